This design comes from an exercise in tuning for a short achievable clock period and few clock cycles on the open sky130 flow, not from production work. Where RTL was checked, it was by simulation tests only, not by an equivalence proof against the original. Order is by start time. A run may have started before the one above it ended, and the first run may already hold edits. The series may have gaps, and a smaller design here may also do less where the tests do not look. Only the layout flow was run in runs 1 to 4, 8 to 10, 12, 14, 15, 21 and 25; the RTL was not checked for function there. No activity file was given, so power comes from the tool's default toggle rates.

[run.sh]
#!/bin/bash
# synth_recipe.tcl (not shown) runs the flow's synth.tcl, then flattens the netlist and writes it again
# the make line also repeats each setting of config.mk as NAME=value (left out here)
make -C /OpenROAD-flow-scripts/flow DESIGN_CONFIG=/design/flow/config.mk WORK_HOME=/design/flow/orfs CLKGATE_MAP_FILE= SYNTH_SCRIPT=/design/flow/synth_recipe.tcl finish
[config.mk]
export PLATFORM = sky130hd
export DESIGN_NAME = toplevel
export DESIGN_NICKNAME = toplevel
export VERILOG_FILES = /design/flow/design.v
export SDC_FILE = /design/flow/constraint.sdc
export NUM_CORES = 4
export LEC_CHECK = 0
export CAP_MARGIN = 20
export CORE_MARGIN = 2
export CORE_UTILIZATION = 40
export SLEW_MARGIN = 20
[constraint.sdc]
create_clock -name core_clock -period 5.0 [get_ports {clk}]
set_input_delay 1.0000 -clock core_clock [delete_from_list [all_inputs] [get_ports {clk}]]
set_output_delay 1.0000 -clock core_clock [all_outputs]
set_load 0.01 [all_outputs]
[design.v]
module pc(rst, clk, pc_en, pc_load, pc_in, pc_out);
  input rst, clk, pc_en, pc_load;
  input [7:0] pc_in;
  output reg [7:0] pc_out;
  always @(posedge clk or posedge rst) begin
    if (rst)
      pc_out <= 0;
    else if (pc_en) begin
      if (pc_load)
        pc_out <= pc_in;
      else
        pc_out <= pc_out + 1;
    end
  end
endmodule
module instr_reg(clk, rst, instr_in, instr_out, instr_load);
input wire clk,rst,instr_load;
input wire [7:0]instr_in;
output reg [7:0]instr_out;
always @(posedge clk or posedge rst) begin
    if (rst)
	instr_out <= 8'h00;
    else if (instr_load)
        instr_out <= instr_in;
  end
endmodule
module control_unit(
input clk, rst,
input [2:0] opcode,
output reg pc_en, pc_load, ir_load, reg_write, mem_read, mem_write,
output reg [2:0] alu_op
);
reg [1:0] state, next_state ;
parameter s0=2'b00, s1=2'b01, s2=2'b10, s3=2'b11;
always @(posedge clk or posedge rst) begin
    if (rst)
        state <= s0;       
    else
        state <= next_state;
end
always @(*) begin
pc_en = 0; 
pc_load = 0; 
ir_load = 0;
reg_write = 0; 
mem_read = 0;
mem_write = 0;
alu_op = 3'b000;
next_state = s0;
	case (state) 
	s0: begin  
		pc_en = 1; 
		pc_load = 0; 
		ir_load = 1;
		reg_write = 0; 
		mem_read = 0;
		mem_write = 0;
		next_state = s1;
		end
	s1: begin  
		pc_en = 0; 
		ir_load = 0; next_state = s2;
		end
	s2: begin  
		if(opcode <= 3'b100)  alu_op = opcode;
		else if (opcode == 3'b101)   mem_read = 1;
		else if (opcode == 3'b110)   mem_write = 1;
		else if (opcode == 3'b111)   begin pc_en = 1; pc_load = 1; end
		next_state = s3;
		end
	s3: begin  
		if(opcode<=3'b100) begin reg_write = 1; alu_op = opcode; end
		else if (opcode == 3'b101)   begin reg_write = 1; mem_read = 1; end
		next_state = s0;
		end
	endcase
end
endmodule
module reg_file(clk, rst, rs_addr, rt_addr, rd_addr, wr_data, reg_write, rs_data, rt_data);
  input wire clk, rst, reg_write;
  input wire [2:0] rs_addr, rd_addr, rt_addr;
  input wire [7:0] wr_data;
  output wire [7:0] rs_data, rt_data;
  reg [7:0] regs [0:7];
  assign rs_data = regs[rs_addr];
  assign rt_data = regs[rt_addr]; 
  integer i;
  always @(posedge clk or posedge rst) begin
    if (rst) begin
      for (i = 0; i < 8; i = i + 1)
        regs[i] <= 8'h00;
    end	
    else if (reg_write) begin
      regs[rd_addr] <= wr_data;
    end
  end
endmodule
module alu(a, b, alu_op, result, zero, carry);
input  wire [7:0] a, b;
input  wire [2:0] alu_op;
output reg  [7:0] result;
output wire       zero;
output reg        carry;
reg [8:0] temp;  
always @(*) begin
    result = 8'h00;
    carry  = 1'b0;
    temp   = 9'h000;
    case (alu_op)
        3'b000: begin   
            temp   = {1'b0, a} + {1'b0, b};
            result = temp[7:0];
            carry  = temp[8];
        end
        3'b001: begin   
            temp   = {1'b0, a} - {1'b0, b};
            result = temp[7:0];
            carry  = temp[8];
        end
        3'b010: result = a & b; 
        3'b011: result = a | b;
        3'b100: result = a ^ b;
        3'b101: result = b;
        3'b110: result = a;
        default: result = 8'h00;
    endcase
end
assign zero = (result == 8'h00);
endmodule
module toplevel(
    input  wire clk,
    input  wire rst,
    output wire [7:0] imem_addr,
    input  wire [7:0] imem_data,
    output wire [7:0] dmem_addr,
    output wire [7:0] dmem_wdata,
    output wire       dmem_we,
    input  wire [7:0] dmem_rdata
);
    wire [7:0] pc;
    wire [7:0] instr_mem_out;
    wire [7:0] ir_out;
    wire [2:0] opcode;
    wire [2:0] rd;
    wire [1:0] rs;
    wire [2:0] rs_addr;
    wire pc_en, pc_load, ir_load;
    wire reg_write, mem_read, mem_write;
    wire [2:0] alu_op;
    wire [7:0] rs_data, rt_data;
    wire [7:0] alu_result;
    wire alu_zero, alu_carry;
    wire [7:0] mem_data;
    wire [7:0] writeback_data;
    assign opcode = ir_out[7:5];
    assign rd     = ir_out[4:2];
    assign rs     = ir_out[1:0];
    assign rs_addr = {1'b0, rs};
    assign writeback_data =
        mem_read ? mem_data : alu_result;
    pc pc_inst (
        .clk(clk),
        .rst(rst),
        .pc_en(pc_en),
        .pc_load(pc_load),
        .pc_in(rt_data),       
        .pc_out(pc)
    );
    assign imem_addr     = pc;
    assign instr_mem_out = imem_data;
    instr_reg ir (
        .clk(clk),
        .rst(rst),
        .instr_in(instr_mem_out),
        .instr_out(ir_out),
        .instr_load(ir_load)
    );
    control_unit cu (
        .clk(clk),
        .rst(rst),
        .opcode(opcode),
        .pc_en(pc_en),
        .pc_load(pc_load),
        .ir_load(ir_load),
        .reg_write(reg_write),
        .mem_read(mem_read),
        .mem_write(mem_write),
        .alu_op(alu_op)
    );
    reg_file rf (
        .clk(clk),
        .rst(rst),
        .rs_addr(rd),
        .rt_addr(rs_addr),
        .rd_addr(rd),
        .wr_data(writeback_data),
        .reg_write(reg_write),
        .rs_data(rs_data),
        .rt_data(rt_data)
    );
    alu alu_inst (
        .a(rs_data),
        .b(rt_data),
        .alu_op(alu_op),
        .result(alu_result),
        .zero(alu_zero),
        .carry(alu_carry)
    );
    assign dmem_addr  = rt_data;
    assign dmem_wdata = rs_data;
    assign dmem_we    = mem_write;
    assign mem_data   = mem_read ? dmem_rdata : 8'h00;
endmodule
==> results.json, run 1 <==
{
  "status": "finished clean",
  "ys_warn_count": 6,
  "critPathArrivalTime_ps": 4480,
  "grt_pass1_vias": 4090,
  "cp_num_buf_inv": 0,
  "synth-main-ff-cell": "dfrtp_1",
  "dpl.hpwl_um": 9830,
  "htreeDepth": 3,
  "synth-seq-area-share_pct": 40.2,
  "vias_per_cell": 5.65,
  "wirelength_um": 13000,
  "final_util_pct": 47.8,
  "drc_errors": 0,
  "cts_sinks": 82,
  "power.density_nw_per_um2": 577,
  "max_freq_ghz": 0.233,
  "dieArea_um2": 13700,
  "die_y_um": 117,
  "clk_pin_slew_ps": 60,
  "clk-insertion-delay-late_ps": 350,
  "ys_ff_latch": 82,
  "cts_hold_buf": 0,
  "drtAntennaViolNets": 0,
  "hold_depth": 2,
  "crit_fanout": 12,
  "cpLargestDelayFamily": "compound AO/OA/AOI/OAI gates",
  "pin_count": 43,
  "die_w_um": 117,
  "ys_async_sr_fraction_pct": 100,
  "grt_setup_unrepaired": "false",
  "grt_max_degree": 52,
  "timing_worst_setup_path_type": "flop to flop",
  "drt_iter0_markers": 187,
  "synth_nets": 554,
  "ff2ff_path_depth": 13,
  "tns_ps": 0,
  "tightest_slew_ps": 899,
  "cts_buffers": 9,
  "syn_inst": 504,
  "clockRootBuffer": "clkbuf_16",
  "layout_commonest_cell": "dfrtp_1",
  "globalRouteOverflowTotal": 0,
  "crit_required_ps": 5190,
  "grt_pass1_wl_um": 21300,
  "drive_above_1_share_pct": 17.7,
  "path_cells": "nor2b_1 > a22oi_1 > o22ai_1 > a211oi_1 > nor2_1 > ha_1 > nor2b_1 > o21a_1 > o21ai_0 > a21oi_1 > or3_1 > a31oi_1 > o31ai_1",
  "slew_violations": 0,
  "place.gp.congestion": 0.911,
  "cts_setup_buffers": 0,
  "vias": 4069,
  "syn_to_final_growth_pct": 17.3,
  "antenna_found_initial": 0,
  "grt.total_usage_pct": 20.5,
  "ir_worst_vdd_v": 0.000222,
  "finalCriticalPeriod_ps": 4290,
  "fill_cells": 1204,
  "clock_skew_ps": 10.9,
  "rows": 41,
  "cts_resized": 0,
  "diodes": 0,
  "final_nets": 593,
  "port_buffers": 42,
  "syn_area_per_cell_um2": 10.1,
  "cts_tree": "yes",
  "finalSetupViolations": 0,
  "fin_crit_sh_pct": 85.8,
  "slowest_delay_ps": 640,
  "crit_top_cell": "nor2b_1",
  "synth_edf_count": 0,
  "leakage_nw": 2.58,
  "startpoint_type": "flop",
  "ys_types": 48,
  "wl_per_cell_um": 18.1,
  "max-slew-margin-rel_pct": 40.0,
  "worstSetupPathDepth": 13,
  "max-cap-violations": 0,
  "syn_area_um2": 5100,
  "cp-end-kind": "flop",
  "first_pass_iters": 4,
  "power.total_mw": 3.45,
  "mostFrequentLayoutCells": "dfrtp_1 (82), mux2_2 (57), nand2_1 (55), clkdlybuf4s50_1 (42), nor2_1 (35)",
  "hold_viol_final": 0,
  "slowest_stage": "a31oi_1",
  "initial_core_util_pct": 40.8,
  "clockBufferDepth": 2,
  "hp-class": "flop to flop",
  "core_area_um2": 12500
}
-- worst min-delay path: cells and delay by family (launching register included) --
kind | cells | cell delay (ps)
AO/OA/AOI/OAI | 1 | 60
flip-flops | 1 | 340
AND/OR/NAND/NOR | 1 | 50
-- per-layer routing --
layer  routed length (um)  share of wire (%)  global-route usage, %  vias up
met4                  378                2.9                   8.63        0
met3                  429                3.3                   3.86       29
met5                    0                  0                      0        -
met1                 5760                 44                   25.9     2037
li1                     -                  -                      -     1917
met2                 6480                 50                   34.7       86
-- stage by stage --
step	instance area (um^2)	setup WS [ps]	hold WS, ps	std cells
6_report	5990	708	483	720
5_1_grt	5990	246	514	720
4_1_cts	5990	715	483	720
3_5_place_dp	5710	712	470	704
3_3_place_gp	5710	868	456	704
2_1_floorplan	5100	1190	443	504
-- cells in the mapped netlist, types with 9 or more instances --
| library cell | instances | area share [%] |
|---|---|---|
| dfrtp_1 | 82 | 40 |
| mux2_2 | 57 | 13 |
| nand2_1 | 55 | 4.0 |
| nor2_1 | 35 | 2.6 |
| ha_1 | 31 | 7.6 |
| inv_1 | 27 | 2.0 |
| a21oi_1 | 25 | 2.5 |
| o21ai_0 | 17 | 1.7 |
| o22ai_1 | 17 | 2.1 |
| o31ai_1 | 15 | 2.2 |
| clkbuf_1 | 14 | 1.0 |
| mux2i_1 | 13 | 2.5 |
| nand3_1 | 10 | 0.98 |
| a22oi_1 | 9 | 1.3 |
| xnor2_1 | 9 | 1.5 |
-- kinds of logic (layout without fill, tap and decap cells) --
| group | count (synthesis) | count (layout) | share of synthesized area [%] |
|---|---|---|---|
| buffers and inverters | 51 | 95 | 4.17 |
| flip-flops | 82 | 82 | 40.2 |
| adder cells (fa/ha/maj) | 32 | 32 | 7.99 |
| XOR/XNOR | 10 | 10 | 1.72 |
| AND/OR/NAND/NOR | 131 | 131 | 11.7 |
| multiplexers | 78 | 78 | 18.7 |
| AO/OA/AOI/OAI | 120 | 120 | 15.6 |
-- power by group --
part	internal, mW	switching (mW)
sequential	0.919	0.200
combinational	0.772	0.927
clock	0.350	0.285
-- layout make-up --
class                      instances  area [um^2]  area share, %
clock buffer                      10          239           3.99
clock inverter                     6         41.3          0.690
inverter                          27          103           1.71
multi-input combinational        371         2840           47.4
sequential                        82         2050           34.3
tap                              172          215           3.60
timing repair buffer              52          495           8.28
-- worst paths after layout --
path / slack, ps / to / startpoint
setup reg to reg: 710 / rf.regs[7][5] / ir.instr_out[2]
setup / recovery: 710 / rf.regs[7][5] / ir.instr_out[2]
min in group asynchronous: 1150 / rf.regs[5][3] / rst
hold / removal: 480 / rf.regs[5][5] / rf.regs[5][5]
hold reg to reg: 480 / rf.regs[5][5] / rf.regs[5][5]
max in group asynchronous: 2910 / rf.regs[0][0] / rst
-- state kept, by name, indices dropped and copies added, names as in the netlist --
| name | flops |
|---|---|
| pc_inst.pc_out | 8 |
| rf.regs | 64 |
| cu.state | 2 |
| ir.instr_out | 8 |
==> inputs of run 2 (changes only) <==
==> design.v (replaced) <==
module toplevel(
    input  wire clk,
    input  wire rst,
    output wire [7:0] imem_addr,
    input  wire [7:0] imem_data,
    output wire [7:0] dmem_addr,
    output wire [7:0] dmem_wdata,
    output wire       dmem_we,
    input  wire [7:0] dmem_rdata
);
    reg [7:0] fpc;
    reg [7:0] r0, r1, r2, r3, r4, r5, r6, r7;
    reg [7:0] op_a, op_b;      
    reg       fwd_a, fwd_b;    
    reg [7:0] last_res;        
    reg       e_wr;            
    reg [2:0] e_rd;
    reg       e_load, e_store;
    reg [2:0] e_op;
    wire [7:0] a = fwd_a ? last_res : op_a;
    wire [7:0] b = fwd_b ? last_res : op_b;
    reg [7:0] alu;
    always @(*) begin
        case (e_op)
            3'b000:  alu = a + b;
            3'b001:  alu = a - b;
            3'b010:  alu = a & b;
            3'b011:  alu = a | b;
            default: alu = a ^ b;
        endcase
    end
    wire [7:0] res = e_load ? dmem_rdata : alu;
    assign dmem_addr  = b;
    assign dmem_wdata = a;
    assign dmem_we    = e_store;
    wire [7:0] ins = imem_data;
    wire [2:0] f_op = ins[7:5];
    wire [2:0] f_rd = ins[4:2];
    wire [1:0] f_rs = ins[1:0];
    reg [7:0] rd_val, rs_val;
    always @(*) begin
        case (f_rd)
            3'd0: rd_val = r0;
            3'd1: rd_val = r1;
            3'd2: rd_val = r2;
            3'd3: rd_val = r3;
            3'd4: rd_val = r4;
            3'd5: rd_val = r5;
            3'd6: rd_val = r6;
            default: rd_val = r7;
        endcase
        case (f_rs)
            2'd0: rs_val = r0;
            2'd1: rs_val = r1;
            2'd2: rs_val = r2;
            default: rs_val = r3;
        endcase
    end
    wire f_jmp   = (f_op == 3'b111);
    wire f_store = (f_op == 3'b110);
    wire f_load  = (f_op == 3'b101);
    wire f_wr    = ~f_jmp & ~f_store;
    wire hit_a   = e_wr & (e_rd == f_rd);
    wire hit_b   = e_wr & (e_rd == {1'b0, f_rs});
    wire stall   = f_jmp & hit_b;
    always @(posedge clk or posedge rst) begin
        if (rst) begin
            fpc <= 8'd0;
        end else if (f_jmp) begin
            if (!stall) fpc <= rs_val;
        end else begin
            fpc <= fpc + 8'd1;
        end
    end
    assign imem_addr = fpc;
    always @(posedge clk or posedge rst) begin
        if (rst) begin
            op_a <= 8'd0; op_b <= 8'd0;
            fwd_a <= 1'b0; fwd_b <= 1'b0;
            e_wr <= 1'b0; e_rd <= 3'd0;
            e_load <= 1'b0; e_store <= 1'b0; e_op <= 3'd0;
            last_res <= 8'd0;
        end else begin
            op_a <= rd_val; op_b <= rs_val;
            fwd_a <= hit_a; fwd_b <= hit_b;
            e_wr <= f_wr; e_rd <= f_rd;
            e_load <= f_load; e_store <= f_store; e_op <= f_op;
            last_res <= res;
        end
    end
    always @(posedge clk or posedge rst) begin
        if (rst) begin
            r0 <= 8'd0; r1 <= 8'd0; r2 <= 8'd0; r3 <= 8'd0;
            r4 <= 8'd0; r5 <= 8'd0; r6 <= 8'd0; r7 <= 8'd0;
        end else if (e_wr) begin
            case (e_rd)
                3'd0: r0 <= res;
                3'd1: r1 <= res;
                3'd2: r2 <= res;
                3'd3: r3 <= res;
                3'd4: r4 <= res;
                3'd5: r5 <= res;
                3'd6: r6 <= res;
                default: r7 <= res;
            endcase
        end
    end
endmodule
--- a/config.mk
+++ b/config.mk
@@ -9,3 +9,4 @@
 export CORE_MARGIN = 2
 export CORE_UTILIZATION = 40
+export SETUP_SLACK_MARGIN = 3.5
 export SLEW_MARGIN = 20
==> run 2 against run 1 <==
  * Total power rose by 57%
  * Cell count rose by 27%
  * Clock power rose by 25%
  * Largest cell class unchanged
  * Global-route usage rose by 4.1 points
  * Utilization rose by 13 points
  * Setup slack improved by 1300 ps
  * Highest routed layer unchanged
  * Critical endpoint is now r4[7]
  * Critical path depth did not move
  * Register-to-register slack improved by 1300 ps
  * Critical path type unchanged
  * Sequential share of layout area fell by 3.5 points
==> results.json, run 2 <==
{
  "combPwrFrac_pct": 56.7,
  "drive_above_1_share_pct": 43.9,
  "ys_warn_count": 1,
  "cp_num_buf_inv": 4,
  "dieArea_um2": 15600,
  "syn_inst": 594,
  "slew_violations": 0,
  "pin_count": 43,
  "vias_per_cell": 5.75,
  "mostFrequentLayoutCells": "dfrtp_1 (100), nand2_1 (79), buf_4 (65), nor2_1 (44), o21ai_1 (39)",
  "placed_area_um2": 6600,
  "seqPwrFrac_pct": 28.6,
  "grt_max_degree": 26,
  "stdcell_area_um2": 8730,
  "ff2ff_path_depth": 13,
  "clockPowerShare_pct": 14.6,
  "startpoint_type": "flop",
  "p_switching_mw": 2.22,
  "synth.area.mux_share_pct": 11.2,
  "holdCritStartpoint": "r7[4]",
  "hold_end": "r7[4]",
  "crit_top_cell": "buf_6",
  "grt_setup_unrepaired": "true",
  "max-cap-violations": 0,
  "crit_fanout": 7,
  "grt.total_usage_pct": 24.7,
  "ys_ff_latch": 107,
  "tightest_slew_ps": 1140,
  "grt_pass1_wl_um": 29800,
  "synth_compound_area_share_pct": 16.2,
  "reg2reg_to": "r4[7]",
  "dpl.hpwl_um": 11200,
  "finalCriticalPeriod_ps": 3040,
  "diodes": 0,
  "ys_top_cells_by_area": "dfrtp_1 (46%), mux4_2 (6.1%), o21ai_0 (5.5%)",
  "crit_required_ps": 5280,
  "synth.most_common_cell": "dfrtp_1",
  "place.gp.congestion": 0.926,
  "synth-main-ff-cell": "dfrtp_1",
  "die_w_um": 125,
  "path_cells": "mux2i_4 > buf_4 > buf_6 > buf_6 > o21ai_4 > inv_1 > ha_1 > nor2b_1 > o21ai_2 > a31o_2 > a21o_1 > mux2_4 > a31oi_2",
  "power.total_mw": 5.43,
  "port_buffers": 42,
  "regToRegStartpoint": "fwd_b",
  "fin_crit_sh_pct": 60.8,
  "globalRouteOverflowTotal": 0,
  "slowest_delay_ps": 560,
  "synth_top_family_by_area": "compound AO/OA/AOI/OAI gates",
  "cts_sinks": 107,
  "intPower_mw": 3.20,
  "drt_iter0_markers": 439,
  "tns_ps": 0,
  "synthSimpleGateAreaFrac_pct": 14.2,
  "status": "finished clean",
  "power.density_nw_per_um2": 622,
  "cp-end-kind": "flop",
  "final_util_pct": 60.5,
  "die_y_um": 125,
  "first_pass_iters": 5,
  "holdWs_ps": 488,
  "timing_worst_setup_path_type": "flop to flop",
  "clock_skew_ps": 13.5,
  "syn_area_um2": 5860,
  "syn_area_per_cell_um2": 9.87,
  "core_area_um2": 14400,
  "synthTopCellsByCount": "dfrtp_1 (107), nand2_1 (83), o21ai_0 (65)",
  "hold_depth": 2,
  "worstSetupPathDepth": 13,
  "slowest_stage": "dfrtp_4",
  "synth_edf_count": 0,
  "layout_commonest_cell": "dfrtp_1",
  "rows": 44,
  "cpLargestDelayFamily": "compound AO/OA/AOI/OAI gates",
  "grt_pass1_vias": 5324,
  "synth_nets": 638,
  "initial_core_util_pct": 40.7,
  "vias": 5269,
  "clk-insertion-delay-late_ps": 360,
  "leakage_nw": 3.80,
  "htreeDepth": 3,
  "max-slew-margin-rel_pct": 23.7,
  "final_nets": 771,
  "synthAdderAreaFrac_pct": 5.68,
  "synth-seq-area-share_pct": 45.7,
  "critPathArrivalTime_ps": 3310,
  "cts_tree": "yes",
  "cts_buffers": 9,
  "max_freq_ghz": 0.329,
  "drtAntennaViolNets": 0,
  "yosys.area.top_type": "dfrtp_1",
  "yosysTopAreaCellShare_pct": 45.7,
  "hp-class": "flop to flop",
  "clockBufferDepth": 2,
  "wl_per_cell_um": 21.5,
  "syn_to_final_growth_pct": 48.9,
  "regToRegSetupSlack_ps": 1960,
  "clockRootBuffer": "clkbuf_16",
  "synth-xor-area-share_pct": 2.24,
  "hold_viol_final": 0,
  "antenna_found_initial": 0,
  "ir_worst_vdd_v": 0.000302,
  "finalSetupViolations": 0,
  "wirelength_um": 19700,
  "power_switching_share_pct": 41.0,
  "drc_errors": 0,
  "ys_types": 60,
  "clk_pin_slew_ps": 70,
  "ys_async_sr_fraction_pct": 100
}
==> run 2: cell count changes after synthesis, sizes merged, moves of 8 or more <==
| cell | change |
|---|---|
| o22ai | -11 |
| o31ai | -11 |
| a21oi | +9 |
| nand2 | +28 |
| dfrtp | +25 |
| mux2 | -49 |
| o21ai | +51 |
| nor2 | +12 |
| a22oi | -8 |
| mux4 | +8 |
==> run 2: cells by family (layout without fill, tap and decap cells) <==
group           after synthesis  count (layout)
compound gates              158             160
xor+xnor                     15              15
fa+ha+maj                    26              26
buf+inv                      60             194
flops                       107             107
mux                          44              46
simple gates                184             184
==> run 2: cell type report <==
| cell class | instances | area (um^2) |
|---|---|---|
| Fill cell | 1113 | 5690 |
| Timing Repair inverter | 2 | 12.5 |
| Inverter | 31 | 125 |
| Sequential cell | 107 | 2690 |
| Clock inverter | 5 | 93.8 |
| Clock buffer | 11 | 243 |
| Tap cell | 184 | 230 |
| Timing Repair Buffer | 145 | 1530 |
| Multi-Input combinational cell | 431 | 3810 |
==> run 2: layer usage <==
metal | vias to the layer above | global-route usage (%) | part of all wire, %
met5 | - | 0 | 0
met4 | 0 | 7.45 | 3.0
met3 | 48 | 5.73 | 5.5
met2 | 201 | 41.8 | 50
met1 | 2639 | 31.7 | 42
li1 | 2381 | - | -
==> run 2: worst max path at each step <==
stage / slack (ps) / start / endpoint
2_1_floorplan: 2250 / fwd_b / r1[7]
6_report: 1960 / fwd_b / r4[7]
3_5_place_dp: 1630 / fwd_b / r7[7]
3_3_place_gp: 1680 / imem_data[2] / op_a[0]
4_1_cts: 2040 / fwd_b / dmem_addr[5]
5_1_grt: 1890 / fwd_b / r4[7]
==> run 2: power groups by stage <==
stage	Sequential (mW)	Clock [mW]	Combinational (mW)
3_3_place_gp	1.49	0	1.88
3_5_place_dp	1.51	0	1.92
4_1_cts	1.53	0.804	2.65
6_report	1.55	0.795	3.08
2_1_floorplan	1.43	0	1.39
5_1_grt	1.59	0.844	3.28
==> run 2: what timing repair did <==
item	4_1_cts	5_1_grt
setup endpoints to repair	234	115
resized for setup	271	85
cloned	12	1
pin swaps	36	31
setup buffers	65	25
hold buffers	0	0
hold endpoints to repair	0	0
==> run 2: stage by stage <==
stage	std cells	worst slack, ps
2_1_floorplan	594	2250
3_3_place_gp	797	1680
3_5_place_dp	797	1630
4_1_cts	890	2040
5_1_grt	916	1890
6_report	916	1960
==> run 2: worst min-delay path, stage by stage (launching register included) <==
cell	delay, ps
dfrtp_1	340
nand2_1	50
o21ai_1	60
==> inputs of run 3 (changes only) <==
==> design.v (replaced) <==
module toplevel(
    input  wire clk,
    input  wire rst,
    output wire [7:0] imem_addr,
    input  wire [7:0] imem_data,
    output wire [7:0] dmem_addr,
    output wire [7:0] dmem_wdata,
    output wire       dmem_we,
    input  wire [7:0] dmem_rdata
);
    reg [7:0] fpc;
    reg [7:0] r0, r1, r2, r3, r4, r5, r6, r7;
    reg [7:0] op_a, op_b;               
    reg [7:0] st_data, st_addr;         
    reg       e_add, e_sub, e_and, e_or, e_xor, e_load, e_store;
    reg [7:0] e_we;                     
    wire [7:0] sum  = op_a + op_b;
    wire [7:0] diff = op_a - op_b;
    wire [7:0] res  = ({8{e_add}}  & sum)
                    | ({8{e_sub}}  & diff)
                    | ({8{e_and}}  & (op_a & op_b))
                    | ({8{e_or}}   & (op_a | op_b))
                    | ({8{e_xor}}  & (op_a ^ op_b))
                    | ({8{e_load}} & dmem_rdata);
    assign dmem_addr  = st_addr;
    assign dmem_wdata = st_data;
    assign dmem_we    = e_store;
    wire [7:0] ins = imem_data;
    wire [2:0] f_op = ins[7:5];
    wire [2:0] f_rd = ins[4:2];
    wire [1:0] f_rs = ins[1:0];
    reg [7:0] rd_val, rs_val;
    reg       hit_a, hit_b;
    always @(*) begin
        case (f_rd)
            3'd0: rd_val = r0;
            3'd1: rd_val = r1;
            3'd2: rd_val = r2;
            3'd3: rd_val = r3;
            3'd4: rd_val = r4;
            3'd5: rd_val = r5;
            3'd6: rd_val = r6;
            default: rd_val = r7;
        endcase
        case (f_rs)
            2'd0: rs_val = r0;
            2'd1: rs_val = r1;
            2'd2: rs_val = r2;
            default: rs_val = r3;
        endcase
        hit_a = e_we[f_rd];
        hit_b = e_we[{1'b0, f_rs}];
    end
    wire [7:0] a_next = hit_a ? res : rd_val;
    wire [7:0] b_next = hit_b ? res : rs_val;
    wire f_jmp   = (f_op == 3'b111);
    wire f_store = (f_op == 3'b110);
    wire f_wr    = ~f_jmp & ~f_store;
    always @(posedge clk or posedge rst) begin
        if (rst) begin
            fpc <= 8'd0;
        end else if (f_jmp) begin
            if (!hit_b) fpc <= rs_val;
        end else begin
            fpc <= fpc + 8'd1;
        end
    end
    assign imem_addr = fpc;
    always @(posedge clk) begin
        op_a    <= a_next;
        op_b    <= b_next;
        st_data <= a_next;
        st_addr <= b_next;
    end
    always @(posedge clk or posedge rst) begin
        if (rst) begin
            e_add <= 1'b0; e_sub <= 1'b0; e_and <= 1'b0; e_or <= 1'b0;
            e_xor <= 1'b0; e_load <= 1'b0; e_store <= 1'b0;
            e_we <= 8'd0;
        end else begin
            e_add   <= (f_op == 3'b000);
            e_sub   <= (f_op == 3'b001);
            e_and   <= (f_op == 3'b010);
            e_or    <= (f_op == 3'b011);
            e_xor   <= (f_op == 3'b100);
            e_load  <= (f_op == 3'b101);
            e_store <= f_store;
            e_we    <= f_wr ? (8'd1 << f_rd) : 8'd0;
        end
    end
    always @(posedge clk or posedge rst) begin
        if (rst) begin
            r0 <= 8'd0; r1 <= 8'd0; r2 <= 8'd0; r3 <= 8'd0;
            r4 <= 8'd0; r5 <= 8'd0; r6 <= 8'd0; r7 <= 8'd0;
        end else begin
            if (e_we[0]) r0 <= res;
            if (e_we[1]) r1 <= res;
            if (e_we[2]) r2 <= res;
            if (e_we[3]) r3 <= res;
            if (e_we[4]) r4 <= res;
            if (e_we[5]) r5 <= res;
            if (e_we[6]) r6 <= res;
            if (e_we[7]) r7 <= res;
        end
    end
endmodule
==> run 3 against run 2 <==
  * Clock power decreased by 11%
  * Still clean
  * Critical path depth is 4 lower
  * Total power is 2.6% lower
  * Via count increased by 4.1%
  * Largest cell class unchanged
==> results.json, run 3 <==
{
  "dieArea_um2": 15200,
  "grt_setup_unrepaired": "true",
  "leakage_nw": 3.64,
  "ys_async_sr_fraction_pct": 84.5,
  "hold_depth": 2,
  "place.gp.congestion": 0.878,
  "status": "finished clean",
  "wl_per_cell_um": 22.8,
  "wirelength_um": 20700,
  "synth-xor-area-share_pct": 0,
  "pin_count": 43,
  "synthAdderAreaFrac_pct": 5.97,
  "diodes": 0,
  "ff2ff_path_depth": 9,
  "crit_fanout": 10,
  "mostFrequentLayoutCells": "dfrtp_1 (78), nor2_1 (72), buf_6 (57), buf_4 (53), a21oi_1 (36)",
  "port_buffers": 42,
  "ys_types": 67,
  "synth-main-ff-cell": "dfrtp_1",
  "cts_hold_buf": 0,
  "drive_above_1_share_pct": 50.1,
  "antenna_found_initial": 0,
  "synth_compound_area_share_pct": 22.3,
  "holdWs_ps": 518,
  "cpLargestDelayFamily": "compound AO/OA/AOI/OAI gates",
  "core_area_um2": 13900,
  "cp-end-kind": "flop",
  "power.density_nw_per_um2": 598,
  "die_y_um": 123,
  "grt_pass1_wl_um": 31000,
  "synth-seq-area-share_pct": 43.8,
  "synth.most_common_cell": "dfrtp_1",
  "layout_commonest_cell": "dfrtp_1",
  "htreeDepth": 3,
  "grt_pass1_vias": 5489,
  "final_util_pct": 63.7,
  "worstSetupPathDepth": 9,
  "syn_area_per_cell_um2": 9.63,
  "synthSimpleGateAreaFrac_pct": 13.4,
  "path_cells": "inv_4 > ha_4 > fa_2 > o21bai_4 > a21oi_2 > a221o_1 > a221oi_4 > buf_12 > a21oi_1",
  "clock_skew_ps": 11.6,
  "drc_errors": 0,
  "vias_per_cell": 6.04,
  "globalRouteOverflowTotal": 0,
  "critPathArrivalTime_ps": 2470,
  "vias": 5484,
  "drt_iter0_markers": 441,
  "cp_num_buf_inv": 2,
  "first_pass_iters": 5,
  "finalCriticalPeriod_ps": 2260,
  "tightest_slew_ps": 687,
  "grt_max_degree": 37,
  "die_w_um": 123,
  "power.total_mw": 5.29,
  "startpoint_type": "flop",
  "drtAntennaViolNets": 0,
  "syn_area_um2": 5700,
  "max_freq_ghz": 0.442,
  "slowest_delay_ps": 420,
  "max-slew-margin-rel_pct": 54.2,
  "fin_crit_sh_pct": 45.2,
  "clk-insertion-delay-late_ps": 350,
  "syn_to_final_growth_pct": 55.0,
  "clk_pin_slew_ps": 60,
  "hp-class": "flop to flop",
  "cts_sinks": 103,
  "final.setup.worst_slack_ps": 2740,
  "stdcell_area_um2": 8840,
  "synth_edf_count": 0,
  "dpl.hpwl_um": 11500,
  "ys_warn_count": 1,
  "synthTopCellsByCount": "dfrtp_1 (87), nor2_1 (77), a21oi_1 (76)",
  "ir_worst_vdd_v": 0.000244,
  "ys_ff_latch": 103,
  "ys_top_cells_by_area": "dfrtp_1 (38%), a21oi_1 (6.7%), dfxtp_1 (5.6%)",
  "place_ws_ps": 1720,
  "max-cap-violations": 0,
  "placed_area_um2": 6420,
  "tns_ps": 0,
  "grt.total_usage_pct": 27.3,
  "clockBufferDepth": 2,
  "hold_viol_final": 0,
  "syn_inst": 592,
  "timing_worst_setup_path_type": "flop to flop",
  "cts_tree": "yes",
  "crit_required_ps": 5210,
  "synth.area.mux_share_pct": 9.04,
  "yosysTopAreaCellShare_pct": 38.2,
  "initial_core_util_pct": 41.1,
  "synth_nets": 636,
  "final_nets": 767,
  "clockRootBuffer": "clkbuf_16",
  "finalSetupViolations": 0,
  "synth_top_family_by_area": "compound AO/OA/AOI/OAI gates",
  "final_cells": 908,
  "cts_buffers": 9,
  "rows": 43,
  "slowest_stage": "fa_2",
  "yosys.area.top_type": "dfrtp_1",
  "slew_violations": 0,
  "place_inst": 779
}
[run 3: cell count changes in the layout (fill, tap and decap cells not counted), moves of 12 or more]
cell     before  now
mux2i_4      17    4
nor2_1       44   72
nand2_1      79   16
o21ai_1      39    8
buf_4        65   53
a21oi_2       8   31
dfrtp_1     100   78
buf_6        28   57
[run 3: area by class of cell]
class / instances / area [um^2]
clock buffers: 13 / 250
clock inverters: 3 / 42.5
fillers: 1053 / 5040
inverters: 35 / 150
multi-input cells: 414 / 3770
flip-flops and latches: 103 / 2550
well taps: 180 / 225
repair buffers: 159 / 1840
repair inverters: 1 / 7.51
[run 3: final timing paths]
| path | endpoint | slack [ps] | startpoint |
|---|---|---|---|
| setup reg to reg | r3[4] | 2740 | st_data[0] |
| setup / recovery | r3[4] | 2740 | st_data[0] |
| max in group asynchronous | r5[2] | 3520 | rst |
| hold reg to reg | r6[1] | 520 | r6[1] |
| min in group asynchronous | r4[5] | 1090 | rst |
| hold / removal | r6[1] | 520 | r6[1] |
[run 3: logic make-up (layout without fill, tap and decap cells)]
logic type | Yosys count | count (layout)
buffers and inverters | 76 | 211
AO/OA/AOI/OAI | 191 | 191
flip-flops | 103 | 103
AND/OR/NAND/NOR | 163 | 164
multiplexers | 33 | 33
adder cells (fa/ha/maj) | 26 | 26
[run 3: report_power, final]
group	leakage, nW	switching (mW)	internal, mW	total [mW]
Sequential	1.14	0.285	1.16	1.44
Combinational	2.36	1.56	1.58	3.14
Clock	0.140	0.307	0.402	0.709
Total	3.64	2.15	3.14	5.29
[run 3: timing repair]
item / 4_1_cts / 5_1_grt
endpoints found under the hold margin: 0 / 0
setup endpoints to repair: 191 / 141
pin swaps: 50 / 41
buffers inserted: 82 / 18
gates resized for setup: 354 / 70
cloned: 12 / 1
[run 3: worst reg2reg max path, stage by stage (launching register included)]
cell and delay [ps]:
dfxtp_4 400, inv_4 50, ha_4 160, fa_2 420
o21bai_4 150, a21oi_2 80, a221o_1 350, a221oi_4 270
buf_12 180, a21oi_1 70
[run 3: routing by layer]
metal | vias up | share of wire (%) | track usage (%)
met3 | 59 | 6.8 | 4.34
met4 | 0 | 3.6 | 10.5
met2 | 289 | 50 | 47.0
met1 | 2728 | 39 | 34.3
met5 | - | 0 | 0
li1 | 2408 | - | -
==> inputs of run 4 (changes only) <==
--- a/config.mk
+++ b/config.mk
@@ -6,4 +6,5 @@
 export NUM_CORES = 4
 export LEC_CHECK = 0
+export ABC_CLOCK_PERIOD_IN_PS = 1500
 export CAP_MARGIN = 20
 export CORE_MARGIN = 2
==> run 4 against run 3 <==
  * Combinational power about the same
  * Synthesized cell count unchanged
  * Hold slack unchanged
  * Fmax unchanged
  * Routed wire length unchanged
  * Sequential share of layout area unchanged
  * Clock power about the same
  * Non-clock buffer count unchanged
==> results.json, run 4 <==
{
  "status": "finished clean",
  "synth.most_common_cell": "dfrtp_1",
  "tns_ps": 0,
  "clk_pin_slew_ps": 60,
  "initial_core_util_pct": 41.1,
  "crit_fanout": 10,
  "max-cap-violations": 0,
  "vias": 5484,
  "synth_nets": 636,
  "mostFrequentLayoutCells": "dfrtp_1 (78), nor2_1 (72), buf_6 (57), buf_4 (53), a21oi_1 (36)",
  "power.density_nw_per_um2": 598,
  "hold_viol_final": 0,
  "dpl.hpwl_um": 11500,
  "ff_latch_area_um2": 2550,
  "clock_skew_ps": 11.6,
  "ir_worst_vdd_v": 0.000244,
  "hp-class": "flop to flop",
  "cp-end-kind": "flop",
  "critPathArrivalTime_ps": 2470,
  "rows": 43,
  "syn_area_um2": 5700,
  "ys_warn_count": 1,
  "fill_cells": 1053,
  "grt_pass1_vias": 5489,
  "ys_async_sr_fraction_pct": 84.5,
  "ys_ff_latch": 103,
  "first_pass_iters": 5,
  "htreeDepth": 3,
  "antenna_found_initial": 0,
  "globalRouteOverflowTotal": 0,
  "grt_pass1_wl_um": 31000,
  "cts_sinks": 103,
  "syn_area_per_cell_um2": 9.63,
  "place.gp.congestion": 0.878,
  "finalSetupViolations": 0,
  "fin_crit_sh_pct": 45.2,
  "wirelength_um": 20700,
  "grt.total_usage_pct": 27.3,
  "diodes": 0,
  "startpoint_type": "flop",
  "synth-seq-area-share_pct": 43.8,
  "drt_iter0_markers": 441,
  "clockRootBuffer": "clkbuf_16",
  "synthTopCellsByCount": "dfrtp_1 (87), nor2_1 (77), a21oi_1 (76)",
  "cts_tree": "yes",
  "multiInputGateArea_um2": 3770,
  "port_buffers": 42,
  "clockPowerShare_pct": 13.4,
  "drive_above_1_share_pct": 50.1,
  "max_freq_ghz": 0.442,
  "finalCriticalPeriod_ps": 2260,
  "combPwrFrac_pct": 59.3,
  "yosys.area.top_type": "dfrtp_1",
  "syn_inst": 592,
  "clk-insertion-delay-late_ps": 350,
  "cts_hold_buf": 0,
  "yosysTopAreaCellShare_pct": 38.2,
  "die_y_um": 123,
  "drc_errors": 0,
  "grt_max_degree": 37,
  "syn_to_final_growth_pct": 55.0,
  "tightest_slew_ps": 687,
  "layout_commonest_cell": "dfrtp_1",
  "max-slew-margin-rel_pct": 54.2,
  "crit_required_ps": 5210,
  "final_nets": 767,
  "vias_per_cell": 6.04,
  "seqPwrFrac_pct": 27.3,
  "intPower_mw": 3.14,
  "synth-main-ff-cell": "dfrtp_1",
  "leakage_nw": 3.64,
  "slew_violations": 0,
  "drtAntennaViolNets": 0,
  "ys_types": 67,
  "power.total_mw": 5.29,
  "die_w_um": 123,
  "power_switching_share_pct": 40.7,
  "p_switching_mw": 2.15,
  "timing_worst_setup_path_type": "flop to flop",
  "grt_setup_unrepaired": "true",
  "cts_buffers": 9,
  "clockBufferDepth": 2,
  "ys_top_cells_by_area": "dfrtp_1 (38%), a21oi_1 (6.7%), dfxtp_1 (5.6%)",
  "pin_count": 43,
  "wl_per_cell_um": 22.8,
  "core_area_um2": 13900,
  "synth_edf_count": 0,
  "dieArea_um2": 15200
}
run 4: cell counts in the layout (fill, tap and decap cells not counted):
Identical to the previous run, type by type.
run 4: kinds of logic after synthesis:
logic type      share of synthesized area [%]
compound gates                           22.3
fa+ha+maj                                5.97
buf+inv                                  5.51
simple gates                             13.4
flops                                    43.8
mux                                      9.04
run 4: layout make-up:
type	instances	share of cell area, %
clock inverters	3	0.481
repair buffers	159	20.8
clock buffers	13	2.83
flip-flops and latches	103	28.9
inverters	35	1.70
well taps	180	2.55
repair inverters	1	0.0849
multi-input cells	414	42.7
run 4: timing repair:
action | 4_1_cts | 5_1_grt
endpoints found under the hold margin | 0 | 0
setup endpoints to repair | 191 | 141
buffers inserted | 82 | 18
pin swaps | 50 | 41
gates cloned | 12 | 1
gates resized for setup | 354 | 70
run 4: path summary, 6_finish.rpt:
kind / startpoint / end / slack [ps] / depth (start not counted)
setup / recovery: st_data[0] / r3[4] / 2740 / 9
setup reg to reg: st_data[0] / r3[4] / 2740 / 9
hold / removal: r6[1] / r6[1] / 520 / 2
min in group asynchronous: rst / r4[5] / 1090 / 2
max in group asynchronous: rst / r5[2] / 3520 / 4
hold reg to reg: r6[1] / r6[1] / 520 / 2
run 4: worst max-delay path, stage by stage (launching register included):
cell and delay [ps]:
dfxtp_4 400, inv_4 50, ha_4 160, fa_2 420, o21bai_4 150, a21oi_2 80, a221o_1 350, a221oi_4 270
buf_12 180, a21oi_1 70
run 4: per-layer routing:
metal	vias to the layer above	global-route usage (%)	part of all wire [%]
met5	-	0	0
met4	0	10.5	3.6
met3	59	4.34	6.8
met2	289	47.0	50
met1	2728	34.3	39
li1	2408	-	-
run 4: power groups by stage:
stage	sequential, mW	clock, mW	combinational, mW
final	1.44	0.709	3.14
after global routing	1.47	0.755	3.32
after CTS	1.42	0.714	2.72
after detailed placement	1.44	0	1.74
after global placement	1.44	0	1.70
after floorplan	1.37	0	1.25
run 4: stage by stage:
step	hold slack (ps)	instances	util (%)	area, um^2	setup WS (ps)
finish	518	908	63.7	8840	2740
CTS	519	889	60.4	8380	2740
detailed placement	516	779	46.2	6420	1720
global placement	506	779	46.2	6420	1760
floorplan	482	592	-	6040	2880
global route	539	908	63.7	8840	2670
==> inputs of run 5 (changes only) <==
==> design.v (replaced) <==
module toplevel(
    input  wire clk,
    input  wire rst,
    output wire [7:0] imem_addr,
    input  wire [7:0] imem_data,
    output wire [7:0] dmem_addr,
    output wire [7:0] dmem_wdata,
    output wire       dmem_we,
    input  wire [7:0] dmem_rdata
);
    reg [7:0] fpc;
    reg [7:0] r0, r1, r2, r3, r4, r5, r6, r7;
    reg [7:0] op_a, op_b;               
    reg [7:0] op_bs;                    
    reg [7:0] st_data, st_addr;         
    reg       e_arith, e_sub, e_and, e_or, e_xor, e_load, e_store;
    reg [7:0] e_we;                     
    reg [7:0] w_res;
    reg [7:0] w_we;                     
    wire [7:0] sum   = op_a + op_bs + {7'd0, e_sub};
    wire [7:0] other = ({8{e_and}}  & (op_a & op_b))
                     | ({8{e_or}}   & (op_a | op_b))
                     | ({8{e_xor}}  & (op_a ^ op_b))
                     | ({8{e_load}} & dmem_rdata);
    wire [7:0] res   = e_arith ? sum : other;
    assign dmem_addr  = st_addr;
    assign dmem_wdata = st_data;
    assign dmem_we    = e_store;
    wire [7:0] q0 = w_we[0] ? w_res : r0;
    wire [7:0] q1 = w_we[1] ? w_res : r1;
    wire [7:0] q2 = w_we[2] ? w_res : r2;
    wire [7:0] q3 = w_we[3] ? w_res : r3;
    wire [7:0] q4 = w_we[4] ? w_res : r4;
    wire [7:0] q5 = w_we[5] ? w_res : r5;
    wire [7:0] q6 = w_we[6] ? w_res : r6;
    wire [7:0] q7 = w_we[7] ? w_res : r7;
    always @(posedge clk or posedge rst) begin
        if (rst) begin
            r0 <= 8'd0; r1 <= 8'd0; r2 <= 8'd0; r3 <= 8'd0;
            r4 <= 8'd0; r5 <= 8'd0; r6 <= 8'd0; r7 <= 8'd0;
        end else begin
            r0 <= q0; r1 <= q1; r2 <= q2; r3 <= q3;
            r4 <= q4; r5 <= q5; r6 <= q6; r7 <= q7;
        end
    end
    wire [7:0] ins = imem_data;
    wire [2:0] f_op = ins[7:5];
    wire [2:0] f_rd = ins[4:2];
    wire [1:0] f_rs = ins[1:0];
    reg [7:0] rd_val, rs_val;
    reg       hit_a, hit_b;
    always @(*) begin
        case (f_rd)
            3'd0: rd_val = q0;
            3'd1: rd_val = q1;
            3'd2: rd_val = q2;
            3'd3: rd_val = q3;
            3'd4: rd_val = q4;
            3'd5: rd_val = q5;
            3'd6: rd_val = q6;
            default: rd_val = q7;
        endcase
        case (f_rs)
            2'd0: rs_val = q0;
            2'd1: rs_val = q1;
            2'd2: rs_val = q2;
            default: rs_val = q3;
        endcase
        hit_a = e_we[f_rd];
        hit_b = e_we[{1'b0, f_rs}];
    end
    wire f_jmp   = (f_op == 3'b111);
    wire f_store = (f_op == 3'b110);
    wire f_sub   = (f_op == 3'b001);
    wire f_wr    = ~f_jmp & ~f_store;
    wire [7:0] a_next = hit_a ? res : rd_val;
    wire [7:0] b_next = hit_b ? res : rs_val;
    always @(posedge clk or posedge rst) begin
        if (rst) begin
            fpc <= 8'd0;
        end else if (f_jmp) begin
            if (!hit_b) fpc <= rs_val;
        end else begin
            fpc <= fpc + 8'd1;
        end
    end
    assign imem_addr = fpc;
    always @(posedge clk) begin
        op_a    <= a_next;
        op_b    <= b_next;
        op_bs   <= f_sub ? ~b_next : b_next;
        st_data <= a_next;
        st_addr <= b_next;
        w_res   <= res;
    end
    always @(posedge clk or posedge rst) begin
        if (rst) begin
            e_arith <= 1'b0; e_sub <= 1'b0; e_and <= 1'b0; e_or <= 1'b0;
            e_xor <= 1'b0; e_load <= 1'b0; e_store <= 1'b0;
            e_we <= 8'd0; w_we <= 8'd0;
        end else begin
            e_arith <= (f_op == 3'b000) | f_sub;
            e_sub   <= f_sub;
            e_and   <= (f_op == 3'b010);
            e_or    <= (f_op == 3'b011);
            e_xor   <= (f_op == 3'b100);
            e_load  <= (f_op == 3'b101);
            e_store <= f_store;
            e_we    <= f_wr ? (8'd1 << f_rd) : 8'd0;
            w_we    <= e_we;
        end
    end
endmodule
--- a/config.mk
+++ b/config.mk
@@ -6,8 +6,7 @@
 export NUM_CORES = 4
 export LEC_CHECK = 0
-export ABC_CLOCK_PERIOD_IN_PS = 1500
 export CAP_MARGIN = 20
 export CORE_MARGIN = 2
 export CORE_UTILIZATION = 40
-export SETUP_SLACK_MARGIN = 3.5
+export SETUP_SLACK_MARGIN = 3.0
 export SLEW_MARGIN = 20
==> run 5 against run 4 <==
  * Still clean
  * Non-clock buffer count shrank 46
  * Largest cell class unchanged
  * Synthesized cell count is 1.9% lower
  * Cell count stayed put
==> results.json, run 5 <==
{
  "die_w_um": 130,
  "finalSetupViolations": 0,
  "grt_pass1_vias": 5058,
  "timing_worst_setup_path_type": "flop to flop",
  "cts_hold_buf": 0,
  "vias": 5065,
  "cpLargestDelayFamily": "adder cells",
  "cp_num_buf_inv": 1,
  "drc_errors": 0,
  "cts_sinks": 127,
  "final_util_pct": 53.6,
  "crit_required_ps": 5290,
  "ys_types": 74,
  "max-cap-violations": 0,
  "port_buffers": 42,
  "grt.total_usage_pct": 22.4,
  "status": "finished clean",
  "synth_edf_count": 0,
  "vias_per_cell": 5.58,
  "ys_top_cells_by_area": "dfrtp_1 (37%), mux2_2 (11%), dfxtp_1 (10%)",
  "cts_buffers": 17,
  "synthTopCellsByCount": "dfrtp_1 (95), mux2_2 (62), nor2_1 (42)",
  "placed_area_um2": 7000,
  "syn_to_final_growth_pct": 32.0,
  "diodes": 0,
  "ff2ff_path_depth": 9,
  "core_area_um2": 15700,
  "stdcell_area_um2": 8420,
  "rows": 46,
  "layout_commonest_cell": "dfrtp_1",
  "ys_ff_latch": 127,
  "place_ws_ps": 1560,
  "ys_warn_count": 1,
  "first_pass_iters": 5,
  "clk-insertion-delay-late_ps": 430,
  "globalRouteOverflowTotal": 0,
  "drive_above_1_share_pct": 42.9,
  "htreeDepth": 4,
  "max_freq_ghz": 0.453,
  "ir_worst_vdd_v": 0.000268,
  "yosys.area.top_type": "dfrtp_1",
  "startpoint_type": "flop",
  "power.density_nw_per_um2": 541,
  "wl_per_cell_um": 20.2,
  "synth-seq-area-share_pct": 47.3,
  "clk_pin_slew_ps": 50,
  "yosysTopAreaCellShare_pct": 37.3,
  "pin_count": 43,
  "drt_iter0_markers": 324,
  "max-slew-margin-rel_pct": 63.4,
  "tns_ps": 0,
  "place.gp.congestion": 0.933,
  "critPathArrivalTime_ps": 2500,
  "hold_viol_final": 0,
  "synth-main-ff-cell": "dfrtp_1",
  "antenna_found_initial": 0,
  "hp-class": "flop to flop",
  "fin_crit_sh_pct": 44.2,
  "mostFrequentLayoutCells": "dfrtp_1 (82), mux2_2 (62), buf_4 (60), nor2_1 (37), nand2_1 (27)",
  "tightest_slew_ps": 547,
  "grt_pass1_wl_um": 28400,
  "final_cells": 908,
  "slowest_delay_ps": 370,
  "drtAntennaViolNets": 0,
  "path_cells": "fa_2 > inv_2 > fa_2 > nor2b_2 > o31a_1 > a21oi_2 > mux2i_2 > mux2i_2 > xor2_1",
  "hold_depth": 0,
  "dpl.hpwl_um": 12000,
  "final.setup.worst_slack_ps": 2790,
  "grt_setup_unrepaired": "true",
  "regToRegSetupSlack_ps": 2790,
  "clockRootBuffer": "clkbuf_16",
  "crit_fanout": 3,
  "dieArea_um2": 17000,
  "syn_area_um2": 6380,
  "place_inst": 809,
  "grt_max_degree": 29,
  "ys_async_sr_fraction_pct": 74.8,
  "holdCritStartpoint": "e_we[6]",
  "reg2reg_to": "op_bs[4]",
  "cts_tree": "yes",
  "cp-end-kind": "flop",
  "slowest_stage": "dfxtp_4",
  "wirelength_um": 18300,
  "regToRegStartpoint": "st_data[0]",
  "clockBufferDepth": 2,
  "synth_nets": 624,
  "synth.most_common_cell": "dfrtp_1",
  "syn_area_per_cell_um2": 11.0,
  "leakage_nw": 3.74,
  "initial_core_util_pct": 40.6,
  "hold_end": "w_we[6]",
  "slew_violations": 0,
  "final_nets": 722,
  "finalCriticalPeriod_ps": 2210,
  "clock_skew_ps": 12.4,
  "die_y_um": 130,
  "syn_inst": 581
}
-- run 5: cell types whose count changed after synthesis, moves of 11 or more --
cell,previous run,this run
clkbuf_1,26,14
a21oi_1,76,27
mux2i_1,11,22
mux2_2,8,62
nor2_1,77,42
dfxtp_1,16,32
o22ai_1,16,4
-- run 5: logic make-up (layout without fill, tap and decap cells) --
| family | Yosys count | count (layout) | share of synthesized area (%) |
|---|---|---|---|
| AOI/OAI and AO/OA | 133 | 133 | 14.4 |
| DFF | 127 | 127 | 47.3 |
| and+or+nand+nor | 125 | 125 | 9.24 |
| muxes | 94 | 94 | 17.8 |
| buffers and inverters | 68 | 179 | 4.85 |
| adders and majority gates | 25 | 25 | 5.14 |
| xor gates and xnor gates | 9 | 9 | 1.24 |
-- run 5: final cells by class --
cell class	count	area, um^2
fill	1361	7300
clock buffer	22	474
multi-input combinational	386	3310
timing repair inverter	3	20.0
clock inverter	10	135
inverter	31	131
timing repair buffer	113	992
sequential	127	3080
tap	216	270
-- run 5: how the worst max path moves through the flow --
| stage | start | end | slack (ps) | depth (start not counted) |
|---|---|---|---|---|
| 6_report | st_data[0] | op_bs[4] | 2790 | 9 |
| 4_1_cts | st_data[0] | op_bs[6] | 2840 | 9 |
| 2_1_floorplan | imem_data[2] | st_data[7] | 2730 | 6 |
| 3_5_place_dp | imem_data[0] | fpc[7] | 1560 | 7 |
| 3_3_place_gp | imem_data[0] | fpc[7] | 1610 | 7 |
| 5_1_grt | op_bs[0] | op_bs[4] | 2710 | 9 |
-- run 5: routing by layer --
| layer | vias up | global-route usage, % | part of all wire (%) |
|---|---|---|---|
| met5 | - | 0 | 0 |
| met4 | 0 | 8.98 | 2.5 |
| met3 | 33 | 5.99 | 6.3 |
| met2 | 182 | 36.2 | 48 |
| met1 | 2554 | 28.9 | 43 |
| li1 | 2296 | - | - |
-- run 5: timing repair --
| action | CTS | global route |
|---|---|---|
| buffers inserted | 40 | 21 |
| hold endpoints to repair | 0 | 0 |
| pin swaps | 15 | 14 |
| gates cloned | 4 | 2 |
| gates resized for setup | 220 | 35 |
| setup endpoints to repair | 122 | 73 |
-- run 5: power by group --
group | internal [mW] | switching [mW]
registers | 1.40 | 0.247
logic | 0.799 | 0.833
clock network | 0.820 | 0.452
total | 3.02 | 1.53
-- run 5: per-stage QoR --
| stage | power (mW) | hold WS, ps |
|---|---|---|
| finish | 4.56 | 370 |
| global route | 4.80 | 397 |
| CTS | 4.47 | 377 |
| detailed placement | 3.04 | 364 |
| global placement | 2.98 | 353 |
| floorplan | 2.52 | 349 |
Testbench counts for the RTL of run 5, summed over its fixed seeds: cycles 49,571.
==> inputs of run 6 (changes only) <==
--- a/config.mk
+++ b/config.mk
@@ -9,4 +9,4 @@
 export CORE_MARGIN = 2
 export CORE_UTILIZATION = 40
-export SETUP_SLACK_MARGIN = 3.0
+export SETUP_SLACK_MARGIN = 3.2
 export SLEW_MARGIN = 20
==> run 6 against run 5 <==
  * Count of clock-buffer cells in the layout stayed put
  * Combinational power is 7% higher
  * Clock power is 9% higher
  * Non-clock buffer count is 6 lower
  * Area after synthesis stayed put
  * Global-route usage hardly changed
  * Synthesized cell count stayed put
  * Routed wire length is 1.4% lower
  * Clock skew is 2.3 ps lower
  * Die area stayed put
==> results.json, run 6 <==
{
  "grt_pass1_wl_um": 28400,
  "die_w_um": 130,
  "syn_to_final_growth_pct": 35.4,
  "endpoint": "op_bs[4]",
  "first_pass_iters": 5,
  "ff_latch_area_um2": 3070,
  "ys_ff_latch": 127,
  "routedLengthMet1_um": 8160,
  "place.gp.congestion": 0.867,
  "fin_crit_sh_pct": 43.6,
  "startpoint_type": "flop",
  "synth_edf_count": 0,
  "status": "finished clean",
  "clock_skew_ps": 10.1,
  "dieArea_um2": 17000,
  "port_buffers": 42,
  "vias_per_cell": 5.50,
  "slew_violations": 0,
  "clk-insertion-delay-late_ps": 430,
  "regToRegStartpoint": "e_sub",
  "initial_core_util_pct": 40.6,
  "final_cells": 900,
  "core_area_um2": 15700,
  "synthTopCellsByCount": "dfrtp_1 (95), mux2_2 (62), nor2_1 (42)",
  "drc_errors": 0,
  "wl_per_cell_um": 20.1,
  "top_layer": "met4",
  "synth_nets": 624,
  "syn_area_um2": 6380,
  "power.total_mw": 4.79,
  "ir_worst_vdd_v": 0.000391,
  "yosys.area.top_type": "dfrtp_1",
  "drive_above_1_share_pct": 44.3,
  "globalRouteOverflowTotal": 0,
  "wirelength_um": 18000,
  "ys_async_sr_fraction_pct": 74.8,
  "holdWs_ps": 361,
  "tightest_slew_ps": 764,
  "final.setup.worst_slack_ps": 2820,
  "syn_inst": 581,
  "fill_cells": 1278,
  "grt_pass1_vias": 5071,
  "hp-class": "flop to flop",
  "finalSetupViolations": 0,
  "synth.most_common_cell": "dfrtp_1",
  "layout_commonest_cell": "dfrtp_1",
  "mostFrequentLayoutCells": "dfrtp_1 (84), mux2_2 (59), buf_4 (49), nor2_1 (35), buf_6 (32)",
  "ys_top_cells_by_area": "dfrtp_1 (37%), mux2_2 (11%), dfxtp_1 (10%)",
  "max_freq_ghz": 0.459,
  "cts_sinks": 127,
  "critPathArrivalTime_ps": 2530,
  "final_util_pct": 55.0,
  "stdcell_area_um2": 8640,
  "place_ws_ps": 1370,
  "crit_fanout": 3,
  "antenna_found_initial": 0,
  "route.met2.wl_um": 8740,
  "ys_warn_count": 1,
  "placed_area_um2": 7010,
  "cts_tree": "yes",
  "final_nets": 714,
  "grt.total_usage_pct": 22.5,
  "leakage_nw": 3.81,
  "clockBufferDepth": 2,
  "place_inst": 808,
  "regToRegSetupSlack_ps": 2820,
  "drt_iter0_markers": 387,
  "cp-end-kind": "flop",
  "synth-seq-area-share_pct": 47.3,
  "finalCriticalPeriod_ps": 2180,
  "crit_required_ps": 5350,
  "dpl.hpwl_um": 11800,
  "cts_buffers": 17,
  "die_y_um": 130,
  "drtAntennaViolNets": 0,
  "wl_met3_um": 669,
  "max-cap-violations": 0,
  "worstSetupStartpoint": "e_sub",
  "syn_area_per_cell_um2": 11.0,
  "diodes": 0,
  "reg2reg_to": "op_bs[4]",
  "vias": 4951,
  "grt_max_degree": 39,
  "multiInputGateArea_um2": 3400,
  "power.density_nw_per_um2": 554,
  "tns_ps": 0,
  "pin_count": 43,
  "clk_pin_slew_ps": 50,
  "rows": 46,
  "hold_viol_final": 0,
  "synth-main-ff-cell": "dfrtp_1",
  "ys_types": 74,
  "yosysTopAreaCellShare_pct": 37.3,
  "grt_setup_unrepaired": "true",
  "ff2ff_path_depth": 9,
  "clockRootBuffer": "clkbuf_16",
  "timing_worst_setup_path_type": "flop to flop",
  "max-slew-margin-rel_pct": 48.8,
  "htreeDepth": 4
}
[run 6: cell counts after synthesis]
Identical to the previous run, type by type.
[run 6: layer usage]
layer | vias to the layer above | track usage, %
li1 | 2289 | -
met1 | 2504 | 29.9
met2 | 123 | 35.8
met3 | 35 | 4.31
met4 | 0 | 10.2
met5 | - | 0
[run 6: report_power, final]
part,internal [mW],switching (mW)
Combinational,0.890,0.846
Sequential,1.41,0.261
Clock,0.935,0.450
[run 6: timing repair]
| action | 4_1_cts | 5_1_grt |
|---|---|---|
| gates cloned | 2 | 1 |
| buffers inserted | 45 | 12 |
| endpoints found under the setup margin | 138 | 98 |
| hold buffers | 0 | 0 |
| pin swaps | 25 | 12 |
| gates resized for setup | 279 | 25 |
[run 6: logic make-up after synthesis]
logic type / Yosys count / synth area share (%)
AOI/OAI and AO/OA: 133 / 14.4
DFF: 127 / 47.3
and+or+nand+nor: 125 / 9.24
muxes: 94 / 17.8
buffers and inverters: 68 / 4.85
adders and majority gates: 25 / 5.14
xor gates and xnor gates: 9 / 1.24
[run 6: worst max-delay path: stages (launching register included)]
cell     delay, ps
dfrtp_1        380
fa_2           400
inv_2           80
fa_2           210
nor2b_2         50
o31a_1         280
a21oi_2        170
mux2i_4        120
mux2i_2        230
xor2_1         180
[run 6: worst min path at each step]
stage,startpoint,endpoint,slack [ps],cells after the start
after floorplan,e_we[6],w_we[6],350,0
after global placement,e_we[4],w_we[4],360,0
after detailed placement,e_we[5],w_we[5],360,0
after CTS,e_we[5],w_we[5],370,0
after global routing,e_we[5],w_we[5],370,0
final,e_we[5],w_we[5],360,0
[run 6: layout make-up]
cell class,count,share of cell area [%]
flip-flops and latches,127,35.6
inverters,31,1.58
well taps,216,3.13
repair buffers,107,12.6
clock buffers,22,5.61
repair inverters,1,0.0579
clock inverters,10,2.10
multi-input cells,386,39.3
==> inputs of run 7 (changes only) <==
==> flow/run.sh (new file) <==
#!/bin/bash
# Standard ORFS layout, with the port buffers inserted as buf_4 cells instead of
# the resizer's default choice (a slow delay buffer).
set -euo pipefail
bash standard.sh "BUFFER_PORTS_ARGS=-buffer_cell sky130_fd_sc_hd__buf_4" finish > standard.log 2>&1
==> standard.sh (new file) <==
#!/bin/bash
# synth_recipe.tcl (not shown) runs the flow's synth.tcl, then flattens the netlist and writes it again
# the make line also repeats each setting of config.mk as NAME=value (left out here)
make -C /OpenROAD-flow-scripts/flow DESIGN_CONFIG=/design/flow/config.mk WORK_HOME=/design/flow/orfs CLKGATE_MAP_FILE= SYNTH_SCRIPT=/design/flow/synth_recipe.tcl "${@:-finish}"
--- a/config.mk
+++ b/config.mk
@@ -9,4 +9,4 @@
 export CORE_MARGIN = 2
 export CORE_UTILIZATION = 40
-export SETUP_SLACK_MARGIN = 3.2
+export SETUP_SLACK_MARGIN = 3.5
 export SLEW_MARGIN = 20
removed: run.sh
==> run 7 against run 6 <==
  * Still clean
  * Synthesized cell count unchanged
  * Hold slack gained 20 ps
  * Area after synthesis is the same
  * Count of clock-buffer cells in the layout is 4 higher
  * Critical path depth unchanged
  * Die area is the same
  * Highest routed layer unchanged
==> results.json, run 7 <==
{
  "hold_depth": 0,
  "holdCritStartpoint": "e_we[4]",
  "timing_worst_setup_path_type": "flop to flop",
  "hp-class": "flop to flop",
  "synth-seq-area-share_pct": 47.3,
  "initial_core_util_pct": 40.6,
  "max-slew-margin-rel_pct": 63.2,
  "grt_pass1_wl_um": 27800,
  "leakage_nw": 3.84,
  "tns_ps": 0,
  "final_nets": 715,
  "slowest_stage": "fa_2",
  "vias": 4994,
  "finalSetupViolations": 0,
  "drive_above_1_share_pct": 46.3,
  "syn_area_um2": 6380,
  "regToRegStartpoint": "e_sub",
  "grt_pass1_vias": 4975,
  "cts_sinks": 127,
  "antenna_found_initial": 0,
  "power.total_mw": 4.75,
  "synth.most_common_cell": "dfrtp_1",
  "clk_pin_slew_ps": 60,
  "cts_tree": "yes",
  "port_buffers": 42,
  "ys_top_cells_by_area": "dfrtp_1 (37%), mux2_2 (11%), dfxtp_1 (10%)",
  "finalCriticalPeriod_ps": 2130,
  "clockBufferDepth": 2,
  "status": "finished clean",
  "dpl.hpwl_um": 11700,
  "crit_fanout": 3,
  "yosysTopAreaCellShare_pct": 37.3,
  "diodes": 0,
  "ir_worst_vdd_v": 0.000277,
  "tightest_slew_ps": 552,
  "final.setup.worst_slack_ps": 2870,
  "drtAntennaViolNets": 0,
  "max-cap-violations": 0,
  "ys_warn_count": 1,
  "first_pass_iters": 5,
  "clockRootBuffer": "clkbuf_16",
  "mostFrequentLayoutCells": "dfrtp_1 (86), buf_4 (64), mux2_2 (52), buf_6 (37), nor2_1 (36)",
  "regToRegSetupSlack_ps": 2870,
  "yosys.area.top_type": "dfrtp_1",
  "clk-insertion-delay-late_ps": 410,
  "grt_setup_unrepaired": "true",
  "syn_to_final_growth_pct": 35.5,
  "synth-main-ff-cell": "dfrtp_1",
  "synthTopCellsByCount": "dfrtp_1 (95), mux2_2 (62), nor2_1 (42)",
  "crit_top_cell": "fa_2",
  "drt_iter0_markers": 301,
  "core_area_um2": 15700,
  "ff2ff_path_depth": 9,
  "crit_required_ps": 5340,
  "ys_ff_latch": 127,
  "hold_end": "w_we[4]",
  "syn_area_per_cell_um2": 11.0,
  "htreeDepth": 4,
  "wirelength_um": 18100,
  "dieArea_um2": 17000,
  "drc_errors": 0,
  "power.density_nw_per_um2": 550,
  "synth_nets": 624,
  "wl_per_cell_um": 20.1,
  "hold_viol_final": 0,
  "place_ws_ps": 1800,
  "cp-end-kind": "flop",
  "cts_buffers": 17,
  "grt_max_degree": 77,
  "max_freq_ghz": 0.470,
  "vias_per_cell": 5.54,
  "fin_crit_sh_pct": 42.5,
  "globalRouteOverflowTotal": 0,
  "place.gp.congestion": 0.898,
  "synth_edf_count": 0,
  "syn_inst": 581,
  "grt.total_usage_pct": 22.0,
  "pin_count": 43,
  "slowest_delay_ps": 390,
  "ys_async_sr_fraction_pct": 74.8,
  "slew_violations": 0,
  "path_cells": "fa_2 > inv_2 > fa_2 > nor2b_2 > o31a_1 > a21oi_2 > mux2i_2 > mux2i_1 > xor2_1",
  "ys_types": 74,
  "startpoint_type": "flop",
  "layout_commonest_cell": "dfrtp_1",
  "critPathArrivalTime_ps": 2460,
  "clock_skew_ps": 6.10,
  "die_y_um": 130,
  "die_w_um": 130,
  "rows": 46,
  "reg2reg_to": "op_bs[4]"
}
==> run 7: cell type report <==
type | instances | area (um^2)
flip-flops and latches | 127 | 3080
clock buffers | 26 | 489
inverters | 31 | 140
fillers | 1335 | 7070
well taps | 216 | 270
multi-input cells | 386 | 3460
repair buffers | 109 | 1090
clock inverters | 6 | 108
==> run 7: worst max path at each step <==
stage,from,endpoint,slack (ps),depth (start not counted)
after global placement,imem_data[2],st_data[7],1930,6
after floorplan,imem_data[2],st_data[7],2730,6
final,e_sub,op_bs[4],2870,9
after CTS,e_sub,op_bs[6],2820,8
after detailed placement,imem_data[2],st_data[7],1800,6
after global routing,e_sub,st_addr[6],2790,9
==> run 7: kinds of logic after synthesis <==
group / after synthesis / synth area share, %
AO/OA/AOI/OAI: 133 / 14.4
flip-flops: 127 / 47.3
AND/OR/NAND/NOR: 125 / 9.24
multiplexers: 94 / 17.8
buffers and inverters: 68 / 4.85
adder cells (fa/ha/maj): 25 / 5.14
XOR/XNOR: 9 / 1.24
==> run 7: power by group <==
group          switching (mW)  internal [mW]  total [mW]
Sequential              0.268           1.41        1.68
Clock                   0.433          0.823        1.26
Combinational           0.859          0.958        1.82
==> run 7: timing repair <==
action,4_1_cts,5_1_grt
pin swaps,27,12
gates cloned,2,0
hold buffers,0,0
hold endpoints to repair,0,0
gates resized for setup,132,30
setup endpoints to repair,144,66
setup buffers,50,14
==> run 7: layer usage <==
metal | share of wire (%) | GRT usage, % | up-vias | wire, um
met4 | 2.7 | 8.98 | 0 | 495
met3 | 4.9 | 5.21 | 36 | 889
met2 | 51 | 36.7 | 129 | 9200
li1 | - | - | 2302 | -
met1 | 41 | 27.6 | 2527 | 7500
met5 | 0 | 0 | - | 0
==> run 7: through the flow <==
| stage | hold slack (ps) | util, % | instances | cell area, um^2 |
|---|---|---|---|---|
| global placement | 363 | 44.1 | 803 | 6940 |
| detailed placement | 360 | 44.1 | 803 | 6940 |
| global route | 398 | 55.0 | 901 | 8640 |
| CTS | 375 | 53.6 | 887 | 8410 |
| finish | 381 | 55.0 | 901 | 8640 |
| floorplan | 349 | - | 581 | 6670 |
==> run 7: critical path, delay by kind of cell (launching register included) <==
kind	cells	cell delay, ps
XOR/XNOR	1	170
AND/OR/NAND/NOR	1	50
flip-flops	1	370
adder cells (fa/ha/maj)	2	590
multiplexers	2	340
AO/OA/AOI/OAI	2	460
buffers and inverters	1	70
==> inputs of run 8 (changes only) <==
--- a/design.v
+++ b/design.v
@@ -12,5 +12,5 @@
     reg [7:0] r0, r1, r2, r3, r4, r5, r6, r7;
     reg [7:0] op_a, op_b;               
-    reg [7:0] op_bs;                    
+    reg [7:0] op_as;                    
     reg [7:0] st_data, st_addr;         
     reg       e_arith, e_sub, e_and, e_or, e_xor, e_load, e_store;
@@ -18,10 +18,10 @@
     reg [7:0] w_res;
     reg [7:0] w_we;                     
-    wire [7:0] sum   = op_a + op_bs + {7'd0, e_sub};
+    wire [7:0] sum   = op_as + op_b;
     wire [7:0] other = ({8{e_and}}  & (op_a & op_b))
                      | ({8{e_or}}   & (op_a | op_b))
                      | ({8{e_xor}}  & (op_a ^ op_b))
                      | ({8{e_load}} & dmem_rdata);
-    wire [7:0] res   = e_arith ? sum : other;
+    wire [7:0] res   = e_arith ? (sum ^ {8{e_sub}}) : other;
     assign dmem_addr  = st_addr;
     assign dmem_wdata = st_data;
@@ -74,4 +74,5 @@
     wire f_sub   = (f_op == 3'b001);
     wire f_wr    = ~f_jmp & ~f_store;
+    wire f_mem   = (f_op == 3'b101) | f_store;
     wire [7:0] a_next = hit_a ? res : rd_val;
     wire [7:0] b_next = hit_b ? res : rs_val;
@@ -89,7 +90,7 @@
         op_a    <= a_next;
         op_b    <= b_next;
-        op_bs   <= f_sub ? ~b_next : b_next;
-        st_data <= a_next;
-        st_addr <= b_next;
+        op_as   <= f_sub ? ~a_next : a_next;
+        st_data <= f_store ? a_next : 8'd0;
+        st_addr <= f_mem ? b_next : 8'd0;
         w_res   <= res;
     end
==> run.sh (new file) <==
#!/bin/bash
# synth_recipe.tcl (not shown) runs the flow's synth.tcl, then flattens the netlist and writes it again
# the make line also repeats each setting of config.mk as NAME=value (left out here)
make -C /OpenROAD-flow-scripts/flow DESIGN_CONFIG=/design/flow/config.mk WORK_HOME=/design/flow/orfs CLKGATE_MAP_FILE= SYNTH_SCRIPT=/design/flow/synth_recipe.tcl finish
removed: flow/run.sh
removed: standard.sh
==> run 8 against run 7 <==
  * Hold slack improved by 8.6 ps
  * Highest routed layer unchanged
  * Largest power group is now sequential cells
  * Die area rose by 4.4%
  * Area after synthesis grew 4.5%
  * Routed wire length up 4.4%
==> results.json, run 8 <==
{
  "status": "finished clean",
  "cts_buffers": 17,
  "dieArea_um2": 17700,
  "clk-insertion-delay-late_ps": 420,
  "first_pass_iters": 5,
  "ys_async_sr_fraction_pct": 66.4,
  "synth-seq-area-share_pct": 50.1,
  "final.setup.worst_slack_ps": 2830,
  "startpoint_type": "primary input",
  "antenna_found_initial": 0,
  "place_ws_ps": 1190,
  "clock_skew_ps": 8.88,
  "hp-class": "flop to flop",
  "die_y_um": 133,
  "ys_types": 62,
  "syn_inst": 587,
  "timing_worst_setup_path_type": "primary input to flop",
  "max-slew-margin-rel_pct": 69.1,
  "synth_nets": 630,
  "clockRootBuffer": "clkbuf_16",
  "path_cells": "buf_16 > mux4_2 > mux2i_4 > buf_12 > buf_16 > o21ai_2 > o22ai_2 > xor2_1",
  "synth.most_common_cell": "dfrtp_1",
  "rows": 47,
  "yosysTopAreaCellShare_pct": 35.7,
  "crit_required_ps": 5340,
  "drive_above_1_share_pct": 48.7,
  "slowest_delay_ps": 530,
  "vias": 5041,
  "ys_top_cells_by_area": "dfrtp_1 (36%), dfxtp_1 (14%), mux2_2 (11%)",
  "yosys.area.top_type": "dfrtp_1",
  "port_buffers": 42,
  "grt_pass1_vias": 5128,
  "wirelength_um": 18900,
  "grt_pass1_wl_um": 28900,
  "stdcell_area_um2": 9320,
  "ys_ff_latch": 143,
  "crit_fanout": 6,
  "drt_iter0_markers": 375,
  "grt.total_usage_pct": 21.7,
  "leakage_nw": 4.16,
  "synth_edf_count": 0,
  "ir_worst_vdd_v": 0.000342,
  "htreeDepth": 4,
  "drc_errors": 0,
  "wl_per_cell_um": 20.4,
  "fin_crit_sh_pct": 43.5,
  "critPathArrivalTime_ps": 2520,
  "synth-main-ff-cell": "dfrtp_1",
  "finalCriticalPeriod_ps": 2170,
  "fill_cells": 1304,
  "max_freq_ghz": 0.460,
  "syn_area_um2": 6660,
  "vias_per_cell": 5.44,
  "power.density_nw_per_um2": 508,
  "slowest_stage": "mux4_2",
  "final_nets": 736,
  "place.gp.congestion": 0.907,
  "pin_count": 43,
  "diodes": 0,
  "cts_sinks": 143,
  "dpl.hpwl_um": 11800,
  "mostFrequentLayoutCells": "dfrtp_1 (87), mux2_2 (56), buf_4 (45), dfxtp_1 (33)",
  "syn_area_per_cell_um2": 11.4,
  "syn_to_final_growth_pct": 39.9,
  "clk_pin_slew_ps": 60,
  "drtAntennaViolNets": 0,
  "layout_commonest_cell": "dfrtp_1",
  "synthTopCellsByCount": "dfrtp_1 (95), mux2_2 (66), dfxtp_1 (48)",
  "cts_tree": "yes",
  "hold_viol_final": 0,
  "tns_ps": 0,
  "core_area_um2": 16400,
  "slew_violations": 0,
  "crit_top_cell": "buf_16",
  "cts_hold_buf": 0,
  "clockBufferDepth": 2,
  "finalSetupViolations": 0,
  "tightest_slew_ps": 463,
  "cp-end-kind": "flop",
  "die_w_um": 133,
  "initial_core_util_pct": 40.6,
  "grt_setup_unrepaired": "true",
  "ys_warn_count": 1,
  "max-cap-violations": 0,
  "grt_max_degree": 96,
  "placed_area_um2": 7340,
  "globalRouteOverflowTotal": 0
}
## run 8: changes by cell type in the layout (fill, tap and decap cells not counted), moves of 9 or more
cell | previous run | this run
and2_1 | 1 | 10
buf_6 | 37 | 25
dfxtp_1 | 15 | 33
nor3_1 | 10 | 1
nor2_1 | 36 | 16
mux2i_1 | 16 | 7
buf_2 | 0 | 18
buf_4 | 64 | 45
## run 8: cell type report
type	count	area [um^2]	share of cell area (%)
clock buffer	21	503	5.40
tap	220	275	2.95
inverter	39	159	1.70
timing repair buffer	118	1250	13.4
clock inverter	11	100	1.07
multi-input combinational	374	3650	39.1
sequential	143	3380	36.3
## run 8: cells by family (layout without fill, tap and decap cells)
family	after synthesis	in the layout	share of synthesized area, %
DFF	143	143	50.1
AOI/OAI and AO/OA	123	123	13.2
and+or+nand+nor	120	120	9.14
muxes	85	85	15.4
buffers and inverters	70	189	4.51
adders and majority gates	25	25	4.81
xor gates and xnor gates	21	21	2.87
## run 8: timing repair
action | CTS | global route
endpoints found under the hold margin | 0 | 0
pin swaps | 36 | 31
gates resized for setup | 272 | 67
gates cloned | 4 | 1
endpoints found under the setup margin | 95 | 178
buffers inserted | 45 | 22
## run 8: critical path, delay by kind of cell
kind / cells / cell delay (ps)
buffers and inverters: 3 / 360
xor gates and xnor gates: 1 / 160
AOI/OAI and AO/OA: 2 / 220
muxes: 2 / 770
## run 8: where the power goes
part	internal [mW]	switching [mW]
Clock	0.772	0.493
Sequential	1.52	0.231
Combinational	0.905	0.813
## run 8: path summary, 6_finish.rpt
check,from,end,slack (ps),cells past startpoint
worst min register to register,e_we[7],w_we[7],390,0
worst max-delay path,imem_data[2],op_as[2],2830,8
min in group asynchronous,rst,w_we[6],1060,3
worst max register to register,op_as[2],st_addr[7],2900,7
max in group asynchronous,rst,e_and,3670,3
worst min-delay path,e_we[7],w_we[7],390,0
## run 8: through the flow
stage | hold WS, ps | total power, mW | instances | utilization (%)
2_1_floorplan | 349 | 2.58 | 587 | -
3_3_place_gp | 375 | 2.93 | 822 | 44.8
3_5_place_dp | 373 | 2.97 | 822 | 44.8
4_1_cts | 393 | 4.51 | 903 | 53.8
5_1_grt | 394 | 4.99 | 926 | 56.8
6_report | 390 | 4.73 | 926 | 56.8
## run 8: layer usage
| metal | global-route usage (%) | part of all wire, % |
|---|---|---|
| met1 | 29.4 | 45 |
| met4 | 5.44 | 0.78 |
| met2 | 34.5 | 49 |
| met5 | 0 | 0 |
| met3 | 5.90 | 4.8 |
==> inputs of run 9 (changes only) <==
--- a/design.v
+++ b/design.v
@@ -18,5 +18,12 @@
     reg [7:0] w_res;
     reg [7:0] w_we;                     
-    wire [7:0] sum   = op_as + op_b;
+    wire [7:0] kg0 = op_as & op_b;
+    wire [7:0] kp0 = op_as ^ op_b;
+    wire [7:0] kg1 = kg0 | (kp0 & {kg0[6:0], 1'b0});
+    wire [7:0] kp1 = kp0 & {kp0[6:0], 1'b0};
+    wire [7:0] kg2 = kg1 | (kp1 & {kg1[5:0], 2'b0});
+    wire [7:0] kp2 = kp1 & {kp1[5:0], 2'b0};
+    wire [7:0] kg3 = kg2 | (kp2 & {kg2[3:0], 4'b0});
+    wire [7:0] sum   = kp0 ^ {kg3[6:0], 1'b0};
     wire [7:0] other = ({8{e_and}}  & (op_a & op_b))
                      | ({8{e_or}}   & (op_a | op_b))
==> run 9 against run 8 <==
  * Fmax fell by 0.22%
  * Sequential share of layout area rose by 0.051 points
  * Via count is 2.9% higher
  * Design area barely moved
  * Sequential power about the same
  * Register-to-register slack worse by 30 ps
  * Hold slack worse by 16 ps
  * Die area is 1.2% higher
  * Count of clock-buffer cells in the layout grew 5
  * Critical endpoint is now op_as[3]
  * Largest power group unchanged
==> results.json, run 9 <==
{
  "antenna_found_initial": 0,
  "fin_crit_sh_pct": 43.6,
  "cts_buffers": 17,
  "critPathArrivalTime_ps": 2530,
  "hold_viol_final": 0,
  "rows": 47,
  "max-slew-margin-rel_pct": 61.1,
  "globalRouteOverflowTotal": 0,
  "ir_worst_vdd_v": 0.000338,
  "slew_violations": 0,
  "vias_per_cell": 5.56,
  "cts_tree": "yes",
  "ys_types": 67,
  "ys_async_sr_fraction_pct": 66.4,
  "synth_nets": 643,
  "grt.total_usage_pct": 23.3,
  "ys_ff_latch": 143,
  "wl_per_cell_um": 21.9,
  "die_y_um": 134,
  "wirelength_um": 20400,
  "slowest_delay_ps": 380,
  "cpLargestDelayFamily": "compound AO/OA/AOI/OAI gates",
  "power.total_mw": 4.76,
  "first_pass_iters": 5,
  "hold_depth": 0,
  "synth-seq-area-share_pct": 49.5,
  "startpoint_type": "primary input",
  "syn_area_um2": 6740,
  "intPower_mw": 3.19,
  "ys_top_cells_by_area": "dfrtp_1 (35%), dfxtp_1 (14%), mux2_2 (11%)",
  "leakage_nw": 4.09,
  "seqPwrFrac_pct": 36.8,
  "slowest_stage": "a221o_1",
  "htreeDepth": 4,
  "yosysTopAreaCellShare_pct": 35.3,
  "synth.most_common_cell": "dfrtp_1",
  "tightest_slew_ps": 583,
  "syn_inst": 600,
  "drc_errors": 0,
  "drt_iter0_markers": 369,
  "layout_commonest_cell": "dfrtp_1",
  "core_area_um2": 16500,
  "crit_fanout": 10,
  "place_ws_ps": 1210,
  "hp-class": "flop to flop",
  "clockPowerShare_pct": 27.4,
  "finalSetupViolations": 0,
  "max_freq_ghz": 0.459,
  "ff2ff_path_depth": 6,
  "mostFrequentLayoutCells": "dfrtp_1 (85), mux2_2 (62), buf_4 (38), buf_6 (34), inv_1 (31)",
  "final_nets": 743,
  "grt_setup_unrepaired": "true",
  "initial_core_util_pct": 40.8,
  "dpl.hpwl_um": 12800,
  "place.gp.congestion": 0.908,
  "syn_area_per_cell_um2": 11.2,
  "dieArea_um2": 17900,
  "tns_ps": 0,
  "power.density_nw_per_um2": 511,
  "power_switching_share_pct": 32.9,
  "status": "finished clean",
  "worstSetupPathDepth": 6,
  "grt_max_degree": 52,
  "final_util_pct": 56.4,
  "grt_pass1_vias": 5407,
  "grt_pass1_wl_um": 31100,
  "drtAntennaViolNets": 0,
  "vias": 5187,
  "cts_sinks": 143,
  "port_buffers": 42,
  "diodes": 0,
  "clk_pin_slew_ps": 60,
  "synth_edf_count": 0,
  "finalCriticalPeriod_ps": 2180,
  "cp-end-kind": "flop",
  "crit_required_ps": 5350,
  "clockBufferDepth": 2,
  "syn_to_final_growth_pct": 38.2,
  "stdcell_area_um2": 9320,
  "drive_above_1_share_pct": 47.4,
  "p_switching_mw": 1.57,
  "combPwrFrac_pct": 35.8,
  "yosys.area.top_type": "dfrtp_1",
  "synth-main-ff-cell": "dfrtp_1",
  "placed_area_um2": 7500,
  "final_cells": 933,
  "place_inst": 834,
  "holdWs_ps": 373,
  "ys_warn_count": 1,
  "regToRegSetupSlack_ps": 2870,
  "clk-insertion-delay-late_ps": 430,
  "pin_count": 43,
  "path_cells": "buf_16 > mux2_4 > a221o_1 > a22o_4 > a22oi_2 > xnor2_1",
  "clockRootBuffer": "clkbuf_16",
  "cp_num_buf_inv": 1,
  "synthTopCellsByCount": "dfrtp_1 (95), mux2_2 (63), dfxtp_1 (48)",
  "max-cap-violations": 0,
  "timing_worst_setup_path_type": "primary input to flop",
  "final.setup.worst_slack_ps": 2820,
  "fill_cells": 1347,
  "die_w_um": 134,
  "clock_skew_ps": 8.26
}
[run 9: changes by cell type after synthesis, sizes merged, moves of 5 or more]
cell     change
nor2         +9
a211oi       +7
a22oi        +7
nand2        -6
a2111oi      +5
o21ai        -5
[run 9: repair_timing]
action	in CTS	in global routing
resized for setup	278	48
gates cloned	5	1
pin swaps	33	35
buffers inserted	46	15
hold buffers	0	0
endpoints found under the setup margin	189	82
[run 9: final cells by class]
type                            instances  area [um^2]  share of cell area [%]
Tap cell                              220          275                    2.96
Timing Repair inverter                  3         20.0                   0.215
Sequential cell                       143         3380                    36.3
Timing Repair Buffer                  110         1080                    11.6
Multi-Input combinational cell        389         3800                    40.8
Clock inverter                          6          106                    1.14
Clock buffer                           26          499                    5.36
Inverter                               36          141                    1.52
[run 9: path summary, 6_finish.rpt]
check	to	start
hold / removal	w_we[6]	e_we[6]
max in group asynchronous	e_sub	rst
min in group asynchronous	r6[0]	rst
hold reg to reg	w_we[6]	e_we[6]
setup / recovery	op_as[3]	imem_data[3]
setup reg to reg	op_as[5]	w_we[2]
[run 9: worst register-to-register path, cell delays in order, from the launching register on]
cell and delay [ps]:
dfrtp_2 510, mux2_2 410, a221oi_1 310, a31oi_1 100, a221oi_2 410, o2bb2ai_4 110
xor2_1 170
[run 9: power groups by stage]
stage | clock, mW | combinational (mW) | sequential, mW
after global routing | 1.37 | 1.84 | 1.78
after global placement | 0 | 1.21 | 1.73
final | 1.30 | 1.71 | 1.75
after CTS | 1.32 | 1.53 | 1.74
after floorplan | 0 | 0.908 | 1.65
after detailed placement | 0 | 1.24 | 1.75
[run 9: metal layers]
layer	up-vias	part of all wire (%)	global-route usage, %
li1	2343	-	-
met3	47	4.4	4.95
met5	-	0	0
met1	2639	42	29.1
met4	0	3.4	9.75
met2	158	50	39.3
[run 9: cell families after synthesis]
kind of cell | share of synthesized area [%]
compound gates | 14.8
xor+xnor | 2.80
fa+ha+maj | 4.75
buf+inv | 4.42
flops | 49.5
mux | 13.7
simple gates | 9.98
==> inputs of run 10 (changes only) <==
--- a/design.v
+++ b/design.v
@@ -82,6 +82,8 @@
     wire f_wr    = ~f_jmp & ~f_store;
     wire f_mem   = (f_op == 3'b101) | f_store;
-    wire [7:0] a_next = hit_a ? res : rd_val;
-    wire [7:0] b_next = hit_b ? res : rs_val;
+    wire f_rd_use = ~f_op[2] | (f_op == 3'b100) | f_store;    
+    wire stall    = e_arith & ((hit_a & f_rd_use) | hit_b);
+    wire [7:0] a_next = hit_a ? other : rd_val;
+    wire [7:0] b_next = hit_b ? other : rs_val;
     always @(posedge clk or posedge rst) begin
         if (rst) begin
@@ -89,5 +91,5 @@
         end else if (f_jmp) begin
             if (!hit_b) fpc <= rs_val;
-        end else begin
+        end else if (!stall) begin
             fpc <= fpc + 8'd1;
         end
@@ -108,12 +110,12 @@
             e_we <= 8'd0; w_we <= 8'd0;
         end else begin
-            e_arith <= (f_op == 3'b000) | f_sub;
+            e_arith <= ~stall & ((f_op == 3'b000) | f_sub);
             e_sub   <= f_sub;
             e_and   <= (f_op == 3'b010);
             e_or    <= (f_op == 3'b011);
             e_xor   <= (f_op == 3'b100);
-            e_load  <= (f_op == 3'b101);
-            e_store <= f_store;
-            e_we    <= f_wr ? (8'd1 << f_rd) : 8'd0;
+            e_load  <= ~stall & (f_op == 3'b101);
+            e_store <= ~stall & f_store;
+            e_we    <= (f_wr & ~stall) ? (8'd1 << f_rd) : 8'd0;
             w_we    <= e_we;
         end
==> run 10 against run 9 <==
  * Still clean
  * Cell count grew 4.8%
  * Global-route usage shrank 0.31 points
  * Sequential power grew 6%
  * Flip-flop and latch count is the same
  * Total power grew 2.4%
  * Critical path type unchanged
  * Critical endpoint is now op_as[1]
==> results.json, run 10 <==
{
  "clk_pin_slew_ps": 60,
  "crit_required_ps": 5310,
  "clock_skew_ps": 8.07,
  "clockBufferDepth": 2,
  "rows": 48,
  "crit_top_cell": "buf_12",
  "fill_cells": 1423,
  "drc_errors": 0,
  "power_switching_share_pct": 33.9,
  "tns_ps": 0,
  "finalCriticalPeriod_ps": 2300,
  "layout_commonest_cell": "dfrtp_1",
  "synth-seq-area-share_pct": 46.8,
  "ys_ff_latch": 143,
  "seqPwrFrac_pct": 38.0,
  "slowest_delay_ps": 550,
  "dpl.hpwl_um": 13600,
  "core_area_um2": 17400,
  "grt_max_degree": 34,
  "p_switching_mw": 1.65,
  "antenna_found_initial": 0,
  "first_pass_iters": 5,
  "port_buffers": 42,
  "ys_types": 60,
  "leakage_nw": 4.14,
  "regToRegSetupSlack_ps": 3000,
  "drtAntennaViolNets": 0,
  "wirelength_um": 20900,
  "clockPowerShare_pct": 26.8,
  "place.gp.congestion": 0.895,
  "status": "finished clean",
  "grt.total_usage_pct": 23.0,
  "holdCritStartpoint": "e_we[7]",
  "cts_buffers": 17,
  "ff_latch_area_um2": 3370,
  "hp-class": "flop to flop",
  "wl_per_cell_um": 21.4,
  "cts_tree": "yes",
  "finalSetupViolations": 0,
  "dieArea_um2": 18900,
  "drive_above_1_share_pct": 45.3,
  "die_w_um": 138,
  "max-cap-violations": 0,
  "mostFrequentLayoutCells": "dfrtp_1 (87), mux2_2 (54), nor2_1 (39), inv_1 (37), dfxtp_1 (33)",
  "yosysTopAreaCellShare_pct": 33.3,
  "synth_edf_count": 0,
  "synthTopCellsByCount": "dfrtp_1 (95), mux2_2 (61), dfxtp_1 (48)",
  "clockRootBuffer": "clkbuf_16",
  "diodes": 0,
  "startpoint_type": "primary input",
  "ys_warn_count": 1,
  "intPower_mw": 3.22,
  "worstSetupStartpoint": "imem_data[2]",
  "hold_viol_final": 0,
  "fin_crit_sh_pct": 46.1,
  "cp-end-kind": "flop",
  "tightest_slew_ps": 688,
  "ys_top_cells_by_area": "dfrtp_1 (33%), dfxtp_1 (13%), mux2_2 (9.6%)",
  "met2_usage_pct": 36.7,
  "synth.most_common_cell": "dfrtp_1",
  "regToRegStartpoint": "e_we[2]",
  "use_met3_pct": 5.19,
  "htreeDepth": 4,
  "syn_inst": 667,
  "syn_to_final_growth_pct": 34.6,
  "combPwrFrac_pct": 35.2,
  "synth-main-ff-cell": "dfrtp_1",
  "initial_core_util_pct": 41.1,
  "cts_hold_buf": 0,
  "cpLargestDelayFamily": "multiplexers",
  "ir_worst_vdd_v": 0.000317,
  "crit_fanout": 5,
  "drt_iter0_markers": 439,
  "multiInputGateArea_um2": 4070,
  "globalRouteOverflowTotal": 0,
  "syn_area_per_cell_um2": 10.7,
  "grt_setup_unrepaired": "true",
  "met1_usage_pct": 30.3,
  "critPathArrivalTime_ps": 2610,
  "clk-insertion-delay-late_ps": 430,
  "syn_area_um2": 7140,
  "cp_num_buf_inv": 3,
  "vias": 5625,
  "slew_violations": 0,
  "path_cells": "buf_12 > mux4_2 > mux2i_4 > buf_12 > buf_12 > mux2i_4 > o21ai_4 > xnor2_1",
  "timing_worst_setup_path_type": "primary input to flop",
  "max_freq_ghz": 0.434,
  "power.density_nw_per_um2": 507,
  "pin_count": 43,
  "cts_sinks": 143,
  "max-slew-margin-rel_pct": 53.9,
  "grt_busiest_layer": "met2",
  "power.total_mw": 4.87,
  "synth_nets": 710,
  "yosys.area.top_type": "dfrtp_1",
  "vias_per_cell": 5.75,
  "grt_pass1_vias": 5741,
  "ys_async_sr_fraction_pct": 66.4,
  "grt_pass1_wl_um": 32400,
  "final_nets": 783,
  "die_y_um": 138,
  "slowest_stage": "mux4_2"
}
==> run 10: cell count changes after synthesis, moves of 11 or more <==
cell and delta:
nor2b_1 -12, clkbuf_1 +23, nor3_1 +13, o221ai_1 +20
and2_1 -11, nor2_1 +11, buf_2 -11
==> run 10: final timing paths <==
kind                            cells past startpoint  endpoint
worst max-delay path                                8  op_as[1]
max in group asynchronous                           3   w_we[1]
min in group asynchronous                           2     r0[4]
worst min-delay path                                0   w_we[7]
worst min register to register                      0   w_we[7]
worst max register to register                      7  op_as[1]
==> run 10: through the flow <==
step	util, %	setup slack (ps)	hold slack (ps)	area, um^2	instances
after global placement	45.1	1360	352	7830	891
after CTS	52.9	2760	375	9180	963
after detailed placement	45.1	1280	362	7830	891
after floorplan	-	2370	349	7370	667
final	55.4	2700	371	9610	978
after global routing	55.4	2640	390	9610	978
==> run 10: what timing repair did <==
action,in CTS,in global routing
hold endpoints to repair,0,0
buffers inserted,37,14
resized for setup,264,79
cloned,3,1
pin swaps,30,26
setup endpoints to repair,163,141
==> run 10: per-layer routing <==
layer  part of all wire [%]  vias to the layer above
met5                      0                        -
li1                       -                     2553
met1                     45                     2820
met2                     47                      213
met4                    2.3                        0
met3                    5.4                       39
==> run 10: power by group through the flow <==
| stage | Clock [mW] | Combinational [mW] | Sequential (mW) |
|---|---|---|---|
| after global routing | 1.38 | 1.86 | 1.89 |
| after detailed placement | 0 | 1.31 | 1.87 |
| after global placement | 0 | 1.28 | 1.86 |
| after floorplan | 0 | 0.999 | 1.71 |
| after CTS | 1.32 | 1.54 | 1.83 |
| final | 1.31 | 1.72 | 1.85 |
==> run 10: cell families (layout without fill, tap and decap cells) <==
family / after synthesis / in the layout / share of synthesized area [%]
buffers and inverters: 95 / 181 / 5.33
DFF: 143 / 143 / 46.8
muxes: 86 / 86 / 14.2
AOI/OAI and AO/OA: 137 / 137 / 14.9
xor gates and xnor gates: 21 / 21 / 2.58
and+or+nand+nor: 160 / 160 / 11.8
adders and majority gates: 25 / 25 / 4.49
==> run 10: layout make-up <==
class                      count  share of cell area (%)
multi-input combinational    429                    42.3
sequential                   143                    35.1
timing repair buffer         100                    10.9
clock buffer                  25                    5.73
tap                          225                    2.93
inverter                      48                    2.21
clock inverter                 7                   0.703
timing repair inverter         1                  0.0781
==> run 10: worst register-to-register path, delay by kind of cell, from the launching register on <==
kind | cells | cell delay, ps
flops | 1 | 430
xor+xnor | 1 | 140
compound gates | 1 | 120
buf+inv | 2 | 270
mux | 3 | 930
==> inputs of run 11 (changes only) <==
==> design.v: back to that of run 5 <==
==> flow/run.sh (new file) <==
#!/bin/bash
# Standard ORFS layout, with the port buffers inserted as buf_4 cells instead of
# the resizer's default choice (a slow delay buffer).
set -euo pipefail
bash standard.sh "BUFFER_PORTS_ARGS=-buffer_cell sky130_fd_sc_hd__buf_4" finish > standard.log 2>&1
==> standard.sh (new file) <==
#!/bin/bash
# synth_recipe.tcl (not shown) runs the flow's synth.tcl, then flattens the netlist and writes it again
# the make line also repeats each setting of config.mk as NAME=value (left out here)
make -C /OpenROAD-flow-scripts/flow DESIGN_CONFIG=/design/flow/config.mk WORK_HOME=/design/flow/orfs CLKGATE_MAP_FILE= SYNTH_SCRIPT=/design/flow/synth_recipe.tcl "${@:-finish}"
--- a/config.mk
+++ b/config.mk
@@ -9,4 +9,4 @@
 export CORE_MARGIN = 2
 export CORE_UTILIZATION = 40
-export SETUP_SLACK_MARGIN = 3.5
+export SETUP_SLACK_MARGIN = 4.5
 export SLEW_MARGIN = 20
removed: run.sh
==> run 11 against run 10 <==
  * Area after synthesis is 11% lower
  * Fmax is 5.7% higher
  * Still clean on timing, DRC and antenna
  * Sequential share of layout area down 4.7 points
  * Largest cell class unchanged
==> results.json, run 11 <==
{
  "synth_edf_count": 0,
  "critPathArrivalTime_ps": 2540,
  "clock_skew_ps": 15.7,
  "cpLargestDelayFamily": "compound AO/OA/AOI/OAI gates",
  "synth-seq-area-share_pct": 47.3,
  "cp_num_buf_inv": 0,
  "grt.total_usage_pct": 26.8,
  "grt_pass1_wl_um": 33100,
  "final_nets": 788,
  "crit_required_ps": 5360,
  "ys_top_cells_by_area": "dfrtp_1 (37%), mux2_2 (11%), dfxtp_1 (10%)",
  "syn_area_um2": 6380,
  "power.density_nw_per_um2": 503,
  "ir_worst_vdd_v": 0.000268,
  "globalRouteOverflowTotal": 0,
  "syn_area_per_cell_um2": 11.0,
  "ys_async_sr_fraction_pct": 74.8,
  "max-slew-margin-rel_pct": 60.6,
  "fill_cells": 1087,
  "synthTopCellsByCount": "dfrtp_1 (95), mux2_2 (62), nor2_1 (42)",
  "holdWs_ps": 380,
  "slew_violations": 0,
  "vias_per_cell": 5.83,
  "drc_errors": 0,
  "finalSetupViolations": 0,
  "timing_worst_setup_path_type": "flop to flop",
  "clockBufferDepth": 2,
  "crit_fanout": 4,
  "ys_ff_latch": 127,
  "tightest_slew_ps": 591,
  "status": "finished clean",
  "diodes": 0,
  "mostFrequentLayoutCells": "dfrtp_1 (80), buf_6 (74), buf_4 (63), mux2_4 (55), nor2_1 (31)",
  "clockRootBuffer": "clkbuf_16",
  "cts_tree": "yes",
  "port_buffers": 42,
  "layout_commonest_cell": "dfrtp_1",
  "cts_buffers": 17,
  "startpoint_type": "flop",
  "slowest_stage": "fa_2",
  "synth-main-ff-cell": "dfrtp_1",
  "grt_pass1_vias": 5582,
  "dpl.hpwl_um": 11800,
  "ys_types": 74,
  "max-cap-violations": 0,
  "syn_to_final_growth_pct": 59.8,
  "vias": 5679,
  "max_freq_ghz": 0.459,
  "yosys.area.top_type": "dfrtp_1",
  "yosysTopAreaCellShare_pct": 37.3,
  "cp-end-kind": "flop",
  "drt_iter0_markers": 565,
  "rows": 46,
  "wl_per_cell_um": 23.6,
  "tns_ps": 0,
  "final_util_pct": 64.9,
  "pin_count": 43,
  "multiInputGateArea_um2": 3790,
  "syn_inst": 581,
  "antenna_found_initial": 0,
  "synth_nets": 624,
  "hold_viol_final": 0,
  "grt_max_degree": 27,
  "leakage_nw": 4.54,
  "ff_latch_area_um2": 3090,
  "slowest_delay_ps": 440,
  "wirelength_um": 23000,
  "synth.most_common_cell": "dfrtp_1",
  "die_w_um": 130,
  "grt_setup_unrepaired": "true",
  "drtAntennaViolNets": 0,
  "die_y_um": 130,
  "first_pass_iters": 5,
  "htreeDepth": 4,
  "core_area_um2": 15700,
  "fin_crit_sh_pct": 43.5,
  "place.gp.congestion": 0.904,
  "cts_sinks": 127,
  "drive_above_1_share_pct": 55.9,
  "clk-insertion-delay-late_ps": 440,
  "clk_pin_slew_ps": 60,
  "ys_warn_count": 1,
  "dieArea_um2": 17000,
  "finalCriticalPeriod_ps": 2180,
  "path_cells": "fa_2 > a211oi_4 > o21ai_1 > a211o_1 > a31oi_4 > o221a_4 > xor2_1",
  "hp-class": "flop to flop",
  "initial_core_util_pct": 40.6,
  "cts_hold_buf": 0
}
-- run 11: cell count changes after synthesis, moves of 9 or more --
cell / delta
nand2_1: +9
or3b_2: -9
a21oi_1: +11
o21ai_0: +12
xnor2_1: -13
o221ai_1: -16
dfxtp_1: -16
inv_1: -15
clkbuf_1: -22
-- run 11: cell type report --
cell class / count / area share (%)
sequential: 127 / 30.4
clock inverter: 14 / 1.61
multi-input combinational: 386 / 37.2
clock buffer: 18 / 4.31
timing repair inverter: 4 / 0.381
timing repair buffer: 178 / 22.0
inverter: 31 / 1.45
tap: 216 / 2.65
-- run 11: routing by layer --
metal	vias to the layer above	GRT usage (%)	part of all wire [%]	routed length, um
met5	-	0	0	0
met4	0	14.0	6.2	1420
met2	308	43.4	48	11000
met1	2823	34.3	40	9150
met3	110	5.29	6.4	1480
li1	2438	-	-	-
-- run 11: worst paths after layout --
kind | start | endpoint | slack [ps] | cells past startpoint
setup / recovery | st_data[0] | op_bs[7] | 2820 | 7
max in group asynchronous | rst | e_we[3] | 4010 | 5
setup reg to reg | st_data[0] | op_bs[7] | 2820 | 7
min in group asynchronous | rst | r6[7] | 680 | 4
hold / removal | e_we[6] | w_we[6] | 380 | 0
hold reg to reg | e_we[6] | w_we[6] | 380 | 0
-- run 11: metrics by stage --
step | cells | power, mW | cell area [um^2] | setup WS, ps
after global placement | 803 | 3.12 | 7200 | 1920
after detailed placement | 803 | 3.16 | 7200 | 1830
final | 974 | 5.12 | 10200 | 2820
after floorplan | 581 | 2.70 | 6990 | 2730
after global routing | 974 | 5.35 | 10200 | 2750
after CTS | 944 | 4.91 | 9750 | 2880
-- run 11: power breakdown --
group | total [mW] | internal (mW) | switching, mW
clock network | 1.29 | 0.794 | 0.498
logic | 2.13 | 1.17 | 0.964
registers | 1.70 | 1.41 | 0.292
total | 5.12 | 3.37 | 1.75
-- run 11: kinds of logic after synthesis --
group / Yosys count / share of synthesized area (%)
AO/OA/AOI/OAI: 133 / 14.4
flip-flops: 127 / 47.3
AND/OR/NAND/NOR: 125 / 9.24
multiplexers: 94 / 17.8
buffers and inverters: 68 / 4.85
adder cells (fa/ha/maj): 25 / 5.14
XOR/XNOR: 9 / 1.24
-- run 11: worst reg2reg max path: stages, from the launching register on --
cell	delay, ps
dfxtp_4	350
fa_2	440
a211oi_4	300
o21ai_1	110
a211o_1	300
a31oi_4	230
o221a_4	230
xor2_1	150
-- run 11: what timing repair did --
item | in CTS | in global routing
endpoints found under the hold margin | 0 | 0
buffers inserted | 92 | 29
setup endpoints to repair | 245 | 246
gates cloned | 17 | 1
pin swaps | 38 | 27
resized for setup | 198 | 56
Testbench counts for the RTL of run 11, summed over its fixed seeds: cycles 49,571.
==> inputs of run 12 (changes only) <==
==> design.v (replaced) <==
module toplevel(
    input  wire clk,
    input  wire rst,
    output wire [7:0] imem_addr,
    input  wire [7:0] imem_data,
    output wire [7:0] dmem_addr,
    output wire [7:0] dmem_wdata,
    output wire       dmem_we,
    input  wire [7:0] dmem_rdata
);
    reg [7:0] fpc;
    reg [7:0] r0, r1, r2, r3, r4, r5, r6, r7;
    reg [7:0] op_a, op_b;               
    reg [7:0] st_data, st_addr;         
    reg       e_add, e_sub, e_and, e_or, e_xor, e_load, e_store;
    reg [7:0] e_we;                     
    wire [7:0] sum   = op_a + op_b;
    wire [7:0] diff  = op_a - op_b;
    wire [7:0] other = ({8{e_and}}  & (op_a & op_b))
                     | ({8{e_or}}   & (op_a | op_b))
                     | ({8{e_xor}}  & (op_a ^ op_b))
                     | ({8{e_load}} & dmem_rdata);
    wire [7:0] res   = ({8{e_add}} & sum) | ({8{e_sub}} & diff) | other;
    assign dmem_addr  = st_addr;
    assign dmem_wdata = st_data;
    assign dmem_we    = e_store;
    wire [7:0] ins = imem_data;
    wire [2:0] f_op = ins[7:5];
    wire [2:0] f_rd = ins[4:2];
    wire [1:0] f_rs = ins[1:0];
    reg [7:0] rd_val, rs_val;
    reg       hit_a, hit_b;
    always @(*) begin
        case (f_rd)
            3'd0: rd_val = r0;
            3'd1: rd_val = r1;
            3'd2: rd_val = r2;
            3'd3: rd_val = r3;
            3'd4: rd_val = r4;
            3'd5: rd_val = r5;
            3'd6: rd_val = r6;
            default: rd_val = r7;
        endcase
        case (f_rs)
            2'd0: rs_val = r0;
            2'd1: rs_val = r1;
            2'd2: rs_val = r2;
            default: rs_val = r3;
        endcase
        hit_a = e_we[f_rd];
        hit_b = e_we[{1'b0, f_rs}];
    end
    wire f_jmp   = (f_op == 3'b111);
    wire f_store = (f_op == 3'b110);
    wire f_mem   = (f_op == 3'b101) | f_store;
    wire f_wr    = ~f_jmp & ~f_store;
    wire [7:0] a_early = hit_a ? other : rd_val;
    wire [7:0] b_early = hit_b ? other : rs_val;
    wire       a_add = hit_a & e_add, a_sub = hit_a & e_sub;
    wire       b_add = hit_b & e_add, b_sub = hit_b & e_sub;
    wire [7:0] a_next = ({8{a_add}} & sum) | ({8{a_sub}} & diff) | ({8{~(a_add | a_sub)}} & a_early);
    wire [7:0] b_next = ({8{b_add}} & sum) | ({8{b_sub}} & diff) | ({8{~(b_add | b_sub)}} & b_early);
    always @(posedge clk or posedge rst) begin
        if (rst) begin
            fpc <= 8'd0;
        end else if (f_jmp) begin
            if (!hit_b) fpc <= rs_val;
        end else begin
            fpc <= fpc + 8'd1;
        end
    end
    assign imem_addr = fpc;
    always @(posedge clk) begin
        op_a    <= a_next;
        op_b    <= b_next;
        st_data <= f_store ? a_next : 8'd0;
        st_addr <= f_mem ? b_next : 8'd0;
    end
    always @(posedge clk or posedge rst) begin
        if (rst) begin
            e_add <= 1'b0; e_sub <= 1'b0; e_and <= 1'b0; e_or <= 1'b0;
            e_xor <= 1'b0; e_load <= 1'b0; e_store <= 1'b0;
            e_we <= 8'd0;
        end else begin
            e_add   <= (f_op == 3'b000);
            e_sub   <= (f_op == 3'b001);
            e_and   <= (f_op == 3'b010);
            e_or    <= (f_op == 3'b011);
            e_xor   <= (f_op == 3'b100);
            e_load  <= (f_op == 3'b101);
            e_store <= f_store;
            e_we    <= f_wr ? (8'd1 << f_rd) : 8'd0;
        end
    end
    always @(posedge clk or posedge rst) begin
        if (rst) begin
            r0 <= 8'd0; r1 <= 8'd0; r2 <= 8'd0; r3 <= 8'd0;
            r4 <= 8'd0; r5 <= 8'd0; r6 <= 8'd0; r7 <= 8'd0;
        end else begin
            if (e_we[0]) r0 <= res;
            if (e_we[1]) r1 <= res;
            if (e_we[2]) r2 <= res;
            if (e_we[3]) r3 <= res;
            if (e_we[4]) r4 <= res;
            if (e_we[5]) r5 <= res;
            if (e_we[6]) r6 <= res;
            if (e_we[7]) r7 <= res;
        end
    end
endmodule
--- a/config.mk
+++ b/config.mk
@@ -9,4 +9,4 @@
 export CORE_MARGIN = 2
 export CORE_UTILIZATION = 40
-export SETUP_SLACK_MARGIN = 4.5
+export SETUP_SLACK_MARGIN = 3.5
 export SLEW_MARGIN = 20
==> run 12 against run 11 <==
  * Still clean on timing, DRC and antenna
  * Utilization fell by 4.5 points
  * Synthesized cell count rose by 14%
  * Sequential share of layout area rose by 0.88 points
  * Flip-flop and latch count fell by 8
  * Area after synthesis fell by 2.0%
  * Count of clock-buffer cells in the layout rose by 5
  * Clock skew fell by 3.3 ps
  * Cell count fell by 0.10%
  * Fmax fell by 4.4%
  * Non-clock buffer count fell by 67
  * Total power rose by 4.7%
  * Largest power group unchanged
  * Highest routed layer unchanged
==> results.json, run 12 <==
{
  "status": "finished clean",
  "port_buffers": 42,
  "drive_above_1_share_pct": 49.1,
  "grt_pass1_vias": 5585,
  "drtAntennaViolNets": 0,
  "ys_warn_count": 1,
  "reg2reg_to": "st_addr[6]",
  "first_pass_iters": 5,
  "startpoint_type": "flop",
  "mostFrequentLayoutCells": "nor2_1 (87), dfrtp_1 (75), a21oi_2 (55), buf_4 (55), buf_6 (40)",
  "ir_worst_vdd_v": 0.000247,
  "cp_num_buf_inv": 1,
  "slowest_stage": "fa_2",
  "cts_hold_buf": 0,
  "synth_nets": 705,
  "clockBufferDepth": 2,
  "layout_commonest_cell": "nor2_1",
  "max-cap-violations": 0,
  "clockRootBuffer": "clkbuf_16",
  "yosysTopAreaCellShare_pct": 34.8,
  "leakage_nw": 3.82,
  "syn_to_final_growth_pct": 47.2,
  "diodes": 0,
  "clock_skew_ps": 12.4,
  "ys_types": 71,
  "place.gp.congestion": 0.871,
  "die_y_um": 129,
  "ys_ff_latch": 119,
  "dpl.hpwl_um": 12900,
  "cp-end-kind": "flop",
  "initial_core_util_pct": 41.0,
  "grt.total_usage_pct": 25.6,
  "htreeDepth": 4,
  "vias": 5733,
  "slew_violations": 0,
  "critPathArrivalTime_ps": 2560,
  "yosys.area.top_type": "dfrtp_1",
  "tns_ps": 0,
  "max-slew-margin-rel_pct": 35.5,
  "grt_max_degree": 46,
  "cpLargestDelayFamily": "compound AO/OA/AOI/OAI gates",
  "ff2ff_path_depth": 9,
  "syn_area_per_cell_um2": 9.47,
  "syn_inst": 660,
  "hold_depth": 2,
  "holdCritStartpoint": "r4[5]",
  "syn_area_um2": 6250,
  "hp-class": "flop to flop",
  "synth-seq-area-share_pct": 45.1,
  "grt_pass1_wl_um": 31700,
  "slowest_delay_ps": 370,
  "ys_top_cells_by_area": "dfrtp_1 (35%), dfxtp_1 (10%), a21oi_1 (7.3%)",
  "synth_edf_count": 0,
  "pin_count": 43,
  "drc_errors": 0,
  "cts_buffers": 17,
  "synth.most_common_cell": "nor2_1",
  "synth-main-ff-cell": "dfrtp_1",
  "ys_async_sr_fraction_pct": 73.1,
  "rows": 45,
  "worstSetupStartpoint": "op_b[0]",
  "clk_pin_slew_ps": 60,
  "endpoint": "st_addr[6]",
  "core_area_um2": 15300,
  "clk-insertion-delay-late_ps": 420,
  "finalSetupViolations": 0,
  "path_cells": "ha_4 > fa_2 > a211oi_4 > nor4b_2 > o31ai_1 > nand3_2 > buf_4 > nor2_4 > a211oi_2",
  "hold_viol_final": 0,
  "drt_iter0_markers": 511,
  "max_freq_ghz": 0.439,
  "cts_tree": "yes",
  "crit_fanout": 4,
  "timing_worst_setup_path_type": "flop to flop",
  "worstSetupPathDepth": 9,
  "regToRegSetupSlack_ps": 2720,
  "grt_setup_unrepaired": "true",
  "final_nets": 794,
  "crit_required_ps": 5290,
  "power.total_mw": 5.36,
  "finalCriticalPeriod_ps": 2280,
  "globalRouteOverflowTotal": 0,
  "power.density_nw_per_um2": 583,
  "regToRegStartpoint": "op_b[0]",
  "wirelength_um": 21300,
  "synthTopCellsByCount": "nor2_1 (109), a21oi_1 (91), dfrtp_1 (87)",
  "die_w_um": 129,
  "cts_sinks": 119,
  "fin_crit_sh_pct": 45.6,
  "dieArea_um2": 16600,
  "wl_per_cell_um": 21.9,
  "antenna_found_initial": 0,
  "vias_per_cell": 5.89,
  "tightest_slew_ps": 962
}
run 12: metrics by stage:
stage / utilization, % / instances / area [um^2] / hold slack [ps] / worst slack [ps]
2_1_floorplan: - / 660 / 6780 / 483 / 2660
3_3_place_gp: 45.6 / 870 / 6950 / 475 / 2120
3_5_place_dp: 45.6 / 870 / 6950 / 500 / 2060
4_1_cts: 57.1 / 955 / 8710 / 516 / 2680
5_1_grt: 60.3 / 973 / 9200 / 526 / 2660
6_report: 60.3 / 973 / 9200 / 511 / 2720
run 12: power by group:
part / switching [mW] / total [mW] / internal (mW) / leakage (nW)
Combinational: 1.35 / 2.55 / 1.20 / 2.25
Sequential: 0.258 / 1.52 / 1.26 / 1.25
Clock: 0.431 / 1.30 / 0.870 / 0.307
run 12: cell type report:
type	count	area (um^2)
multi-input combinational	469	4080
fill	1216	6050
tap	211	264
clock buffer	23	478
clock inverter	9	148
sequential	119	2880
inverter	30	131
timing repair inverter	1	5.00
timing repair buffer	111	1230
run 12: metal layers:
metal  wire length [um]  vias up  GRT usage [%]
met1               8250     2839           31.8
li1                   -     2534              -
met2              10700      281           41.7
met4                947        0           13.4
met5                  0        -              0
met3               1430       79           5.86
run 12: worst register-to-register path, stage by stage (launching register included):
cell,delay (ps)
dfxtp_4,360
ha_4,170
fa_2,370
a211oi_4,270
nor4b_2,80
o31ai_1,310
nand3_2,200
buf_4,190
nor2_4,130
a211oi_2,80
run 12: worst min-delay path by stage:
stage,to
after floorplan,r4[3]
after global placement,fpc[7]
after detailed placement,fpc[7]
after CTS,r4[1]
after global routing,r4[5]
final,r4[5]
run 12: kinds of logic (layout without fill, tap and decap cells):
kind of cell	count (synthesis)	count (layout)	synth area share (%)
compound gates	193	193	20.3
buf+inv	74	174	5.48
xor+xnor	5	5	0.821
mux	27	29	6.86
fa+ha+maj	27	27	5.64
flops	119	119	45.1
simple gates	215	215	15.8
run 12: repair_timing:
item | 4_1_cts | 5_1_grt
gates cloned | 6 | 0
setup buffers | 47 | 18
gates resized for setup | 151 | 81
endpoints found under the setup margin | 174 | 174
pin swaps | 37 | 49
==> inputs of run 13 (changes only) <==
==> design.v: back to that of run 5 <==
==> run.sh (new file) <==
#!/bin/bash
# synth_recipe.tcl (not shown) runs the flow's synth.tcl, then flattens the netlist and writes it again
# the make line also repeats each setting of config.mk as NAME=value (left out here)
make -C /OpenROAD-flow-scripts/flow DESIGN_CONFIG=/design/flow/config.mk WORK_HOME=/design/flow/orfs CLKGATE_MAP_FILE= SYNTH_SCRIPT=/design/flow/synth_recipe.tcl finish
removed: flow/run.sh
removed: standard.sh
==> run 13 against run 12 <==
  * Fmax up 5.8%
  * Non-clock buffer count is 13 higher
  * Via count shrank 11%
  * Critical path depth is 1 lower
  * Critical path type unchanged
  * Largest cell class unchanged
  * Largest power group unchanged
==> results.json, run 13 <==
{
  "yosysTopAreaCellShare_pct": 37.3,
  "synth_edf_count": 0,
  "tightest_slew_ps": 493,
  "cp-end-kind": "flop",
  "grt_setup_unrepaired": "true",
  "cts_buffers": 17,
  "max-slew-margin-rel_pct": 67.2,
  "clk_pin_slew_ps": 60,
  "cpLargestDelayFamily": "compound AO/OA/AOI/OAI gates",
  "vias_per_cell": 5.57,
  "layout_commonest_cell": "dfrtp_1",
  "cts_sinks": 127,
  "final_cells": 916,
  "intPower_mw": 3.09,
  "ys_top_cells_by_area": "dfrtp_1 (37%), mux2_2 (11%), dfxtp_1 (10%)",
  "dieArea_um2": 17000,
  "drc_errors": 0,
  "timing_worst_setup_path_type": "flop to flop",
  "synth-seq-area-share_pct": 47.3,
  "ys_ff_latch": 127,
  "final_nets": 730,
  "max-cap-violations": 0,
  "grt_max_degree": 47,
  "p_switching_mw": 1.56,
  "fin_crit_sh_pct": 43.1,
  "syn_to_final_growth_pct": 37.0,
  "synthTopCellsByCount": "dfrtp_1 (95), mux2_2 (62), nor2_1 (42)",
  "antenna_found_initial": 0,
  "grt_pass1_wl_um": 28400,
  "dpl.hpwl_um": 11700,
  "seqPwrFrac_pct": 35.6,
  "synth_nets": 624,
  "syn_inst": 581,
  "leakage_nw": 3.90,
  "cts_hold_buf": 0,
  "max_freq_ghz": 0.464,
  "clockRootBuffer": "clkbuf_16",
  "crit_required_ps": 5300,
  "slew_violations": 0,
  "grt_pass1_vias": 5187,
  "worstSetupPathDepth": 8,
  "slowest_delay_ps": 400,
  "worstSetupStartpoint": "e_sub",
  "grt.total_usage_pct": 22.3,
  "wl_per_cell_um": 19.9,
  "ys_async_sr_fraction_pct": 74.8,
  "tns_ps": 0,
  "hold_depth": 0,
  "slowest_stage": "fa_2",
  "status": "finished clean",
  "port_buffers": 42,
  "clockBufferDepth": 2,
  "die_y_um": 130,
  "initial_core_util_pct": 40.6,
  "ff2ff_path_depth": 8,
  "place_inst": 809,
  "first_pass_iters": 5,
  "vias": 5098,
  "crit_fanout": 3,
  "critPathArrivalTime_ps": 2450,
  "core_area_um2": 15700,
  "startpoint_type": "flop",
  "power.density_nw_per_um2": 531,
  "ir_worst_vdd_v": 0.000220,
  "drtAntennaViolNets": 0,
  "htreeDepth": 4,
  "combPwrFrac_pct": 38.2,
  "clock_skew_ps": 6.74,
  "die_w_um": 130,
  "hp-class": "flop to flop",
  "finalCriticalPeriod_ps": 2150,
  "cts_tree": "yes",
  "place.gp.congestion": 0.910,
  "synth-main-ff-cell": "dfrtp_1",
  "wirelength_um": 18200,
  "regToRegStartpoint": "e_sub",
  "syn_area_per_cell_um2": 11.0,
  "clockPowerShare_pct": 26.2,
  "pin_count": 43,
  "holdCritStartpoint": "e_we[4]",
  "rows": 46,
  "ys_warn_count": 1,
  "hold_viol_final": 0,
  "synth.most_common_cell": "dfrtp_1",
  "clk-insertion-delay-late_ps": 420,
  "syn_area_um2": 6380,
  "mostFrequentLayoutCells": "dfrtp_1 (85), buf_4 (64), mux2_2 (58), nor2_1 (35), buf_6 (30)",
  "finalSetupViolations": 0,
  "globalRouteOverflowTotal": 0,
  "path_cells": "fa_2 > a211oi_4 > buf_6 > nor2_4 > o221ai_2 > a31oi_4 > o221a_4 > xor2_1",
  "ys_types": 74,
  "drt_iter0_markers": 385,
  "cp_num_buf_inv": 1,
  "power_switching_share_pct": 33.5,
  "yosys.area.top_type": "dfrtp_1",
  "diodes": 0,
  "drive_above_1_share_pct": 47.4
}
## run 13: cell types whose count changed after synthesis, sizes merged, moves of 8 or more
| cell | change |
|---|---|
| a21oi | -64 |
| dfrtp | +8 |
| mux2 | +59 |
| mux2i | +11 |
| nor2 | -68 |
| o21ai | +11 |
## run 13: cell type report
cell class	instances	area [um^2]
Inverter	31	140
Sequential cell	127	3070
Clock inverter	10	111
Timing Repair Buffer	124	1210
Clock buffer	22	474
Fill cell	1292	6980
Tap cell	216	270
Multi-Input combinational cell	386	3460
## run 13: final timing paths
path / endpoint / slack [ps]
min in group asynchronous: r5[3] / 1070
min reg2reg: w_we[4] / 380
max in group asynchronous: e_arith / 3590
min: w_we[4] / 380
max: op_bs[7] / 2850
max reg2reg: op_bs[7] / 2850
## run 13: cells by family (layout without fill, tap and decap cells)
kind of cell	after synthesis	after routing	synth area share, %
multiplexers	94	94	17.8
AND/OR/NAND/NOR	125	125	9.24
flip-flops	127	127	47.3
AO/OA/AOI/OAI	133	133	14.4
XOR/XNOR	9	9	1.24
buffers and inverters	68	187	4.85
adder cells (fa/ha/maj)	25	25	5.14
## run 13: what timing repair did
item | in CTS | in global routing
setup buffers | 50 | 22
cloned | 3 | 0
pin swaps | 23 | 11
setup endpoints to repair | 159 | 151
resized for setup | 252 | 35
## run 13: stage by stage
| stage | hold WS (ps) | worst slack [ps] | area, um^2 | total power [mW] | util, % |
|---|---|---|---|---|---|
| floorplan | 349 | 2730 | 6670 | 2.55 | - |
| global placement | 358 | 1500 | 7090 | 2.99 | 45.1 |
| detailed placement | 368 | 1490 | 7090 | 3.04 | 45.1 |
| CTS | 381 | 2800 | 8450 | 4.50 | 53.8 |
| global route | 388 | 2780 | 8740 | 4.90 | 55.6 |
| finish | 384 | 2850 | 8740 | 4.64 | 55.6 |
## run 13: power by group through the flow
stage	clock [mW]	sequential [mW]	combinational, mW
after CTS	1.23	1.65	1.63
after floorplan	0	1.59	0.958
after global placement	0	1.66	1.34
final	1.21	1.65	1.77
after detailed placement	0	1.67	1.37
after global routing	1.28	1.69	1.92
## run 13: layer usage
| layer | vias up | wire [um] | global-route usage, % |
|---|---|---|---|
| met5 | - | 0 | 0 |
| met3 | 38 | 814 | 3.57 |
| met1 | 2599 | 7740 | 29.1 |
| met4 | 0 | 507 | 8.86 |
| met2 | 145 | 9130 | 37.1 |
| li1 | 2316 | - | - |
Testbench counts for the RTL of run 13, summed over its fixed seeds: cycles 49,571.
==> inputs of run 14 (changes only) <==
--- a/design.v
+++ b/design.v
@@ -12,5 +12,5 @@
     reg [7:0] r0, r1, r2, r3, r4, r5, r6, r7;
     reg [7:0] op_a, op_b;               
-    reg [7:0] op_bs;                    
+    reg [7:0] op_as;                    
     reg [7:0] st_data, st_addr;         
     reg       e_arith, e_sub, e_and, e_or, e_xor, e_load, e_store;
@@ -18,10 +18,10 @@
     reg [7:0] w_res;
     reg [7:0] w_we;                     
-    wire [7:0] sum   = op_a + op_bs + {7'd0, e_sub};
+    wire [7:0] sum   = op_as + op_b;
     wire [7:0] other = ({8{e_and}}  & (op_a & op_b))
                      | ({8{e_or}}   & (op_a | op_b))
                      | ({8{e_xor}}  & (op_a ^ op_b))
                      | ({8{e_load}} & dmem_rdata);
-    wire [7:0] res   = e_arith ? sum : other;
+    wire [7:0] res   = e_arith ? (sum ^ {8{e_sub}}) : other;
     assign dmem_addr  = st_addr;
     assign dmem_wdata = st_data;
@@ -74,4 +74,5 @@
     wire f_sub   = (f_op == 3'b001);
     wire f_wr    = ~f_jmp & ~f_store;
+    wire f_mem   = (f_op == 3'b101) | f_store;
     wire [7:0] a_next = hit_a ? res : rd_val;
     wire [7:0] b_next = hit_b ? res : rs_val;
@@ -89,7 +90,7 @@
         op_a    <= a_next;
         op_b    <= b_next;
-        op_bs   <= f_sub ? ~b_next : b_next;
-        st_data <= a_next;
-        st_addr <= b_next;
+        op_as   <= f_sub ? ~a_next : a_next;
+        st_data <= f_store ? a_next : 8'd0;
+        st_addr <= f_mem ? b_next : 8'd0;
         w_res   <= res;
     end
==> flow/run.sh (new file) <==
#!/bin/bash
# Standard ORFS layout with two changes: the port buffers are inserted as buf_4
# cells instead of the resizer's default choice (a slow delay buffer), and
# synthesis leaves adders to ABC instead of mapping them to full-adder cells.
set -euo pipefail
bash standard.sh "ADDER_MAP_FILE=" "BUFFER_PORTS_ARGS=-buffer_cell sky130_fd_sc_hd__buf_4" finish > standard.log 2>&1
==> standard.sh (new file) <==
#!/bin/bash
# synth_recipe.tcl (not shown) runs the flow's synth.tcl, then flattens the netlist and writes it again
# the make line also repeats each setting of config.mk as NAME=value (left out here)
make -C /OpenROAD-flow-scripts/flow DESIGN_CONFIG=/design/flow/config.mk WORK_HOME=/design/flow/orfs CLKGATE_MAP_FILE= SYNTH_SCRIPT=/design/flow/synth_recipe.tcl "${@:-finish}"
removed: run.sh
==> run 14 against run 13 <==
  * Highest routed layer unchanged
  * Cell count rose by 1.4%
  * Synthesized cell count grew 4.6%
  * Non-clock buffer count is 16 lower
  * Global-route usage rose by 0.22 points
  * Clock skew about the same
  * Total power up 2.9%
==> results.json, run 14 <==
{
  "status": "finished clean",
  "clockRootBuffer": "clkbuf_16",
  "slew_violations": 0,
  "first_pass_iters": 4,
  "yosysTopAreaCellShare_pct": 36.4,
  "tns_ps": 0,
  "syn_area_per_cell_um2": 10.8,
  "max-cap-violations": 0,
  "dpl.hpwl_um": 12000,
  "leakage_nw": 3.88,
  "die_y_um": 132,
  "port_buffers": 42,
  "ys_warn_count": 1,
  "synth-main-ff-cell": "dfrtp_1",
  "grt_pass1_wl_um": 30100,
  "finalSetupViolations": 0,
  "ys_ff_latch": 143,
  "final_cells": 929,
  "syn_inst": 608,
  "crit_required_ps": 5340,
  "max-slew-margin-rel_pct": 53.7,
  "p_switching_mw": 1.64,
  "holdCritStartpoint": "e_we[5]",
  "dieArea_um2": 17400,
  "grt_setup_unrepaired": "true",
  "mostFrequentLayoutCells": "dfrtp_1 (85), buf_4 (61), mux2_2 (47), nor2_1 (39), buf_6 (36)",
  "hold_end": "w_we[5]",
  "grt_pass1_vias": 5236,
  "synthTopCellsByCount": "dfrtp_1 (95), mux2_2 (53), nor2_1 (52)",
  "drt_iter0_markers": 299,
  "hp-class": "flop to flop",
  "initial_core_util_pct": 41.0,
  "cts_hold_buf": 0,
  "fill_cells": 1290,
  "clk_pin_slew_ps": 60,
  "drive_above_1_share_pct": 48.7,
  "diodes": 0,
  "final_nets": 718,
  "wirelength_um": 19100,
  "crit_fanout": 6,
  "drc_errors": 0,
  "synth.most_common_cell": "dfrtp_1",
  "power.total_mw": 4.78,
  "antenna_found_initial": 0,
  "vias_per_cell": 5.50,
  "globalRouteOverflowTotal": 0,
  "clockBufferDepth": 2,
  "syn_area_um2": 6540,
  "synth-seq-area-share_pct": 51.1,
  "combPwrFrac_pct": 36.8,
  "synth_edf_count": 0,
  "fin_crit_sh_pct": 45.4,
  "core_area_um2": 15900,
  "syn_to_final_growth_pct": 39.1,
  "seqPwrFrac_pct": 38.3,
  "place.gp.congestion": 0.859,
  "intPower_mw": 3.14,
  "stdcell_area_um2": 9100,
  "finalCriticalPeriod_ps": 2270,
  "ys_types": 60,
  "rows": 46,
  "hold_depth": 0,
  "clock_skew_ps": 6.82,
  "cp-end-kind": "flop",
  "die_w_um": 132,
  "cts_tree": "yes",
  "timing_worst_setup_path_type": "primary input to flop",
  "cts_buffers": 17,
  "yosys.area.top_type": "dfrtp_1",
  "layout_commonest_cell": "dfrtp_1",
  "wl_per_cell_um": 20.6,
  "slowest_delay_ps": 530,
  "ir_worst_vdd_v": 0.000312,
  "drtAntennaViolNets": 0,
  "pin_count": 43,
  "placed_area_um2": 7140,
  "slowest_stage": "mux4_2",
  "critPathArrivalTime_ps": 2610,
  "place_inst": 830,
  "tightest_slew_ps": 695,
  "path_cells": "buf_16 > mux4_2 > mux2_4 > inv_6 > nor2_4 > or3_1 > o211ai_1",
  "grt_max_degree": 54,
  "cpLargestDelayFamily": "multiplexers",
  "reg2reg_to": "op_as[3]",
  "ys_top_cells_by_area": "dfrtp_1 (36%), dfxtp_1 (15%), mux2_2 (9.1%)",
  "max_freq_ghz": 0.441,
  "clk-insertion-delay-late_ps": 410,
  "grt.total_usage_pct": 22.5,
  "power.density_nw_per_um2": 525,
  "vias": 5108,
  "synth_nets": 626,
  "regToRegSetupSlack_ps": 2920,
  "hold_viol_final": 0,
  "cts_sinks": 143,
  "htreeDepth": 4,
  "startpoint_type": "primary input",
  "regToRegStartpoint": "w_we[1]",
  "ff2ff_path_depth": 7,
  "ys_async_sr_fraction_pct": 66.4,
  "power_switching_share_pct": 34.2,
  "cp_num_buf_inv": 2,
  "clockPowerShare_pct": 24.9
}
## run 14: cell types whose count changed after synthesis, moves of 8 or more
cell / delta
a211oi_1: +8
dfxtp_1: +16
ha_1: -23
mux2_2: -9
nor2_1: +10
nor2b_1: +8
o21ai_0: -15
xnor2_1: +19
## run 14: power by group through the flow
stage / combinational [mW] / sequential (mW) / clock, mW
finish: 1.76 / 1.83 / 1.19
floorplan: 1.00 / 1.71 / 0
CTS: 1.63 / 1.81 / 1.21
global placement: 1.25 / 1.81 / 0
global route: 1.89 / 1.87 / 1.26
detailed placement: 1.27 / 1.82 / 0
## run 14: worst max path at each step
stage	end	cells after the start	slack (ps)	startpoint
CTS	op_as[7]	7	2770	imem_data[2]
global placement	op_as[7]	6	2150	imem_data[2]
floorplan	op_as[6]	7	2440	imem_data[2]
global route	op_as[7]	7	2700	imem_data[2]
finish	op_as[7]	7	2730	imem_data[2]
detailed placement	op_as[7]	6	2080	imem_data[2]
## run 14: logic make-up after synthesis
kind of cell	Yosys count	synth area share (%)
simple gates	147	11.0
mux	81	14.9
xor+xnor	29	3.88
compound gates	138	14.3
flops	143	51.1
buf+inv	70	4.75
## run 14: worst register-to-register path, delay by kind of cell, from the launching register on
kind,cells,cell delay (ps)
simple gates,1,100
flops,1,490
compound gates,3,700
xor+xnor,1,130
mux,1,380
buf+inv,1,220
## run 14: final cells by class
type | count | area (um^2) | area share (%)
clock inverters | 4 | 21.3 | 0.234
flip-flops and latches | 143 | 3400 | 37.4
clock buffers | 28 | 538 | 5.91
inverters | 32 | 129 | 1.42
well taps | 216 | 270 | 2.97
repair buffers | 108 | 1100 | 12.1
multi-input cells | 398 | 3630 | 40.0
## run 14: layer usage
layer / vias up / global-route usage [%] / part of all wire [%]
met2: 145 / 35.7 / 50
met1: 2592 / 30.4 / 45
li1: 2348 / - / -
met5: - / 0 / 0
met3: 23 / 4.42 / 3.9
met4: 0 / 9.00 / 1.9
## run 14: what timing repair did
item	CTS	global route
resized for setup	152	53
endpoints found under the hold margin	0	0
buffers inserted	51	11
pin swaps	33	19
endpoints found under the setup margin	80	79
gates cloned	5	0
## run 14: metrics by stage
stage                     util, %  setup WS (ps)  hold WS (ps)
final                        57.1           2730           370
after global routing         57.1           2700           384
after CTS                    55.0           2770           366
after detailed placement     44.8           2080           358
after global placement       44.8           2150           358
after floorplan                 -           2440           349
==> inputs of run 15 (changes only) <==
==> design.v (replaced) <==
module toplevel(
    input  wire clk,
    input  wire rst,
    output wire [7:0] imem_addr,
    input  wire [7:0] imem_data,
    output wire [7:0] dmem_addr,
    output wire [7:0] dmem_wdata,
    output wire       dmem_we,
    input  wire [7:0] dmem_rdata
);
    reg [7:0] fpc;
    reg [7:0] r0, r1, r2, r3, r4, r5, r6, r7;
    reg [7:0] op_a, op_b;               
    reg [7:0] st_data, st_addr;         
    reg       e_add, e_sub, e_and, e_or, e_xor, e_load, e_store;
    reg [7:0] e_we;                     
    wire [7:0] sum  = op_a + op_b;
    wire [7:0] diff = op_a - op_b;
    wire [7:0] res  = ({8{e_add}}  & sum)
                    | ({8{e_sub}}  & diff)
                    | ({8{e_and}}  & (op_a & op_b))
                    | ({8{e_or}}   & (op_a | op_b))
                    | ({8{e_xor}}  & (op_a ^ op_b))
                    | ({8{e_load}} & dmem_rdata);
    assign dmem_addr  = st_addr;
    assign dmem_wdata = st_data;
    assign dmem_we    = e_store;
    wire [7:0] ins = imem_data;
    wire [2:0] f_op = ins[7:5];
    wire [2:0] f_rd = ins[4:2];
    wire [1:0] f_rs = ins[1:0];
    reg [7:0] rd_val, rs_val;
    reg       hit_a, hit_b;
    always @(*) begin
        case (f_rd)
            3'd0: rd_val = r0;
            3'd1: rd_val = r1;
            3'd2: rd_val = r2;
            3'd3: rd_val = r3;
            3'd4: rd_val = r4;
            3'd5: rd_val = r5;
            3'd6: rd_val = r6;
            default: rd_val = r7;
        endcase
        case (f_rs)
            2'd0: rs_val = r0;
            2'd1: rs_val = r1;
            2'd2: rs_val = r2;
            default: rs_val = r3;
        endcase
        hit_a = e_we[f_rd];
        hit_b = e_we[{1'b0, f_rs}];
    end
    wire [7:0] a_next = hit_a ? res : rd_val;
    wire [7:0] b_next = hit_b ? res : rs_val;
    wire f_jmp   = (f_op == 3'b111);
    wire f_store = (f_op == 3'b110);
    wire f_wr    = ~f_jmp & ~f_store;
    wire f_mem   = (f_op == 3'b101) | f_store;
    always @(posedge clk or posedge rst) begin
        if (rst) begin
            fpc <= 8'd0;
        end else if (f_jmp) begin
            if (!hit_b) fpc <= rs_val;
        end else begin
            fpc <= fpc + 8'd1;
        end
    end
    assign imem_addr = fpc;
    always @(posedge clk) begin
        op_a    <= a_next;
        op_b    <= b_next;
        st_data <= f_store ? a_next : 8'd0;
        st_addr <= f_mem ? b_next : 8'd0;
    end
    always @(posedge clk or posedge rst) begin
        if (rst) begin
            e_add <= 1'b0; e_sub <= 1'b0; e_and <= 1'b0; e_or <= 1'b0;
            e_xor <= 1'b0; e_load <= 1'b0; e_store <= 1'b0;
            e_we <= 8'd0;
        end else begin
            e_add   <= (f_op == 3'b000);
            e_sub   <= (f_op == 3'b001);
            e_and   <= (f_op == 3'b010);
            e_or    <= (f_op == 3'b011);
            e_xor   <= (f_op == 3'b100);
            e_load  <= (f_op == 3'b101);
            e_store <= f_store;
            e_we    <= f_wr ? (8'd1 << f_rd) : 8'd0;
        end
    end
    always @(posedge clk or posedge rst) begin
        if (rst) begin
            r0 <= 8'd0; r1 <= 8'd0; r2 <= 8'd0; r3 <= 8'd0;
            r4 <= 8'd0; r5 <= 8'd0; r6 <= 8'd0; r7 <= 8'd0;
        end else begin
            if (e_we[0]) r0 <= res;
            if (e_we[1]) r1 <= res;
            if (e_we[2]) r2 <= res;
            if (e_we[3]) r3 <= res;
            if (e_we[4]) r4 <= res;
            if (e_we[5]) r5 <= res;
            if (e_we[6]) r6 <= res;
            if (e_we[7]) r7 <= res;
        end
    end
endmodule
==> run 15 against run 14 <==
  * Flip-flop and latch count decreased by 24
  * Hold slack better by 140 ps
  * Sequential power fell by 8%
  * Critical path depth up 2
  * Synthesized cell count up 8.4%
  * Die area down 3.7%
  * Register-to-register slack worse by 60 ps
  * Via count is 13% higher
  * Total power up 23%
  * Largest cell class unchanged
  * Critical endpoint is now op_b[4]
  * Combinational power is 57% higher
  * Setup slack gained 120 ps
  * Clock skew rose by 0.84 ps
==> results.json, run 15 <==
{
  "status": "finished clean",
  "ys_types": 76,
  "clk_pin_slew_ps": 60,
  "synthTopCellsByCount": "nor2_1 (104), dfrtp_1 (87), a21oi_1 (58)",
  "drtAntennaViolNets": 0,
  "hold_viol_final": 0,
  "syn_to_final_growth_pct": 48.8,
  "dieArea_um2": 16700,
  "grt_pass1_wl_um": 31900,
  "ys_warn_count": 1,
  "mostFrequentLayoutCells": "nor2_1 (96), dfrtp_1 (72), buf_4 (65), buf_6 (40), a21oi_2 (37)",
  "cts_sinks": 119,
  "grt_pass1_vias": 5711,
  "ff_latch_area_um2": 2900,
  "synth.most_common_cell": "nor2_1",
  "layout_commonest_cell": "nor2_1",
  "syn_area_per_cell_um2": 9.54,
  "critPathArrivalTime_ps": 2450,
  "synth_edf_count": 0,
  "drive_above_1_share_pct": 51.4,
  "vias": 5769,
  "fill_cells": 1188,
  "slew_violations": 0,
  "synth-seq-area-share_pct": 44.8,
  "tightest_slew_ps": 774,
  "yosysTopAreaCellShare_pct": 34.6,
  "dpl.hpwl_um": 12200,
  "synth-main-ff-cell": "dfrtp_1",
  "hp-class": "flop to flop",
  "place.gp.congestion": 0.883,
  "ys_ff_latch": 119,
  "clockBufferDepth": 2,
  "die_y_um": 129,
  "finalCriticalPeriod_ps": 2140,
  "power.total_mw": 5.87,
  "fin_crit_sh_pct": 42.9,
  "crit_fanout": 6,
  "timing_worst_setup_path_type": "flop to flop",
  "routedLengthMet1_um": 8540,
  "startpoint_type": "flop",
  "final_nets": 771,
  "wirelength_um": 21100,
  "final_util_pct": 61.3,
  "max-cap-violations": 0,
  "drc_errors": 0,
  "diodes": 0,
  "ys_top_cells_by_area": "dfrtp_1 (35%), dfxtp_1 (10%), nor2_1 (6.2%)",
  "initial_core_util_pct": 41.2,
  "crit_required_ps": 5300,
  "first_pass_iters": 5,
  "top_layer": "met4",
  "tns_ps": 0,
  "wl_met3_um": 1140,
  "cp-end-kind": "flop",
  "pin_count": 43,
  "leakage_nw": 3.76,
  "cts_tree": "yes",
  "globalRouteOverflowTotal": 0,
  "clockRootBuffer": "clkbuf_16",
  "clk-insertion-delay-late_ps": 420,
  "die_w_um": 129,
  "syn_area_um2": 6290,
  "power.density_nw_per_um2": 627,
  "ir_worst_vdd_v": 0.000256,
  "ys_async_sr_fraction_pct": 73.1,
  "route.met2.wl_um": 10800,
  "wl_per_cell_um": 21.6,
  "port_buffers": 42,
  "max-slew-margin-rel_pct": 48.1,
  "htreeDepth": 4,
  "cts_hold_buf": 0,
  "grt_max_degree": 56,
  "yosys.area.top_type": "dfrtp_1",
  "finalSetupViolations": 0,
  "antenna_found_initial": 0,
  "multiInputGateArea_um2": 4010,
  "grt_setup_unrepaired": "true",
  "cts_buffers": 17,
  "synth_nets": 677,
  "rows": 45,
  "core_area_um2": 15300,
  "vias_per_cell": 5.90,
  "drt_iter0_markers": 445,
  "holdWs_ps": 509,
  "syn_inst": 659,
  "grt.total_usage_pct": 25.4,
  "max_freq_ghz": 0.466,
  "clock_skew_ps": 7.66
}
==> run 15: cell count changes after synthesis, moves of 7 or more <==
cell	previous run	this run
inv_1	29	15
nor2_1	52	104
dfxtp_1	48	32
a31oi_1	4	27
mux2i_1	20	7
mux2_2	53	9
xnor2_1	21	10
nor2b_1	10	3
a21oi_1	34	58
and2_1	5	14
dfrtp_1	95	87
a21oi_2	0	21
==> run 15: final timing paths <==
check	from	endpoint	slack, ps	cells after the start
max	op_a[1]	op_b[4]	2860	9
min	r5[4]	r5[4]	510	2
max reg2reg	op_a[1]	op_b[4]	2860	9
min reg2reg	r5[4]	r5[4]	510	2
max in group asynchronous	rst	fpc[0]	3620	3
min in group asynchronous	rst	e_we[5]	620	2
==> run 15: logic make-up after synthesis <==
family | after synthesis | synth area share (%)
and+or+nand+nor | 219 | 16.9
AOI/OAI and AO/OA | 203 | 22.6
DFF | 119 | 44.8
buffers and inverters | 69 | 4.98
muxes | 32 | 8.14
xor gates and xnor gates | 14 | 2.07
adders and majority gates | 3 | 0.478
==> run 15: worst max-delay path, cell delays in order (launching register included) <==
cell	delay, ps
dfxtp_4	390
buf_12	140
a21oi_4	160
buf_4	150
o2111ai_2	140
a31oi_1	320
nor3b_4	100
a311oi_4	340
buf_6	220
o21ai_1	80
==> run 15: through the flow <==
stage               std cells  worst slack, ps  instance area, um^2
floorplan                 659             2650                 6760
global placement          861             2140                 6960
detailed placement        861             2130                 6960
CTS                       959             2890                 8890
global route              977             2810                 9360
finish                    977             2860                 9360
==> run 15: where the power goes <==
group,leakage [nW],internal [mW],switching [mW]
clock network,0.338,0.999,0.421
registers,1.25,1.31,0.374
logic,2.18,1.36,1.40
==> run 15: final cells by class <==
type	instances	area share [%]
Timing Repair Buffer	126	15.2
Tap cell	211	2.82
Inverter	15	0.722
Timing Repair inverter	1	0.0535
Clock inverter	8	2.02
Clock buffer	24	5.36
Sequential cell	119	31.0
Multi-Input combinational cell	473	42.9
==> run 15: repair_timing <==
item,CTS,global route
setup endpoints to repair,184,184
pin swaps,28,36
gates resized for setup,148,70
endpoints found under the hold margin,0,0
setup buffers,58,17
cloned,8,1
==> run 15: metal layers <==
metal	up-vias	track usage (%)
li1	2581	-
met1	2918	31.2
met2	220	43.6
met3	50	5.78
met4	0	9.46
met5	-	0
==> inputs of run 16 (changes only) <==
==> design.v: back to that of run 5 <==
==> run 16 against run 15 <==
  * Global-route usage fell by 3.3 points
  * Largest power group unchanged
  * Design area fell by 9.9%
  * Cell count fell by 13%
  * Hold slack got worse by 120 ps
  * Via count fell by 15%
  * Sequential power barely moved
==> results.json, run 16 <==
{
  "final_nets": 664,
  "stdcell_area_um2": 8430,
  "synth_top_family_by_area": "multiplexers",
  "clock_skew_ps": 7.08,
  "slowest_delay_ps": 470,
  "power_switching_share_pct": 33.6,
  "grt.total_usage_pct": 22.1,
  "crit_required_ps": 5310,
  "wl_per_cell_um": 21.3,
  "core_area_um2": 15200,
  "initial_core_util_pct": 41.0,
  "hold_end": "w_we[4]",
  "synthTopCellsByCount": "dfrtp_1 (95), mux2_2 (64), nor2_1 (47)",
  "grt_pass1_vias": 4987,
  "synthAdderAreaFrac_pct": 0.521,
  "fin_crit_sh_pct": 41.0,
  "finalSetupViolations": 0,
  "vias": 4875,
  "crit_fanout": 3,
  "ff2ff_path_depth": 6,
  "diodes": 0,
  "htreeDepth": 4,
  "grt_pass1_wl_um": 27500,
  "intPower_mw": 3.07,
  "ff_latch_area_um2": 3070,
  "clockRootBuffer": "clkbuf_16",
  "timing_worst_setup_path_type": "flop to flop",
  "antenna_found_initial": 0,
  "synth_compound_area_share_pct": 12.9,
  "first_pass_iters": 5,
  "reg2reg_to": "st_data[2]",
  "placed_area_um2": 6780,
  "syn_area_per_cell_um2": 11.5,
  "vias_per_cell": 5.76,
  "synth_nets": 561,
  "rows": 45,
  "cts_buffers": 17,
  "clk_pin_slew_ps": 50,
  "path_cells": "buf_6 > mux2_4 > mux4_2 > and2_4 > o22a_1 > mux2_4",
  "clk-insertion-delay-late_ps": 420,
  "critPathArrivalTime_ps": 2360,
  "place_ws_ps": 2220,
  "yosysTopAreaCellShare_pct": 38.1,
  "dpl.hpwl_um": 11300,
  "synth.area.mux_share_pct": 21.9,
  "yosys.area.top_type": "dfrtp_1",
  "grt_max_degree": 43,
  "finalCriticalPeriod_ps": 2050,
  "tightest_slew_ps": 688,
  "ys_warn_count": 1,
  "ys_types": 70,
  "die_y_um": 129,
  "power.total_mw": 4.62,
  "final_util_pct": 55.5,
  "synth-xor-area-share_pct": 2.81,
  "hp-class": "flop to flop",
  "cts_sinks": 127,
  "pin_count": 43,
  "synth_edf_count": 0,
  "regToRegStartpoint": "w_we[2]",
  "place.gp.congestion": 0.806,
  "synth-seq-area-share_pct": 48.4,
  "seqPwrFrac_pct": 36.6,
  "syn_inst": 543,
  "syn_area_um2": 6240,
  "final.setup.worst_slack_ps": 2950,
  "drtAntennaViolNets": 0,
  "max-slew-margin-rel_pct": 53.9,
  "max-cap-violations": 0,
  "layout_commonest_cell": "dfrtp_1",
  "clockPowerShare_pct": 24.4,
  "syn_to_final_growth_pct": 35.1,
  "cts_tree": "yes",
  "die_w_um": 129,
  "hold_depth": 0,
  "cp-end-kind": "flop",
  "crit_top_cell": "mux2_4",
  "power.density_nw_per_um2": 549,
  "combPwrFrac_pct": 39.0,
  "slowest_stage": "mux4_2",
  "p_switching_mw": 1.55,
  "mostFrequentLayoutCells": "dfrtp_1 (87), buf_4 (68), mux2_2 (53), nor2_1 (42), buf_6 (39)",
  "multiInputGateArea_um2": 3370,
  "regToRegSetupSlack_ps": 2950,
  "fill_cells": 1207,
  "ys_async_sr_fraction_pct": 74.8,
  "dieArea_um2": 16600,
  "drt_iter0_markers": 324,
  "synthSimpleGateAreaFrac_pct": 9.79,
  "slew_violations": 0,
  "startpoint_type": "flop",
  "drc_errors": 0,
  "hold_viol_final": 0,
  "synth-main-ff-cell": "dfrtp_1",
  "tns_ps": 0,
  "wirelength_um": 18100,
  "globalRouteOverflowTotal": 0,
  "holdCritStartpoint": "e_we[4]",
  "status": "finished clean",
  "clockBufferDepth": 2,
  "port_buffers": 42,
  "ir_worst_vdd_v": 0.000267,
  "drive_above_1_share_pct": 47.5,
  "max_freq_ghz": 0.488,
  "ys_top_cells_by_area": "dfrtp_1 (38%), mux2_2 (12%), dfxtp_1 (10%)",
  "leakage_nw": 3.69,
  "grt_setup_unrepaired": "true",
  "ys_ff_latch": 127,
  "synth.most_common_cell": "dfrtp_1"
}
==> run 16: changes by cell type after synthesis, sizes merged, moves of 11 or more <==
cell	previous run	this run
nor2	104	47
o21ai	30	15
a21oi	79	29
mux2i	8	22
nand2	33	22
mux2	10	77
a31oi	27	6
buf	33	20
==> run 16: metrics by stage <==
stage / hold slack, ps / cells
CTS: 386 / 832
floorplan: 349 / 543
global route: 389 / 847
global placement: 367 / 742
detailed placement: 374 / 742
finish: 388 / 847
==> run 16: metal layers <==
layer | track usage (%) | vias up | part of all wire (%)
li1 | - | 2206 | -
met1 | 28.3 | 2484 | 43
met2 | 36.4 | 145 | 49
met3 | 4.41 | 40 | 4.3
met4 | 9.78 | 0 | 3.3
met5 | 0 | - | 0
==> run 16: cell type report <==
class | instances | share of cell area, %
multi-input cells | 372 | 39.9
flip-flops and latches | 127 | 36.4
inverters | 11 | 0.757
repair inverters | 1 | 0.0594
clock inverters | 5 | 0.356
repair buffers | 116 | 13.6
well taps | 188 | 2.79
clock buffers | 27 | 6.08
==> run 16: cells by family after synthesis <==
kind of cell    after synthesis
mux                         109
xor+xnor                     20
flops                       127
simple gates                126
buf+inv                      44
compound gates              114
fa+ha+maj                     3
==> run 16: worst max-delay path by stage <==
stage / start / to / slack (ps) / depth (start not counted)
final: w_we[2] / st_data[2] / 2950 / 6
after global routing: w_we[2] / st_data[2] / 2920 / 6
after CTS: w_we[2] / st_data[2] / 2980 / 6
after detailed placement: imem_data[0] / op_bs[0] / 2220 / 7
after global placement: imem_data[2] / st_data[1] / 2280 / 4
after floorplan: imem_data[2] / st_data[0] / 2610 / 4
==> run 16: what timing repair did <==
action,in CTS,in global routing
buffers inserted,55,15
hold buffers,0,0
resized for setup,107,26
gates cloned,3,0
endpoints found under the setup margin,136,64
pin swaps,17,12
==> run 16: power by group through the flow <==
stage	Clock, mW	Combinational, mW	Sequential (mW)
after global placement	0	1.27	1.69
after CTS	1.14	1.68	1.68
final	1.13	1.80	1.69
after detailed placement	0	1.31	1.71
after floorplan	0	0.977	1.61
after global routing	1.19	1.92	1.73
==> run 16: worst max-delay path: cells and delay by family (launching register included) <==
family / cells / cell delay, ps
flops: 1 / 430
simple gates: 1 / 170
compound gates: 1 / 170
buf+inv: 1 / 150
mux: 3 / 1030
Testbench counts for the RTL of run 16, summed over its fixed seeds: cycles 49,571.
==> inputs of run 17 (changes only) <==
--- a/design.v
+++ b/design.v
@@ -12,5 +12,4 @@
     reg [7:0] r0, r1, r2, r3, r4, r5, r6, r7;
     reg [7:0] op_a, op_b;               
-    reg [7:0] op_bs;                    
     reg [7:0] st_data, st_addr;         
     reg       e_arith, e_sub, e_and, e_or, e_xor, e_load, e_store;
@@ -18,10 +17,11 @@
     reg [7:0] w_res;
     reg [7:0] w_we;                     
-    wire [7:0] sum   = op_a + op_bs + {7'd0, e_sub};
+    wire [7:0] sum   = op_a + op_b;
+    wire [7:0] diff  = op_a - op_b;
     wire [7:0] other = ({8{e_and}}  & (op_a & op_b))
                      | ({8{e_or}}   & (op_a | op_b))
                      | ({8{e_xor}}  & (op_a ^ op_b))
                      | ({8{e_load}} & dmem_rdata);
-    wire [7:0] res   = e_arith ? sum : other;
+    wire [7:0] res   = ({8{e_arith & ~e_sub}} & sum) | ({8{e_sub}} & diff) | other;
     assign dmem_addr  = st_addr;
     assign dmem_wdata = st_data;
@@ -89,5 +89,4 @@
         op_a    <= a_next;
         op_b    <= b_next;
-        op_bs   <= f_sub ? ~b_next : b_next;
         st_data <= a_next;
         st_addr <= b_next;
--- a/config.mk
+++ b/config.mk
@@ -8,5 +8,5 @@
 export CAP_MARGIN = 20
 export CORE_MARGIN = 2
-export CORE_UTILIZATION = 40
+export CORE_UTILIZATION = 65
 export SETUP_SLACK_MARGIN = 3.5
 export SLEW_MARGIN = 20
==> run 17 against run 16 <==
  * The run now fails in global routing (5_1_grt)
  * Synthesized cell count grew 3.3%
  * Area after synthesis shrank 4.6%
==> results.json, run 17 <==
{
  "status": "did not finish",
  "stop_stage": "global routing (5_1_grt)",
  "error": "[ERROR DPL-0038] Utilization greater than 100%, impossible to legalize",
  "yosys.area.top_type": "dfrtp_1",
  "ys_warn_count": 1,
  "syn_inst": 561,
  "initial_core_util_pct": 67.6,
  "die_y_um": 99.7,
  "worstEndpointGrtRepair": "dmem_wdata[0]",
  "synthTopCellsByCount": "dfrtp_1 (95), mux2_2 (63), nor2_1 (57)",
  "clockRootBuffer": "clkbuf_8",
  "synth-xor-area-share_pct": 2.02,
  "syn_area_um2": 5950,
  "port_buffers": 42,
  "yosysTopAreaCellShare_pct": 39.9,
  "synth.area.mux_share_pct": 19.0,
  "ys_ff_latch": 119,
  "ys_async_sr_fraction_pct": 79.8,
  "synth_edf_count": 0,
  "synth-main-ff-cell": "dfrtp_1",
  "ys_types": 67,
  "synth_top_family_by_area": "multiplexers",
  "ys_top_cells_by_area": "dfrtp_1 (40%), mux2_2 (12%), dfxtp_1 (8.1%)",
  "place_ws_ps": 2040,
  "die_w_um": 99.7,
  "cts_buffers": 17,
  "rows": 34,
  "grt_max_degree": 58,
  "synthSimpleGateAreaFrac_pct": 11.8,
  "place.gp.congestion": 0.973,
  "synth.most_common_cell": "dfrtp_1",
  "cts_sinks": 119,
  "dpl.hpwl_um": 10300,
  "clockBufferDepth": 2,
  "synthAdderAreaFrac_pct": 1.22,
  "synth_compound_area_share_pct": 14.0,
  "pin_count": 43,
  "worst-ep-kind": "primary output",
  "htreeDepth": 4,
  "syn_area_per_cell_um2": 10.6,
  "synth_nets": 579,
  "synth-seq-area-share_pct": 48.0
}
==> run 17: changes by cell type after synthesis, moves of 6 or more <==
cell / change
a21boi_0: -6
a221oi_1: +6
buf_6: -6
clkbuf_1: +8
dfxtp_1: -8
inv_1: +11
mux2_4: -8
nand2_1: +15
nand3_1: -6
nor2_1: +10
o21ai_0: +17
o22ai_1: +6
xor2_1: -9
==> run 17: cells by family after synthesis <==
group | Yosys count
compound gates | 126
xor+xnor | 12
fa+ha+maj | 7
buf+inv | 57
flops | 119
mux | 90
simple gates | 150
==> run 17: worst max path at each step <==
| stage | start | endpoint | slack (ps) | depth (start not counted) |
|---|---|---|---|---|
| 2_1_floorplan | imem_data[0] | fpc[7] | 2730 | 5 |
| 3_3_place_gp | imem_data[2] | st_data[7] | 2100 | 5 |
| 3_5_place_dp | imem_data[2] | st_data[7] | 2040 | 5 |
| 4_1_cts | fpc[0] | imem_addr[0] | 2940 | 1 |
==> run 17: repair_timing <==
action                                  CTS
hold buffers                              0
cloned                                    3
pin swaps                                40
endpoints found under the setup margin  115
setup buffers                            76
gates resized for setup                 157
==> run 17: per-stage QoR <==
step	instance area (um^2)	hold slack, ps	std cells
after floorplan	6280	349	561
after global placement	6390	353	676
after detailed placement	6390	365	676
after CTS	8250	378	787
==> run 17: power by group through the flow <==
stage / clock network [mW] / registers, mW / logic (mW)
after detailed placement: 0 / 1.70 / 1.57
after CTS: 1.21 / 1.68 / 2.29
after floorplan: 0 / 1.58 / 1.21
after global placement: 0 / 1.67 / 1.52
Testbench counts for the RTL of run 17, summed over its fixed seeds: cycles 49,571.
==> inputs of run 18 (changes only) <==
--- a/config.mk
+++ b/config.mk
@@ -8,5 +8,5 @@
 export CAP_MARGIN = 20
 export CORE_MARGIN = 2
-export CORE_UTILIZATION = 65
+export CORE_UTILIZATION = 40
 export SETUP_SLACK_MARGIN = 3.5
 export SLEW_MARGIN = 20
==> run 18 against run 17 <==
  * Now clean on timing, DRC and antenna
  * Synthesized cell count is the same
  * Area after synthesis is the same
==> results.json, run 18 <==
{
  "power_switching_share_pct": 33.7,
  "syn_area_per_cell_um2": 10.6,
  "syn_area_um2": 5950,
  "seqPwrFrac_pct": 32.2,
  "max_freq_ghz": 0.494,
  "ys_types": 67,
  "die_w_um": 126,
  "ys_async_sr_fraction_pct": 79.8,
  "combPwrFrac_pct": 42.1,
  "fin_crit_sh_pct": 40.5,
  "globalRouteOverflowTotal": 0,
  "dieArea_um2": 15900,
  "final_util_pct": 58.9,
  "htreeDepth": 4,
  "ys_top_cells_by_area": "dfrtp_1 (40%), mux2_2 (12%), dfxtp_1 (8.1%)",
  "critPathArrivalTime_ps": 2350,
  "syn_to_final_growth_pct": 43.7,
  "tightest_slew_ps": 666,
  "status": "finished clean",
  "regToRegSetupSlack_ps": 3020,
  "mostFrequentLayoutCells": "dfrtp_1 (85), buf_4 (62), mux2_2 (50), nor2_1 (49), buf_6 (42)",
  "ys_warn_count": 1,
  "holdCritStartpoint": "e_we[7]",
  "hold_depth": 0,
  "cts_sinks": 119,
  "first_pass_iters": 5,
  "tns_ps": 0,
  "synthTopCellsByCount": "dfrtp_1 (95), mux2_2 (63), nor2_1 (57)",
  "drive_above_1_share_pct": 49.8,
  "clockRootBuffer": "clkbuf_16",
  "die_y_um": 126,
  "grt_pass1_vias": 5019,
  "intPower_mw": 3.53,
  "clockPowerShare_pct": 25.8,
  "max-cap-violations": 0,
  "p_switching_mw": 1.80,
  "grt_max_degree": 66,
  "grt_setup_unrepaired": "true",
  "crit_fanout": 6,
  "core_area_um2": 14500,
  "ff2ff_path_depth": 7,
  "vias": 4965,
  "place.gp.congestion": 0.875,
  "diodes": 0,
  "clk-insertion-delay-late_ps": 410,
  "finalSetupViolations": 0,
  "yosys.area.top_type": "dfrtp_1",
  "synth_edf_count": 0,
  "hold_end": "w_we[7]",
  "hp-class": "flop to flop",
  "holdWs_ps": 369,
  "regToRegStartpoint": "st_data[4]",
  "synth.most_common_cell": "dfrtp_1",
  "wirelength_um": 17400,
  "synth_nets": 579,
  "cp-end-kind": "flop",
  "cts_tree": "yes",
  "antenna_found_initial": 0,
  "fill_cells": 1153,
  "grt.total_usage_pct": 22.5,
  "initial_core_util_pct": 41.0,
  "clk_pin_slew_ps": 50,
  "synth-seq-area-share_pct": 48.0,
  "yosysTopAreaCellShare_pct": 39.9,
  "startpoint_type": "primary input",
  "wl_per_cell_um": 20.2,
  "drc_errors": 0,
  "max-slew-margin-rel_pct": 55.4,
  "power.density_nw_per_um2": 622,
  "pin_count": 43,
  "clockBufferDepth": 2,
  "crit_required_ps": 5320,
  "drtAntennaViolNets": 0,
  "reg2reg_to": "st_addr[7]",
  "rows": 44,
  "drt_iter0_markers": 440,
  "ir_worst_vdd_v": 0.000329,
  "ys_ff_latch": 119,
  "timing_worst_setup_path_type": "primary input to flop",
  "syn_inst": 561,
  "cts_buffers": 17,
  "leakage_nw": 3.73,
  "port_buffers": 42,
  "layout_commonest_cell": "dfrtp_1",
  "synth-main-ff-cell": "dfrtp_1",
  "clock_skew_ps": 6.06,
  "hold_viol_final": 0,
  "grt_pass1_wl_um": 27700,
  "dpl.hpwl_um": 10900,
  "final_nets": 680,
  "slew_violations": 0,
  "vias_per_cell": 5.78,
  "finalCriticalPeriod_ps": 2020
}
## run 18: cell counts after synthesis
Identical to the previous run, type by type.
## run 18: kinds of logic (layout without fill, tap and decap cells)
group | after synthesis | after routing | synth area share, %
compound gates | 126 | 126 | 14.0
xor+xnor | 12 | 12 | 2.02
fa+ha+maj | 7 | 7 | 1.22
buf+inv | 57 | 171 | 4.01
flops | 119 | 119 | 48.0
mux | 90 | 90 | 19.0
simple gates | 150 | 150 | 11.8
## run 18: timing repair
item                                   CTS  global route
pin swaps                               26            24
setup endpoints to repair              125            59
endpoints found under the hold margin    0             0
hold buffers                             0             0
buffers inserted                        59            12
gates resized for setup                139            56
cloned                                   4             0
## run 18: how the worst max path moves through the flow
stage / startpoint / to / slack [ps]
after floorplan: imem_data[0] / fpc[7] / 2730
after global placement: imem_data[2] / st_data[7] / 2060
after detailed placement: imem_data[2] / st_data[0] / 1980
after CTS: fpc[5] / imem_addr[5] / 2990
after global routing: imem_data[2] / st_data[7] / 2970
final: imem_data[2] / st_data[7] / 2980
## run 18: stage by stage
step                      instances  power (mW)  cell area [um^2]  setup slack (ps)
after detailed placement        752        3.27              6480              1980
after global routing            859        5.61              8550              2970
final                           859        5.32              8550              2980
after global placement          752        3.22              6480              2060
after floorplan                 561        2.79              6280              2730
after CTS                       847        5.12              8220              2990
## run 18: power groups by stage
stage | Combinational [mW] | Sequential [mW] | Clock, mW
final | 2.24 | 1.71 | 1.37
after CTS | 2.03 | 1.70 | 1.39
after global placement | 1.54 | 1.68 | 0
after global routing | 2.41 | 1.76 | 1.44
after detailed placement | 1.57 | 1.70 | 0
after floorplan | 1.21 | 1.58 | 0
## run 18: layer usage
metal  global-route usage, %  share of wire, %
met2                    35.2                49
met4                    8.34               1.6
met5                       0                 0
met3                    4.72               5.3
met1                    31.1                44
## run 18: final cells by class
| type | count | area (um^2) | share of cell area (%) |
|---|---|---|---|
| Inverter | 21 | 106 | 1.24 |
| Sequential cell | 119 | 2930 | 34.2 |
| Clock inverter | 9 | 195 | 2.28 |
| Timing Repair Buffer | 117 | 1240 | 14.5 |
| Tap cell | 184 | 230 | 2.69 |
| Timing Repair inverter | 1 | 5.00 | 0.0585 |
| Multi-Input combinational cell | 385 | 3380 | 39.5 |
| Clock buffer | 23 | 468 | 5.47 |
## run 18: worst max-delay path, stage by stage
cell and delay, ps:
buf_16 100, mux4_2 550, mux2i_4 230, buf_12 150, and3b_1 180, a22oi_1 130
==> inputs of run 19 (changes only) <==
--- a/config.mk
+++ b/config.mk
@@ -8,5 +8,5 @@
 export CAP_MARGIN = 20
 export CORE_MARGIN = 2
-export CORE_UTILIZATION = 40
+export CORE_UTILIZATION = 55
 export SETUP_SLACK_MARGIN = 3.5
 export SLEW_MARGIN = 20
==> run 19 against run 18 <==
  * Cell count is 2.8% lower
  * Setup slack worse by 91 ps
  * Highest routed layer unchanged
  * Synthesized cell count stayed put
  * Critical path type is now flop to primary output
  * Clock power is 12% lower
  * Via count is 5.7% higher
  * Total power is 3.0% higher
  * Sequential power hardly changed
==> results.json, run 19 <==
{
  "status": "finished clean",
  "clockRootBuffer": "clkbuf_8",
  "vias_per_cell": 6.29,
  "place.gp.congestion": 0.888,
  "drtAntennaViolNets": 0,
  "clock_skew_ps": 10.8,
  "grt_setup_unrepaired": "true",
  "drive_above_1_share_pct": 51.4,
  "worstSetupStartpoint": "st_addr[2]",
  "dpl.hpwl_um": 10700,
  "grt_pass1_vias": 5208,
  "globalRouteOverflowTotal": 0,
  "rows": 37,
  "clockPowerShare_pct": 22.0,
  "intPower_mw": 3.47,
  "drt_iter0_markers": 478,
  "die_y_um": 108,
  "grt_pass1_wl_um": 28900,
  "fin_crit_sh_pct": 42.3,
  "vias": 5248,
  "power.density_nw_per_um2": 640,
  "syn_area_um2": 5950,
  "max-slew-margin-rel_pct": 56.7,
  "die_w_um": 108,
  "syn_area_per_cell_um2": 10.6,
  "pin_count": 43,
  "max-cap-violations": 0,
  "grt_max_degree": 55,
  "cts_hold_buf": 0,
  "port_buffers": 42,
  "ys_top_cells_by_area": "dfrtp_1 (40%), mux2_2 (12%), dfxtp_1 (8.1%)",
  "ys_types": 67,
  "htreeDepth": 4,
  "seqPwrFrac_pct": 30.9,
  "ir_worst_vdd_v": 0.000363,
  "cts_buffers": 17,
  "finalSetupViolations": 0,
  "power.total_mw": 5.48,
  "final_nets": 704,
  "timing_worst_setup_path_type": "flop to primary output",
  "crit_required_ps": 4000,
  "initial_core_util_pct": 57.2,
  "combPwrFrac_pct": 47.1,
  "p_switching_mw": 2.01,
  "tightest_slew_ps": 648,
  "reg2reg_to": "st_addr[7]",
  "synthTopCellsByCount": "dfrtp_1 (95), mux2_2 (63), nor2_1 (57)",
  "regToRegSetupSlack_ps": 2890,
  "finalCriticalPeriod_ps": 2110,
  "synth-main-ff-cell": "dfrtp_1",
  "startpoint_type": "flop",
  "syn_inst": 561,
  "leakage_nw": 3.78,
  "drc_errors": 0,
  "placed_area_um2": 6420,
  "syn_to_final_growth_pct": 43.8,
  "synth-seq-area-share_pct": 48.0,
  "synth_edf_count": 0,
  "antenna_found_initial": 0,
  "cp-end-kind": "primary output",
  "diodes": 0,
  "place_inst": 704,
  "synth_nets": 579,
  "wl_per_cell_um": 23.2,
  "cts_sinks": 119,
  "mostFrequentLayoutCells": "buf_4 (86), dfrtp_1 (85), nor2_1 (53), mux2_2 (48), buf_6 (43)",
  "first_pass_iters": 8,
  "dieArea_um2": 11700,
  "clk-insertion-delay-late_ps": 520,
  "tns_ps": 0,
  "slew_violations": 0,
  "critPathArrivalTime_ps": 1110,
  "core_area_um2": 10400,
  "yosys.area.top_type": "dfrtp_1",
  "clockBufferDepth": 2,
  "ys_ff_latch": 119,
  "regToRegStartpoint": "st_data[4]",
  "wirelength_um": 19400,
  "power_switching_share_pct": 36.7,
  "synth.most_common_cell": "dfrtp_1",
  "cts_tree": "yes",
  "endpoint": "dmem_addr[2]",
  "clk_pin_slew_ps": 60,
  "hp-class": "flop to flop",
  "grt.total_usage_pct": 33.3,
  "ys_async_sr_fraction_pct": 79.8,
  "stdcell_area_um2": 8560,
  "ys_warn_count": 1,
  "max_freq_ghz": 0.473,
  "final_util_pct": 82.2,
  "crit_fanout": 2,
  "yosysTopAreaCellShare_pct": 39.9,
  "hold_viol_final": 0,
  "ff2ff_path_depth": 8,
  "layout_commonest_cell": "buf_4",
  "final_cells": 835
}
[run 19: cell type report]
type,instances,area [um^2]
multi-input combinational,385,3380
sequential,119,2920
fill,572,1850
timing repair buffer,141,1390
clock buffer,19,442
tap,136,170
clock inverter,13,146
inverter,21,106
timing repair inverter,1,7.51
[run 19: worst max-delay path, cell delays in order, from the launching register on]
cell and delay (ps):
dfxtp_4 350, buf_4 140, buf_6 110
[run 19: logic make-up (layout without fill, tap and decap cells)]
logic type | Yosys count | count (layout) | synth area share, %
simple gates | 150 | 150 | 11.8
mux | 90 | 90 | 19.0
buf+inv | 57 | 195 | 4.01
flops | 119 | 119 | 48.0
fa+ha+maj | 7 | 7 | 1.22
compound gates | 126 | 126 | 14.0
xor+xnor | 12 | 12 | 2.02
[run 19: worst min path at each step]
stage | startpoint | endpoint | slack [ps] | depth (start not counted)
after floorplan | e_we[6] | w_we[6] | 350 | 0
after global routing | e_we[7] | w_we[7] | 390 | 0
final | e_we[7] | w_we[7] | 380 | 0
after CTS | e_we[7] | w_we[7] | 380 | 0
after global placement | e_we[7] | w_we[7] | 350 | 0
after detailed placement | e_we[7] | w_we[7] | 360 | 0
[run 19: metal layers]
layer	global-route usage, %	vias up	part of all wire (%)
li1	-	2291	-
met1	45.2	2657	42
met2	52.5	249	49
met3	7.78	51	7.0
met4	12.7	0	2.3
met5	0	-	0
[run 19: what timing repair did]
item                                   4_1_cts  5_1_grt
gates cloned                                 2        0
pin swaps                                   40       21
setup endpoints to repair                  113      113
resized for setup                          139       40
buffers inserted                            76       21
endpoints found under the hold margin        0        0
[run 19: power by group through the flow]
stage,combinational (mW),sequential [mW],clock [mW]
after floorplan,1.21,1.58,0
after global placement,1.54,1.68,0
after detailed placement,1.57,1.70,0
after CTS,2.22,1.67,1.20
after global routing,2.73,1.72,1.24
final,2.58,1.69,1.20
[run 19: stage by stage]
| stage | setup WS [ps] | hold slack, ps |
|---|---|---|
| detailed placement | 1980 | 357 |
| finish | 2890 | 378 |
| CTS | 2930 | 377 |
| global route | 2850 | 391 |
| floorplan | 2730 | 349 |
| global placement | 2070 | 355 |
==> inputs of run 20 (changes only) <==
--- a/config.mk
+++ b/config.mk
@@ -8,5 +8,6 @@
 export CAP_MARGIN = 20
 export CORE_MARGIN = 2
-export CORE_UTILIZATION = 55
+export CORE_UTILIZATION = 40
+export PLACE_DENSITY = 0.7
 export SETUP_SLACK_MARGIN = 3.5
 export SLEW_MARGIN = 20
==> run 20 against run 19 <==
  * Total power fell by 9.3%
  * Combinational power decreased by 16%
  * Utilization shrank 26 points
  * Die area grew 36%
  * Clock power is 8% lower
  * Routed wire length decreased by 7.0%
  * Fmax up 5.8%
  * Design area shrank 4.4%
  * Flip-flop and latch count did not move
  * Sequential share of layout area grew 1.6 points
  * Clock skew fell by 3.0 ps
  * Largest cell class unchanged
==> results.json, run 20 <==
{
  "status": "finished clean",
  "clk_pin_slew_ps": 50,
  "clock_skew_ps": 7.85,
  "place_ws_ps": 2030,
  "ys_types": 67,
  "synth_nets": 579,
  "grt_setup_unrepaired": "true",
  "tns_ps": 0,
  "htreeDepth": 4,
  "antenna_found_initial": 0,
  "dpl.hpwl_um": 10800,
  "clockPowerShare_pct": 22.0,
  "power.density_nw_per_um2": 607,
  "drive_above_1_share_pct": 47.1,
  "cpLargestDelayFamily": "simple AND/OR/NAND/NOR gates",
  "synthTopCellsByCount": "dfrtp_1 (95), mux2_2 (63), nor2_1 (57)",
  "ys_async_sr_fraction_pct": 79.8,
  "yosysTopAreaCellShare_pct": 39.9,
  "final_nets": 669,
  "leakage_nw": 3.58,
  "p_switching_mw": 1.77,
  "cts_buffers": 17,
  "finalCriticalPeriod_ps": 2000,
  "first_pass_iters": 5,
  "port_buffers": 42,
  "vias_per_cell": 5.93,
  "wl_per_cell_um": 21.3,
  "grt_pass1_vias": 5036,
  "hold_viol_final": 0,
  "max-slew-margin-rel_pct": 47.4,
  "timing_worst_setup_path_type": "flop to flop",
  "hp-class": "flop to flop",
  "yosys.area.top_type": "dfrtp_1",
  "clockRootBuffer": "clkbuf_16",
  "layout_commonest_cell": "dfrtp_1",
  "cts_hold_buf": 0,
  "finalSetupViolations": 0,
  "rows": 44,
  "final.setup.worst_slack_ps": 3000,
  "initial_core_util_pct": 41.0,
  "cts_tree": "yes",
  "place.gp.congestion": 0.860,
  "slew_violations": 0,
  "ys_ff_latch": 119,
  "cp-end-kind": "flop",
  "slowest_delay_ps": 490,
  "core_area_um2": 14500,
  "die_w_um": 126,
  "tightest_slew_ps": 784,
  "slowest_stage": "or4b_4",
  "max_freq_ghz": 0.500,
  "grt_busiest_layer": "met2",
  "ys_warn_count": 1,
  "use_met3_pct": 4.16,
  "mostFrequentLayoutCells": "dfrtp_1 (84), buf_4 (61), mux2_2 (50), nor2_1 (50), buf_6 (33)",
  "synth-main-ff-cell": "dfrtp_1",
  "cp_num_buf_inv": 0,
  "clk-insertion-delay-late_ps": 410,
  "max-cap-violations": 0,
  "critPathArrivalTime_ps": 2260,
  "synth.most_common_cell": "dfrtp_1",
  "die_y_um": 126,
  "crit_fanout": 6,
  "combPwrFrac_pct": 43.6,
  "cts_sinks": 119,
  "fin_crit_sh_pct": 40.0,
  "drtAntennaViolNets": 0,
  "drt_iter0_markers": 533,
  "grt_max_degree": 63,
  "clockBufferDepth": 2,
  "grt.total_usage_pct": 22.8,
  "grt_pass1_wl_um": 28200,
  "globalRouteOverflowTotal": 0,
  "crit_required_ps": 5260,
  "wirelength_um": 18000,
  "pin_count": 43,
  "syn_area_per_cell_um2": 10.6,
  "drc_errors": 0,
  "syn_to_final_growth_pct": 37.5,
  "met1_usage_pct": 30.4,
  "met2_usage_pct": 37.5,
  "dieArea_um2": 15900,
  "intPower_mw": 3.20,
  "power_switching_share_pct": 35.6,
  "synth_edf_count": 0,
  "syn_inst": 561,
  "seqPwrFrac_pct": 34.4,
  "diodes": 0,
  "vias": 5028,
  "ir_worst_vdd_v": 0.000317,
  "synth-seq-area-share_pct": 48.0,
  "path_cells": "xnor2_2 > or4b_4 > a21oi_2 > o21ai_1 > and3_1 > o21ai_2 > nand3_1",
  "ys_top_cells_by_area": "dfrtp_1 (40%), mux2_2 (12%), dfxtp_1 (8.1%)",
  "startpoint_type": "flop",
  "syn_area_um2": 5950
}
run 20: cell types whose count changed in the layout (fill, tap and decap cells not counted), sizes merged:
cell	change
bufbuf	+1
clkinv	-1
inv	-1
clkinvlp	-5
clkbuf	+10
buf	-37
bufinv	-2
run 20: cell families after synthesis:
logic type	count (synthesis)	share of synthesized area (%)
buffers and inverters	57	4.01
flip-flops	119	48.0
AO/OA/AOI/OAI	126	14.0
adder cells (fa/ha/maj)	7	1.22
multiplexers	90	19.0
AND/OR/NAND/NOR	150	11.8
XOR/XNOR	12	2.02
run 20: final timing paths:
kind	from	endpoint	slack (ps)	cells past startpoint
max	st_addr[3]	w_res[7]	3000	7
min	e_we[2]	w_we[2]	400	0
max reg2reg	st_addr[3]	w_res[7]	3000	7
min reg2reg	e_we[2]	w_we[2]	400	0
max in group asynchronous	rst	fpc[5]	3680	3
min in group asynchronous	rst	r5[2]	640	2
run 20: routing by layer:
metal  up-vias  wire, um  part of all wire (%)
met5         -         0                     0
met2       211      8850                    49
li1       2224         -                     -
met1      2552      7620                    42
met3        41      1090                   6.0
met4         0       463                   2.6
run 20: area by class of cell:
type / count / area (um^2)
Timing Repair Buffer: 106 / 1120
Multi-Input combinational cell: 385 / 3250
Sequential cell: 119 / 2930
Clock inverter: 4 / 20.0
Timing Repair inverter: 1 / 5.00
Inverter: 21 / 109
Fill cell: 1189 / 6350
Tap cell: 184 / 230
Clock buffer: 28 / 517
run 20: per-stage QoR:
step | hold WS, ps | std cells | cell area, um^2 | total power [mW] | utilization, %
2_1_floorplan | 349 | 561 | 6280 | 2.79 | -
3_3_place_gp | 353 | 752 | 6480 | 3.22 | 44.6
3_5_place_dp | 373 | 752 | 6480 | 3.28 | 44.6
4_1_cts | 386 | 833 | 7910 | 4.77 | 54.4
5_1_grt | 412 | 848 | 8190 | 5.23 | 56.3
6_report | 403 | 848 | 8190 | 4.97 | 56.3
run 20: what timing repair did:
action	4_1_cts	5_1_grt
gates cloned	4	1
resized for setup	124	36
pin swaps	17	24
setup buffers	45	14
setup endpoints to repair	122	121
run 20: power by group through the flow:
| stage | registers (mW) | clock network (mW) | logic [mW] |
|---|---|---|---|
| CTS | 1.70 | 1.10 | 1.97 |
| detailed placement | 1.70 | 0 | 1.57 |
| finish | 1.71 | 1.10 | 2.17 |
| global route | 1.75 | 1.16 | 2.32 |
| floorplan | 1.58 | 0 | 1.21 |
| global placement | 1.68 | 0 | 1.54 |
==> inputs of run 21 (changes only) <==
--- a/design.v
+++ b/design.v
@@ -74,4 +74,5 @@
     wire f_sub   = (f_op == 3'b001);
     wire f_wr    = ~f_jmp & ~f_store;
+    wire f_mem   = (f_op == 3'b101) | f_store;
     wire [7:0] a_next = hit_a ? res : rd_val;
     wire [7:0] b_next = hit_b ? res : rs_val;
@@ -89,6 +90,6 @@
         op_a    <= a_next;
         op_b    <= b_next;
-        st_data <= a_next;
-        st_addr <= b_next;
+        st_data <= f_store ? a_next : 8'd0;
+        st_addr <= f_mem ? b_next : 8'd0;
         w_res   <= res;
     end
--- a/config.mk
+++ b/config.mk
@@ -9,5 +9,4 @@
 export CORE_MARGIN = 2
 export CORE_UTILIZATION = 40
-export PLACE_DENSITY = 0.7
 export SETUP_SLACK_MARGIN = 3.5
 export SLEW_MARGIN = 20
==> run 21 against run 20 <==
  * Sequential share of layout area decreased by 1.4 points
  * Non-clock buffer count increased by 25
  * Hold slack got worse by 17 ps
  * Critical path type is now primary input to flop
  * Largest power group unchanged
  * Highest routed layer unchanged
==> results.json, run 21 <==
{
  "status": "finished clean",
  "fin_crit_sh_pct": 45.6,
  "synth-seq-area-share_pct": 48.2,
  "power.density_nw_per_um2": 580,
  "drc_errors": 0,
  "ys_ff_latch": 135,
  "startpoint_type": "primary input",
  "finalCriticalPeriod_ps": 2280,
  "syn_area_per_cell_um2": 10.7,
  "grt.total_usage_pct": 23.7,
  "intPower_mw": 3.51,
  "vias_per_cell": 5.75,
  "grt_max_degree": 63,
  "fill_cells": 1298,
  "first_pass_iters": 7,
  "synth.most_common_cell": "dfrtp_1",
  "seqPwrFrac_pct": 33.9,
  "yosysTopAreaCellShare_pct": 36.0,
  "critPathArrivalTime_ps": 2600,
  "power.total_mw": 5.46,
  "regToRegStartpoint": "w_we[6]",
  "cts_hold_buf": 0,
  "syn_inst": 617,
  "vias": 5518,
  "holdCritStartpoint": "e_we[7]",
  "hold_viol_final": 0,
  "leakage_nw": 4.03,
  "drt_iter0_markers": 414,
  "place.gp.congestion": 0.877,
  "slew_violations": 0,
  "ys_warn_count": 1,
  "grt_pass1_wl_um": 31800,
  "dieArea_um2": 17500,
  "final_nets": 748,
  "wirelength_um": 20600,
  "mostFrequentLayoutCells": "dfrtp_1 (85), buf_4 (68), buf_6 (50), mux2_2 (49), nor2_1 (38)",
  "core_area_um2": 16000,
  "ir_worst_vdd_v": 0.000299,
  "max_freq_ghz": 0.439,
  "yosys.area.top_type": "dfrtp_1",
  "cts_tree": "yes",
  "pin_count": 43,
  "diodes": 0,
  "rows": 46,
  "ys_async_sr_fraction_pct": 70.4,
  "reg2reg_to": "st_data[7]",
  "crit_fanout": 8,
  "max-cap-violations": 0,
  "regToRegSetupSlack_ps": 2820,
  "ys_top_cells_by_area": "dfrtp_1 (36%), dfxtp_1 (12%), mux2_2 (9.7%)",
  "dpl.hpwl_um": 12700,
  "clk_pin_slew_ps": 50,
  "grt_pass1_vias": 5578,
  "tns_ps": 0,
  "die_y_um": 132,
  "drive_above_1_share_pct": 51.8,
  "ys_types": 65,
  "cts_sinks": 135,
  "syn_to_final_growth_pct": 42.6,
  "synth-main-ff-cell": "dfrtp_1",
  "cts_buffers": 17,
  "power_switching_share_pct": 35.7,
  "grt_setup_unrepaired": "true",
  "htreeDepth": 4,
  "hold_depth": 0,
  "synth_nets": 635,
  "wl_per_cell_um": 21.4,
  "finalSetupViolations": 0,
  "ff2ff_path_depth": 8,
  "antenna_found_initial": 0,
  "hold_end": "w_we[7]",
  "combPwrFrac_pct": 41.7,
  "tightest_slew_ps": 823,
  "p_switching_mw": 1.95,
  "clockRootBuffer": "clkbuf_16",
  "die_w_um": 132,
  "synth_edf_count": 0,
  "clockPowerShare_pct": 24.4,
  "crit_required_ps": 5320,
  "syn_area_um2": 6600,
  "synthTopCellsByCount": "dfrtp_1 (95), mux2_2 (57), nor2_1 (55)",
  "holdWs_ps": 386,
  "globalRouteOverflowTotal": 0,
  "port_buffers": 42,
  "clockBufferDepth": 2,
  "max-slew-margin-rel_pct": 44.8,
  "clk-insertion-delay-late_ps": 430,
  "cp-end-kind": "flop",
  "timing_worst_setup_path_type": "primary input to flop",
  "layout_commonest_cell": "dfrtp_1",
  "clock_skew_ps": 9.78,
  "hp-class": "flop to flop",
  "initial_core_util_pct": 41.2,
  "drtAntennaViolNets": 0
}
## run 21: cell count changes after synthesis, sizes merged, moves of 4 or more
cell	change
dfxtp	+16
o21ai	-12
inv	+11
a211oi	+8
and2	+7
nor2b	+7
mux2	-6
nand2	-6
a21oi	+5
a31oi	+4
nand3b	+4
nor3	+4
## run 21: area by class of cell
type / count / area (um^2) / share of cell area (%)
clock inverter: 8 / 145 / 1.54
sequential: 135 / 3240 / 34.4
multi-input combinational: 413 / 3750 / 39.9
clock buffer: 24 / 482 / 5.12
inverter: 31 / 139 / 1.48
timing repair buffer: 131 / 1380 / 14.7
timing repair inverter: 1 / 5.00 / 0.0532
tap: 216 / 270 / 2.87
## run 21: metal layers
| layer | vias to the layer above | share of wire (%) | global-route usage [%] |
|---|---|---|---|
| li1 | 2452 | - | - |
| met1 | 2815 | 44 | 32.2 |
| met2 | 204 | 47 | 36.7 |
| met3 | 47 | 6.2 | 5.79 |
| met4 | 0 | 2.6 | 9.08 |
| met5 | - | 0 | 0 |
## run 21: how the worst max path moves through the flow
stage	startpoint	to	slack [ps]	cells after the start
2_1_floorplan	imem_data[0]	fpc[7]	2440	8
3_3_place_gp	imem_data[2]	st_data[7]	1810	7
3_5_place_dp	imem_data[2]	st_data[7]	1770	7
4_1_cts	imem_data[2]	st_data[7]	2740	8
5_1_grt	imem_data[2]	st_data[7]	2650	10
6_report	imem_data[2]	st_data[7]	2720	10
## run 21: critical path, stage by stage
cell and delay, ps:
buf_16 120, buf_12 120, or3b_4 230, nor2_2 50, a2111oi_4 350, buf_4 170
a21oi_2 40, a2111oi_4 300, a31oi_2 70, and2_1 150
## run 21: through the flow
step / area, um^2 / utilization (%) / worst slack, ps / cells
after floorplan: 6950 / - / 2440 / 617
after global placement: 7160 / 44.8 / 1810 / 838
after detailed placement: 7160 / 44.8 / 1770 / 838
after CTS: 9120 / 57.0 / 2740 / 942
after global routing: 9410 / 58.8 / 2650 / 959
final: 9410 / 58.8 / 2720 / 959
## run 21: cells by family (layout without fill, tap and decap cells)
family,count (synthesis),after routing,synth area share (%)
mux,84,84,15.5
fa+ha+maj,10,10,1.52
simple gates,163,163,12.2
flops,135,135,48.2
compound gates,140,140,15.0
xor+xnor,16,16,2.12
buf+inv,69,195,5.56
## run 21: power by group through the flow
stage               Clock (mW)  Combinational, mW  Sequential (mW)
finish                    1.33               2.28             1.85
global route              1.40               2.44             1.89
CTS                       1.34               2.05             1.83
detailed placement           0               1.58             1.83
global placement             0               1.56             1.82
floorplan                    0               1.28             1.68
## run 21: timing repair
item / 4_1_cts / 5_1_grt
pin swaps: 37 / 17
cloned: 5 / 0
setup endpoints to repair: 137 / 132
gates resized for setup: 191 / 36
setup buffers: 67 / 17
==> inputs of run 22 (changes only) <==
--- a/design.v
+++ b/design.v
@@ -74,5 +74,4 @@
     wire f_sub   = (f_op == 3'b001);
     wire f_wr    = ~f_jmp & ~f_store;
-    wire f_mem   = (f_op == 3'b101) | f_store;
     wire [7:0] a_next = hit_a ? res : rd_val;
     wire [7:0] b_next = hit_b ? res : rs_val;
@@ -90,6 +89,6 @@
         op_a    <= a_next;
         op_b    <= b_next;
-        st_data <= f_store ? a_next : 8'd0;
-        st_addr <= f_mem ? b_next : 8'd0;
+        st_data <= a_next;
+        st_addr <= b_next;
         w_res   <= res;
     end
--- a/config.mk
+++ b/config.mk
@@ -9,4 +9,4 @@
 export CORE_MARGIN = 2
 export CORE_UTILIZATION = 40
-export SETUP_SLACK_MARGIN = 3.5
+export SETUP_SLACK_MARGIN = 5.0
 export SLEW_MARGIN = 20
==> run 22 against run 21 <==
  * Setup slack gained 290 ps
  * Still clean
  * Critical path type is now flop to flop
  * Utilization grew 11 points
  * Clock skew shrank 1.7 ps
  * Combinational power grew 16%
  * Largest power group unchanged
  * Via count grew 2.2%
  * Total power grew 3.1%
  * Hold slack gained 12 ps
==> results.json, run 22 <==
{
  "status": "finished clean",
  "syn_area_um2": 5950,
  "final_util_pct": 69.6,
  "dieArea_um2": 15900,
  "core_area_um2": 14500,
  "globalRouteOverflowTotal": 0,
  "die_y_um": 126,
  "initial_core_util_pct": 41.0,
  "synth-main-ff-cell": "dfrtp_1",
  "syn_to_final_growth_pct": 69.9,
  "finalCriticalPeriod_ps": 1990,
  "synthTopCellsByCount": "dfrtp_1 (95), mux2_2 (63), nor2_1 (57)",
  "critPathArrivalTime_ps": 2270,
  "power.density_nw_per_um2": 556,
  "wl_per_cell_um": 23.7,
  "die_w_um": 126,
  "synth_edf_count": 0,
  "power_switching_share_pct": 35.8,
  "cp-end-kind": "flop",
  "seqPwrFrac_pct": 31.4,
  "syn_area_per_cell_um2": 10.6,
  "leakage_nw": 4.54,
  "drc_errors": 0,
  "clockBufferDepth": 2,
  "grt_pass1_vias": 5536,
  "synth-seq-area-share_pct": 48.0,
  "place.gp.congestion": 0.897,
  "intPower_mw": 3.61,
  "ys_types": 67,
  "clockPowerShare_pct": 21.6,
  "cts_sinks": 119,
  "ys_top_cells_by_area": "dfrtp_1 (40%), mux2_2 (12%), dfxtp_1 (8.1%)",
  "dpl.hpwl_um": 11400,
  "regToRegSetupSlack_ps": 3010,
  "slew_violations": 0,
  "regToRegStartpoint": "st_addr[0]",
  "hp-class": "flop to flop",
  "htreeDepth": 4,
  "hold_depth": 0,
  "grt_setup_unrepaired": "true",
  "tns_ps": 0,
  "max-cap-violations": 0,
  "synth.most_common_cell": "dfrtp_1",
  "vias_per_cell": 5.90,
  "mostFrequentLayoutCells": "buf_4 (87), buf_6 (82), dfrtp_1 (81), mux2_4 (61), nor2_1 (46)",
  "ys_ff_latch": 119,
  "ff2ff_path_depth": 7,
  "diodes": 0,
  "combPwrFrac_pct": 47.0,
  "clockRootBuffer": "clkbuf_16",
  "crit_required_ps": 5290,
  "rows": 44,
  "fin_crit_sh_pct": 39.8,
  "antenna_found_initial": 0,
  "drt_iter0_markers": 502,
  "tightest_slew_ps": 633,
  "ir_worst_vdd_v": 0.000356,
  "grt_pass1_wl_um": 33000,
  "clock_skew_ps": 8.13,
  "yosys.area.top_type": "dfrtp_1",
  "startpoint_type": "flop",
  "hold_end": "w_we[7]",
  "crit_fanout": 5,
  "syn_inst": 561,
  "timing_worst_setup_path_type": "flop to flop",
  "p_switching_mw": 2.01,
  "first_pass_iters": 5,
  "finalSetupViolations": 0,
  "clk-insertion-delay-late_ps": 420,
  "grt.total_usage_pct": 27.5,
  "synth_nets": 579,
  "pin_count": 43,
  "drive_above_1_share_pct": 57.6,
  "max-slew-margin-rel_pct": 57.7,
  "wirelength_um": 22600,
  "ys_warn_count": 1,
  "yosysTopAreaCellShare_pct": 39.9,
  "ys_async_sr_fraction_pct": 79.8,
  "reg2reg_to": "st_addr[5]",
  "port_buffers": 42,
  "drtAntennaViolNets": 0,
  "vias": 5639,
  "cts_tree": "yes",
  "holdWs_ps": 398,
  "holdCritStartpoint": "e_we[7]",
  "clk_pin_slew_ps": 60,
  "cts_buffers": 17,
  "max_freq_ghz": 0.503,
  "layout_commonest_cell": "buf_4",
  "grt_max_degree": 18,
  "final_nets": 776,
  "hold_viol_final": 0
}
-- run 22: power groups by stage --
stage | clock network, mW | registers (mW) | logic [mW]
after CTS | 1.21 | 1.74 | 2.33
after detailed placement | 0 | 1.75 | 1.72
after global routing | 1.27 | 1.80 | 2.79
final | 1.22 | 1.77 | 2.64
after floorplan | 0 | 1.62 | 1.34
after global placement | 0 | 1.74 | 1.69
-- run 22: worst max-delay path by stage --
stage                            start  depth (start not counted)           end  slack [ps]
after floorplan           imem_data[0]                          5        fpc[7]        2730
after global placement    imem_data[2]                          5    st_data[7]        1990
after detailed placement  imem_data[2]                          5    st_data[7]        1980
after CTS                       fpc[3]                          1  imem_addr[3]        2990
after global routing        st_data[4]                          8      w_res[7]        2940
final                       st_addr[0]                          7    st_addr[5]        3010
-- run 22: logic make-up after synthesis --
family          Yosys count  synth area share [%]
flops                   119                  48.0
fa+ha+maj                 7                  1.22
mux                      90                  19.0
compound gates          126                  14.0
simple gates            150                  11.8
xor+xnor                 12                  2.02
buf+inv                  57                  4.01
-- run 22: area by class of cell --
cell class | count | area [um^2]
clock buffers | 24 | 492
inverters | 21 | 131
fillers | 958 | 4420
multi-input cells | 385 | 3620
flip-flops and latches | 119 | 2940
clock inverters | 8 | 95.1
well taps | 184 | 230
repair buffers | 214 | 2610
-- run 22: routing by layer --
layer  GRT usage (%)  share of wire [%]  vias to the layer above
met2            43.2                 48                      263
met5               0                  0                        -
met4            11.2                3.5                        0
li1                -                  -                     2446
met1            37.5                 42                     2870
met3            5.48                6.4                       60
-- run 22: worst max-delay path, cell delays in order (launching register included) --
cell and delay, ps:
dfxtp_4 360, nor2b_4 130, maj3_2 350, a221oi_2 250, nor2_1 100, xor2_1 170, a221oi_4 370, mux2i_1 120
-- run 22: timing repair --
action,in CTS,in global routing
pin swaps,50,46
cloned,18,0
hold buffers,0,0
endpoints found under the setup margin,239,239
resized for setup,208,69
setup buffers,114,38
-- run 22: per-stage QoR --
| step | total power [mW] | worst slack [ps] | instances | cell area (um^2) |
|---|---|---|---|---|
| CTS | 5.29 | 2990 | 917 | 9550 |
| floorplan | 2.96 | 2730 | 561 | 6610 |
| finish | 5.63 | 3010 | 955 | 10100 |
| global placement | 3.43 | 1990 | 753 | 6750 |
| global route | 5.87 | 2940 | 955 | 10100 |
| detailed placement | 3.47 | 1980 | 753 | 6750 |
Testbench counts for the RTL of run 22, summed over its fixed seeds: cycles 49,571.
==> inputs of run 23 (changes only) <==
--- a/config.mk
+++ b/config.mk
@@ -9,4 +9,4 @@
 export CORE_MARGIN = 2
 export CORE_UTILIZATION = 40
-export SETUP_SLACK_MARGIN = 5.0
+export SETUP_SLACK_MARGIN = 4.5
 export SLEW_MARGIN = 20
==> run 23 against run 22 <==
  * Global-route usage stayed put
  * Critical path depth stayed put
  * Cell count stayed put
  * Fmax stayed put
  * Still clean
  * Count of clock-buffer cells in the layout stayed put
==> results.json, run 23 <==
{
  "max-cap-violations": 0,
  "slew_violations": 0,
  "cts_sinks": 119,
  "synth_nets": 579,
  "clk_pin_slew_ps": 60,
  "synthTopCellsByCount": "dfrtp_1 (95), mux2_2 (63), nor2_1 (57)",
  "hold_viol_final": 0,
  "timing_worst_setup_path_type": "flop to flop",
  "clk-insertion-delay-late_ps": 420,
  "cts_hold_buf": 0,
  "grt_setup_unrepaired": "true",
  "layout_commonest_cell": "buf_4",
  "yosys.area.top_type": "dfrtp_1",
  "place.gp.congestion": 0.897,
  "vias_per_cell": 5.90,
  "clockRootBuffer": "clkbuf_16",
  "mostFrequentLayoutCells": "buf_4 (87), buf_6 (82), dfrtp_1 (81), mux2_4 (61), nor2_1 (46)",
  "core_area_um2": 14500,
  "initial_core_util_pct": 41.0,
  "fin_crit_sh_pct": 39.8,
  "grt_pass1_wl_um": 33000,
  "final_nets": 776,
  "globalRouteOverflowTotal": 0,
  "syn_area_per_cell_um2": 10.6,
  "drt_iter0_markers": 502,
  "cpLargestDelayFamily": "compound AO/OA/AOI/OAI gates",
  "critPathArrivalTime_ps": 2270,
  "slowest_delay_ps": 370,
  "grt_max_degree": 18,
  "tightest_slew_ps": 633,
  "synth-main-ff-cell": "dfrtp_1",
  "finalSetupViolations": 0,
  "synth-seq-area-share_pct": 48.0,
  "clockBufferDepth": 2,
  "rows": 44,
  "startpoint_type": "flop",
  "synth.most_common_cell": "dfrtp_1",
  "synth_edf_count": 0,
  "cts_tree": "yes",
  "vias": 5639,
  "cp-end-kind": "flop",
  "ys_ff_latch": 119,
  "status": "finished clean",
  "pin_count": 43,
  "dpl.hpwl_um": 11400,
  "ys_warn_count": 1,
  "slowest_stage": "a221oi_4",
  "syn_to_final_growth_pct": 69.9,
  "tns_ps": 0,
  "htreeDepth": 4,
  "wirelength_um": 22600,
  "final_cells": 955,
  "diodes": 0,
  "dieArea_um2": 15900,
  "ys_types": 67,
  "drive_above_1_share_pct": 57.6,
  "cts_buffers": 17,
  "wl_per_cell_um": 23.7,
  "cp_num_buf_inv": 0,
  "place_inst": 753,
  "ys_async_sr_fraction_pct": 79.8,
  "die_y_um": 126,
  "max-slew-margin-rel_pct": 57.7,
  "grt_pass1_vias": 5536,
  "port_buffers": 42,
  "clock_skew_ps": 8.13,
  "syn_inst": 561,
  "drc_errors": 0,
  "path_cells": "nor2b_4 > maj3_2 > a221oi_2 > nor2_1 > xor2_1 > a221oi_4 > mux2i_1",
  "grt.total_usage_pct": 27.5,
  "crit_required_ps": 5290,
  "crit_fanout": 5,
  "die_w_um": 126,
  "power.density_nw_per_um2": 556,
  "ys_top_cells_by_area": "dfrtp_1 (40%), mux2_2 (12%), dfxtp_1 (8.1%)",
  "leakage_nw": 4.54,
  "finalCriticalPeriod_ps": 1990,
  "antenna_found_initial": 0,
  "drtAntennaViolNets": 0,
  "ir_worst_vdd_v": 0.000356,
  "yosysTopAreaCellShare_pct": 39.9,
  "first_pass_iters": 5,
  "hp-class": "flop to flop",
  "max_freq_ghz": 0.503,
  "syn_area_um2": 5950
}
## run 23: cell counts after synthesis
Identical to the previous run, type by type.
## run 23: worst paths after layout
| kind | from | end | slack, ps | cells past startpoint |
|---|---|---|---|---|
| max | st_addr[0] | st_addr[5] | 3010 | 7 |
| min | e_we[7] | w_we[7] | 400 | 0 |
| max reg2reg | st_addr[0] | st_addr[5] | 3010 | 7 |
| min reg2reg | e_we[7] | w_we[7] | 400 | 0 |
| max in group asynchronous | rst | e_load | 3980 | 6 |
| min in group asynchronous | rst | w_we[7] | 810 | 5 |
## run 23: logic make-up after synthesis
logic type               synth area share, %
multiplexers                            19.0
flip-flops                              48.0
AND/OR/NAND/NOR                         11.8
AO/OA/AOI/OAI                           14.0
XOR/XNOR                                2.02
adder cells (fa/ha/maj)                 1.22
buffers and inverters                   4.01
## run 23: through the flow
stage	area (um^2)	power [mW]	worst slack, ps	util (%)	hold slack (ps)
global route	10100	5.87	2940	69.6	391
global placement	6750	3.43	1990	46.5	373
finish	10100	5.63	3010	69.6	398
floorplan	6610	2.96	2730	-	349
CTS	9550	5.29	2990	65.7	381
detailed placement	6750	3.47	1980	46.5	374
## run 23: timing repair
action / in CTS / in global routing
gates resized for setup: 208 / 69
cloned: 18 / 0
setup buffers: 114 / 38
endpoints found under the setup margin: 237 / 238
pin swaps: 50 / 46
hold endpoints to repair: 0 / 0
## run 23: power by group
group / leakage [nW] / switching (mW) / internal [mW]
Sequential: 1.39 / 0.386 / 1.38
Combinational: 2.86 / 1.19 / 1.45
Clock: 0.294 / 0.433 / 0.783
Total: 4.54 / 2.01 / 3.61
## run 23: final cells by class
class,count,area (um^2)
timing repair buffer,214,2610
clock buffer,24,492
inverter,21,131
multi-input combinational,385,3620
sequential,119,2940
clock inverter,8,95.1
tap,184,230
fill,958,4420
## run 23: layer usage
metal	vias up	share of wire [%]	track usage, %
li1	2446	-	-
met4	0	3.5	11.2
met2	263	48	43.2
met5	-	0	0
met1	2870	42	37.5
met3	60	6.4	5.48
==> inputs of run 24 (changes only) <==
--- a/config.mk
+++ b/config.mk
@@ -9,4 +9,4 @@
 export CORE_MARGIN = 2
 export CORE_UTILIZATION = 40
-export SETUP_SLACK_MARGIN = 4.5
+export SETUP_SLACK_MARGIN = 4.0
 export SLEW_MARGIN = 20
==> run 24 against run 23 <==
  * Sequential share of layout area rose by 3.2 points
  * Die area did not move
  * Design area fell by 10%
  * Critical path type unchanged
  * Highest routed layer unchanged
  * Global-route usage fell by 3.6 points
==> results.json, run 24 <==
{
  "drt_iter0_markers": 493,
  "place_inst": 752,
  "finalCriticalPeriod_ps": 1980,
  "timing_worst_setup_path_type": "flop to flop",
  "clockBufferDepth": 2,
  "reg2reg_to": "st_addr[6]",
  "die_y_um": 126,
  "ff2ff_path_depth": 8,
  "clk_pin_slew_ps": 50,
  "syn_inst": 561,
  "status": "finished clean",
  "cts_sinks": 119,
  "core_area_um2": 14500,
  "drc_errors": 0,
  "hold_viol_final": 0,
  "cts_hold_buf": 0,
  "first_pass_iters": 5,
  "pin_count": 43,
  "holdWs_ps": 373,
  "grt_pass1_vias": 5258,
  "wl_per_cell_um": 21.7,
  "yosysTopAreaCellShare_pct": 39.9,
  "slew_violations": 0,
  "crit_required_ps": 5310,
  "initial_core_util_pct": 41.0,
  "placed_area_um2": 6570,
  "final_cells": 899,
  "layout_commonest_cell": "dfrtp_1",
  "critPathArrivalTime_ps": 2290,
  "place.gp.congestion": 0.861,
  "cp-end-kind": "flop",
  "ys_async_sr_fraction_pct": 79.8,
  "wirelength_um": 19500,
  "synth.most_common_cell": "dfrtp_1",
  "ir_worst_vdd_v": 0.000391,
  "synth_edf_count": 0,
  "max-cap-violations": 0,
  "crit_fanout": 7,
  "clockRootBuffer": "clkbuf_16",
  "grt.total_usage_pct": 23.9,
  "max_freq_ghz": 0.504,
  "final_nets": 720,
  "fin_crit_sh_pct": 39.7,
  "antenna_found_initial": 0,
  "finalSetupViolations": 0,
  "grt_setup_unrepaired": "true",
  "dpl.hpwl_um": 11200,
  "drive_above_1_share_pct": 53.3,
  "hold_depth": 0,
  "tightest_slew_ps": 744,
  "grt_pass1_wl_um": 29100,
  "grt_max_degree": 47,
  "syn_area_per_cell_um2": 10.6,
  "vias": 5256,
  "power.density_nw_per_um2": 595,
  "stdcell_area_um2": 9100,
  "ys_ff_latch": 119,
  "ys_types": 67,
  "rows": 44,
  "clk-insertion-delay-late_ps": 420,
  "synth-main-ff-cell": "dfrtp_1",
  "clock_skew_ps": 7.10,
  "dieArea_um2": 15900,
  "mostFrequentLayoutCells": "dfrtp_1 (83), buf_4 (73), buf_6 (61), nor2_1 (51), mux2_2 (33)",
  "holdCritStartpoint": "e_we[4]",
  "tns_ps": 0,
  "synth_nets": 579,
  "htreeDepth": 4,
  "syn_area_um2": 5950,
  "cts_tree": "yes",
  "vias_per_cell": 5.85,
  "ys_top_cells_by_area": "dfrtp_1 (40%), mux2_2 (12%), dfxtp_1 (8.1%)",
  "yosys.area.top_type": "dfrtp_1",
  "hp-class": "flop to flop",
  "startpoint_type": "flop",
  "ys_warn_count": 1,
  "leakage_nw": 4.01,
  "regToRegSetupSlack_ps": 3020,
  "synthTopCellsByCount": "dfrtp_1 (95), mux2_2 (63), nor2_1 (57)",
  "drtAntennaViolNets": 0,
  "globalRouteOverflowTotal": 0,
  "die_w_um": 126,
  "synth-seq-area-share_pct": 48.0,
  "max-slew-margin-rel_pct": 50.3,
  "port_buffers": 42,
  "diodes": 0,
  "regToRegStartpoint": "st_data[1]",
  "hold_end": "w_we[4]",
  "syn_to_final_growth_pct": 52.8,
  "cts_buffers": 17
}
-- run 24: worst max path at each step --
stage                            end  slack, ps  depth (start not counted)          start
after floorplan               fpc[7]       2730                          5   imem_data[0]
after global placement    st_data[7]       2040                          5   imem_data[2]
after detailed placement  st_data[7]       1990                          5   imem_data[2]
after CTS                 st_addr[3]       3020                          7     st_addr[0]
after global routing      st_addr[6]       2920                          6  dmem_rdata[6]
final                     st_addr[6]       3020                          8     st_data[1]
-- run 24: per-stage QoR --
step / power (mW) / worst slack [ps] / utilization, %
after floorplan: 2.83 / 2730 / -
after global placement: 3.26 / 2040 / 45.2
after detailed placement: 3.32 / 1990 / 45.2
after CTS: 5.03 / 3020 / 58.3
after global routing: 5.69 / 2920 / 62.6
final: 5.42 / 3020 / 62.6
-- run 24: cell type report --
type / instances / area [um^2]
Clock buffer: 23 / 478
Clock inverter: 9 / 123
Tap cell: 184 / 230
Multi-Input combinational cell: 385 / 3500
Timing Repair inverter: 3 / 22.5
Fill cell: 1133 / 5430
Timing Repair Buffer: 155 / 1700
Inverter: 21 / 118
Sequential cell: 119 / 2930
-- run 24: power breakdown --
part | internal, mW | total [mW] | switching, mW
logic | 1.33 | 2.46 | 1.13
clock network | 0.817 | 1.24 | 0.423
registers | 1.38 | 1.71 | 0.332
-- run 24: layer usage --
metal | routed length, um | track usage [%] | vias to the layer above
li1 | - | - | 2325
met1 | 8700 | 32.8 | 2710
met2 | 9390 | 38.6 | 186
met3 | 976 | 4.50 | 35
met4 | 425 | 7.50 | 0
met5 | 0 | 0 | -
-- run 24: cells by family after synthesis --
logic type / Yosys count / share of synthesized area (%)
buffers and inverters: 57 / 4.01
DFF: 119 / 48.0
adders and majority gates: 7 / 1.22
xor gates and xnor gates: 12 / 2.02
AOI/OAI and AO/OA: 126 / 14.0
muxes: 90 / 19.0
and+or+nand+nor: 150 / 11.8
-- run 24: worst max-delay path: stages, from the launching register on --
cell and delay (ps):
dfxtp_4 400, inv_1 80, maj3_2 360, a21o_1 200, buf_6 120, a21oi_4 200
buf_4 140, o311a_1 260, a21oi_1 90
-- run 24: what timing repair did --
item / in CTS / in global routing
endpoints found under the hold margin: 0 / 0
setup buffers: 81 / 27
gates cloned: 6 / 1
resized for setup: 148 / 83
pin swaps: 35 / 41
endpoints found under the setup margin: 229 / 157
==> inputs of run 25 (changes only) <==
--- a/design.v
+++ b/design.v
@@ -12,4 +12,5 @@
     reg [7:0] r0, r1, r2, r3, r4, r5, r6, r7;
     reg [7:0] op_a, op_b;               
+    reg [7:0] op_an;                    
     reg [7:0] st_data, st_addr;         
     reg       e_arith, e_sub, e_and, e_or, e_xor, e_load, e_store;
@@ -18,5 +19,5 @@
     reg [7:0] w_we;                     
     wire [7:0] sum   = op_a + op_b;
-    wire [7:0] diff  = op_a - op_b;
+    wire [7:0] diff  = ~(op_an + op_b);    
     wire [7:0] other = ({8{e_and}}  & (op_a & op_b))
                      | ({8{e_or}}   & (op_a | op_b))
@@ -89,4 +90,5 @@
         op_a    <= a_next;
         op_b    <= b_next;
+        op_an   <= ~a_next;
         st_data <= a_next;
         st_addr <= b_next;
==> run 25 against run 24 <==
  * Largest power group unchanged
  * Hold slack gained 11 ps
  * Design area grew 8.9%
  * Routed wire length grew 12%
  * Largest cell class unchanged
  * Critical path type unchanged
  * Critical path depth shrank 2
  * Register-to-register slack lost 220 ps
  * Still clean on timing, DRC and antenna
  * Utilization grew 0.48 points
  * Count of clock-buffer cells in the layout shrank 2
==> results.json, run 25 <==
{
  "yosysTopAreaCellShare_pct": 37.3,
  "vias": 5670,
  "synthSimpleGateAreaFrac_pct": 10.2,
  "final_util_pct": 63.1,
  "syn_area_per_cell_um2": 10.8,
  "clockBufferDepth": 2,
  "core_area_um2": 15700,
  "dieArea_um2": 17000,
  "ir_worst_vdd_v": 0.000273,
  "die_w_um": 130,
  "synthAdderAreaFrac_pct": 0.157,
  "htreeDepth": 4,
  "diodes": 0,
  "status": "finished clean",
  "ff_latch_area_um2": 3100,
  "finalSetupViolations": 0,
  "ys_ff_latch": 127,
  "drive_above_1_share_pct": 54.5,
  "max_freq_ghz": 0.453,
  "clockPowerShare_pct": 22.5,
  "wl_per_cell_um": 22.7,
  "syn_to_final_growth_pct": 55.6,
  "place.gp.congestion": 0.842,
  "grt_pass1_vias": 5647,
  "port_buffers": 42,
  "wirelength_um": 21800,
  "mostFrequentLayoutCells": "dfrtp_1 (82), buf_6 (71), buf_4 (70), mux2_4 (47), nor2_1 (41)",
  "fin_crit_sh_pct": 44.1,
  "crit_required_ps": 5310,
  "grt_max_degree": 24,
  "first_pass_iters": 5,
  "clk-insertion-delay-late_ps": 430,
  "drt_iter0_markers": 493,
  "clockRootBuffer": "clkbuf_16",
  "critPathArrivalTime_ps": 2520,
  "drc_errors": 0,
  "stdcell_area_um2": 9910,
  "grt_pass1_wl_um": 31900,
  "grt_setup_unrepaired": "true",
  "cp-end-kind": "flop",
  "antenna_found_initial": 0,
  "die_y_um": 130,
  "clock_skew_ps": 11.6,
  "intPower_mw": 3.74,
  "cts_tree": "yes",
  "drtAntennaViolNets": 0,
  "synth_edf_count": 0,
  "layout_commonest_cell": "dfrtp_1",
  "syn_area_um2": 6370,
  "hp-class": "flop to flop",
  "timing_worst_setup_path_type": "flop to flop",
  "vias_per_cell": 5.90,
  "grt.total_usage_pct": 25.4,
  "synth.most_common_cell": "dfrtp_1",
  "rows": 46,
  "placed_area_um2": 6990,
  "cts_buffers": 17,
  "tightest_slew_ps": 484,
  "tns_ps": 0,
  "synthTopCellsByCount": "dfrtp_1 (95), mux2_2 (66), nor2_1 (52)",
  "synth_top_family_by_area": "multiplexers",
  "power.density_nw_per_um2": 592,
  "yosys.area.top_type": "dfrtp_1",
  "globalRouteOverflowTotal": 0,
  "leakage_nw": 4.28,
  "finalCriticalPeriod_ps": 2210,
  "startpoint_type": "flop",
  "seqPwrFrac_pct": 32.6,
  "synth-seq-area-share_pct": 47.4,
  "cts_sinks": 127,
  "max-slew-margin-rel_pct": 67.6,
  "p_switching_mw": 2.13,
  "slew_violations": 0,
  "synth.area.mux_share_pct": 20.7,
  "combPwrFrac_pct": 44.8,
  "crit_fanout": 6,
  "synth-main-ff-cell": "dfrtp_1",
  "clk_pin_slew_ps": 60,
  "ys_top_cells_by_area": "dfrtp_1 (37%), mux2_2 (12%), dfxtp_1 (10%)",
  "syn_inst": 590,
  "ys_types": 66,
  "synth-xor-area-share_pct": 3.02,
  "pin_count": 43,
  "initial_core_util_pct": 40.6,
  "ys_async_sr_fraction_pct": 74.8,
  "multiInputGateArea_um2": 3930,
  "synth_nets": 608,
  "hold_viol_final": 0,
  "power_switching_share_pct": 36.3,
  "synth_compound_area_share_pct": 14.7,
  "cts_hold_buf": 0,
  "ys_warn_count": 1,
  "max-cap-violations": 0,
  "dpl.hpwl_um": 11600,
  "final_nets": 750,
  "fill_cells": 1110
}
[run 25: kinds of logic (layout without fill, tap and decap cells)]
kind of cell    after synthesis  in the layout
simple gates                134            134
compound gates              141            141
fa+ha+maj                     1              1
mux                         103            103
xor+xnor                     22             22
flops                       127            127
buf+inv                      62            217
[run 25: power groups by stage]
stage               registers [mW]  logic, mW  clock network (mW)
finish                        1.91       2.63                1.32
global route                  1.96       2.78                1.37
CTS                           1.87       2.28                1.32
detailed placement            1.91       1.63                   0
global placement              1.88       1.60                   0
floorplan                     1.72       1.33                   0
[run 25: final cells by class]
class                           count  share of cell area (%)
Inverter                           19                    1.31
Clock buffer                       21                    4.85
Multi-Input combinational cell    401                    39.6
Clock inverter                     11                    1.54
Tap cell                          216                    2.73
Sequential cell                   127                    31.3
Timing Repair Buffer              166                    18.7
[run 25: layer usage]
metal  share of wire [%]  track usage, %
met1                  41            32.8
met2                  49            40.9
met3                 5.6            5.08
met4                 4.5            13.0
met5                   0               0
[run 25: critical path, cell delays in order, from the launching register on]
cell and delay, ps:
dfxtp_4 420, xor2_4 190, nand2_1 80, or4_4 550
and4_4 190, or3_4 390, mux2_4 280
[run 25: worst paths after layout]
| kind | startpoint | to | slack (ps) | cells past startpoint |
|---|---|---|---|---|
| min in group asynchronous | rst | r1[7] | 630 | 3 |
| hold reg to reg | e_we[6] | w_we[6] | 380 | 0 |
| hold / removal | e_we[6] | w_we[6] | 380 | 0 |
| setup / recovery | st_addr[4] | st_data[7] | 2790 | 6 |
| setup reg to reg | st_addr[4] | st_data[7] | 2790 | 6 |
| max in group asynchronous | rst | r4[5] | 4040 | 3 |
[run 25: repair_timing]
item,CTS,global route
gates cloned,5,0
endpoints found under the setup margin,233,134
pin swaps,27,21
resized for setup,204,85
buffers inserted,92,25
[run 25: metrics by stage]
stage,worst slack (ps),std cells,total power [mW],hold slack (ps)
global placement,2050,807,3.48,360
finish,2790,961,5.87,383
global route,2760,961,6.11,395
CTS,2800,936,5.47,379
floorplan,2600,590,3.05,349
detailed placement,2020,807,3.54,363
==> inputs of run 26 (changes only) <==
--- a/design.v
+++ b/design.v
@@ -12,5 +12,4 @@
     reg [7:0] r0, r1, r2, r3, r4, r5, r6, r7;
     reg [7:0] op_a, op_b;               
-    reg [7:0] op_an;                    
     reg [7:0] st_data, st_addr;         
     reg       e_arith, e_sub, e_and, e_or, e_xor, e_load, e_store;
@@ -19,5 +18,5 @@
     reg [7:0] w_we;                     
     wire [7:0] sum   = op_a + op_b;
-    wire [7:0] diff  = ~(op_an + op_b);    
+    wire [7:0] diff  = op_a - op_b;
     wire [7:0] other = ({8{e_and}}  & (op_a & op_b))
                      | ({8{e_or}}   & (op_a | op_b))
@@ -90,5 +89,4 @@
         op_a    <= a_next;
         op_b    <= b_next;
-        op_an   <= ~a_next;
         st_data <= a_next;
         st_addr <= b_next;
--- a/config.mk
+++ b/config.mk
@@ -9,4 +9,6 @@
 export CORE_MARGIN = 2
 export CORE_UTILIZATION = 40
+export CTS_CLUSTER_DIAMETER = 150
+export CTS_CLUSTER_SIZE = 60
 export SETUP_SLACK_MARGIN = 4.0
 export SLEW_MARGIN = 20
==> run 26 against run 25 <==
  * Fmax is 11% higher
  * Count of clock-buffer cells in the layout is 2 higher
  * Utilization is 0.48 points lower
  * Routed wire length is 10% lower
  * Largest power group unchanged
  * First-iteration DRC count stayed put
  * Non-clock buffer count is 11 lower
  * Cell count is 6.5% lower
  * Synthesized cell count is 4.9% lower
  * Clock power is 6% lower
  * Register-to-register slack better by 220 ps
  * Still clean
  * Total power is 7.7% lower
  * Highest routed layer unchanged
==> results.json, run 26 <==
{
  "tns_ps": 0,
  "die_w_um": 126,
  "drive_above_1_share_pct": 53.3,
  "synth-main-ff-cell": "dfrtp_1",
  "met1_usage_pct": 32.8,
  "hold_end": "w_we[4]",
  "crit_required_ps": 5310,
  "antenna_found_initial": 0,
  "clk-insertion-delay-late_ps": 420,
  "timing_worst_setup_path_type": "flop to flop",
  "cp-end-kind": "flop",
  "ys_top_cells_by_area": "dfrtp_1 (40%), mux2_2 (12%), dfxtp_1 (8.1%)",
  "path_cells": "inv_1 > maj3_2 > a21o_1 > buf_6 > a21oi_4 > buf_4 > o311a_1 > a21oi_1",
  "startpoint_type": "flop",
  "hold_depth": 0,
  "use_met3_pct": 4.50,
  "yosysTopAreaCellShare_pct": 39.9,
  "yosys.area.top_type": "dfrtp_1",
  "rows": 44,
  "ys_ff_latch": 119,
  "clock_skew_ps": 7.10,
  "diodes": 0,
  "wl_per_cell_um": 21.7,
  "wirelength_um": 19500,
  "final.setup.worst_slack_ps": 3020,
  "cts_hold_buf": 0,
  "met2_usage_pct": 38.6,
  "synth_nets": 579,
  "hp-class": "flop to flop",
  "vias_per_cell": 5.85,
  "finalCriticalPeriod_ps": 1980,
  "grt_pass1_wl_um": 29100,
  "first_pass_iters": 5,
  "place_ws_ps": 1990,
  "grt.total_usage_pct": 23.9,
  "syn_to_final_growth_pct": 52.8,
  "syn_area_per_cell_um2": 10.6,
  "initial_core_util_pct": 41.0,
  "mostFrequentLayoutCells": "dfrtp_1 (83), buf_4 (73), buf_6 (61), nor2_1 (51), mux2_2 (33)",
  "finalSetupViolations": 0,
  "layout_commonest_cell": "dfrtp_1",
  "crit_fanout": 7,
  "status": "finished clean",
  "core_area_um2": 14500,
  "ys_types": 67,
  "place.gp.congestion": 0.861,
  "port_buffers": 42,
  "cts_tree": "yes",
  "clk_pin_slew_ps": 50,
  "drtAntennaViolNets": 0,
  "synth-seq-area-share_pct": 48.0,
  "power.density_nw_per_um2": 595,
  "cts_sinks": 119,
  "vias": 5256,
  "leakage_nw": 4.01,
  "critPathArrivalTime_ps": 2290,
  "pin_count": 43,
  "drt_iter0_markers": 493,
  "syn_inst": 561,
  "die_y_um": 126,
  "ir_worst_vdd_v": 0.000391,
  "grt_pass1_vias": 5258,
  "ys_warn_count": 1,
  "synth.most_common_cell": "dfrtp_1",
  "syn_area_um2": 5950,
  "dieArea_um2": 15900,
  "max-slew-margin-rel_pct": 50.3,
  "max_freq_ghz": 0.504,
  "holdCritStartpoint": "e_we[4]",
  "slowest_delay_ps": 400,
  "reg2reg_to": "st_addr[6]",
  "tightest_slew_ps": 744,
  "slew_violations": 0,
  "slowest_stage": "dfxtp_4",
  "regToRegStartpoint": "st_data[1]",
  "cts_buffers": 17,
  "grt_setup_unrepaired": "true",
  "grt_busiest_layer": "met2",
  "regToRegSetupSlack_ps": 3020,
  "globalRouteOverflowTotal": 0,
  "synth_edf_count": 0,
  "hold_viol_final": 0,
  "fin_crit_sh_pct": 39.7,
  "ff2ff_path_depth": 8,
  "final_nets": 720,
  "drc_errors": 0,
  "dpl.hpwl_um": 11200,
  "ys_async_sr_fraction_pct": 79.8,
  "htreeDepth": 4,
  "grt_max_degree": 47,
  "clockRootBuffer": "clkbuf_16",
  "clockBufferDepth": 2,
  "synthTopCellsByCount": "dfrtp_1 (95), mux2_2 (63), nor2_1 (57)",
  "max-cap-violations": 0
}
-- run 26: cell types whose count changed after synthesis, sizes merged, moves of 5 or more --
cell / change
dfxtp: -8
xor2: -10
maj3: +6
clkbuf: -13
buf: +6
mux2i: -5
o21ai: +9
nand2b: +6
a221oi: +7
a21oi: -6
o211ai: -5
nand2: +8
nor2: +5
-- run 26: layer usage --
metal	part of all wire [%]	wire length, um
met1	45	8700
met2	48	9390
met3	5.0	976
met4	2.2	425
met5	0	0
-- run 26: worst max path at each step --
stage / start / endpoint / slack, ps
finish: st_data[1] / st_addr[6] / 3020
global route: dmem_rdata[6] / st_addr[6] / 2920
CTS: st_addr[0] / st_addr[3] / 3020
detailed placement: imem_data[2] / st_data[7] / 1990
global placement: imem_data[2] / st_data[7] / 2040
floorplan: imem_data[0] / fpc[7] / 2730
-- run 26: report_power, final --
part / total, mW / internal [mW] / switching [mW]
Combinational: 2.46 / 1.33 / 1.13
Sequential: 1.71 / 1.38 / 0.332
Clock: 1.24 / 0.817 / 0.423
-- run 26: final cells by class --
cell class / count / area (um^2)
sequential: 119 / 2930
clock inverter: 9 / 123
clock buffer: 23 / 478
multi-input combinational: 385 / 3500
tap: 184 / 230
inverter: 21 / 118
timing repair inverter: 3 / 22.5
timing repair buffer: 155 / 1700
fill: 1133 / 5430
-- run 26: repair_timing --
action	4_1_cts	5_1_grt
buffers inserted	81	27
endpoints found under the setup margin	229	157
hold endpoints to repair	0	0
pin swaps	35	41
gates cloned	6	1
gates resized for setup	148	83
-- run 26: kinds of logic (layout without fill, tap and decap cells) --
family | after synthesis | in the layout | synth area share, %
AO/OA/AOI/OAI | 126 | 126 | 14.0
adder cells (fa/ha/maj) | 7 | 7 | 1.22
multiplexers | 90 | 90 | 19.0
flip-flops | 119 | 119 | 48.0
buffers and inverters | 57 | 211 | 4.01
AND/OR/NAND/NOR | 150 | 150 | 11.8
XOR/XNOR | 12 | 12 | 2.02
-- run 26: stage by stage --
step,util [%],area [um^2],hold slack (ps),total power [mW],cells
after global routing,62.6,9100,388,5.69,899
final,62.6,9100,373,5.42,899
after detailed placement,45.2,6570,362,3.32,752
after CTS,58.3,8480,375,5.03,871
after floorplan,-,6380,349,2.83,561
after global placement,45.2,6570,367,3.26,752
-- run 26: worst max-delay path: cells and delay by family (launching register included) --
| family | cells | cell delay [ps] |
|---|---|---|
| AO/OA/AOI/OAI | 4 | 750 |
| adder cells (fa/ha/maj) | 1 | 360 |
| buffers and inverters | 3 | 340 |
| flip-flops | 1 | 400 |
Testbench counts for the RTL of run 26, summed over its fixed seeds: cycles 49,571.
==> inputs of run 27 (changes only) <==
--- a/config.mk
+++ b/config.mk
@@ -8,7 +8,6 @@
 export CAP_MARGIN = 20
 export CORE_MARGIN = 2
-export CORE_UTILIZATION = 40
-export CTS_CLUSTER_DIAMETER = 150
-export CTS_CLUSTER_SIZE = 60
+export CORE_UTILIZATION = 50
+export PLACE_DENSITY = 0.75
 export SETUP_SLACK_MARGIN = 4.0
 export SLEW_MARGIN = 20
==> run 27 against run 26 <==
  * Via count increased by 17%
  * Die area is 19% lower
  * Fmax fell by 9.5%
  * Count of clock-buffer cells in the layout is 1 lower
  * Total power increased by 4.2%
  * Sequential power up 4%
  * Design area is 2.1% higher
  * Cell count down 2.7%
  * Global-route usage rose by 9.5 points
  * Synthesized cell count is the same
  * Clock skew increased by 3.1 ps
  * Critical path type is now primary input to flop
  * Largest cell class unchanged
  * Highest routed layer unchanged
==> results.json, run 27 <==
{
  "die_y_um": 113,
  "status": "finished clean",
  "final_nets": 738,
  "place_inst": 711,
  "hp-class": "flop to flop",
  "leakage_nw": 4.15,
  "finalCriticalPeriod_ps": 2190,
  "cts_tree": "yes",
  "final.setup.worst_slack_ps": 2810,
  "finalSetupViolations": 0,
  "fin_crit_sh_pct": 43.9,
  "cp_num_buf_inv": 1,
  "synth-main-ff-cell": "dfrtp_1",
  "worstSetupPathDepth": 8,
  "port_buffers": 42,
  "final_util_pct": 80.7,
  "startpoint_type": "primary input",
  "drtAntennaViolNets": 0,
  "ys_top_cells_by_area": "dfrtp_1 (40%), mux2_2 (12%), dfxtp_1 (8.1%)",
  "ff2ff_path_depth": 5,
  "first_pass_iters": 17,
  "ys_types": 67,
  "grt_setup_unrepaired": "true",
  "clk_pin_slew_ps": 60,
  "syn_area_per_cell_um2": 10.6,
  "clockBufferDepth": 2,
  "drc_errors": 0,
  "cts_buffers": 17,
  "drive_above_1_share_pct": 55.6,
  "drt_iter0_markers": 1078,
  "wl_per_cell_um": 28.5,
  "yosys.area.top_type": "dfrtp_1",
  "max_freq_ghz": 0.456,
  "slowest_stage": "o21ai_0",
  "die_w_um": 113,
  "slew_violations": 0,
  "hold_viol_final": 0,
  "max-cap-violations": 0,
  "syn_area_um2": 5950,
  "tns_ps": 0,
  "dieArea_um2": 12800,
  "place_ws_ps": 1960,
  "crit_required_ps": 5350,
  "grt_pass1_vias": 5673,
  "vias": 6155,
  "initial_core_util_pct": 51.7,
  "slowest_delay_ps": 360,
  "yosysTopAreaCellShare_pct": 39.9,
  "hold_depth": 0,
  "max-slew-margin-rel_pct": 56.9,
  "ir_worst_vdd_v": 0.000468,
  "core_area_um2": 11500,
  "placed_area_um2": 6520,
  "cp-end-kind": "flop",
  "pin_count": 43,
  "synth_nets": 579,
  "synth.most_common_cell": "dfrtp_1",
  "synth-seq-area-share_pct": 48.0,
  "globalRouteOverflowTotal": 0,
  "synthTopCellsByCount": "dfrtp_1 (95), mux2_2 (63), nor2_1 (57)",
  "layout_commonest_cell": "buf_4",
  "wirelength_um": 24900,
  "timing_worst_setup_path_type": "primary input to flop",
  "clk-insertion-delay-late_ps": 430,
  "syn_to_final_growth_pct": 56.1,
  "htreeDepth": 4,
  "critPathArrivalTime_ps": 2540,
  "cpLargestDelayFamily": "compound AO/OA/AOI/OAI gates",
  "dpl.hpwl_um": 10700,
  "ys_async_sr_fraction_pct": 79.8,
  "vias_per_cell": 7.03,
  "ys_ff_latch": 119,
  "antenna_found_initial": 0,
  "ys_warn_count": 1,
  "clockRootBuffer": "clkbuf_16",
  "stdcell_area_um2": 9290,
  "place.gp.congestion": 0.901,
  "path_cells": "buf_16 > mux2i_4 > o21ai_0 > a211oi_1 > a211oi_1 > o21ai_0 > o211ai_1 > o21ai_1",
  "grt.total_usage_pct": 33.3,
  "rows": 39,
  "synth_edf_count": 0,
  "crit_fanout": 7,
  "power.total_mw": 5.65,
  "tightest_slew_ps": 646,
  "mostFrequentLayoutCells": "buf_4 (88), dfrtp_1 (82), buf_6 (60), mux2_4 (47), nor2_1 (42)",
  "grt_pass1_wl_um": 32100,
  "diodes": 0,
  "final_cells": 875,
  "clock_skew_ps": 10.2,
  "syn_inst": 561,
  "cts_sinks": 119,
  "cts_hold_buf": 0,
  "power.density_nw_per_um2": 608,
  "holdWs_ps": 392,
  "grt_max_degree": 35
}
[run 27: cell count changes in the layout (fill, tap and decap cells not counted), sizes merged]
cell / delta
bufinv: -2
clkinvlp: -2
clkbuf: -1
buf: +19
clkinv: +2
inv: +1
[run 27: cell families (layout without fill, tap and decap cells)]
kind of cell | count (synthesis) | in the layout | synth area share [%]
adder cells (fa/ha/maj) | 7 | 7 | 1.22
buffers and inverters | 57 | 228 | 4.01
AND/OR/NAND/NOR | 150 | 150 | 11.8
XOR/XNOR | 12 | 12 | 2.02
AO/OA/AOI/OAI | 126 | 126 | 14.0
multiplexers | 90 | 90 | 19.0
flip-flops | 119 | 119 | 48.0
[run 27: final timing paths]
| kind | startpoint | endpoint | slack [ps] |
|---|---|---|---|
| worst min register to register | e_we[4] | w_we[4] | 390 |
| worst min-delay path | e_we[4] | w_we[4] | 390 |
| worst max register to register | st_addr[7] | st_data[7] | 2820 |
| worst max-delay path | imem_data[3] | st_data[5] | 2810 |
| min in group asynchronous | rst | r5[0] | 590 |
| max in group asynchronous | rst | fpc[3] | 4000 |
[run 27: timing repair]
item / in CTS / in global routing
gates cloned: 5 / 2
setup endpoints to repair: 229 / 141
pin swaps: 32 / 29
gates resized for setup: 167 / 83
buffers inserted: 91 / 35
[run 27: power by group]
group	switching, mW	leakage, nW	internal (mW)	total [mW]
Combinational	1.34	2.48	1.36	2.70
Clock	0.458	0.277	0.727	1.18
Sequential	0.385	1.39	1.38	1.77
[run 27: metal layers]
layer | track usage [%] | up-vias | share of wire [%]
met5 | 0 | - | 0
met4 | 16.2 | 0 | 8.0
met3 | 7.61 | 204 | 12
met2 | 54.8 | 619 | 47
met1 | 41.7 | 2976 | 33
li1 | - | 2356 | -
[run 27: worst reg2reg max path, stage by stage, from the launching register on]
cell and delay (ps):
dfxtp_4 370, xnor2_1 530, o21ai_0 210, a221oi_1 620
and3b_1 250, a22oi_1 80
[run 27: final cells by class]
class                      count  area [um^2]
timing repair buffer         174         1890
multi-input combinational    385         3590
sequential                   119         2930
clock buffer                  22          484
timing repair inverter         2         16.3
clock inverter                 9         75.1
tap                          143          179
fill                         531         2220
inverter                      21          128

==> what the ideal ports hide <==
Ports are ideal in the flow. The routed layouts listed here were re-timed in OpenROAD.
Step 1 sets driving cells, clkbuf_16 on the clock port and buf_2 on the other inputs (assumed; they add their load-dependent delay and slew).
Step 2 times the ports against the registers' clock, not the clock port: input delays grow and output delays shrink by t, the midpoint of the rising clock arrivals with the driver on.
Slacks: no drivers / after step 1 / after step 2; pairs: no drivers / after step 1.
| run | t (ns) | setup slack, ns | worst slew at a driven data input, ns |
|---|---|---|---|
| run 1 | 0.379 | 0.708 / 0.708 / 0.708 | 0.03 |
| run 2 | 0.391 | 1.962 / 1.962 / 1.962 | 0.18 |
| run 3 | 0.388 | 2.740 / 2.740 / 2.528 | 0.18 |
| run 4 | 0.388 | 2.740 / 2.740 / 2.528 | 0.18 |
| run 5 | 0.460 | 2.790 / 2.790 / 2.360 | 0.14 |
| run 6 | 0.468 | 2.822 / 2.822 / 2.456 | 0.18 |
| run 7 | 0.454 | 2.874 / 2.874 / 2.424 | 0.14 |
| run 8 | 0.459 | 2.827 / 2.733 / 2.274 | 0.14 |
| run 9 | 0.465 | 2.822 / 2.791 / 2.326 | 0.08 |
| run 10 | 0.464 | 2.697 / 2.674 / 2.210 | 0.19 |
| run 11 | 0.472 | 2.823 / 2.823 / 2.430 | 0.19 |
| run 12 | 0.457 | 2.721 / 2.721 / 2.346 | 0.14 |
| run 13 | 0.460 | 2.847 / 2.847 / 2.437 | 0.13 |
| run 14 | 0.455 | 2.732 / 2.653 / 2.198 | 0.12 |
| run 15 | 0.453 | 2.855 / 2.761 / 2.308 | 0.17 |
| run 16 | 0.457 | 2.949 / 2.866 / 2.409 | 0.15 |
| run 18 | 0.448 | 2.977 / 2.891 / 2.443 | 0.12 |
| run 19 | 0.554 | 2.885 / 2.850 / 2.477 | 0.13 |
| run 20 | 0.449 | 3.000 / 2.925 / 2.476 | 0.16 |
| run 21 | 0.462 | 2.720 / 2.669 / 2.208 | 0.15 |
| run 22 | 0.458 | 3.012 / 2.880 / 2.423 | 0.21 |
| run 23 | 0.458 | 3.012 / 2.880 / 2.423 | 0.21 |
| run 24 | 0.458 | 3.016 / 2.912 / 2.455 | 0.21 |
| run 25 | 0.471 | 2.794 / 2.784 / 2.366 | 0.20 |
| run 26 | 0.458 | 3.016 / 2.912 / 2.455 | 0.21 |
| run 27 | 0.462 | 2.807 / 2.715 / 2.254 | 0.22 |
After both steps every run listed still meets setup and hold.
